This is an optimization exercise on Yosys and OpenROAD, whose aim is small area and a short achievable clock period, not a production implementation. At most, simulation tests tie the RTL to the original design; equivalence was not proved. The runs stand in the order in which they began. Some may have run side by side, so a run need not build on the results above it, and the first need not be the original design. The series may have gaps, and a smaller design here may also do less where the tests do not look. For run 1, only the layout was checked, not whether the RTL still works.

## design/flow/design.v

```verilog
module md5_radd #(parameter S = 7) (
  input  wire [31:0] B, X, F,
  output wire [31:0] Y);
  wire [31:0] Xr = (X << S) | (X >> (32 - S));
  wire [31:0] Fr = (F << S) | (F >> (32 - S));
  wire [31:0] t = B ^ Xr ^ Fr;
  wire [31:0] w = (B & Xr) | (B & Fr) | (Xr & Fr);
  wire [31:0] ws;
  wire [31:0] G [0:5];
  wire [31:0] P [0:5];
  wire [31:0] GX [0:5];
  wire [31:0] PX [0:5];
  genvar i, l;
  generate
    for (i = 0; i < 32; i = i + 1) begin : g_ws
      if (i == 0 || i == S) begin : z
        assign ws[i] = 1'b0;
      end else begin : nz
        assign ws[i] = w[i-1];
      end
    end
  endgenerate
  assign P[0] = t ^ ws;
  assign G[0] = t & ws;
  assign PX[0] = Xr ^ Fr;
  assign GX[0] = Xr & Fr;
  generate
    for (l = 0; l < 5; l = l + 1) begin : g_lvl
      for (i = 0; i < 32; i = i + 1) begin : g_bit
        if (i - (1 << l) >= ((i < S) ? 0 : S)) begin : comb
          assign G[l+1][i]  = G[l][i]  | (P[l][i]  & G[l][i - (1 << l)]);
          assign P[l+1][i]  = P[l][i]  & P[l][i - (1 << l)];
          assign GX[l+1][i] = GX[l][i] | (PX[l][i] & GX[l][i - (1 << l)]);
          assign PX[l+1][i] = PX[l][i] & PX[l][i - (1 << l)];
        end else begin : pass
          assign G[l+1][i]  = G[l][i];
          assign P[l+1][i]  = P[l][i];
          assign GX[l+1][i] = GX[l][i];
          assign PX[l+1][i] = PX[l][i];
        end
      end
    end
  endgenerate
  wire c1 = GX[5][31];
  wire c3_0 = w[S-1] ^ G[5][S-1] ^ GX[5][S-1];
  wire c3_1 = w[S-1] ^ (G[5][S-1] | P[5][S-1]) ^ (GX[5][S-1] | PX[5][S-1]);
  wire c3 = c1 ? c3_1 : c3_0;
  wire [31:0] cy;
  generate
    for (i = 0; i < 32; i = i + 1) begin : g_cy
      if (i == 0) begin : b0
        assign cy[i] = c1;
      end else if (i == S) begin : bs
        assign cy[i] = c3;
      end else if (i < S) begin : lo
        assign cy[i] = G[5][i-1] | (P[5][i-1] & c1);
      end else begin : hi
        assign cy[i] = G[5][i-1] | (P[5][i-1] & c3);
      end
    end
  endgenerate
  assign Y = P[0] ^ cy;
endmodule
module md5_fstep #(parameter R = 0, parameter S = 7) (
  input  wire [31:0] B, C, D, X,
  output wire [31:0] Y);
  wire [31:0] F = (R == 0) ? ((B & C) | (~B & D)) :
                  (R == 1) ? ((D & B) | (~D & C)) :
                  (R == 2) ? (B ^ C ^ D) : (C ^ (B | ~D));
  md5_radd #(.S(S)) u_add (.B(B), .X(X), .F(F), .Y(Y));
endmodule
module md5_step0 #(parameter S = 7, parameter [31:0] K = 32'h0) (
  input  wire [31:0] A, B, C, D, M,
  output wire [31:0] Y);
  wire [31:0] F = (B & C) | (~B & D);
  wire [31:0] xs = A ^ M ^ K;
  wire [31:0] xc = (A & M) | (A & K) | (M & K);
  wire [31:0] xc2 = {xc[30:0], 1'b0};
  wire [31:0] u = xs ^ xc2 ^ F;
  wire [31:0] v = (xs & xc2) | (xs & F) | (xc2 & F);
  md5_radd #(.S(S)) u_add (.B(B), .X(u), .F({v[30:0], 1'b0}), .Y(Y));
endmodule
module md5_xadd #(parameter [31:0] K = 32'h0) (
  input  wire [31:0] D, M,
  output wire [31:0] X);
  assign X = D + M + K;
endmodule
module Md5Core (
  input  wire clk,
  input  wire [511:0] wordChunk,
  input  wire [31:0] A0,
  input  wire [31:0] B0,
  input  wire [31:0] C0,
  input  wire [31:0] D0,
  output wire [31:0] A64,
  output wire [31:0] B64,
  output wire [31:0] C64,
  output wire [31:0] D64,
  output reg  [127:0] digestValue);
  reg [31:0] B1, C1, D1;
  reg [31:0] X1;
  reg [31:0] B2, C2, D2;
  reg [31:0] X2;
  reg [31:0] B3, C3, D3;
  reg [31:0] X3;
  reg [31:0] B4, C4, D4;
  reg [31:0] X4;
  reg [31:0] B5, C5, D5;
  reg [31:0] X5;
  reg [31:0] B6, C6, D6;
  reg [31:0] X6;
  reg [31:0] B7, C7, D7;
  reg [31:0] X7;
  reg [31:0] B8, C8, D8;
  reg [31:0] X8;
  reg [31:0] B9, C9, D9;
  reg [31:0] X9;
  reg [31:0] B10, C10, D10;
  reg [31:0] X10;
  reg [31:0] B11, C11, D11;
  reg [31:0] X11;
  reg [31:0] B12, C12, D12;
  reg [31:0] X12;
  reg [31:0] B13, C13, D13;
  reg [31:0] X13;
  reg [31:0] B14, C14, D14;
  reg [31:0] X14;
  reg [31:0] B15, C15, D15;
  reg [31:0] X15;
  reg [31:0] B16, C16, D16;
  reg [31:0] X16;
  reg [31:0] B17, C17, D17;
  reg [31:0] X17;
  reg [31:0] B18, C18, D18;
  reg [31:0] X18;
  reg [31:0] B19, C19, D19;
  reg [31:0] X19;
  reg [31:0] B20, C20, D20;
  reg [31:0] X20;
  reg [31:0] B21, C21, D21;
  reg [31:0] X21;
  reg [31:0] B22, C22, D22;
  reg [31:0] X22;
  reg [31:0] B23, C23, D23;
  reg [31:0] X23;
  reg [31:0] B24, C24, D24;
  reg [31:0] X24;
  reg [31:0] B25, C25, D25;
  reg [31:0] X25;
  reg [31:0] B26, C26, D26;
  reg [31:0] X26;
  reg [31:0] B27, C27, D27;
  reg [31:0] X27;
  reg [31:0] B28, C28, D28;
  reg [31:0] X28;
  reg [31:0] B29, C29, D29;
  reg [31:0] X29;
  reg [31:0] B30, C30, D30;
  reg [31:0] X30;
  reg [31:0] B31, C31, D31;
  reg [31:0] X31;
  reg [31:0] B32, C32, D32;
  reg [31:0] X32;
  reg [31:0] B33, C33, D33;
  reg [31:0] X33;
  reg [31:0] B34, C34, D34;
  reg [31:0] X34;
  reg [31:0] B35, C35, D35;
  reg [31:0] X35;
  reg [31:0] B36, C36, D36;
  reg [31:0] X36;
  reg [31:0] B37, C37, D37;
  reg [31:0] X37;
  reg [31:0] B38, C38, D38;
  reg [31:0] X38;
  reg [31:0] B39, C39, D39;
  reg [31:0] X39;
  reg [31:0] B40, C40, D40;
  reg [31:0] X40;
  reg [31:0] B41, C41, D41;
  reg [31:0] X41;
  reg [31:0] B42, C42, D42;
  reg [31:0] X42;
  reg [31:0] B43, C43, D43;
  reg [31:0] X43;
  reg [31:0] B44, C44, D44;
  reg [31:0] X44;
  reg [31:0] B45, C45, D45;
  reg [31:0] X45;
  reg [31:0] B46, C46, D46;
  reg [31:0] X46;
  reg [31:0] B47, C47, D47;
  reg [31:0] X47;
  reg [31:0] B48, C48, D48;
  reg [31:0] X48;
  reg [31:0] B49, C49, D49;
  reg [31:0] X49;
  reg [31:0] B50, C50, D50;
  reg [31:0] X50;
  reg [31:0] B51, C51, D51;
  reg [31:0] X51;
  reg [31:0] B52, C52, D52;
  reg [31:0] X52;
  reg [31:0] B53, C53, D53;
  reg [31:0] X53;
  reg [31:0] B54, C54, D54;
  reg [31:0] X54;
  reg [31:0] B55, C55, D55;
  reg [31:0] X55;
  reg [31:0] B56, C56, D56;
  reg [31:0] X56;
  reg [31:0] B57, C57, D57;
  reg [31:0] X57;
  reg [31:0] B58, C58, D58;
  reg [31:0] X58;
  reg [31:0] B59, C59, D59;
  reg [31:0] X59;
  reg [31:0] B60, C60, D60;
  reg [31:0] X60;
  reg [31:0] B61, C61, D61;
  reg [31:0] X61;
  reg [31:0] B62, C62, D62;
  reg [31:0] X62;
  reg [31:0] B63, C63, D63;
  reg [31:0] X63;
  reg [31:0] B64r, C64r, D64r;
  reg [31:0] A64r;
  reg [31:0] m1_0;
  reg [31:0] m2_0;
  reg [31:0] m3_0;
  reg [31:0] m4_0;
  reg [31:0] m5_0;
  reg [31:0] m6_0;
  reg [31:0] m7_0;
  reg [31:0] m8_0;
  reg [31:0] m9_0;
  reg [31:0] m10_0;
  reg [31:0] m11_0;
  reg [31:0] m12_0;
  reg [31:0] m13_0;
  reg [31:0] m14_0;
  reg [31:0] m15_0;
  reg [31:0] m16_0;
  reg [31:0] m17_0;
  reg [31:0] m18_0;
  reg [31:0] m19_0;
  reg [31:0] m20_0;
  reg [31:0] m21_0;
  reg [31:0] m22_0;
  reg [31:0] m23_0;
  reg [31:0] m24_0;
  reg [31:0] m25_0;
  reg [31:0] m26_0;
  reg [31:0] m27_0;
  reg [31:0] m28_0;
  reg [31:0] m29_0;
  reg [31:0] m30_0;
  reg [31:0] m31_0;
  reg [31:0] m32_0;
  reg [31:0] m33_0;
  reg [31:0] m34_0;
  reg [31:0] m35_0;
  reg [31:0] m36_0;
  reg [31:0] m37_0;
  reg [31:0] m38_0;
  reg [31:0] m39_0;
  reg [31:0] m40_0;
  reg [31:0] m41_0;
  reg [31:0] m42_0;
  reg [31:0] m43_0;
  reg [31:0] m44_0;
  reg [31:0] m45_0;
  reg [31:0] m46_0;
  reg [31:0] m47_0;
  reg [31:0] m1_1;
  reg [31:0] m2_1;
  reg [31:0] m3_1;
  reg [31:0] m4_1;
  reg [31:0] m5_1;
  reg [31:0] m6_1;
  reg [31:0] m7_1;
  reg [31:0] m8_1;
  reg [31:0] m9_1;
  reg [31:0] m10_1;
  reg [31:0] m11_1;
  reg [31:0] m12_1;
  reg [31:0] m13_1;
  reg [31:0] m14_1;
  reg [31:0] m15_1;
  reg [31:0] m16_1;
  reg [31:0] m17_1;
  reg [31:0] m18_1;
  reg [31:0] m19_1;
  reg [31:0] m20_1;
  reg [31:0] m21_1;
  reg [31:0] m22_1;
  reg [31:0] m23_1;
  reg [31:0] m24_1;
  reg [31:0] m25_1;
  reg [31:0] m26_1;
  reg [31:0] m27_1;
  reg [31:0] m28_1;
  reg [31:0] m29_1;
  reg [31:0] m30_1;
  reg [31:0] m31_1;
  reg [31:0] m32_1;
  reg [31:0] m33_1;
  reg [31:0] m34_1;
  reg [31:0] m35_1;
  reg [31:0] m36_1;
  reg [31:0] m37_1;
  reg [31:0] m38_1;
  reg [31:0] m39_1;
  reg [31:0] m40_1;
  reg [31:0] m41_1;
  reg [31:0] m42_1;
  reg [31:0] m43_1;
  reg [31:0] m44_1;
  reg [31:0] m45_1;
  reg [31:0] m46_1;
  reg [31:0] m47_1;
  reg [31:0] m48_1;
  reg [31:0] m49_1;
  reg [31:0] m50_1;
  reg [31:0] m51_1;
  reg [31:0] m52_1;
  reg [31:0] m53_1;
  reg [31:0] m54_1;
  reg [31:0] m1_2;
  reg [31:0] m2_2;
  reg [31:0] m3_2;
  reg [31:0] m4_2;
  reg [31:0] m5_2;
  reg [31:0] m6_2;
  reg [31:0] m7_2;
  reg [31:0] m8_2;
  reg [31:0] m9_2;
  reg [31:0] m10_2;
  reg [31:0] m11_2;
  reg [31:0] m12_2;
  reg [31:0] m13_2;
  reg [31:0] m14_2;
  reg [31:0] m15_2;
  reg [31:0] m16_2;
  reg [31:0] m17_2;
  reg [31:0] m18_2;
  reg [31:0] m19_2;
  reg [31:0] m20_2;
  reg [31:0] m21_2;
  reg [31:0] m22_2;
  reg [31:0] m23_2;
  reg [31:0] m24_2;
  reg [31:0] m25_2;
  reg [31:0] m26_2;
  reg [31:0] m27_2;
  reg [31:0] m28_2;
  reg [31:0] m29_2;
  reg [31:0] m30_2;
  reg [31:0] m31_2;
  reg [31:0] m32_2;
  reg [31:0] m33_2;
  reg [31:0] m34_2;
  reg [31:0] m35_2;
  reg [31:0] m36_2;
  reg [31:0] m37_2;
  reg [31:0] m38_2;
  reg [31:0] m39_2;
  reg [31:0] m40_2;
  reg [31:0] m41_2;
  reg [31:0] m42_2;
  reg [31:0] m43_2;
  reg [31:0] m44_2;
  reg [31:0] m45_2;
  reg [31:0] m46_2;
  reg [31:0] m47_2;
  reg [31:0] m48_2;
  reg [31:0] m49_2;
  reg [31:0] m50_2;
  reg [31:0] m51_2;
  reg [31:0] m52_2;
  reg [31:0] m53_2;
  reg [31:0] m54_2;
  reg [31:0] m55_2;
  reg [31:0] m56_2;
  reg [31:0] m57_2;
  reg [31:0] m58_2;
  reg [31:0] m59_2;
  reg [31:0] m60_2;
  reg [31:0] m61_2;
  reg [31:0] m1_3;
  reg [31:0] m2_3;
  reg [31:0] m3_3;
  reg [31:0] m4_3;
  reg [31:0] m5_3;
  reg [31:0] m6_3;
  reg [31:0] m7_3;
  reg [31:0] m8_3;
  reg [31:0] m9_3;
  reg [31:0] m10_3;
  reg [31:0] m11_3;
  reg [31:0] m12_3;
  reg [31:0] m13_3;
  reg [31:0] m14_3;
  reg [31:0] m15_3;
  reg [31:0] m16_3;
  reg [31:0] m17_3;
  reg [31:0] m18_3;
  reg [31:0] m19_3;
  reg [31:0] m20_3;
  reg [31:0] m21_3;
  reg [31:0] m22_3;
  reg [31:0] m23_3;
  reg [31:0] m24_3;
  reg [31:0] m25_3;
  reg [31:0] m26_3;
  reg [31:0] m27_3;
  reg [31:0] m28_3;
  reg [31:0] m29_3;
  reg [31:0] m30_3;
  reg [31:0] m31_3;
  reg [31:0] m32_3;
  reg [31:0] m33_3;
  reg [31:0] m34_3;
  reg [31:0] m35_3;
  reg [31:0] m36_3;
  reg [31:0] m37_3;
  reg [31:0] m38_3;
  reg [31:0] m39_3;
  reg [31:0] m40_3;
  reg [31:0] m41_3;
  reg [31:0] m42_3;
  reg [31:0] m43_3;
  reg [31:0] m44_3;
  reg [31:0] m45_3;
  reg [31:0] m46_3;
  reg [31:0] m47_3;
  reg [31:0] m48_3;
  reg [31:0] m49_3;
  reg [31:0] m50_3;
  reg [31:0] m51_3;
  reg [31:0] m52_3;
  reg [31:0] m1_4;
  reg [31:0] m2_4;
  reg [31:0] m3_4;
  reg [31:0] m4_4;
  reg [31:0] m5_4;
  reg [31:0] m6_4;
  reg [31:0] m7_4;
  reg [31:0] m8_4;
  reg [31:0] m9_4;
  reg [31:0] m10_4;
  reg [31:0] m11_4;
  reg [31:0] m12_4;
  reg [31:0] m13_4;
  reg [31:0] m14_4;
  reg [31:0] m15_4;
  reg [31:0] m16_4;
  reg [31:0] m17_4;
  reg [31:0] m18_4;
  reg [31:0] m19_4;
  reg [31:0] m20_4;
  reg [31:0] m21_4;
  reg [31:0] m22_4;
  reg [31:0] m23_4;
  reg [31:0] m24_4;
  reg [31:0] m25_4;
  reg [31:0] m26_4;
  reg [31:0] m27_4;
  reg [31:0] m28_4;
  reg [31:0] m29_4;
  reg [31:0] m30_4;
  reg [31:0] m31_4;
  reg [31:0] m32_4;
  reg [31:0] m33_4;
  reg [31:0] m34_4;
  reg [31:0] m35_4;
  reg [31:0] m36_4;
  reg [31:0] m37_4;
  reg [31:0] m38_4;
  reg [31:0] m39_4;
  reg [31:0] m40_4;
  reg [31:0] m41_4;
  reg [31:0] m42_4;
  reg [31:0] m43_4;
  reg [31:0] m44_4;
  reg [31:0] m45_4;
  reg [31:0] m46_4;
  reg [31:0] m47_4;
  reg [31:0] m48_4;
  reg [31:0] m49_4;
  reg [31:0] m50_4;
  reg [31:0] m51_4;
  reg [31:0] m52_4;
  reg [31:0] m53_4;
  reg [31:0] m54_4;
  reg [31:0] m55_4;
  reg [31:0] m56_4;
  reg [31:0] m57_4;
  reg [31:0] m58_4;
  reg [31:0] m59_4;
  reg [31:0] m1_5;
  reg [31:0] m2_5;
  reg [31:0] m3_5;
  reg [31:0] m4_5;
  reg [31:0] m5_5;
  reg [31:0] m6_5;
  reg [31:0] m7_5;
  reg [31:0] m8_5;
  reg [31:0] m9_5;
  reg [31:0] m10_5;
  reg [31:0] m11_5;
  reg [31:0] m12_5;
  reg [31:0] m13_5;
  reg [31:0] m14_5;
  reg [31:0] m15_5;
  reg [31:0] m16_5;
  reg [31:0] m17_5;
  reg [31:0] m18_5;
  reg [31:0] m19_5;
  reg [31:0] m20_5;
  reg [31:0] m21_5;
  reg [31:0] m22_5;
  reg [31:0] m23_5;
  reg [31:0] m24_5;
  reg [31:0] m25_5;
  reg [31:0] m26_5;
  reg [31:0] m27_5;
  reg [31:0] m28_5;
  reg [31:0] m29_5;
  reg [31:0] m30_5;
  reg [31:0] m31_5;
  reg [31:0] m32_5;
  reg [31:0] m33_5;
  reg [31:0] m34_5;
  reg [31:0] m35_5;
  reg [31:0] m36_5;
  reg [31:0] m37_5;
  reg [31:0] m38_5;
  reg [31:0] m39_5;
  reg [31:0] m40_5;
  reg [31:0] m41_5;
  reg [31:0] m42_5;
  reg [31:0] m43_5;
  reg [31:0] m44_5;
  reg [31:0] m45_5;
  reg [31:0] m46_5;
  reg [31:0] m47_5;
  reg [31:0] m48_5;
  reg [31:0] m49_5;
  reg [31:0] m50_5;
  reg [31:0] m1_6;
  reg [31:0] m2_6;
  reg [31:0] m3_6;
  reg [31:0] m4_6;
  reg [31:0] m5_6;
  reg [31:0] m6_6;
  reg [31:0] m7_6;
  reg [31:0] m8_6;
  reg [31:0] m9_6;
  reg [31:0] m10_6;
  reg [31:0] m11_6;
  reg [31:0] m12_6;
  reg [31:0] m13_6;
  reg [31:0] m14_6;
  reg [31:0] m15_6;
  reg [31:0] m16_6;
  reg [31:0] m17_6;
  reg [31:0] m18_6;
  reg [31:0] m19_6;
  reg [31:0] m20_6;
  reg [31:0] m21_6;
  reg [31:0] m22_6;
  reg [31:0] m23_6;
  reg [31:0] m24_6;
  reg [31:0] m25_6;
  reg [31:0] m26_6;
  reg [31:0] m27_6;
  reg [31:0] m28_6;
  reg [31:0] m29_6;
  reg [31:0] m30_6;
  reg [31:0] m31_6;
  reg [31:0] m32_6;
  reg [31:0] m33_6;
  reg [31:0] m34_6;
  reg [31:0] m35_6;
  reg [31:0] m36_6;
  reg [31:0] m37_6;
  reg [31:0] m38_6;
  reg [31:0] m39_6;
  reg [31:0] m40_6;
  reg [31:0] m41_6;
  reg [31:0] m42_6;
  reg [31:0] m43_6;
  reg [31:0] m44_6;
  reg [31:0] m45_6;
  reg [31:0] m46_6;
  reg [31:0] m47_6;
  reg [31:0] m48_6;
  reg [31:0] m49_6;
  reg [31:0] m50_6;
  reg [31:0] m51_6;
  reg [31:0] m52_6;
  reg [31:0] m53_6;
  reg [31:0] m54_6;
  reg [31:0] m55_6;
  reg [31:0] m56_6;
  reg [31:0] m57_6;
  reg [31:0] m1_7;
  reg [31:0] m2_7;
  reg [31:0] m3_7;
  reg [31:0] m4_7;
  reg [31:0] m5_7;
  reg [31:0] m6_7;
  reg [31:0] m7_7;
  reg [31:0] m8_7;
  reg [31:0] m9_7;
  reg [31:0] m10_7;
  reg [31:0] m11_7;
  reg [31:0] m12_7;
  reg [31:0] m13_7;
  reg [31:0] m14_7;
  reg [31:0] m15_7;
  reg [31:0] m16_7;
  reg [31:0] m17_7;
  reg [31:0] m18_7;
  reg [31:0] m19_7;
  reg [31:0] m20_7;
  reg [31:0] m21_7;
  reg [31:0] m22_7;
  reg [31:0] m23_7;
  reg [31:0] m24_7;
  reg [31:0] m25_7;
  reg [31:0] m26_7;
  reg [31:0] m27_7;
  reg [31:0] m28_7;
  reg [31:0] m29_7;
  reg [31:0] m30_7;
  reg [31:0] m31_7;
  reg [31:0] m32_7;
  reg [31:0] m33_7;
  reg [31:0] m34_7;
  reg [31:0] m35_7;
  reg [31:0] m36_7;
  reg [31:0] m37_7;
  reg [31:0] m38_7;
  reg [31:0] m39_7;
  reg [31:0] m40_7;
  reg [31:0] m41_7;
  reg [31:0] m42_7;
  reg [31:0] m43_7;
  reg [31:0] m44_7;
  reg [31:0] m45_7;
  reg [31:0] m46_7;
  reg [31:0] m47_7;
  reg [31:0] m48_7;
  reg [31:0] m1_8;
  reg [31:0] m2_8;
  reg [31:0] m3_8;
  reg [31:0] m4_8;
  reg [31:0] m5_8;
  reg [31:0] m6_8;
  reg [31:0] m7_8;
  reg [31:0] m8_8;
  reg [31:0] m9_8;
  reg [31:0] m10_8;
  reg [31:0] m11_8;
  reg [31:0] m12_8;
  reg [31:0] m13_8;
  reg [31:0] m14_8;
  reg [31:0] m15_8;
  reg [31:0] m16_8;
  reg [31:0] m17_8;
  reg [31:0] m18_8;
  reg [31:0] m19_8;
  reg [31:0] m20_8;
  reg [31:0] m21_8;
  reg [31:0] m22_8;
  reg [31:0] m23_8;
  reg [31:0] m24_8;
  reg [31:0] m25_8;
  reg [31:0] m26_8;
  reg [31:0] m27_8;
  reg [31:0] m28_8;
  reg [31:0] m29_8;
  reg [31:0] m30_8;
  reg [31:0] m31_8;
  reg [31:0] m32_8;
  reg [31:0] m33_8;
  reg [31:0] m34_8;
  reg [31:0] m35_8;
  reg [31:0] m36_8;
  reg [31:0] m37_8;
  reg [31:0] m38_8;
  reg [31:0] m39_8;
  reg [31:0] m40_8;
  reg [31:0] m41_8;
  reg [31:0] m42_8;
  reg [31:0] m43_8;
  reg [31:0] m44_8;
  reg [31:0] m45_8;
  reg [31:0] m46_8;
  reg [31:0] m47_8;
  reg [31:0] m48_8;
  reg [31:0] m49_8;
  reg [31:0] m50_8;
  reg [31:0] m51_8;
  reg [31:0] m52_8;
  reg [31:0] m53_8;
  reg [31:0] m54_8;
  reg [31:0] m55_8;
  reg [31:0] m1_9;
  reg [31:0] m2_9;
  reg [31:0] m3_9;
  reg [31:0] m4_9;
  reg [31:0] m5_9;
  reg [31:0] m6_9;
  reg [31:0] m7_9;
  reg [31:0] m8_9;
  reg [31:0] m9_9;
  reg [31:0] m10_9;
  reg [31:0] m11_9;
  reg [31:0] m12_9;
  reg [31:0] m13_9;
  reg [31:0] m14_9;
  reg [31:0] m15_9;
  reg [31:0] m16_9;
  reg [31:0] m17_9;
  reg [31:0] m18_9;
  reg [31:0] m19_9;
  reg [31:0] m20_9;
  reg [31:0] m21_9;
  reg [31:0] m22_9;
  reg [31:0] m23_9;
  reg [31:0] m24_9;
  reg [31:0] m25_9;
  reg [31:0] m26_9;
  reg [31:0] m27_9;
  reg [31:0] m28_9;
  reg [31:0] m29_9;
  reg [31:0] m30_9;
  reg [31:0] m31_9;
  reg [31:0] m32_9;
  reg [31:0] m33_9;
  reg [31:0] m34_9;
  reg [31:0] m35_9;
  reg [31:0] m36_9;
  reg [31:0] m37_9;
  reg [31:0] m38_9;
  reg [31:0] m39_9;
  reg [31:0] m40_9;
  reg [31:0] m41_9;
  reg [31:0] m42_9;
  reg [31:0] m43_9;
  reg [31:0] m44_9;
  reg [31:0] m45_9;
  reg [31:0] m46_9;
  reg [31:0] m47_9;
  reg [31:0] m48_9;
  reg [31:0] m49_9;
  reg [31:0] m50_9;
  reg [31:0] m51_9;
  reg [31:0] m52_9;
  reg [31:0] m53_9;
  reg [31:0] m54_9;
  reg [31:0] m55_9;
  reg [31:0] m56_9;
  reg [31:0] m57_9;
  reg [31:0] m58_9;
  reg [31:0] m59_9;
  reg [31:0] m60_9;
  reg [31:0] m61_9;
  reg [31:0] m62_9;
  reg [31:0] m1_10;
  reg [31:0] m2_10;
  reg [31:0] m3_10;
  reg [31:0] m4_10;
  reg [31:0] m5_10;
  reg [31:0] m6_10;
  reg [31:0] m7_10;
  reg [31:0] m8_10;
  reg [31:0] m9_10;
  reg [31:0] m10_10;
  reg [31:0] m11_10;
  reg [31:0] m12_10;
  reg [31:0] m13_10;
  reg [31:0] m14_10;
  reg [31:0] m15_10;
  reg [31:0] m16_10;
  reg [31:0] m17_10;
  reg [31:0] m18_10;
  reg [31:0] m19_10;
  reg [31:0] m20_10;
  reg [31:0] m21_10;
  reg [31:0] m22_10;
  reg [31:0] m23_10;
  reg [31:0] m24_10;
  reg [31:0] m25_10;
  reg [31:0] m26_10;
  reg [31:0] m27_10;
  reg [31:0] m28_10;
  reg [31:0] m29_10;
  reg [31:0] m30_10;
  reg [31:0] m31_10;
  reg [31:0] m32_10;
  reg [31:0] m33_10;
  reg [31:0] m34_10;
  reg [31:0] m35_10;
  reg [31:0] m36_10;
  reg [31:0] m37_10;
  reg [31:0] m38_10;
  reg [31:0] m39_10;
  reg [31:0] m40_10;
  reg [31:0] m41_10;
  reg [31:0] m42_10;
  reg [31:0] m43_10;
  reg [31:0] m44_10;
  reg [31:0] m45_10;
  reg [31:0] m46_10;
  reg [31:0] m47_10;
  reg [31:0] m48_10;
  reg [31:0] m49_10;
  reg [31:0] m50_10;
  reg [31:0] m51_10;
  reg [31:0] m52_10;
  reg [31:0] m53_10;
  reg [31:0] m1_11;
  reg [31:0] m2_11;
  reg [31:0] m3_11;
  reg [31:0] m4_11;
  reg [31:0] m5_11;
  reg [31:0] m6_11;
  reg [31:0] m7_11;
  reg [31:0] m8_11;
  reg [31:0] m9_11;
  reg [31:0] m10_11;
  reg [31:0] m11_11;
  reg [31:0] m12_11;
  reg [31:0] m13_11;
  reg [31:0] m14_11;
  reg [31:0] m15_11;
  reg [31:0] m16_11;
  reg [31:0] m17_11;
  reg [31:0] m18_11;
  reg [31:0] m19_11;
  reg [31:0] m20_11;
  reg [31:0] m21_11;
  reg [31:0] m22_11;
  reg [31:0] m23_11;
  reg [31:0] m24_11;
  reg [31:0] m25_11;
  reg [31:0] m26_11;
  reg [31:0] m27_11;
  reg [31:0] m28_11;
  reg [31:0] m29_11;
  reg [31:0] m30_11;
  reg [31:0] m31_11;
  reg [31:0] m32_11;
  reg [31:0] m33_11;
  reg [31:0] m34_11;
  reg [31:0] m35_11;
  reg [31:0] m36_11;
  reg [31:0] m37_11;
  reg [31:0] m38_11;
  reg [31:0] m39_11;
  reg [31:0] m40_11;
  reg [31:0] m41_11;
  reg [31:0] m42_11;
  reg [31:0] m43_11;
  reg [31:0] m44_11;
  reg [31:0] m45_11;
  reg [31:0] m46_11;
  reg [31:0] m47_11;
  reg [31:0] m48_11;
  reg [31:0] m49_11;
  reg [31:0] m50_11;
  reg [31:0] m51_11;
  reg [31:0] m52_11;
  reg [31:0] m53_11;
  reg [31:0] m54_11;
  reg [31:0] m55_11;
  reg [31:0] m56_11;
  reg [31:0] m57_11;
  reg [31:0] m58_11;
  reg [31:0] m59_11;
  reg [31:0] m60_11;
  reg [31:0] m1_12;
  reg [31:0] m2_12;
  reg [31:0] m3_12;
  reg [31:0] m4_12;
  reg [31:0] m5_12;
  reg [31:0] m6_12;
  reg [31:0] m7_12;
  reg [31:0] m8_12;
  reg [31:0] m9_12;
  reg [31:0] m10_12;
  reg [31:0] m11_12;
  reg [31:0] m12_12;
  reg [31:0] m13_12;
  reg [31:0] m14_12;
  reg [31:0] m15_12;
  reg [31:0] m16_12;
  reg [31:0] m17_12;
  reg [31:0] m18_12;
  reg [31:0] m19_12;
  reg [31:0] m20_12;
  reg [31:0] m21_12;
  reg [31:0] m22_12;
  reg [31:0] m23_12;
  reg [31:0] m24_12;
  reg [31:0] m25_12;
  reg [31:0] m26_12;
  reg [31:0] m27_12;
  reg [31:0] m28_12;
  reg [31:0] m29_12;
  reg [31:0] m30_12;
  reg [31:0] m31_12;
  reg [31:0] m32_12;
  reg [31:0] m33_12;
  reg [31:0] m34_12;
  reg [31:0] m35_12;
  reg [31:0] m36_12;
  reg [31:0] m37_12;
  reg [31:0] m38_12;
  reg [31:0] m39_12;
  reg [31:0] m40_12;
  reg [31:0] m41_12;
  reg [31:0] m42_12;
  reg [31:0] m43_12;
  reg [31:0] m44_12;
  reg [31:0] m45_12;
  reg [31:0] m46_12;
  reg [31:0] m47_12;
  reg [31:0] m48_12;
  reg [31:0] m49_12;
  reg [31:0] m50_12;
  reg [31:0] m51_12;
  reg [31:0] m1_13;
  reg [31:0] m2_13;
  reg [31:0] m3_13;
  reg [31:0] m4_13;
  reg [31:0] m5_13;
  reg [31:0] m6_13;
  reg [31:0] m7_13;
  reg [31:0] m8_13;
  reg [31:0] m9_13;
  reg [31:0] m10_13;
  reg [31:0] m11_13;
  reg [31:0] m12_13;
  reg [31:0] m13_13;
  reg [31:0] m14_13;
  reg [31:0] m15_13;
  reg [31:0] m16_13;
  reg [31:0] m17_13;
  reg [31:0] m18_13;
  reg [31:0] m19_13;
  reg [31:0] m20_13;
  reg [31:0] m21_13;
  reg [31:0] m22_13;
  reg [31:0] m23_13;
  reg [31:0] m24_13;
  reg [31:0] m25_13;
  reg [31:0] m26_13;
  reg [31:0] m27_13;
  reg [31:0] m28_13;
  reg [31:0] m29_13;
  reg [31:0] m30_13;
  reg [31:0] m31_13;
  reg [31:0] m32_13;
  reg [31:0] m33_13;
  reg [31:0] m34_13;
  reg [31:0] m35_13;
  reg [31:0] m36_13;
  reg [31:0] m37_13;
  reg [31:0] m38_13;
  reg [31:0] m39_13;
  reg [31:0] m40_13;
  reg [31:0] m41_13;
  reg [31:0] m42_13;
  reg [31:0] m43_13;
  reg [31:0] m44_13;
  reg [31:0] m45_13;
  reg [31:0] m46_13;
  reg [31:0] m47_13;
  reg [31:0] m48_13;
  reg [31:0] m49_13;
  reg [31:0] m50_13;
  reg [31:0] m51_13;
  reg [31:0] m52_13;
  reg [31:0] m53_13;
  reg [31:0] m54_13;
  reg [31:0] m55_13;
  reg [31:0] m56_13;
  reg [31:0] m57_13;
  reg [31:0] m58_13;
  reg [31:0] m1_14;
  reg [31:0] m2_14;
  reg [31:0] m3_14;
  reg [31:0] m4_14;
  reg [31:0] m5_14;
  reg [31:0] m6_14;
  reg [31:0] m7_14;
  reg [31:0] m8_14;
  reg [31:0] m9_14;
  reg [31:0] m10_14;
  reg [31:0] m11_14;
  reg [31:0] m12_14;
  reg [31:0] m13_14;
  reg [31:0] m14_14;
  reg [31:0] m15_14;
  reg [31:0] m16_14;
  reg [31:0] m17_14;
  reg [31:0] m18_14;
  reg [31:0] m19_14;
  reg [31:0] m20_14;
  reg [31:0] m21_14;
  reg [31:0] m22_14;
  reg [31:0] m23_14;
  reg [31:0] m24_14;
  reg [31:0] m25_14;
  reg [31:0] m26_14;
  reg [31:0] m27_14;
  reg [31:0] m28_14;
  reg [31:0] m29_14;
  reg [31:0] m30_14;
  reg [31:0] m31_14;
  reg [31:0] m32_14;
  reg [31:0] m33_14;
  reg [31:0] m34_14;
  reg [31:0] m35_14;
  reg [31:0] m36_14;
  reg [31:0] m37_14;
  reg [31:0] m38_14;
  reg [31:0] m39_14;
  reg [31:0] m40_14;
  reg [31:0] m41_14;
  reg [31:0] m42_14;
  reg [31:0] m43_14;
  reg [31:0] m44_14;
  reg [31:0] m45_14;
  reg [31:0] m46_14;
  reg [31:0] m47_14;
  reg [31:0] m48_14;
  reg [31:0] m49_14;
  reg [31:0] m1_15;
  reg [31:0] m2_15;
  reg [31:0] m3_15;
  reg [31:0] m4_15;
  reg [31:0] m5_15;
  reg [31:0] m6_15;
  reg [31:0] m7_15;
  reg [31:0] m8_15;
  reg [31:0] m9_15;
  reg [31:0] m10_15;
  reg [31:0] m11_15;
  reg [31:0] m12_15;
  reg [31:0] m13_15;
  reg [31:0] m14_15;
  reg [31:0] m15_15;
  reg [31:0] m16_15;
  reg [31:0] m17_15;
  reg [31:0] m18_15;
  reg [31:0] m19_15;
  reg [31:0] m20_15;
  reg [31:0] m21_15;
  reg [31:0] m22_15;
  reg [31:0] m23_15;
  reg [31:0] m24_15;
  reg [31:0] m25_15;
  reg [31:0] m26_15;
  reg [31:0] m27_15;
  reg [31:0] m28_15;
  reg [31:0] m29_15;
  reg [31:0] m30_15;
  reg [31:0] m31_15;
  reg [31:0] m32_15;
  reg [31:0] m33_15;
  reg [31:0] m34_15;
  reg [31:0] m35_15;
  reg [31:0] m36_15;
  reg [31:0] m37_15;
  reg [31:0] m38_15;
  reg [31:0] m39_15;
  reg [31:0] m40_15;
  reg [31:0] m41_15;
  reg [31:0] m42_15;
  reg [31:0] m43_15;
  reg [31:0] m44_15;
  reg [31:0] m45_15;
  reg [31:0] m46_15;
  reg [31:0] m47_15;
  reg [31:0] m48_15;
  reg [31:0] m49_15;
  reg [31:0] m50_15;
  reg [31:0] m51_15;
  reg [31:0] m52_15;
  reg [31:0] m53_15;
  reg [31:0] m54_15;
  reg [31:0] m55_15;
  reg [31:0] m56_15;
  reg [31:0] dA, dB, dC, dD;
  wire [31:0] M0 = wordChunk[31:0];
  wire [31:0] M1 = wordChunk[63:32];
  wire [31:0] M2 = wordChunk[95:64];
  wire [31:0] M3 = wordChunk[127:96];
  wire [31:0] M4 = wordChunk[159:128];
  wire [31:0] M5 = wordChunk[191:160];
  wire [31:0] M6 = wordChunk[223:192];
  wire [31:0] M7 = wordChunk[255:224];
  wire [31:0] M8 = wordChunk[287:256];
  wire [31:0] M9 = wordChunk[319:288];
  wire [31:0] M10 = wordChunk[351:320];
  wire [31:0] M11 = wordChunk[383:352];
  wire [31:0] M12 = wordChunk[415:384];
  wire [31:0] M13 = wordChunk[447:416];
  wire [31:0] M14 = wordChunk[479:448];
  wire [31:0] M15 = wordChunk[511:480];
  wire [31:0] Y0;
  md5_step0 #(.S(7), .K(32'hd76aa478)) st0 (.A(A0), .B(B0), .C(C0), .D(D0), .M(M0), .Y(Y0));
  wire [31:0] X1n;
  md5_xadd #(.K(32'he8c7b756)) xa1 (.D(D0), .M(M1), .X(X1n));
  wire [31:0] X2n;
  md5_xadd #(.K(32'h242070db)) xa2 (.D(D1), .M(m1_2), .X(X2n));
  wire [31:0] X3n;
  md5_xadd #(.K(32'hc1bdceee)) xa3 (.D(D2), .M(m2_3), .X(X3n));
  wire [31:0] X4n;
  md5_xadd #(.K(32'hf57c0faf)) xa4 (.D(D3), .M(m3_4), .X(X4n));
  wire [31:0] X5n;
  md5_xadd #(.K(32'h4787c62a)) xa5 (.D(D4), .M(m4_5), .X(X5n));
  wire [31:0] X6n;
  md5_xadd #(.K(32'ha8304613)) xa6 (.D(D5), .M(m5_6), .X(X6n));
  wire [31:0] X7n;
  md5_xadd #(.K(32'hfd469501)) xa7 (.D(D6), .M(m6_7), .X(X7n));
  wire [31:0] X8n;
  md5_xadd #(.K(32'h698098d8)) xa8 (.D(D7), .M(m7_8), .X(X8n));
  wire [31:0] X9n;
  md5_xadd #(.K(32'h8b44f7af)) xa9 (.D(D8), .M(m8_9), .X(X9n));
  wire [31:0] X10n;
  md5_xadd #(.K(32'hffff5bb1)) xa10 (.D(D9), .M(m9_10), .X(X10n));
  wire [31:0] X11n;
  md5_xadd #(.K(32'h895cd7be)) xa11 (.D(D10), .M(m10_11), .X(X11n));
  wire [31:0] X12n;
  md5_xadd #(.K(32'h6b901122)) xa12 (.D(D11), .M(m11_12), .X(X12n));
  wire [31:0] X13n;
  md5_xadd #(.K(32'hfd987193)) xa13 (.D(D12), .M(m12_13), .X(X13n));
  wire [31:0] X14n;
  md5_xadd #(.K(32'ha679438e)) xa14 (.D(D13), .M(m13_14), .X(X14n));
  wire [31:0] X15n;
  md5_xadd #(.K(32'h49b40821)) xa15 (.D(D14), .M(m14_15), .X(X15n));
  wire [31:0] X16n;
  md5_xadd #(.K(32'hf61e2562)) xa16 (.D(D15), .M(m15_1), .X(X16n));
  wire [31:0] X17n;
  md5_xadd #(.K(32'hc040b340)) xa17 (.D(D16), .M(m16_6), .X(X17n));
  wire [31:0] X18n;
  md5_xadd #(.K(32'h265e5a51)) xa18 (.D(D17), .M(m17_11), .X(X18n));
  wire [31:0] X19n;
  md5_xadd #(.K(32'he9b6c7aa)) xa19 (.D(D18), .M(m18_0), .X(X19n));
  wire [31:0] X20n;
  md5_xadd #(.K(32'hd62f105d)) xa20 (.D(D19), .M(m19_5), .X(X20n));
  wire [31:0] X21n;
  md5_xadd #(.K(32'h02441453)) xa21 (.D(D20), .M(m20_10), .X(X21n));
  wire [31:0] X22n;
  md5_xadd #(.K(32'hd8a1e681)) xa22 (.D(D21), .M(m21_15), .X(X22n));
  wire [31:0] X23n;
  md5_xadd #(.K(32'he7d3fbc8)) xa23 (.D(D22), .M(m22_4), .X(X23n));
  wire [31:0] X24n;
  md5_xadd #(.K(32'h21e1cde6)) xa24 (.D(D23), .M(m23_9), .X(X24n));
  wire [31:0] X25n;
  md5_xadd #(.K(32'hc33707d6)) xa25 (.D(D24), .M(m24_14), .X(X25n));
  wire [31:0] X26n;
  md5_xadd #(.K(32'hf4d50d87)) xa26 (.D(D25), .M(m25_3), .X(X26n));
  wire [31:0] X27n;
  md5_xadd #(.K(32'h455a14ed)) xa27 (.D(D26), .M(m26_8), .X(X27n));
  wire [31:0] X28n;
  md5_xadd #(.K(32'ha9e3e905)) xa28 (.D(D27), .M(m27_13), .X(X28n));
  wire [31:0] X29n;
  md5_xadd #(.K(32'hfcefa3f8)) xa29 (.D(D28), .M(m28_2), .X(X29n));
  wire [31:0] X30n;
  md5_xadd #(.K(32'h676f02d9)) xa30 (.D(D29), .M(m29_7), .X(X30n));
  wire [31:0] X31n;
  md5_xadd #(.K(32'h8d2a4c8a)) xa31 (.D(D30), .M(m30_12), .X(X31n));
  wire [31:0] X32n;
  md5_xadd #(.K(32'hfffa3942)) xa32 (.D(D31), .M(m31_5), .X(X32n));
  wire [31:0] X33n;
  md5_xadd #(.K(32'h8771f681)) xa33 (.D(D32), .M(m32_8), .X(X33n));
  wire [31:0] X34n;
  md5_xadd #(.K(32'h6d9d6122)) xa34 (.D(D33), .M(m33_11), .X(X34n));
  wire [31:0] X35n;
  md5_xadd #(.K(32'hfde5380c)) xa35 (.D(D34), .M(m34_14), .X(X35n));
  wire [31:0] X36n;
  md5_xadd #(.K(32'ha4beea44)) xa36 (.D(D35), .M(m35_1), .X(X36n));
  wire [31:0] X37n;
  md5_xadd #(.K(32'h4bdecfa9)) xa37 (.D(D36), .M(m36_4), .X(X37n));
  wire [31:0] X38n;
  md5_xadd #(.K(32'hf6bb4b60)) xa38 (.D(D37), .M(m37_7), .X(X38n));
  wire [31:0] X39n;
  md5_xadd #(.K(32'hbebfbc70)) xa39 (.D(D38), .M(m38_10), .X(X39n));
  wire [31:0] X40n;
  md5_xadd #(.K(32'h289b7ec6)) xa40 (.D(D39), .M(m39_13), .X(X40n));
  wire [31:0] X41n;
  md5_xadd #(.K(32'heaa127fa)) xa41 (.D(D40), .M(m40_0), .X(X41n));
  wire [31:0] X42n;
  md5_xadd #(.K(32'hd4ef3085)) xa42 (.D(D41), .M(m41_3), .X(X42n));
  wire [31:0] X43n;
  md5_xadd #(.K(32'h04881d05)) xa43 (.D(D42), .M(m42_6), .X(X43n));
  wire [31:0] X44n;
  md5_xadd #(.K(32'hd9d4d039)) xa44 (.D(D43), .M(m43_9), .X(X44n));
  wire [31:0] X45n;
  md5_xadd #(.K(32'he6db99e5)) xa45 (.D(D44), .M(m44_12), .X(X45n));
  wire [31:0] X46n;
  md5_xadd #(.K(32'h1fa27cf8)) xa46 (.D(D45), .M(m45_15), .X(X46n));
  wire [31:0] X47n;
  md5_xadd #(.K(32'hc4ac5665)) xa47 (.D(D46), .M(m46_2), .X(X47n));
  wire [31:0] X48n;
  md5_xadd #(.K(32'hf4292244)) xa48 (.D(D47), .M(m47_0), .X(X48n));
  wire [31:0] X49n;
  md5_xadd #(.K(32'h432aff97)) xa49 (.D(D48), .M(m48_7), .X(X49n));
  wire [31:0] X50n;
  md5_xadd #(.K(32'hab9423a7)) xa50 (.D(D49), .M(m49_14), .X(X50n));
  wire [31:0] X51n;
  md5_xadd #(.K(32'hfc93a039)) xa51 (.D(D50), .M(m50_5), .X(X51n));
  wire [31:0] X52n;
  md5_xadd #(.K(32'h655b59c3)) xa52 (.D(D51), .M(m51_12), .X(X52n));
  wire [31:0] X53n;
  md5_xadd #(.K(32'h8f0ccc92)) xa53 (.D(D52), .M(m52_3), .X(X53n));
  wire [31:0] X54n;
  md5_xadd #(.K(32'hffeff47d)) xa54 (.D(D53), .M(m53_10), .X(X54n));
  wire [31:0] X55n;
  md5_xadd #(.K(32'h85845dd1)) xa55 (.D(D54), .M(m54_1), .X(X55n));
  wire [31:0] X56n;
  md5_xadd #(.K(32'h6fa87e4f)) xa56 (.D(D55), .M(m55_8), .X(X56n));
  wire [31:0] X57n;
  md5_xadd #(.K(32'hfe2ce6e0)) xa57 (.D(D56), .M(m56_15), .X(X57n));
  wire [31:0] X58n;
  md5_xadd #(.K(32'ha3014314)) xa58 (.D(D57), .M(m57_6), .X(X58n));
  wire [31:0] X59n;
  md5_xadd #(.K(32'h4e0811a1)) xa59 (.D(D58), .M(m58_13), .X(X59n));
  wire [31:0] X60n;
  md5_xadd #(.K(32'hf7537e82)) xa60 (.D(D59), .M(m59_4), .X(X60n));
  wire [31:0] X61n;
  md5_xadd #(.K(32'hbd3af235)) xa61 (.D(D60), .M(m60_11), .X(X61n));
  wire [31:0] X62n;
  md5_xadd #(.K(32'h2ad7d2bb)) xa62 (.D(D61), .M(m61_2), .X(X62n));
  wire [31:0] X63n;
  md5_xadd #(.K(32'heb86d391)) xa63 (.D(D62), .M(m62_9), .X(X63n));
  wire [31:0] Y1;
  md5_fstep #(.R(0), .S(12)) st1 (.B(B1), .C(C1), .D(D1), .X(X1), .Y(Y1));
  wire [31:0] Y2;
  md5_fstep #(.R(0), .S(17)) st2 (.B(B2), .C(C2), .D(D2), .X(X2), .Y(Y2));
  wire [31:0] Y3;
  md5_fstep #(.R(0), .S(22)) st3 (.B(B3), .C(C3), .D(D3), .X(X3), .Y(Y3));
  wire [31:0] Y4;
  md5_fstep #(.R(0), .S(7)) st4 (.B(B4), .C(C4), .D(D4), .X(X4), .Y(Y4));
  wire [31:0] Y5;
  md5_fstep #(.R(0), .S(12)) st5 (.B(B5), .C(C5), .D(D5), .X(X5), .Y(Y5));
  wire [31:0] Y6;
  md5_fstep #(.R(0), .S(17)) st6 (.B(B6), .C(C6), .D(D6), .X(X6), .Y(Y6));
  wire [31:0] Y7;
  md5_fstep #(.R(0), .S(22)) st7 (.B(B7), .C(C7), .D(D7), .X(X7), .Y(Y7));
  wire [31:0] Y8;
  md5_fstep #(.R(0), .S(7)) st8 (.B(B8), .C(C8), .D(D8), .X(X8), .Y(Y8));
  wire [31:0] Y9;
  md5_fstep #(.R(0), .S(12)) st9 (.B(B9), .C(C9), .D(D9), .X(X9), .Y(Y9));
  wire [31:0] Y10;
  md5_fstep #(.R(0), .S(17)) st10 (.B(B10), .C(C10), .D(D10), .X(X10), .Y(Y10));
  wire [31:0] Y11;
  md5_fstep #(.R(0), .S(22)) st11 (.B(B11), .C(C11), .D(D11), .X(X11), .Y(Y11));
  wire [31:0] Y12;
  md5_fstep #(.R(0), .S(7)) st12 (.B(B12), .C(C12), .D(D12), .X(X12), .Y(Y12));
  wire [31:0] Y13;
  md5_fstep #(.R(0), .S(12)) st13 (.B(B13), .C(C13), .D(D13), .X(X13), .Y(Y13));
  wire [31:0] Y14;
  md5_fstep #(.R(0), .S(17)) st14 (.B(B14), .C(C14), .D(D14), .X(X14), .Y(Y14));
  wire [31:0] Y15;
  md5_fstep #(.R(0), .S(22)) st15 (.B(B15), .C(C15), .D(D15), .X(X15), .Y(Y15));
  wire [31:0] Y16;
  md5_fstep #(.R(1), .S(5)) st16 (.B(B16), .C(C16), .D(D16), .X(X16), .Y(Y16));
  wire [31:0] Y17;
  md5_fstep #(.R(1), .S(9)) st17 (.B(B17), .C(C17), .D(D17), .X(X17), .Y(Y17));
  wire [31:0] Y18;
  md5_fstep #(.R(1), .S(14)) st18 (.B(B18), .C(C18), .D(D18), .X(X18), .Y(Y18));
  wire [31:0] Y19;
  md5_fstep #(.R(1), .S(20)) st19 (.B(B19), .C(C19), .D(D19), .X(X19), .Y(Y19));
  wire [31:0] Y20;
  md5_fstep #(.R(1), .S(5)) st20 (.B(B20), .C(C20), .D(D20), .X(X20), .Y(Y20));
  wire [31:0] Y21;
  md5_fstep #(.R(1), .S(9)) st21 (.B(B21), .C(C21), .D(D21), .X(X21), .Y(Y21));
  wire [31:0] Y22;
  md5_fstep #(.R(1), .S(14)) st22 (.B(B22), .C(C22), .D(D22), .X(X22), .Y(Y22));
  wire [31:0] Y23;
  md5_fstep #(.R(1), .S(20)) st23 (.B(B23), .C(C23), .D(D23), .X(X23), .Y(Y23));
  wire [31:0] Y24;
  md5_fstep #(.R(1), .S(5)) st24 (.B(B24), .C(C24), .D(D24), .X(X24), .Y(Y24));
  wire [31:0] Y25;
  md5_fstep #(.R(1), .S(9)) st25 (.B(B25), .C(C25), .D(D25), .X(X25), .Y(Y25));
  wire [31:0] Y26;
  md5_fstep #(.R(1), .S(14)) st26 (.B(B26), .C(C26), .D(D26), .X(X26), .Y(Y26));
  wire [31:0] Y27;
  md5_fstep #(.R(1), .S(20)) st27 (.B(B27), .C(C27), .D(D27), .X(X27), .Y(Y27));
  wire [31:0] Y28;
  md5_fstep #(.R(1), .S(5)) st28 (.B(B28), .C(C28), .D(D28), .X(X28), .Y(Y28));
  wire [31:0] Y29;
  md5_fstep #(.R(1), .S(9)) st29 (.B(B29), .C(C29), .D(D29), .X(X29), .Y(Y29));
  wire [31:0] Y30;
  md5_fstep #(.R(1), .S(14)) st30 (.B(B30), .C(C30), .D(D30), .X(X30), .Y(Y30));
  wire [31:0] Y31;
  md5_fstep #(.R(1), .S(20)) st31 (.B(B31), .C(C31), .D(D31), .X(X31), .Y(Y31));
  wire [31:0] Y32;
  md5_fstep #(.R(2), .S(4)) st32 (.B(B32), .C(C32), .D(D32), .X(X32), .Y(Y32));
  wire [31:0] Y33;
  md5_fstep #(.R(2), .S(11)) st33 (.B(B33), .C(C33), .D(D33), .X(X33), .Y(Y33));
  wire [31:0] Y34;
  md5_fstep #(.R(2), .S(16)) st34 (.B(B34), .C(C34), .D(D34), .X(X34), .Y(Y34));
  wire [31:0] Y35;
  md5_fstep #(.R(2), .S(23)) st35 (.B(B35), .C(C35), .D(D35), .X(X35), .Y(Y35));
  wire [31:0] Y36;
  md5_fstep #(.R(2), .S(4)) st36 (.B(B36), .C(C36), .D(D36), .X(X36), .Y(Y36));
  wire [31:0] Y37;
  md5_fstep #(.R(2), .S(11)) st37 (.B(B37), .C(C37), .D(D37), .X(X37), .Y(Y37));
  wire [31:0] Y38;
  md5_fstep #(.R(2), .S(16)) st38 (.B(B38), .C(C38), .D(D38), .X(X38), .Y(Y38));
  wire [31:0] Y39;
  md5_fstep #(.R(2), .S(23)) st39 (.B(B39), .C(C39), .D(D39), .X(X39), .Y(Y39));
  wire [31:0] Y40;
  md5_fstep #(.R(2), .S(4)) st40 (.B(B40), .C(C40), .D(D40), .X(X40), .Y(Y40));
  wire [31:0] Y41;
  md5_fstep #(.R(2), .S(11)) st41 (.B(B41), .C(C41), .D(D41), .X(X41), .Y(Y41));
  wire [31:0] Y42;
  md5_fstep #(.R(2), .S(16)) st42 (.B(B42), .C(C42), .D(D42), .X(X42), .Y(Y42));
  wire [31:0] Y43;
  md5_fstep #(.R(2), .S(23)) st43 (.B(B43), .C(C43), .D(D43), .X(X43), .Y(Y43));
  wire [31:0] Y44;
  md5_fstep #(.R(2), .S(4)) st44 (.B(B44), .C(C44), .D(D44), .X(X44), .Y(Y44));
  wire [31:0] Y45;
  md5_fstep #(.R(2), .S(11)) st45 (.B(B45), .C(C45), .D(D45), .X(X45), .Y(Y45));
  wire [31:0] Y46;
  md5_fstep #(.R(2), .S(16)) st46 (.B(B46), .C(C46), .D(D46), .X(X46), .Y(Y46));
  wire [31:0] Y47;
  md5_fstep #(.R(2), .S(23)) st47 (.B(B47), .C(C47), .D(D47), .X(X47), .Y(Y47));
  wire [31:0] Y48;
  md5_fstep #(.R(3), .S(6)) st48 (.B(B48), .C(C48), .D(D48), .X(X48), .Y(Y48));
  wire [31:0] Y49;
  md5_fstep #(.R(3), .S(10)) st49 (.B(B49), .C(C49), .D(D49), .X(X49), .Y(Y49));
  wire [31:0] Y50;
  md5_fstep #(.R(3), .S(15)) st50 (.B(B50), .C(C50), .D(D50), .X(X50), .Y(Y50));
  wire [31:0] Y51;
  md5_fstep #(.R(3), .S(21)) st51 (.B(B51), .C(C51), .D(D51), .X(X51), .Y(Y51));
  wire [31:0] Y52;
  md5_fstep #(.R(3), .S(6)) st52 (.B(B52), .C(C52), .D(D52), .X(X52), .Y(Y52));
  wire [31:0] Y53;
  md5_fstep #(.R(3), .S(10)) st53 (.B(B53), .C(C53), .D(D53), .X(X53), .Y(Y53));
  wire [31:0] Y54;
  md5_fstep #(.R(3), .S(15)) st54 (.B(B54), .C(C54), .D(D54), .X(X54), .Y(Y54));
  wire [31:0] Y55;
  md5_fstep #(.R(3), .S(21)) st55 (.B(B55), .C(C55), .D(D55), .X(X55), .Y(Y55));
  wire [31:0] Y56;
  md5_fstep #(.R(3), .S(6)) st56 (.B(B56), .C(C56), .D(D56), .X(X56), .Y(Y56));
  wire [31:0] Y57;
  md5_fstep #(.R(3), .S(10)) st57 (.B(B57), .C(C57), .D(D57), .X(X57), .Y(Y57));
  wire [31:0] Y58;
  md5_fstep #(.R(3), .S(15)) st58 (.B(B58), .C(C58), .D(D58), .X(X58), .Y(Y58));
  wire [31:0] Y59;
  md5_fstep #(.R(3), .S(21)) st59 (.B(B59), .C(C59), .D(D59), .X(X59), .Y(Y59));
  wire [31:0] Y60;
  md5_fstep #(.R(3), .S(6)) st60 (.B(B60), .C(C60), .D(D60), .X(X60), .Y(Y60));
  wire [31:0] Y61;
  md5_fstep #(.R(3), .S(10)) st61 (.B(B61), .C(C61), .D(D61), .X(X61), .Y(Y61));
  wire [31:0] Y62;
  md5_fstep #(.R(3), .S(15)) st62 (.B(B62), .C(C62), .D(D62), .X(X62), .Y(Y62));
  wire [31:0] Y63;
  md5_fstep #(.R(3), .S(21)) st63 (.B(B63), .C(C63), .D(D63), .X(X63), .Y(Y63));
  always @(posedge clk) begin
    B1 <= Y0; C1 <= B0; D1 <= C0; X1 <= X1n;
    m1_0 <= M0;
    m1_1 <= M1;
    m1_2 <= M2;
    m1_3 <= M3;
    m1_4 <= M4;
    m1_5 <= M5;
    m1_6 <= M6;
    m1_7 <= M7;
    m1_8 <= M8;
    m1_9 <= M9;
    m1_10 <= M10;
    m1_11 <= M11;
    m1_12 <= M12;
    m1_13 <= M13;
    m1_14 <= M14;
    m1_15 <= M15;
    B2 <= Y1; C2 <= B1; D2 <= C1;
    X2 <= X2n;
    m2_0 <= m1_0;
    m2_1 <= m1_1;
    m2_2 <= m1_2;
    m2_3 <= m1_3;
    m2_4 <= m1_4;
    m2_5 <= m1_5;
    m2_6 <= m1_6;
    m2_7 <= m1_7;
    m2_8 <= m1_8;
    m2_9 <= m1_9;
    m2_10 <= m1_10;
    m2_11 <= m1_11;
    m2_12 <= m1_12;
    m2_13 <= m1_13;
    m2_14 <= m1_14;
    m2_15 <= m1_15;
    B3 <= Y2; C3 <= B2; D3 <= C2;
    X3 <= X3n;
    m3_0 <= m2_0;
    m3_1 <= m2_1;
    m3_2 <= m2_2;
    m3_3 <= m2_3;
    m3_4 <= m2_4;
    m3_5 <= m2_5;
    m3_6 <= m2_6;
    m3_7 <= m2_7;
    m3_8 <= m2_8;
    m3_9 <= m2_9;
    m3_10 <= m2_10;
    m3_11 <= m2_11;
    m3_12 <= m2_12;
    m3_13 <= m2_13;
    m3_14 <= m2_14;
    m3_15 <= m2_15;
    B4 <= Y3; C4 <= B3; D4 <= C3;
    X4 <= X4n;
    m4_0 <= m3_0;
    m4_1 <= m3_1;
    m4_2 <= m3_2;
    m4_3 <= m3_3;
    m4_4 <= m3_4;
    m4_5 <= m3_5;
    m4_6 <= m3_6;
    m4_7 <= m3_7;
    m4_8 <= m3_8;
    m4_9 <= m3_9;
    m4_10 <= m3_10;
    m4_11 <= m3_11;
    m4_12 <= m3_12;
    m4_13 <= m3_13;
    m4_14 <= m3_14;
    m4_15 <= m3_15;
    B5 <= Y4; C5 <= B4; D5 <= C4;
    X5 <= X5n;
    m5_0 <= m4_0;
    m5_1 <= m4_1;
    m5_2 <= m4_2;
    m5_3 <= m4_3;
    m5_4 <= m4_4;
    m5_5 <= m4_5;
    m5_6 <= m4_6;
    m5_7 <= m4_7;
    m5_8 <= m4_8;
    m5_9 <= m4_9;
    m5_10 <= m4_10;
    m5_11 <= m4_11;
    m5_12 <= m4_12;
    m5_13 <= m4_13;
    m5_14 <= m4_14;
    m5_15 <= m4_15;
    B6 <= Y5; C6 <= B5; D6 <= C5;
    X6 <= X6n;
    m6_0 <= m5_0;
    m6_1 <= m5_1;
    m6_2 <= m5_2;
    m6_3 <= m5_3;
    m6_4 <= m5_4;
    m6_5 <= m5_5;
    m6_6 <= m5_6;
    m6_7 <= m5_7;
    m6_8 <= m5_8;
    m6_9 <= m5_9;
    m6_10 <= m5_10;
    m6_11 <= m5_11;
    m6_12 <= m5_12;
    m6_13 <= m5_13;
    m6_14 <= m5_14;
    m6_15 <= m5_15;
    B7 <= Y6; C7 <= B6; D7 <= C6;
    X7 <= X7n;
    m7_0 <= m6_0;
    m7_1 <= m6_1;
    m7_2 <= m6_2;
    m7_3 <= m6_3;
    m7_4 <= m6_4;
    m7_5 <= m6_5;
    m7_6 <= m6_6;
    m7_7 <= m6_7;
    m7_8 <= m6_8;
    m7_9 <= m6_9;
    m7_10 <= m6_10;
    m7_11 <= m6_11;
    m7_12 <= m6_12;
    m7_13 <= m6_13;
    m7_14 <= m6_14;
    m7_15 <= m6_15;
    B8 <= Y7; C8 <= B7; D8 <= C7;
    X8 <= X8n;
    m8_0 <= m7_0;
    m8_1 <= m7_1;
    m8_2 <= m7_2;
    m8_3 <= m7_3;
    m8_4 <= m7_4;
    m8_5 <= m7_5;
    m8_6 <= m7_6;
    m8_7 <= m7_7;
    m8_8 <= m7_8;
    m8_9 <= m7_9;
    m8_10 <= m7_10;
    m8_11 <= m7_11;
    m8_12 <= m7_12;
    m8_13 <= m7_13;
    m8_14 <= m7_14;
    m8_15 <= m7_15;
    B9 <= Y8; C9 <= B8; D9 <= C8;
    X9 <= X9n;
    m9_0 <= m8_0;
    m9_1 <= m8_1;
    m9_2 <= m8_2;
    m9_3 <= m8_3;
    m9_4 <= m8_4;
    m9_5 <= m8_5;
    m9_6 <= m8_6;
    m9_7 <= m8_7;
    m9_8 <= m8_8;
    m9_9 <= m8_9;
    m9_10 <= m8_10;
    m9_11 <= m8_11;
    m9_12 <= m8_12;
    m9_13 <= m8_13;
    m9_14 <= m8_14;
    m9_15 <= m8_15;
    B10 <= Y9; C10 <= B9; D10 <= C9;
    X10 <= X10n;
    m10_0 <= m9_0;
    m10_1 <= m9_1;
    m10_2 <= m9_2;
    m10_3 <= m9_3;
    m10_4 <= m9_4;
    m10_5 <= m9_5;
    m10_6 <= m9_6;
    m10_7 <= m9_7;
    m10_8 <= m9_8;
    m10_9 <= m9_9;
    m10_10 <= m9_10;
    m10_11 <= m9_11;
    m10_12 <= m9_12;
    m10_13 <= m9_13;
    m10_14 <= m9_14;
    m10_15 <= m9_15;
    B11 <= Y10; C11 <= B10; D11 <= C10;
    X11 <= X11n;
    m11_0 <= m10_0;
    m11_1 <= m10_1;
    m11_2 <= m10_2;
    m11_3 <= m10_3;
    m11_4 <= m10_4;
    m11_5 <= m10_5;
    m11_6 <= m10_6;
    m11_7 <= m10_7;
    m11_8 <= m10_8;
    m11_9 <= m10_9;
    m11_10 <= m10_10;
    m11_11 <= m10_11;
    m11_12 <= m10_12;
    m11_13 <= m10_13;
    m11_14 <= m10_14;
    m11_15 <= m10_15;
    B12 <= Y11; C12 <= B11; D12 <= C11;
    X12 <= X12n;
    m12_0 <= m11_0;
    m12_1 <= m11_1;
    m12_2 <= m11_2;
    m12_3 <= m11_3;
    m12_4 <= m11_4;
    m12_5 <= m11_5;
    m12_6 <= m11_6;
    m12_7 <= m11_7;
    m12_8 <= m11_8;
    m12_9 <= m11_9;
    m12_10 <= m11_10;
    m12_11 <= m11_11;
    m12_12 <= m11_12;
    m12_13 <= m11_13;
    m12_14 <= m11_14;
    m12_15 <= m11_15;
    B13 <= Y12; C13 <= B12; D13 <= C12;
    X13 <= X13n;
    m13_0 <= m12_0;
    m13_1 <= m12_1;
    m13_2 <= m12_2;
    m13_3 <= m12_3;
    m13_4 <= m12_4;
    m13_5 <= m12_5;
    m13_6 <= m12_6;
    m13_7 <= m12_7;
    m13_8 <= m12_8;
    m13_9 <= m12_9;
    m13_10 <= m12_10;
    m13_11 <= m12_11;
    m13_12 <= m12_12;
    m13_13 <= m12_13;
    m13_14 <= m12_14;
    m13_15 <= m12_15;
    B14 <= Y13; C14 <= B13; D14 <= C13;
    X14 <= X14n;
    m14_0 <= m13_0;
    m14_1 <= m13_1;
    m14_2 <= m13_2;
    m14_3 <= m13_3;
    m14_4 <= m13_4;
    m14_5 <= m13_5;
    m14_6 <= m13_6;
    m14_7 <= m13_7;
    m14_8 <= m13_8;
    m14_9 <= m13_9;
    m14_10 <= m13_10;
    m14_11 <= m13_11;
    m14_12 <= m13_12;
    m14_13 <= m13_13;
    m14_14 <= m13_14;
    m14_15 <= m13_15;
    B15 <= Y14; C15 <= B14; D15 <= C14;
    X15 <= X15n;
    m15_0 <= m14_0;
    m15_1 <= m14_1;
    m15_2 <= m14_2;
    m15_3 <= m14_3;
    m15_4 <= m14_4;
    m15_5 <= m14_5;
    m15_6 <= m14_6;
    m15_7 <= m14_7;
    m15_8 <= m14_8;
    m15_9 <= m14_9;
    m15_10 <= m14_10;
    m15_11 <= m14_11;
    m15_12 <= m14_12;
    m15_13 <= m14_13;
    m15_14 <= m14_14;
    m15_15 <= m14_15;
    B16 <= Y15; C16 <= B15; D16 <= C15;
    X16 <= X16n;
    m16_0 <= m15_0;
    m16_1 <= m15_1;
    m16_2 <= m15_2;
    m16_3 <= m15_3;
    m16_4 <= m15_4;
    m16_5 <= m15_5;
    m16_6 <= m15_6;
    m16_7 <= m15_7;
    m16_8 <= m15_8;
    m16_9 <= m15_9;
    m16_10 <= m15_10;
    m16_11 <= m15_11;
    m16_12 <= m15_12;
    m16_13 <= m15_13;
    m16_14 <= m15_14;
    m16_15 <= m15_15;
    B17 <= Y16; C17 <= B16; D17 <= C16;
    X17 <= X17n;
    m17_0 <= m16_0;
    m17_1 <= m16_1;
    m17_2 <= m16_2;
    m17_3 <= m16_3;
    m17_4 <= m16_4;
    m17_5 <= m16_5;
    m17_6 <= m16_6;
    m17_7 <= m16_7;
    m17_8 <= m16_8;
    m17_9 <= m16_9;
    m17_10 <= m16_10;
    m17_11 <= m16_11;
    m17_12 <= m16_12;
    m17_13 <= m16_13;
    m17_14 <= m16_14;
    m17_15 <= m16_15;
    B18 <= Y17; C18 <= B17; D18 <= C17;
    X18 <= X18n;
    m18_0 <= m17_0;
    m18_1 <= m17_1;
    m18_2 <= m17_2;
    m18_3 <= m17_3;
    m18_4 <= m17_4;
    m18_5 <= m17_5;
    m18_6 <= m17_6;
    m18_7 <= m17_7;
    m18_8 <= m17_8;
    m18_9 <= m17_9;
    m18_10 <= m17_10;
    m18_11 <= m17_11;
    m18_12 <= m17_12;
    m18_13 <= m17_13;
    m18_14 <= m17_14;
    m18_15 <= m17_15;
    B19 <= Y18; C19 <= B18; D19 <= C18;
    X19 <= X19n;
    m19_0 <= m18_0;
    m19_1 <= m18_1;
    m19_2 <= m18_2;
    m19_3 <= m18_3;
    m19_4 <= m18_4;
    m19_5 <= m18_5;
    m19_6 <= m18_6;
    m19_7 <= m18_7;
    m19_8 <= m18_8;
    m19_9 <= m18_9;
    m19_10 <= m18_10;
    m19_11 <= m18_11;
    m19_12 <= m18_12;
    m19_13 <= m18_13;
    m19_14 <= m18_14;
    m19_15 <= m18_15;
    B20 <= Y19; C20 <= B19; D20 <= C19;
    X20 <= X20n;
    m20_0 <= m19_0;
    m20_1 <= m19_1;
    m20_2 <= m19_2;
    m20_3 <= m19_3;
    m20_4 <= m19_4;
    m20_5 <= m19_5;
    m20_6 <= m19_6;
    m20_7 <= m19_7;
    m20_8 <= m19_8;
    m20_9 <= m19_9;
    m20_10 <= m19_10;
    m20_11 <= m19_11;
    m20_12 <= m19_12;
    m20_13 <= m19_13;
    m20_14 <= m19_14;
    m20_15 <= m19_15;
    B21 <= Y20; C21 <= B20; D21 <= C20;
    X21 <= X21n;
    m21_0 <= m20_0;
    m21_1 <= m20_1;
    m21_2 <= m20_2;
    m21_3 <= m20_3;
    m21_4 <= m20_4;
    m21_5 <= m20_5;
    m21_6 <= m20_6;
    m21_7 <= m20_7;
    m21_8 <= m20_8;
    m21_9 <= m20_9;
    m21_10 <= m20_10;
    m21_11 <= m20_11;
    m21_12 <= m20_12;
    m21_13 <= m20_13;
    m21_14 <= m20_14;
    m21_15 <= m20_15;
    B22 <= Y21; C22 <= B21; D22 <= C21;
    X22 <= X22n;
    m22_0 <= m21_0;
    m22_1 <= m21_1;
    m22_2 <= m21_2;
    m22_3 <= m21_3;
    m22_4 <= m21_4;
    m22_5 <= m21_5;
    m22_6 <= m21_6;
    m22_7 <= m21_7;
    m22_8 <= m21_8;
    m22_9 <= m21_9;
    m22_10 <= m21_10;
    m22_11 <= m21_11;
    m22_12 <= m21_12;
    m22_13 <= m21_13;
    m22_14 <= m21_14;
    m22_15 <= m21_15;
    B23 <= Y22; C23 <= B22; D23 <= C22;
    X23 <= X23n;
    m23_0 <= m22_0;
    m23_1 <= m22_1;
    m23_2 <= m22_2;
    m23_3 <= m22_3;
    m23_4 <= m22_4;
    m23_5 <= m22_5;
    m23_6 <= m22_6;
    m23_7 <= m22_7;
    m23_8 <= m22_8;
    m23_9 <= m22_9;
    m23_10 <= m22_10;
    m23_11 <= m22_11;
    m23_12 <= m22_12;
    m23_13 <= m22_13;
    m23_14 <= m22_14;
    m23_15 <= m22_15;
    B24 <= Y23; C24 <= B23; D24 <= C23;
    X24 <= X24n;
    m24_0 <= m23_0;
    m24_1 <= m23_1;
    m24_2 <= m23_2;
    m24_3 <= m23_3;
    m24_4 <= m23_4;
    m24_5 <= m23_5;
    m24_6 <= m23_6;
    m24_7 <= m23_7;
    m24_8 <= m23_8;
    m24_9 <= m23_9;
    m24_10 <= m23_10;
    m24_11 <= m23_11;
    m24_12 <= m23_12;
    m24_13 <= m23_13;
    m24_14 <= m23_14;
    m24_15 <= m23_15;
    B25 <= Y24; C25 <= B24; D25 <= C24;
    X25 <= X25n;
    m25_0 <= m24_0;
    m25_1 <= m24_1;
    m25_2 <= m24_2;
    m25_3 <= m24_3;
    m25_4 <= m24_4;
    m25_5 <= m24_5;
    m25_6 <= m24_6;
    m25_7 <= m24_7;
    m25_8 <= m24_8;
    m25_9 <= m24_9;
    m25_10 <= m24_10;
    m25_11 <= m24_11;
    m25_12 <= m24_12;
    m25_13 <= m24_13;
    m25_14 <= m24_14;
    m25_15 <= m24_15;
    B26 <= Y25; C26 <= B25; D26 <= C25;
    X26 <= X26n;
    m26_0 <= m25_0;
    m26_1 <= m25_1;
    m26_2 <= m25_2;
    m26_3 <= m25_3;
    m26_4 <= m25_4;
    m26_5 <= m25_5;
    m26_6 <= m25_6;
    m26_7 <= m25_7;
    m26_8 <= m25_8;
    m26_9 <= m25_9;
    m26_10 <= m25_10;
    m26_11 <= m25_11;
    m26_12 <= m25_12;
    m26_13 <= m25_13;
    m26_14 <= m25_14;
    m26_15 <= m25_15;
    B27 <= Y26; C27 <= B26; D27 <= C26;
    X27 <= X27n;
    m27_0 <= m26_0;
    m27_1 <= m26_1;
    m27_2 <= m26_2;
    m27_3 <= m26_3;
    m27_4 <= m26_4;
    m27_5 <= m26_5;
    m27_6 <= m26_6;
    m27_7 <= m26_7;
    m27_8 <= m26_8;
    m27_9 <= m26_9;
    m27_10 <= m26_10;
    m27_11 <= m26_11;
    m27_12 <= m26_12;
    m27_13 <= m26_13;
    m27_14 <= m26_14;
    m27_15 <= m26_15;
    B28 <= Y27; C28 <= B27; D28 <= C27;
    X28 <= X28n;
    m28_0 <= m27_0;
    m28_1 <= m27_1;
    m28_2 <= m27_2;
    m28_3 <= m27_3;
    m28_4 <= m27_4;
    m28_5 <= m27_5;
    m28_6 <= m27_6;
    m28_7 <= m27_7;
    m28_8 <= m27_8;
    m28_9 <= m27_9;
    m28_10 <= m27_10;
    m28_11 <= m27_11;
    m28_12 <= m27_12;
    m28_13 <= m27_13;
    m28_14 <= m27_14;
    m28_15 <= m27_15;
    B29 <= Y28; C29 <= B28; D29 <= C28;
    X29 <= X29n;
    m29_0 <= m28_0;
    m29_1 <= m28_1;
    m29_2 <= m28_2;
    m29_3 <= m28_3;
    m29_4 <= m28_4;
    m29_5 <= m28_5;
    m29_6 <= m28_6;
    m29_7 <= m28_7;
    m29_8 <= m28_8;
    m29_9 <= m28_9;
    m29_10 <= m28_10;
    m29_11 <= m28_11;
    m29_12 <= m28_12;
    m29_13 <= m28_13;
    m29_14 <= m28_14;
    m29_15 <= m28_15;
    B30 <= Y29; C30 <= B29; D30 <= C29;
    X30 <= X30n;
    m30_0 <= m29_0;
    m30_1 <= m29_1;
    m30_2 <= m29_2;
    m30_3 <= m29_3;
    m30_4 <= m29_4;
    m30_5 <= m29_5;
    m30_6 <= m29_6;
    m30_7 <= m29_7;
    m30_8 <= m29_8;
    m30_9 <= m29_9;
    m30_10 <= m29_10;
    m30_11 <= m29_11;
    m30_12 <= m29_12;
    m30_13 <= m29_13;
    m30_14 <= m29_14;
    m30_15 <= m29_15;
    B31 <= Y30; C31 <= B30; D31 <= C30;
    X31 <= X31n;
    m31_0 <= m30_0;
    m31_1 <= m30_1;
    m31_2 <= m30_2;
    m31_3 <= m30_3;
    m31_4 <= m30_4;
    m31_5 <= m30_5;
    m31_6 <= m30_6;
    m31_7 <= m30_7;
    m31_8 <= m30_8;
    m31_9 <= m30_9;
    m31_10 <= m30_10;
    m31_11 <= m30_11;
    m31_12 <= m30_12;
    m31_13 <= m30_13;
    m31_14 <= m30_14;
    m31_15 <= m30_15;
    B32 <= Y31; C32 <= B31; D32 <= C31;
    X32 <= X32n;
    m32_0 <= m31_0;
    m32_1 <= m31_1;
    m32_2 <= m31_2;
    m32_3 <= m31_3;
    m32_4 <= m31_4;
    m32_5 <= m31_5;
    m32_6 <= m31_6;
    m32_7 <= m31_7;
    m32_8 <= m31_8;
    m32_9 <= m31_9;
    m32_10 <= m31_10;
    m32_11 <= m31_11;
    m32_12 <= m31_12;
    m32_13 <= m31_13;
    m32_14 <= m31_14;
    m32_15 <= m31_15;
    B33 <= Y32; C33 <= B32; D33 <= C32;
    X33 <= X33n;
    m33_0 <= m32_0;
    m33_1 <= m32_1;
    m33_2 <= m32_2;
    m33_3 <= m32_3;
    m33_4 <= m32_4;
    m33_5 <= m32_5;
    m33_6 <= m32_6;
    m33_7 <= m32_7;
    m33_8 <= m32_8;
    m33_9 <= m32_9;
    m33_10 <= m32_10;
    m33_11 <= m32_11;
    m33_12 <= m32_12;
    m33_13 <= m32_13;
    m33_14 <= m32_14;
    m33_15 <= m32_15;
    B34 <= Y33; C34 <= B33; D34 <= C33;
    X34 <= X34n;
    m34_0 <= m33_0;
    m34_1 <= m33_1;
    m34_2 <= m33_2;
    m34_3 <= m33_3;
    m34_4 <= m33_4;
    m34_5 <= m33_5;
    m34_6 <= m33_6;
    m34_7 <= m33_7;
    m34_8 <= m33_8;
    m34_9 <= m33_9;
    m34_10 <= m33_10;
    m34_11 <= m33_11;
    m34_12 <= m33_12;
    m34_13 <= m33_13;
    m34_14 <= m33_14;
    m34_15 <= m33_15;
    B35 <= Y34; C35 <= B34; D35 <= C34;
    X35 <= X35n;
    m35_0 <= m34_0;
    m35_1 <= m34_1;
    m35_2 <= m34_2;
    m35_3 <= m34_3;
    m35_4 <= m34_4;
    m35_5 <= m34_5;
    m35_6 <= m34_6;
    m35_7 <= m34_7;
    m35_8 <= m34_8;
    m35_9 <= m34_9;
    m35_10 <= m34_10;
    m35_11 <= m34_11;
    m35_12 <= m34_12;
    m35_13 <= m34_13;
    m35_14 <= m34_14;
    m35_15 <= m34_15;
    B36 <= Y35; C36 <= B35; D36 <= C35;
    X36 <= X36n;
    m36_0 <= m35_0;
    m36_1 <= m35_1;
    m36_2 <= m35_2;
    m36_3 <= m35_3;
    m36_4 <= m35_4;
    m36_5 <= m35_5;
    m36_6 <= m35_6;
    m36_7 <= m35_7;
    m36_8 <= m35_8;
    m36_9 <= m35_9;
    m36_10 <= m35_10;
    m36_11 <= m35_11;
    m36_12 <= m35_12;
    m36_13 <= m35_13;
    m36_14 <= m35_14;
    m36_15 <= m35_15;
    B37 <= Y36; C37 <= B36; D37 <= C36;
    X37 <= X37n;
    m37_0 <= m36_0;
    m37_1 <= m36_1;
    m37_2 <= m36_2;
    m37_3 <= m36_3;
    m37_4 <= m36_4;
    m37_5 <= m36_5;
    m37_6 <= m36_6;
    m37_7 <= m36_7;
    m37_8 <= m36_8;
    m37_9 <= m36_9;
    m37_10 <= m36_10;
    m37_11 <= m36_11;
    m37_12 <= m36_12;
    m37_13 <= m36_13;
    m37_14 <= m36_14;
    m37_15 <= m36_15;
    B38 <= Y37; C38 <= B37; D38 <= C37;
    X38 <= X38n;
    m38_0 <= m37_0;
    m38_1 <= m37_1;
    m38_2 <= m37_2;
    m38_3 <= m37_3;
    m38_4 <= m37_4;
    m38_5 <= m37_5;
    m38_6 <= m37_6;
    m38_7 <= m37_7;
    m38_8 <= m37_8;
    m38_9 <= m37_9;
    m38_10 <= m37_10;
    m38_11 <= m37_11;
    m38_12 <= m37_12;
    m38_13 <= m37_13;
    m38_14 <= m37_14;
    m38_15 <= m37_15;
    B39 <= Y38; C39 <= B38; D39 <= C38;
    X39 <= X39n;
    m39_0 <= m38_0;
    m39_1 <= m38_1;
    m39_2 <= m38_2;
    m39_3 <= m38_3;
    m39_4 <= m38_4;
    m39_5 <= m38_5;
    m39_6 <= m38_6;
    m39_7 <= m38_7;
    m39_8 <= m38_8;
    m39_9 <= m38_9;
    m39_10 <= m38_10;
    m39_11 <= m38_11;
    m39_12 <= m38_12;
    m39_13 <= m38_13;
    m39_14 <= m38_14;
    m39_15 <= m38_15;
    B40 <= Y39; C40 <= B39; D40 <= C39;
    X40 <= X40n;
    m40_0 <= m39_0;
    m40_1 <= m39_1;
    m40_2 <= m39_2;
    m40_3 <= m39_3;
    m40_4 <= m39_4;
    m40_5 <= m39_5;
    m40_6 <= m39_6;
    m40_7 <= m39_7;
    m40_8 <= m39_8;
    m40_9 <= m39_9;
    m40_10 <= m39_10;
    m40_11 <= m39_11;
    m40_12 <= m39_12;
    m40_13 <= m39_13;
    m40_14 <= m39_14;
    m40_15 <= m39_15;
    B41 <= Y40; C41 <= B40; D41 <= C40;
    X41 <= X41n;
    m41_0 <= m40_0;
    m41_1 <= m40_1;
    m41_2 <= m40_2;
    m41_3 <= m40_3;
    m41_4 <= m40_4;
    m41_5 <= m40_5;
    m41_6 <= m40_6;
    m41_7 <= m40_7;
    m41_8 <= m40_8;
    m41_9 <= m40_9;
    m41_10 <= m40_10;
    m41_11 <= m40_11;
    m41_12 <= m40_12;
    m41_13 <= m40_13;
    m41_14 <= m40_14;
    m41_15 <= m40_15;
    B42 <= Y41; C42 <= B41; D42 <= C41;
    X42 <= X42n;
    m42_0 <= m41_0;
    m42_1 <= m41_1;
    m42_2 <= m41_2;
    m42_3 <= m41_3;
    m42_4 <= m41_4;
    m42_5 <= m41_5;
    m42_6 <= m41_6;
    m42_7 <= m41_7;
    m42_8 <= m41_8;
    m42_9 <= m41_9;
    m42_10 <= m41_10;
    m42_11 <= m41_11;
    m42_12 <= m41_12;
    m42_13 <= m41_13;
    m42_14 <= m41_14;
    m42_15 <= m41_15;
    B43 <= Y42; C43 <= B42; D43 <= C42;
    X43 <= X43n;
    m43_0 <= m42_0;
    m43_1 <= m42_1;
    m43_2 <= m42_2;
    m43_3 <= m42_3;
    m43_4 <= m42_4;
    m43_5 <= m42_5;
    m43_6 <= m42_6;
    m43_7 <= m42_7;
    m43_8 <= m42_8;
    m43_9 <= m42_9;
    m43_10 <= m42_10;
    m43_11 <= m42_11;
    m43_12 <= m42_12;
    m43_13 <= m42_13;
    m43_14 <= m42_14;
    m43_15 <= m42_15;
    B44 <= Y43; C44 <= B43; D44 <= C43;
    X44 <= X44n;
    m44_0 <= m43_0;
    m44_1 <= m43_1;
    m44_2 <= m43_2;
    m44_3 <= m43_3;
    m44_4 <= m43_4;
    m44_5 <= m43_5;
    m44_6 <= m43_6;
    m44_7 <= m43_7;
    m44_8 <= m43_8;
    m44_9 <= m43_9;
    m44_10 <= m43_10;
    m44_11 <= m43_11;
    m44_12 <= m43_12;
    m44_13 <= m43_13;
    m44_14 <= m43_14;
    m44_15 <= m43_15;
    B45 <= Y44; C45 <= B44; D45 <= C44;
    X45 <= X45n;
    m45_0 <= m44_0;
    m45_1 <= m44_1;
    m45_2 <= m44_2;
    m45_3 <= m44_3;
    m45_4 <= m44_4;
    m45_5 <= m44_5;
    m45_6 <= m44_6;
    m45_7 <= m44_7;
    m45_8 <= m44_8;
    m45_9 <= m44_9;
    m45_10 <= m44_10;
    m45_11 <= m44_11;
    m45_12 <= m44_12;
    m45_13 <= m44_13;
    m45_14 <= m44_14;
    m45_15 <= m44_15;
    B46 <= Y45; C46 <= B45; D46 <= C45;
    X46 <= X46n;
    m46_0 <= m45_0;
    m46_1 <= m45_1;
    m46_2 <= m45_2;
    m46_3 <= m45_3;
    m46_4 <= m45_4;
    m46_5 <= m45_5;
    m46_6 <= m45_6;
    m46_7 <= m45_7;
    m46_8 <= m45_8;
    m46_9 <= m45_9;
    m46_10 <= m45_10;
    m46_11 <= m45_11;
    m46_12 <= m45_12;
    m46_13 <= m45_13;
    m46_14 <= m45_14;
    m46_15 <= m45_15;
    B47 <= Y46; C47 <= B46; D47 <= C46;
    X47 <= X47n;
    m47_0 <= m46_0;
    m47_1 <= m46_1;
    m47_2 <= m46_2;
    m47_3 <= m46_3;
    m47_4 <= m46_4;
    m47_5 <= m46_5;
    m47_6 <= m46_6;
    m47_7 <= m46_7;
    m47_8 <= m46_8;
    m47_9 <= m46_9;
    m47_10 <= m46_10;
    m47_11 <= m46_11;
    m47_12 <= m46_12;
    m47_13 <= m46_13;
    m47_14 <= m46_14;
    m47_15 <= m46_15;
    B48 <= Y47; C48 <= B47; D48 <= C47;
    X48 <= X48n;
    m48_1 <= m47_1;
    m48_2 <= m47_2;
    m48_3 <= m47_3;
    m48_4 <= m47_4;
    m48_5 <= m47_5;
    m48_6 <= m47_6;
    m48_7 <= m47_7;
    m48_8 <= m47_8;
    m48_9 <= m47_9;
    m48_10 <= m47_10;
    m48_11 <= m47_11;
    m48_12 <= m47_12;
    m48_13 <= m47_13;
    m48_14 <= m47_14;
    m48_15 <= m47_15;
    B49 <= Y48; C49 <= B48; D49 <= C48;
    X49 <= X49n;
    m49_1 <= m48_1;
    m49_2 <= m48_2;
    m49_3 <= m48_3;
    m49_4 <= m48_4;
    m49_5 <= m48_5;
    m49_6 <= m48_6;
    m49_8 <= m48_8;
    m49_9 <= m48_9;
    m49_10 <= m48_10;
    m49_11 <= m48_11;
    m49_12 <= m48_12;
    m49_13 <= m48_13;
    m49_14 <= m48_14;
    m49_15 <= m48_15;
    B50 <= Y49; C50 <= B49; D50 <= C49;
    X50 <= X50n;
    m50_1 <= m49_1;
    m50_2 <= m49_2;
    m50_3 <= m49_3;
    m50_4 <= m49_4;
    m50_5 <= m49_5;
    m50_6 <= m49_6;
    m50_8 <= m49_8;
    m50_9 <= m49_9;
    m50_10 <= m49_10;
    m50_11 <= m49_11;
    m50_12 <= m49_12;
    m50_13 <= m49_13;
    m50_15 <= m49_15;
    B51 <= Y50; C51 <= B50; D51 <= C50;
    X51 <= X51n;
    m51_1 <= m50_1;
    m51_2 <= m50_2;
    m51_3 <= m50_3;
    m51_4 <= m50_4;
    m51_6 <= m50_6;
    m51_8 <= m50_8;
    m51_9 <= m50_9;
    m51_10 <= m50_10;
    m51_11 <= m50_11;
    m51_12 <= m50_12;
    m51_13 <= m50_13;
    m51_15 <= m50_15;
    B52 <= Y51; C52 <= B51; D52 <= C51;
    X52 <= X52n;
    m52_1 <= m51_1;
    m52_2 <= m51_2;
    m52_3 <= m51_3;
    m52_4 <= m51_4;
    m52_6 <= m51_6;
    m52_8 <= m51_8;
    m52_9 <= m51_9;
    m52_10 <= m51_10;
    m52_11 <= m51_11;
    m52_13 <= m51_13;
    m52_15 <= m51_15;
    B53 <= Y52; C53 <= B52; D53 <= C52;
    X53 <= X53n;
    m53_1 <= m52_1;
    m53_2 <= m52_2;
    m53_4 <= m52_4;
    m53_6 <= m52_6;
    m53_8 <= m52_8;
    m53_9 <= m52_9;
    m53_10 <= m52_10;
    m53_11 <= m52_11;
    m53_13 <= m52_13;
    m53_15 <= m52_15;
    B54 <= Y53; C54 <= B53; D54 <= C53;
    X54 <= X54n;
    m54_1 <= m53_1;
    m54_2 <= m53_2;
    m54_4 <= m53_4;
    m54_6 <= m53_6;
    m54_8 <= m53_8;
    m54_9 <= m53_9;
    m54_11 <= m53_11;
    m54_13 <= m53_13;
    m54_15 <= m53_15;
    B55 <= Y54; C55 <= B54; D55 <= C54;
    X55 <= X55n;
    m55_2 <= m54_2;
    m55_4 <= m54_4;
    m55_6 <= m54_6;
    m55_8 <= m54_8;
    m55_9 <= m54_9;
    m55_11 <= m54_11;
    m55_13 <= m54_13;
    m55_15 <= m54_15;
    B56 <= Y55; C56 <= B55; D56 <= C55;
    X56 <= X56n;
    m56_2 <= m55_2;
    m56_4 <= m55_4;
    m56_6 <= m55_6;
    m56_9 <= m55_9;
    m56_11 <= m55_11;
    m56_13 <= m55_13;
    m56_15 <= m55_15;
    B57 <= Y56; C57 <= B56; D57 <= C56;
    X57 <= X57n;
    m57_2 <= m56_2;
    m57_4 <= m56_4;
    m57_6 <= m56_6;
    m57_9 <= m56_9;
    m57_11 <= m56_11;
    m57_13 <= m56_13;
    B58 <= Y57; C58 <= B57; D58 <= C57;
    X58 <= X58n;
    m58_2 <= m57_2;
    m58_4 <= m57_4;
    m58_9 <= m57_9;
    m58_11 <= m57_11;
    m58_13 <= m57_13;
    B59 <= Y58; C59 <= B58; D59 <= C58;
    X59 <= X59n;
    m59_2 <= m58_2;
    m59_4 <= m58_4;
    m59_9 <= m58_9;
    m59_11 <= m58_11;
    B60 <= Y59; C60 <= B59; D60 <= C59;
    X60 <= X60n;
    m60_2 <= m59_2;
    m60_9 <= m59_9;
    m60_11 <= m59_11;
    B61 <= Y60; C61 <= B60; D61 <= C60;
    X61 <= X61n;
    m61_2 <= m60_2;
    m61_9 <= m60_9;
    B62 <= Y61; C62 <= B61; D62 <= C61;
    X62 <= X62n;
    m62_9 <= m61_9;
    B63 <= Y62; C63 <= B62; D63 <= C62;
    X63 <= X63n;
    B64r <= Y63; C64r <= B63; D64r <= C63;
    A64r <= D63;
    dA <= A64r + 32'h67452301; dB <= B64 + 32'hefcdab89; dC <= C64 + 32'h98badcfe; dD <= D64 + 32'h10325476;
    digestValue <= {dA, dB, dC, dD};
  end
  assign A64 = A64r;
  assign B64 = B64r;
  assign C64 = C64r;
  assign D64 = D64r;
endmodule
```

## design/flow/run.sh

```bash
#!/bin/bash
# synth_recipe.tcl (not shown) runs the flow's synth.tcl, then flattens the netlist and writes it again
# the make line also repeats each setting of config.mk as NAME=value (left out here)
make -C /OpenROAD-flow-scripts/flow DESIGN_CONFIG=/design/flow/config.mk WORK_HOME=/design/flow/orfs CLKGATE_MAP_FILE= SYNTH_SCRIPT=/design/flow/synth_recipe.tcl finish
```

## design/flow/config.mk

```make
export PLATFORM = sky130hd
export DESIGN_NAME = Md5Core
export DESIGN_NICKNAME = Md5Core
export VERILOG_FILES = /design/flow/design.v
export SDC_FILE = /design/flow/constraint.sdc
export NUM_CORES = 8
export LEC_CHECK = 0
export CAP_MARGIN = 20
export CORE_MARGIN = 2
export CORE_UTILIZATION = 55
export PLACE_DENSITY = 0.65
export SETUP_SLACK_MARGIN = 4.5
export SLEW_MARGIN = 20
export SYNTH_HIERARCHICAL = 1
```

## design/flow/constraint.sdc

```tcl
create_clock -name core_clock -period 8.5 [get_ports {clk}]
set_input_delay 1.7000 -clock core_clock [delete_from_list [all_inputs] [get_ports {clk}]]
set_output_delay 1.7000 -clock core_clock [all_outputs]
set_load 0.01 [all_outputs]
```

==> notes.md, run 1 <==
- From bottom edge to top edge, the die measures between 1 and 1.5 mm.
* WL/cell: between 30 and 40 um
- The worst hold path belongs to the class in -> reg.
* Setup Skew: between 0.15 and 0.2 ns
- Required arrival time at the worst endpoint: ~10 ns
* Area enclosed by the die boundary: around 2000000 um^2
- Die outline width: roughly 1.4 mm
* Worst stage delay on the critical path: 0.88 ns
* CTS tree: built
- STA classifies the critical path startpoint as a flip-flop.
- After filler insertion, the fill cell instance count of the layout stands at 142000.
- Capturing element of the worst setup path: X16[31]$_DFF_P_
- Number of top-level design ports: 897
- Max-cap violations in this run came to 2.
- The register with the most flip-flops in the layout has 128 of them.
- Clk pin slew, worst setup/hold paths: roughly 0.08 ns
- Counting every sink on the clock net gives around 36000.
* # nets final: roughly 95000
* Sum of overflow across all layers after global routing: 0
* Data arrival time of the critical path: around 5.7 ns
* Layout violations: antenna rules, capacitance limit, slew limit
* Headroom to the max-slew limit: -15.0%
* Cell breakdown of the critical path: inv_1 -> ha_1 -> inv_1 -> ha_1 -> fa_1 -> nand3_1 -> a31oi_2 -> o311ai_4 -> o21ai_2 -> and4bb_1 -> nor4_2
- In this run, post-CTS hold repair placed 0 buffers.
- Average footprint of a synthesized cell: roughly 14 um^2
- Post-detailed-placement cell area: between 1000000 and 1500000 um^2
- Timing-limited maximum frequency: between 200 and 250 MHz
- Number of core rows: about 520
- Count of warnings emitted by yosys: 23
- In this run, CTS created clock tree buffers numbering ~3200.
* Post-synth design cell area: ~1100000 um^2
- Core Region: between 1500000 and 2000000 um^2
* Via density per instance: roughly 5.3
* Actual transition at the worst max-transition pin: roughly 1.7 ns
* First-pass DRT Iterations: 10
- The routed layout has 618000 vias.
- Mapped Cells: around 80000
- Compared with the post-synthesis result, the final layout area differs by 16.9%.
- Pin count of the biggest net entering global routing: 26
* Drc violations: 0
* Max Fanout on Critical Path: 8
* Top reg by flops: digestValue
- The initial antenna violation count is between 1000 and 1500.
- In this run the remaining antenna-violating nets after routing total 1.
- Adding up every negative setup slack in the final design gives 0 ns.
* Startpoint of the most critical setup path: m15_1[1]$_DFF_P_
- Final period demand of the worst path: approximately 4.2 ns
* Final WL: about 3900 mm
- Clock network latency to the later pin of the worst-skew pair: around 1.7 ns
- Number of global-route vias before repair: a little over 600k
* GRT Total Usage: between 30% and 40%
- H-tree levels: 8
- The worst setup path is of the reg -> reg kind.
- Post-DP HPWL: slightly below 3000 mm
* Launching point of the worst reg2reg path: m15_1[1]$_DFF_P_
- Final worst path period share: around half
- The first global-routing pass estimated between 4000 and 5000 mm of wire.
* Critical path endpoint category: flip-flop
* Effective utilization at floorplan: about 55%
* Slowest cell on the critical path: sky130_fd_sc_hd__dfxtp_1
* Setup repair after global routing missed its margin: true
- R2R setup slack: 4.29 ns
* Cell count of the worst reg-to-reg path: 11
* Post-route design area: roughly 1300000 um^2
- The run finished, with violations left.
- The final number of hold-violating endpoints came to 0.
* Root Buffer Master: sky130_fd_sc_hd__clkbuf_16
- Reg2Reg Capture Point: X16[31]$_DFF_P_
- Total count of max-transition violations in the final report: slightly above 70
* Final core area utilization: ~64%
- Last weighted congestion value of the routability-driven placer: roughly 1.0
* Post-route worst hold slack: approximately 0.17 ns
- During placement, the flow inserted port buffers numbering approximately 900.
- Share of cells above drive strength 1: between 10% and 20%
- Number of setup violations in the final report: 0
- Worst-case clock buffer depth: 6
* Initial DRC count: between 50000 and 60000
cell usage in the layout (no fill, tap or decap), types with 555 or more instances in the layout:
cell	instances
sky130_fd_sc_hd__a21o_1	1483
sky130_fd_sc_hd__diode_2	3169
sky130_fd_sc_hd__nor3_1	676
sky130_fd_sc_hd__inv_1	4980
sky130_fd_sc_hd__ha_1	7332
sky130_fd_sc_hd__a21oi_1	3488
sky130_fd_sc_hd__nand3_1	847
sky130_fd_sc_hd__mux2_4	1017
sky130_fd_sc_hd__dfxtp_2	1135
sky130_fd_sc_hd__xor2_1	1418
sky130_fd_sc_hd__dfxtp_1	34700
sky130_fd_sc_hd__nand2_1	2547
sky130_fd_sc_hd__nand4_1	877
sky130_fd_sc_hd__buf_4	818
sky130_fd_sc_hd__dfxtp_4	555
sky130_fd_sc_hd__xnor2_1	2579
sky130_fd_sc_hd__clkbuf_8	676
sky130_fd_sc_hd__nor2_1	2084
sky130_fd_sc_hd__o21ai_0	1516
sky130_fd_sc_hd__clkbuf_16	3222
sky130_fd_sc_hd__fa_1	2027
layout make-up:
| class | instances | area (um^2) | share of cell area, % |
|---|---|---|---|
| multi-input cells | 37700 | 358000 | 28.0 |
| repair buffers | 1740 | 14900 | 1.16 |
| clock inverters | 1513 | 21900 | 1.72 |
| diodes | 3169 | 7930 | 0.621 |
| well taps | 26500 | 33200 | 2.60 |
| clock buffers | 4417 | 91900 | 7.19 |
| inverters | 5043 | 19000 | 1.48 |
| flip-flops and latches | 36400 | 731000 | 57.2 |
per-layer routing:
layer  vias to the layer above  track usage [%]  part of all wire (%)
li1                     282000                -                     -
met1                    302000             40.3                    36
met2                     24500             60.3                    48
met3                      8980             5.91                   5.8
met4                       210             34.7                    11
met5                         -                0                 0.037
worst max-delay path: cells and delay by family (launching register included):
family                     cells  cell delay (ns)
and+or+nand+nor                3             0.69
buffers and inverters          2             0.26
AOI/OAI and AO/OA              3             0.96
adders and majority gates      3             1.19
DFF                            1             0.88
metrics by stage:
stage,cells,setup slack [ns]
after global placement,107000,1.39
after CTS,113000,4.39
after global routing,116000,4.17
final,116000,4.29
after detailed placement,107000,1.47
after floorplan,79600,3.33
worst min path at each step:
stage | from | to | slack, ns | cells past startpoint
finish | C0[27] | D1[27]$_DFF_P_ | 0.17 | 1
global route | C0[29] | D1[29]$_DFF_P_ | 0.12 | 1
CTS | B0[30] | C1[30]$_DFF_P_ | 0.06 | 1
detailed placement | m25_8[20]$_DFF_P_ | m26_8[20]$_DFF_P_ | 0.31 | 0
global placement | m51_4[2]$_DFF_P_ | m52_4[2]$_DFF_P_ | 0.31 | 0
floorplan | dD[0]$_DFF_P_ | digestValue[0]$_DFF_P_ | 0.31 | 0
timing repair:
action	4_1_cts	5_1_grt
pin swaps	497	834
buffers inserted	332	346
resized for setup	3780	1955
setup endpoints to repair	1232	781
Power of run 1 is left out: the tool's default activity adds up to more than one toggle a clock period on the data nets, which glitch-free logic cannot reach.
==> run 2: changes to the inputs <==
--- a/design/flow/design.v
+++ b/design/flow/design.v
@@ -84,5 +84,37 @@
   input  wire [31:0] D, M,
   output wire [31:0] X);
-  assign X = D + M + K;
+  wire [31:0] xs = D ^ M ^ K;
+  wire [31:0] xc = (D & M) | (D & K) | (M & K);
+  wire [31:0] a = xs, b = {xc[30:0], 1'b0};
+  wire [31:0] p0 = a ^ b, g0 = a & b;
+  wire [31:0] G [0:9];
+  wire [31:0] P [0:9];
+  assign G[0] = g0; assign P[0] = p0;
+  genvar i, l;
+  generate
+    for (l = 0; l < 5; l = l + 1) begin : up
+      for (i = 0; i < 32; i = i + 1) begin : b
+        if ((i % (2 << l)) == (2 << l) - 1) begin : c
+          assign G[l+1][i] = G[l][i] | (P[l][i] & G[l][i - (1 << l)]);
+          assign P[l+1][i] = P[l][i] & P[l][i - (1 << l)];
+        end else begin : p
+          assign G[l+1][i] = G[l][i];
+          assign P[l+1][i] = P[l][i];
+        end
+      end
+    end
+    for (l = 0; l < 4; l = l + 1) begin : dn
+      for (i = 0; i < 32; i = i + 1) begin : b
+        if (i >= (3 << (3 - l)) - 1 && (i % (2 << (3 - l))) == (3 << (3 - l)) - 1 - (2 << (3 - l)) * ((3 << (3 - l)) - 1 >= (2 << (3 - l)) ? 1 : 0)) begin : c
+          assign G[l+6][i] = G[l+5][i] | (P[l+5][i] & G[l+5][i - (1 << (3 - l))]);
+          assign P[l+6][i] = P[l+5][i] & P[l+5][i - (1 << (3 - l))];
+        end else begin : p
+          assign G[l+6][i] = G[l+5][i];
+          assign P[l+6][i] = P[l+5][i];
+        end
+      end
+    end
+  endgenerate
+  assign X = p0 ^ {G[9][30:0], 1'b0};
 endmodule
 module Md5Core (
==> design/flow/flow/run.sh (new file) <==
#!/bin/bash
# Own flow: the standard layout (standard.sh) with a few extra settings
# appended to config.mk (see flow/extra.mk).  All tool output goes to
# orfs/logs/... (per step) and flow_standard.log (the make run).
set -euo pipefail
cat flow/extra.mk >> config.mk
bash standard.sh > flow_standard.log 2>&1
==> design/flow/flow/extra.mk (new file) <==
# Added to the standard flow's config.mk by run.sh.
# Keep synthesis and repair away from the slow 3- and 4-input complex cells.
export DONT_USE_CELLS += sky130_fd_sc_hd__a2111o_1 sky130_fd_sc_hd__a2111o_2 sky130_fd_sc_hd__a2111o_4 sky130_fd_sc_hd__a2111oi_0 sky130_fd_sc_hd__a2111oi_1 sky130_fd_sc_hd__a2111oi_2 sky130_fd_sc_hd__a2111oi_4 sky130_fd_sc_hd__a211o_1 sky130_fd_sc_hd__a211o_2 sky130_fd_sc_hd__a211o_4 sky130_fd_sc_hd__a211oi_1 sky130_fd_sc_hd__a211oi_2 sky130_fd_sc_hd__a211oi_4 sky130_fd_sc_hd__a221o_1 sky130_fd_sc_hd__a221o_2 sky130_fd_sc_hd__a221o_4 sky130_fd_sc_hd__a221oi_1 sky130_fd_sc_hd__a221oi_2 sky130_fd_sc_hd__a221oi_4 sky130_fd_sc_hd__a222oi_1 sky130_fd_sc_hd__a311o_1 sky130_fd_sc_hd__a311o_2 sky130_fd_sc_hd__a311o_4 sky130_fd_sc_hd__a311oi_1 sky130_fd_sc_hd__a311oi_2 sky130_fd_sc_hd__a311oi_4 sky130_fd_sc_hd__a31o_1 sky130_fd_sc_hd__a31o_2 sky130_fd_sc_hd__a31o_4 sky130_fd_sc_hd__a31oi_1 sky130_fd_sc_hd__a31oi_2 sky130_fd_sc_hd__a31oi_4 sky130_fd_sc_hd__a32o_1 sky130_fd_sc_hd__a32o_2 sky130_fd_sc_hd__a32o_4 sky130_fd_sc_hd__a32oi_1 sky130_fd_sc_hd__a32oi_2 sky130_fd_sc_hd__a32oi_4 sky130_fd_sc_hd__a41o_1 sky130_fd_sc_hd__a41o_2 sky130_fd_sc_hd__a41o_4 sky130_fd_sc_hd__a41oi_1 sky130_fd_sc_hd__a41oi_2 sky130_fd_sc_hd__a41oi_4 sky130_fd_sc_hd__and3_1 sky130_fd_sc_hd__and3_2 sky130_fd_sc_hd__and3_4 sky130_fd_sc_hd__and3b_1 sky130_fd_sc_hd__and3b_2 sky130_fd_sc_hd__and3b_4 sky130_fd_sc_hd__and4_1 sky130_fd_sc_hd__and4_2 sky130_fd_sc_hd__and4_4 sky130_fd_sc_hd__and4b_1 sky130_fd_sc_hd__and4b_2 sky130_fd_sc_hd__and4b_4 sky130_fd_sc_hd__and4bb_1 sky130_fd_sc_hd__and4bb_2 sky130_fd_sc_hd__and4bb_4 sky130_fd_sc_hd__nand3_1 sky130_fd_sc_hd__nand3_2 sky130_fd_sc_hd__nand3_4 sky130_fd_sc_hd__nand3b_1 sky130_fd_sc_hd__nand3b_2 sky130_fd_sc_hd__nand3b_4 sky130_fd_sc_hd__nand4_1 sky130_fd_sc_hd__nand4_2 sky130_fd_sc_hd__nand4_4 sky130_fd_sc_hd__nand4b_1 sky130_fd_sc_hd__nand4b_2 sky130_fd_sc_hd__nand4b_4 sky130_fd_sc_hd__nand4bb_1 sky130_fd_sc_hd__nand4bb_2 sky130_fd_sc_hd__nand4bb_4 sky130_fd_sc_hd__nor3_1 sky130_fd_sc_hd__nor3_2 sky130_fd_sc_hd__nor3_4 sky130_fd_sc_hd__nor3b_1 sky130_fd_sc_hd__nor3b_2 sky130_fd_sc_hd__nor3b_4 sky130_fd_sc_hd__nor4_1 sky130_fd_sc_hd__nor4_2 sky130_fd_sc_hd__nor4_4 sky130_fd_sc_hd__nor4b_1 sky130_fd_sc_hd__nor4b_2 sky130_fd_sc_hd__nor4b_4 sky130_fd_sc_hd__nor4bb_1 sky130_fd_sc_hd__nor4bb_2 sky130_fd_sc_hd__nor4bb_4 sky130_fd_sc_hd__o2111a_1 sky130_fd_sc_hd__o2111a_2 sky130_fd_sc_hd__o2111a_4 sky130_fd_sc_hd__o2111ai_1 sky130_fd_sc_hd__o2111ai_2 sky130_fd_sc_hd__o2111ai_4 sky130_fd_sc_hd__o211a_1 sky130_fd_sc_hd__o211a_2 sky130_fd_sc_hd__o211a_4 sky130_fd_sc_hd__o211ai_1 sky130_fd_sc_hd__o211ai_2 sky130_fd_sc_hd__o211ai_4 sky130_fd_sc_hd__o221a_1 sky130_fd_sc_hd__o221a_2 sky130_fd_sc_hd__o221a_4 sky130_fd_sc_hd__o221ai_1 sky130_fd_sc_hd__o221ai_2 sky130_fd_sc_hd__o221ai_4 sky130_fd_sc_hd__o311a_1 sky130_fd_sc_hd__o311a_2 sky130_fd_sc_hd__o311a_4 sky130_fd_sc_hd__o311ai_0 sky130_fd_sc_hd__o311ai_1 sky130_fd_sc_hd__o311ai_2 sky130_fd_sc_hd__o311ai_4 sky130_fd_sc_hd__o31a_1 sky130_fd_sc_hd__o31a_2 sky130_fd_sc_hd__o31a_4 sky130_fd_sc_hd__o31ai_1 sky130_fd_sc_hd__o31ai_2 sky130_fd_sc_hd__o31ai_4 sky130_fd_sc_hd__o32a_1 sky130_fd_sc_hd__o32a_2 sky130_fd_sc_hd__o32a_4 sky130_fd_sc_hd__o32ai_1 sky130_fd_sc_hd__o32ai_2 sky130_fd_sc_hd__o32ai_4 sky130_fd_sc_hd__o41a_1 sky130_fd_sc_hd__o41a_2 sky130_fd_sc_hd__o41a_4 sky130_fd_sc_hd__o41ai_1 sky130_fd_sc_hd__o41ai_2 sky130_fd_sc_hd__o41ai_4 sky130_fd_sc_hd__or3_1 sky130_fd_sc_hd__or3_2 sky130_fd_sc_hd__or3_4 sky130_fd_sc_hd__or3b_1 sky130_fd_sc_hd__or3b_2 sky130_fd_sc_hd__or3b_4 sky130_fd_sc_hd__or4_1 sky130_fd_sc_hd__or4_2 sky130_fd_sc_hd__or4_4 sky130_fd_sc_hd__or4b_1 sky130_fd_sc_hd__or4b_2 sky130_fd_sc_hd__or4b_4 sky130_fd_sc_hd__or4bb_1 sky130_fd_sc_hd__or4bb_2 sky130_fd_sc_hd__or4bb_4 sky130_fd_sc_hd__xnor3_1 sky130_fd_sc_hd__xnor3_2 sky130_fd_sc_hd__xnor3_4 sky130_fd_sc_hd__xor3_1 sky130_fd_sc_hd__xor3_2 sky130_fd_sc_hd__xor3_4 
# Clock tree: larger sink clusters and no dummy loads (fewer clock buffers).
export CTS_ARGS = -sink_clustering_enable -repair_clock_nets -dont_use_dummy_load -sink_clustering_size 25 -sink_clustering_max_diameter 60
==> design/flow/standard.sh (new file) <==
#!/bin/bash
# synth_recipe.tcl (not shown) runs the flow's synth.tcl, then flattens the netlist and writes it again
# the make line also repeats each setting of config.mk as NAME=value (left out here)
make -C /OpenROAD-flow-scripts/flow DESIGN_CONFIG=/design/flow/config.mk WORK_HOME=/design/flow/orfs CLKGATE_MAP_FILE= SYNTH_SCRIPT=/design/flow/synth_recipe.tcl "${@:-finish}"
==> design/flow/config.mk (replaced) <==
export PLATFORM = sky130hd
export DESIGN_NAME = Md5Core
export DESIGN_NICKNAME = Md5Core
export VERILOG_FILES = /design/flow/design.v
export SDC_FILE = /design/flow/constraint.sdc
export NUM_CORES = 8
export LEC_CHECK = 0
export CAP_MARGIN = 30
export CORE_MARGIN = 2
export CORE_UTILIZATION = 62
export PLACE_DENSITY = 0.72
export SETUP_SLACK_MARGIN = 4.6
export SLEW_MARGIN = 30
export SYNTH_HIERARCHICAL = 1
# Added to bench's config.mk by run.sh.
# Keep synthesis and repair away from the slow 3- and 4-input complex cells.
export DONT_USE_CELLS += sky130_fd_sc_hd__a2111o_1 sky130_fd_sc_hd__a2111o_2 sky130_fd_sc_hd__a2111o_4 sky130_fd_sc_hd__a2111oi_0 sky130_fd_sc_hd__a2111oi_1 sky130_fd_sc_hd__a2111oi_2 sky130_fd_sc_hd__a2111oi_4 sky130_fd_sc_hd__a211o_1 sky130_fd_sc_hd__a211o_2 sky130_fd_sc_hd__a211o_4 sky130_fd_sc_hd__a211oi_1 sky130_fd_sc_hd__a211oi_2 sky130_fd_sc_hd__a211oi_4 sky130_fd_sc_hd__a221o_1 sky130_fd_sc_hd__a221o_2 sky130_fd_sc_hd__a221o_4 sky130_fd_sc_hd__a221oi_1 sky130_fd_sc_hd__a221oi_2 sky130_fd_sc_hd__a221oi_4 sky130_fd_sc_hd__a222oi_1 sky130_fd_sc_hd__a311o_1 sky130_fd_sc_hd__a311o_2 sky130_fd_sc_hd__a311o_4 sky130_fd_sc_hd__a311oi_1 sky130_fd_sc_hd__a311oi_2 sky130_fd_sc_hd__a311oi_4 sky130_fd_sc_hd__a31o_1 sky130_fd_sc_hd__a31o_2 sky130_fd_sc_hd__a31o_4 sky130_fd_sc_hd__a31oi_1 sky130_fd_sc_hd__a31oi_2 sky130_fd_sc_hd__a31oi_4 sky130_fd_sc_hd__a32o_1 sky130_fd_sc_hd__a32o_2 sky130_fd_sc_hd__a32o_4 sky130_fd_sc_hd__a32oi_1 sky130_fd_sc_hd__a32oi_2 sky130_fd_sc_hd__a32oi_4 sky130_fd_sc_hd__a41o_1 sky130_fd_sc_hd__a41o_2 sky130_fd_sc_hd__a41o_4 sky130_fd_sc_hd__a41oi_1 sky130_fd_sc_hd__a41oi_2 sky130_fd_sc_hd__a41oi_4 sky130_fd_sc_hd__and3_1 sky130_fd_sc_hd__and3_2 sky130_fd_sc_hd__and3_4 sky130_fd_sc_hd__and3b_1 sky130_fd_sc_hd__and3b_2 sky130_fd_sc_hd__and3b_4 sky130_fd_sc_hd__and4_1 sky130_fd_sc_hd__and4_2 sky130_fd_sc_hd__and4_4 sky130_fd_sc_hd__and4b_1 sky130_fd_sc_hd__and4b_2 sky130_fd_sc_hd__and4b_4 sky130_fd_sc_hd__and4bb_1 sky130_fd_sc_hd__and4bb_2 sky130_fd_sc_hd__and4bb_4 sky130_fd_sc_hd__nand3_1 sky130_fd_sc_hd__nand3_2 sky130_fd_sc_hd__nand3_4 sky130_fd_sc_hd__nand3b_1 sky130_fd_sc_hd__nand3b_2 sky130_fd_sc_hd__nand3b_4 sky130_fd_sc_hd__nand4_1 sky130_fd_sc_hd__nand4_2 sky130_fd_sc_hd__nand4_4 sky130_fd_sc_hd__nand4b_1 sky130_fd_sc_hd__nand4b_2 sky130_fd_sc_hd__nand4b_4 sky130_fd_sc_hd__nand4bb_1 sky130_fd_sc_hd__nand4bb_2 sky130_fd_sc_hd__nand4bb_4 sky130_fd_sc_hd__nor3_1 sky130_fd_sc_hd__nor3_2 sky130_fd_sc_hd__nor3_4 sky130_fd_sc_hd__nor3b_1 sky130_fd_sc_hd__nor3b_2 sky130_fd_sc_hd__nor3b_4 sky130_fd_sc_hd__nor4_1 sky130_fd_sc_hd__nor4_2 sky130_fd_sc_hd__nor4_4 sky130_fd_sc_hd__nor4b_1 sky130_fd_sc_hd__nor4b_2 sky130_fd_sc_hd__nor4b_4 sky130_fd_sc_hd__nor4bb_1 sky130_fd_sc_hd__nor4bb_2 sky130_fd_sc_hd__nor4bb_4 sky130_fd_sc_hd__o2111a_1 sky130_fd_sc_hd__o2111a_2 sky130_fd_sc_hd__o2111a_4 sky130_fd_sc_hd__o2111ai_1 sky130_fd_sc_hd__o2111ai_2 sky130_fd_sc_hd__o2111ai_4 sky130_fd_sc_hd__o211a_1 sky130_fd_sc_hd__o211a_2 sky130_fd_sc_hd__o211a_4 sky130_fd_sc_hd__o211ai_1 sky130_fd_sc_hd__o211ai_2 sky130_fd_sc_hd__o211ai_4 sky130_fd_sc_hd__o221a_1 sky130_fd_sc_hd__o221a_2 sky130_fd_sc_hd__o221a_4 sky130_fd_sc_hd__o221ai_1 sky130_fd_sc_hd__o221ai_2 sky130_fd_sc_hd__o221ai_4 sky130_fd_sc_hd__o311a_1 sky130_fd_sc_hd__o311a_2 sky130_fd_sc_hd__o311a_4 sky130_fd_sc_hd__o311ai_0 sky130_fd_sc_hd__o311ai_1 sky130_fd_sc_hd__o311ai_2 sky130_fd_sc_hd__o311ai_4 sky130_fd_sc_hd__o31a_1 sky130_fd_sc_hd__o31a_2 sky130_fd_sc_hd__o31a_4 sky130_fd_sc_hd__o31ai_1 sky130_fd_sc_hd__o31ai_2 sky130_fd_sc_hd__o31ai_4 sky130_fd_sc_hd__o32a_1 sky130_fd_sc_hd__o32a_2 sky130_fd_sc_hd__o32a_4 sky130_fd_sc_hd__o32ai_1 sky130_fd_sc_hd__o32ai_2 sky130_fd_sc_hd__o32ai_4 sky130_fd_sc_hd__o41a_1 sky130_fd_sc_hd__o41a_2 sky130_fd_sc_hd__o41a_4 sky130_fd_sc_hd__o41ai_1 sky130_fd_sc_hd__o41ai_2 sky130_fd_sc_hd__o41ai_4 sky130_fd_sc_hd__or3_1 sky130_fd_sc_hd__or3_2 sky130_fd_sc_hd__or3_4 sky130_fd_sc_hd__or3b_1 sky130_fd_sc_hd__or3b_2 sky130_fd_sc_hd__or3b_4 sky130_fd_sc_hd__or4_1 sky130_fd_sc_hd__or4_2 sky130_fd_sc_hd__or4_4 sky130_fd_sc_hd__or4b_1 sky130_fd_sc_hd__or4b_2 sky130_fd_sc_hd__or4b_4 sky130_fd_sc_hd__or4bb_1 sky130_fd_sc_hd__or4bb_2 sky130_fd_sc_hd__or4bb_4 sky130_fd_sc_hd__xnor3_1 sky130_fd_sc_hd__xnor3_2 sky130_fd_sc_hd__xnor3_4 sky130_fd_sc_hd__xor3_1 sky130_fd_sc_hd__xor3_2 sky130_fd_sc_hd__xor3_4 
# Clock tree: larger sink clusters and no dummy loads (fewer clock buffers).
export CTS_ARGS = -sink_clustering_enable -repair_clock_nets -dont_use_dummy_load -sink_clustering_size 25 -sink_clustering_max_diameter 60
removed: design/flow/run.sh
==> run 2 against run 1 <==
Net effect:
- the run now fails in clock tree synthesis (4_1_cts)
- area after synthesis shrank 2.3%
- synthesized cell count shrank 3.3%
==> notes.md, run 2 <==
- Yosys instantiated no cell more often than sky130_fd_sc_hd__dfxtp_1.
- Post-DP HPWL: a little over 3000 mm
* Number of distinct standard cells referenced by the synthesized netlist: 87
- Summed over all instances, the cell type with the most area after synthesis is sky130_fd_sc_hd__dfxtp_1.
- Stage at which the run stopped: clock tree synthesis (4_1_cts)
- Die outline width: approximately 1.3 mm
- Post-synthesis xor/xnor area fraction: ~4%
- Worst-case clock buffer depth: 6
- Root Buffer Master: sky130_fd_sc_hd__clkbuf_16
- In this run the cell area of the synthesized design comes to ~1100000 um^2.
* Last weighted congestion value of the routability-driven placer: 1.05
* Buffers inserted by post-CTS timing repair: 300
- Post-synth top area share: 68.2%
- Of the total synthesized cell area, the portion taken by full adders, half adders and majority gates is between 10% and 20%.
* H-tree levels: 8
- Count of buffers inserted at the top-level ports: 896
- Count of warnings emitted by yosys: 86
- Pre-CTS setup slack: about 1.6 ns
- Number of register bits inferred by synthesis: between 30000 and 40000
- For this run, asynchronously set or reset flops after synthesis account for 0%.
- Post-detailed-placement cell area: 1110000 um^2
- The floorplan has a little under 500 rows.
- For this run, the leading register cell type out of synthesis is sky130_fd_sc_hd__dfxtp_1.
- The synthesized netlist devotes 4.95% of its cell area to compound gates.
- Largest family of logic cells by synthesized area: adder cells
- Top cells by area, synth: sky130_fd_sc_hd__dfxtp_1, sky130_fd_sc_hd__ha_1, sky130_fd_sc_hd__fa_1
- Sequential cells were found to cover 68.2% of the synthesized design area.
- Average footprint of a synthesized cell: 13.9 um^2
* CTS resizes: around 3200
- Mapped Cells: a little under 80000
* Effective utilization at floorplan: about 62%
- The die is 1.32 mm tall.
* Outcome: aborted with a tool error
- Error text reported by the tool: [ERROR DPL-0033] detailed placement checks failed during check placement.
- Simple-gate share of the synthesized area: roughly 4.5%
- CTS saw roughly 36000 sinks.
- Dpl cells: 101000
- In this run the count of I/O pins placed on the die edge is ~900.
- After synthesis, the most frequently instantiated cells are sky130_fd_sc_hd__dfxtp_1, sky130_fd_sc_hd__ha_1, sky130_fd_sc_hd__inv_1.
* Mux contribution to synthesized area: approximately 1.6%
- Hold buffer count at cts: 0
* Number of enable-type register cells in the synthesized netlist: 0
* Inserted Clock Buffers: ~2200
==> run 2: cell families after synthesis <==
logic type	after synthesis
xor gates and xnor gates	4824
buffers and inverters	5925
and+or+nand+nor	9778
adders and majority gates	10700
other	1
AOI/OAI and AO/OA	8188
muxes	1201
DFF	36400
==> run 2: worst max-delay path by stage <==
stage / slack, ns / cells past startpoint / to / start
floorplan: 3.47 / 20 / B1[24]$_DFF_P_ / A0[30]
global placement: 1.56 / 19 / B1[31]$_DFF_P_ / B0[24]
detailed placement: 1.62 / 19 / B1[31]$_DFF_P_ / B0[24]
==> run 2: stage by stage <==
stage	util, %	hold WS, ns
3_3_place_gp	64.3	0.310
3_5_place_dp	64.3	0.312
2_1_floorplan	-	0.310
==> run 3: changes to the inputs <==
--- a/design/flow/design.v
+++ b/design/flow/design.v
@@ -76,8 +76,5 @@
   wire [31:0] xs = A ^ M ^ K;
   wire [31:0] xc = (A & M) | (A & K) | (M & K);
-  wire [31:0] xc2 = {xc[30:0], 1'b0};
-  wire [31:0] u = xs ^ xc2 ^ F;
-  wire [31:0] v = (xs & xc2) | (xs & F) | (xc2 & F);
-  md5_radd #(.S(S)) u_add (.B(B), .X(u), .F({v[30:0], 1'b0}), .Y(Y));
+  md5_radd3 #(.S(S)) u_add (.B(B), .U(xs), .V({xc[30:0], 1'b0}), .F(F), .Y(Y));
 endmodule
 module md5_xadd #(parameter [31:0] K = 32'h0) (
@@ -87,15 +84,15 @@
   wire [31:0] xc = (D & M) | (D & K) | (M & K);
   wire [31:0] a = xs, b = {xc[30:0], 1'b0};
-  wire [31:0] p0 = a ^ b, g0 = a & b;
-  wire [31:0] G [0:9];
-  wire [31:0] P [0:9];
-  assign G[0] = g0; assign P[0] = p0;
+  wire [31:0] G [0:5];
+  wire [31:0] P [0:5];
+  assign G[0] = a & b;
+  assign P[0] = a ^ b;
   genvar i, l;
   generate
-    for (l = 0; l < 5; l = l + 1) begin : up
+    for (l = 0; l < 5; l = l + 1) begin : lv
       for (i = 0; i < 32; i = i + 1) begin : b
-        if ((i % (2 << l)) == (2 << l) - 1) begin : c
-          assign G[l+1][i] = G[l][i] | (P[l][i] & G[l][i - (1 << l)]);
-          assign P[l+1][i] = P[l][i] & P[l][i - (1 << l)];
+        if ((i >> l) & 1) begin : c
+          assign G[l+1][i] = G[l][i] | (P[l][i] & G[l][((i >> l) << l) - 1]);
+          assign P[l+1][i] = P[l][i] & P[l][((i >> l) << l) - 1];
         end else begin : p
           assign G[l+1][i] = G[l][i];
@@ -104,17 +101,86 @@
       end
     end
-    for (l = 0; l < 4; l = l + 1) begin : dn
-      for (i = 0; i < 32; i = i + 1) begin : b
-        if (i >= (3 << (3 - l)) - 1 && (i % (2 << (3 - l))) == (3 << (3 - l)) - 1 - (2 << (3 - l)) * ((3 << (3 - l)) - 1 >= (2 << (3 - l)) ? 1 : 0)) begin : c
-          assign G[l+6][i] = G[l+5][i] | (P[l+5][i] & G[l+5][i - (1 << (3 - l))]);
-          assign P[l+6][i] = P[l+5][i] & P[l+5][i - (1 << (3 - l))];
-        end else begin : p
-          assign G[l+6][i] = G[l+5][i];
-          assign P[l+6][i] = P[l+5][i];
+  endgenerate
+  assign X = P[0] ^ {G[5][30:0], 1'b0};
+endmodule
+module md5_radd3 #(parameter S = 7) (
+  input  wire [31:0] B, U, V, F,
+  output wire [31:0] Y);
+  localparam N = 32 - S;
+  wire [31:0] Ur = (U << S) | (U >> N);
+  wire [31:0] Vr = (V << S) | (V >> N);
+  wire [31:0] Fr = (F << S) | (F >> N);
+  wire [31:0] u = U ^ V ^ F;
+  wire [31:0] v = (U & V) | (U & F) | (V & F);
+  wire [31:0] v2 = {v[30:0], 1'b0};
+  wire c1a = v[N-1];
+  wire [31:0] s1 = B ^ Ur ^ Vr;
+  wire [31:0] k1 = (B & Ur) | (B & Vr) | (Ur & Vr);
+  wire [31:0] k1s, ws;
+  wire [31:0] t = s1 ^ k1s ^ Fr;
+  wire [31:0] w = (s1 & k1s) | (s1 & Fr) | (k1s & Fr);
+  genvar i, l;
+  generate
+    for (i = 0; i < 32; i = i + 1) begin : g_sh
+      if (i == 0) begin : b0
+        assign k1s[i] = 1'b0;
+        assign ws[i] = c1a;
+      end else if (i == S) begin : bs
+        assign k1s[i] = 1'b0;
+        assign ws[i] = 1'b0;
+      end else begin : bn
+        assign k1s[i] = k1[i-1];
+        assign ws[i] = w[i-1];
+      end
+    end
+  endgenerate
+  wire [31:0] G [0:5];
+  wire [31:0] P [0:5];
+  wire [31:0] GX [0:5];
+  wire [31:0] PX [0:5];
+  assign P[0] = t ^ ws;
+  assign G[0] = t & ws;
+  assign PX[0] = u ^ v2;
+  assign GX[0] = u & v2;
+  generate
+    for (l = 0; l < 5; l = l + 1) begin : g_lvl
+      for (i = 0; i < 32; i = i + 1) begin : g_bit
+        if (i - (1 << l) >= ((i < S) ? 0 : S)) begin : comb
+          assign G[l+1][i] = G[l][i] | (P[l][i] & G[l][i - (1 << l)]);
+          assign P[l+1][i] = P[l][i] & P[l][i - (1 << l)];
+        end else begin : pass
+          assign G[l+1][i] = G[l][i];
+          assign P[l+1][i] = P[l][i];
         end
+        if (i - (1 << l) >= ((i < N) ? 0 : N)) begin : combx
+          assign GX[l+1][i] = GX[l][i] | (PX[l][i] & GX[l][i - (1 << l)]);
+          assign PX[l+1][i] = PX[l][i] & PX[l][i - (1 << l)];
+        end else begin : passx
+          assign GX[l+1][i] = GX[l][i];
+          assign PX[l+1][i] = PX[l][i];
+        end
+      end
+    end
+  endgenerate
+  wire c1b = GX[5][N-1];                     
+  wire base = k1[S-1] ^ w[S-1] ^ v[31];
+  wire c3_0 = base ^ G[5][S-1] ^ GX[5][31];
+  wire c3_1 = base ^ (G[5][S-1] | P[5][S-1]) ^ (GX[5][31] | PX[5][31]);
+  wire c3 = c1b ? c3_1 : c3_0;
+  wire [31:0] cy;
+  generate
+    for (i = 0; i < 32; i = i + 1) begin : g_cy
+      if (i == 0) begin : b0
+        assign cy[i] = c1b;
+      end else if (i == S) begin : bs
+        assign cy[i] = c3;
+      end else if (i < S) begin : lo
+        assign cy[i] = G[5][i-1] | (P[5][i-1] & c1b);
+      end else begin : hi
+        assign cy[i] = G[5][i-1] | (P[5][i-1] & c3);
       end
     end
   endgenerate
-  assign X = p0 ^ {G[9][30:0], 1'b0};
+  assign Y = P[0] ^ cy;
 endmodule
 module Md5Core (
@@ -1131,4 +1197,5 @@
   reg [31:0] m56_15;
   reg [31:0] dA, dB, dC, dD;
+  reg [31:0] tA, tC, tD, tB, tS;
   wire [31:0] M0 = wordChunk[31:0];
   wire [31:0] M1 = wordChunk[63:32];
@@ -1401,4 +1468,7 @@
   wire [31:0] Y63;
   md5_fstep #(.R(3), .S(21)) st63 (.B(B63), .C(C63), .D(D63), .X(X63), .Y(Y63));
+  wire [31:0] F63 = C63 ^ (B63 | ~D63);
+  wire [31:0] T63 = X63 + F63;
+  wire [31:0] S63 = (T63 << 21) | (T63 >> 11);
   always @(posedge clk) begin
     B1 <= Y0; C1 <= B0; D1 <= C0; X1 <= X1n;
@@ -2401,5 +2471,7 @@
     B64r <= Y63; C64r <= B63; D64r <= C63;
     A64r <= D63;
-    dA <= A64r + 32'h67452301; dB <= B64 + 32'hefcdab89; dC <= C64 + 32'h98badcfe; dD <= D64 + 32'h10325476;
+    tA <= D63 + 32'h67452301; tC <= B63 + 32'h98badcfe; tD <= C63 + 32'h10325476;
+    tB <= B63 + 32'hefcdab89; tS <= S63;
+    dA <= tA; dB <= tB + tS; dC <= tC; dD <= tD;
     digestValue <= {dA, dB, dC, dD};
   end
==> design/flow/flow/run.sh (replaced) <==
#!/bin/bash
# Own flow: the standard layout (standard.sh) with extra settings appended
# to config.mk (flow/extra.mk), and the pipeline state registers upsized to
# dfxtp_2 after synthesis (flow/upsize.tcl).  Each tool's output is in
# orfs/logs/... (per step), flow_synth.log, upsize.log and flow_standard.log.
set -euo pipefail
cat flow/extra.mk >> config.mk
bash standard.sh synth > flow_synth.log 2>&1
RESULTS=$(pwd)/orfs/results/$FLOW_PLATFORM/Md5Core/base openroad -no_init -exit flow/upsize.tcl > upsize.log 2>&1
bash standard.sh > flow_standard.log 2>&1
==> design/flow/flow/extra.mk (replaced) <==
# Added to the standard flow's config.mk by run.sh.
# Keep synthesis and repair away from the slow 3- and 4-input complex cells.
export DONT_USE_CELLS += sky130_fd_sc_hd__a2111o_1 sky130_fd_sc_hd__a2111o_2 sky130_fd_sc_hd__a2111o_4 sky130_fd_sc_hd__a2111oi_0 sky130_fd_sc_hd__a2111oi_1 sky130_fd_sc_hd__a2111oi_2 sky130_fd_sc_hd__a2111oi_4 sky130_fd_sc_hd__a211o_1 sky130_fd_sc_hd__a211o_2 sky130_fd_sc_hd__a211o_4 sky130_fd_sc_hd__a211oi_1 sky130_fd_sc_hd__a211oi_2 sky130_fd_sc_hd__a211oi_4 sky130_fd_sc_hd__a221o_1 sky130_fd_sc_hd__a221o_2 sky130_fd_sc_hd__a221o_4 sky130_fd_sc_hd__a221oi_1 sky130_fd_sc_hd__a221oi_2 sky130_fd_sc_hd__a221oi_4 sky130_fd_sc_hd__a222oi_1 sky130_fd_sc_hd__a311o_1 sky130_fd_sc_hd__a311o_2 sky130_fd_sc_hd__a311o_4 sky130_fd_sc_hd__a311oi_1 sky130_fd_sc_hd__a311oi_2 sky130_fd_sc_hd__a311oi_4 sky130_fd_sc_hd__a31o_1 sky130_fd_sc_hd__a31o_2 sky130_fd_sc_hd__a31o_4 sky130_fd_sc_hd__a31oi_1 sky130_fd_sc_hd__a31oi_2 sky130_fd_sc_hd__a31oi_4 sky130_fd_sc_hd__a32o_1 sky130_fd_sc_hd__a32o_2 sky130_fd_sc_hd__a32o_4 sky130_fd_sc_hd__a32oi_1 sky130_fd_sc_hd__a32oi_2 sky130_fd_sc_hd__a32oi_4 sky130_fd_sc_hd__a41o_1 sky130_fd_sc_hd__a41o_2 sky130_fd_sc_hd__a41o_4 sky130_fd_sc_hd__a41oi_1 sky130_fd_sc_hd__a41oi_2 sky130_fd_sc_hd__a41oi_4 sky130_fd_sc_hd__and3_1 sky130_fd_sc_hd__and3_2 sky130_fd_sc_hd__and3_4 sky130_fd_sc_hd__and3b_1 sky130_fd_sc_hd__and3b_2 sky130_fd_sc_hd__and3b_4 sky130_fd_sc_hd__and4_1 sky130_fd_sc_hd__and4_2 sky130_fd_sc_hd__and4_4 sky130_fd_sc_hd__and4b_1 sky130_fd_sc_hd__and4b_2 sky130_fd_sc_hd__and4b_4 sky130_fd_sc_hd__and4bb_1 sky130_fd_sc_hd__and4bb_2 sky130_fd_sc_hd__and4bb_4 sky130_fd_sc_hd__nand3_1 sky130_fd_sc_hd__nand3_2 sky130_fd_sc_hd__nand3_4 sky130_fd_sc_hd__nand3b_1 sky130_fd_sc_hd__nand3b_2 sky130_fd_sc_hd__nand3b_4 sky130_fd_sc_hd__nand4_1 sky130_fd_sc_hd__nand4_2 sky130_fd_sc_hd__nand4_4 sky130_fd_sc_hd__nand4b_1 sky130_fd_sc_hd__nand4b_2 sky130_fd_sc_hd__nand4b_4 sky130_fd_sc_hd__nand4bb_1 sky130_fd_sc_hd__nand4bb_2 sky130_fd_sc_hd__nand4bb_4 sky130_fd_sc_hd__nor3_1 sky130_fd_sc_hd__nor3_2 sky130_fd_sc_hd__nor3_4 sky130_fd_sc_hd__nor3b_1 sky130_fd_sc_hd__nor3b_2 sky130_fd_sc_hd__nor3b_4 sky130_fd_sc_hd__nor4_1 sky130_fd_sc_hd__nor4_2 sky130_fd_sc_hd__nor4_4 sky130_fd_sc_hd__nor4b_1 sky130_fd_sc_hd__nor4b_2 sky130_fd_sc_hd__nor4b_4 sky130_fd_sc_hd__nor4bb_1 sky130_fd_sc_hd__nor4bb_2 sky130_fd_sc_hd__nor4bb_4 sky130_fd_sc_hd__o2111a_1 sky130_fd_sc_hd__o2111a_2 sky130_fd_sc_hd__o2111a_4 sky130_fd_sc_hd__o2111ai_1 sky130_fd_sc_hd__o2111ai_2 sky130_fd_sc_hd__o2111ai_4 sky130_fd_sc_hd__o211a_1 sky130_fd_sc_hd__o211a_2 sky130_fd_sc_hd__o211a_4 sky130_fd_sc_hd__o211ai_1 sky130_fd_sc_hd__o211ai_2 sky130_fd_sc_hd__o211ai_4 sky130_fd_sc_hd__o221a_1 sky130_fd_sc_hd__o221a_2 sky130_fd_sc_hd__o221a_4 sky130_fd_sc_hd__o221ai_1 sky130_fd_sc_hd__o221ai_2 sky130_fd_sc_hd__o221ai_4 sky130_fd_sc_hd__o311a_1 sky130_fd_sc_hd__o311a_2 sky130_fd_sc_hd__o311a_4 sky130_fd_sc_hd__o311ai_0 sky130_fd_sc_hd__o311ai_1 sky130_fd_sc_hd__o311ai_2 sky130_fd_sc_hd__o311ai_4 sky130_fd_sc_hd__o31a_1 sky130_fd_sc_hd__o31a_2 sky130_fd_sc_hd__o31a_4 sky130_fd_sc_hd__o31ai_1 sky130_fd_sc_hd__o31ai_2 sky130_fd_sc_hd__o31ai_4 sky130_fd_sc_hd__o32a_1 sky130_fd_sc_hd__o32a_2 sky130_fd_sc_hd__o32a_4 sky130_fd_sc_hd__o32ai_1 sky130_fd_sc_hd__o32ai_2 sky130_fd_sc_hd__o32ai_4 sky130_fd_sc_hd__o41a_1 sky130_fd_sc_hd__o41a_2 sky130_fd_sc_hd__o41a_4 sky130_fd_sc_hd__o41ai_1 sky130_fd_sc_hd__o41ai_2 sky130_fd_sc_hd__o41ai_4 sky130_fd_sc_hd__or3_1 sky130_fd_sc_hd__or3_2 sky130_fd_sc_hd__or3_4 sky130_fd_sc_hd__or3b_1 sky130_fd_sc_hd__or3b_2 sky130_fd_sc_hd__or3b_4 sky130_fd_sc_hd__or4_1 sky130_fd_sc_hd__or4_2 sky130_fd_sc_hd__or4_4 sky130_fd_sc_hd__or4b_1 sky130_fd_sc_hd__or4b_2 sky130_fd_sc_hd__or4b_4 sky130_fd_sc_hd__or4bb_1 sky130_fd_sc_hd__or4bb_2 sky130_fd_sc_hd__or4bb_4 sky130_fd_sc_hd__xnor3_1 sky130_fd_sc_hd__xnor3_2 sky130_fd_sc_hd__xnor3_4 sky130_fd_sc_hd__xor3_1 sky130_fd_sc_hd__xor3_2 sky130_fd_sc_hd__xor3_4 
# Clock tree: no dummy loads.
export CTS_ARGS = -sink_clustering_enable -repair_clock_nets -dont_use_dummy_load
# Buffer the ports with a plain buffer rather than the default delay cell.
export BUFFER_PORTS_ARGS = -buffer_cell sky130_fd_sc_hd__buf_4
# More antenna repair passes.
export MAX_REPAIR_ANTENNAS_ITER_GRT = 10
export MAX_REPAIR_ANTENNAS_ITER_DRT = 15
==> design/flow/flow/upsize.tcl (new file) <==
# Give the pipeline state registers (B, C, D, X) a stronger output stage:
# dfxtp_1 -> dfxtp_2 (same flip-flop, larger drive), right after synthesis.
set results $::env(RESULTS)
read_db $results/1_synth.odb
set db [ord::get_db]
set m2 [$db findMaster sky130_fd_sc_hd__dfxtp_2]
set n 0
foreach inst [[ord::get_db_block] getInsts] {
  if {[regexp {^[BCDX][0-9]+\\?\[} [$inst getName]] && [[$inst getMaster] getName] eq "sky130_fd_sc_hd__dfxtp_1"} {
    $inst swapMaster $m2
    incr n
  }
}
puts "upsized $n registers"
write_db $results/1_synth.odb
==> design/flow/config.mk (replaced) <==
export PLATFORM = sky130hd
export DESIGN_NAME = Md5Core
export DESIGN_NICKNAME = Md5Core
export VERILOG_FILES = /design/flow/design.v
export SDC_FILE = /design/flow/constraint.sdc
export NUM_CORES = 8
export LEC_CHECK = 0
export CAP_MARGIN = 30
export CORE_MARGIN = 2
export CORE_UTILIZATION = 55
export PLACE_DENSITY = 0.65
export SETUP_SLACK_MARGIN = 4.6
export SLEW_MARGIN = 30
export SYNTH_HIERARCHICAL = 1
export TNS_END_PERCENT = 30
# Added to bench's config.mk by run.sh.
# Keep synthesis and repair away from the slow 3- and 4-input complex cells.
export DONT_USE_CELLS += sky130_fd_sc_hd__a2111o_1 sky130_fd_sc_hd__a2111o_2 sky130_fd_sc_hd__a2111o_4 sky130_fd_sc_hd__a2111oi_0 sky130_fd_sc_hd__a2111oi_1 sky130_fd_sc_hd__a2111oi_2 sky130_fd_sc_hd__a2111oi_4 sky130_fd_sc_hd__a211o_1 sky130_fd_sc_hd__a211o_2 sky130_fd_sc_hd__a211o_4 sky130_fd_sc_hd__a211oi_1 sky130_fd_sc_hd__a211oi_2 sky130_fd_sc_hd__a211oi_4 sky130_fd_sc_hd__a221o_1 sky130_fd_sc_hd__a221o_2 sky130_fd_sc_hd__a221o_4 sky130_fd_sc_hd__a221oi_1 sky130_fd_sc_hd__a221oi_2 sky130_fd_sc_hd__a221oi_4 sky130_fd_sc_hd__a222oi_1 sky130_fd_sc_hd__a311o_1 sky130_fd_sc_hd__a311o_2 sky130_fd_sc_hd__a311o_4 sky130_fd_sc_hd__a311oi_1 sky130_fd_sc_hd__a311oi_2 sky130_fd_sc_hd__a311oi_4 sky130_fd_sc_hd__a31o_1 sky130_fd_sc_hd__a31o_2 sky130_fd_sc_hd__a31o_4 sky130_fd_sc_hd__a31oi_1 sky130_fd_sc_hd__a31oi_2 sky130_fd_sc_hd__a31oi_4 sky130_fd_sc_hd__a32o_1 sky130_fd_sc_hd__a32o_2 sky130_fd_sc_hd__a32o_4 sky130_fd_sc_hd__a32oi_1 sky130_fd_sc_hd__a32oi_2 sky130_fd_sc_hd__a32oi_4 sky130_fd_sc_hd__a41o_1 sky130_fd_sc_hd__a41o_2 sky130_fd_sc_hd__a41o_4 sky130_fd_sc_hd__a41oi_1 sky130_fd_sc_hd__a41oi_2 sky130_fd_sc_hd__a41oi_4 sky130_fd_sc_hd__and3_1 sky130_fd_sc_hd__and3_2 sky130_fd_sc_hd__and3_4 sky130_fd_sc_hd__and3b_1 sky130_fd_sc_hd__and3b_2 sky130_fd_sc_hd__and3b_4 sky130_fd_sc_hd__and4_1 sky130_fd_sc_hd__and4_2 sky130_fd_sc_hd__and4_4 sky130_fd_sc_hd__and4b_1 sky130_fd_sc_hd__and4b_2 sky130_fd_sc_hd__and4b_4 sky130_fd_sc_hd__and4bb_1 sky130_fd_sc_hd__and4bb_2 sky130_fd_sc_hd__and4bb_4 sky130_fd_sc_hd__nand3_1 sky130_fd_sc_hd__nand3_2 sky130_fd_sc_hd__nand3_4 sky130_fd_sc_hd__nand3b_1 sky130_fd_sc_hd__nand3b_2 sky130_fd_sc_hd__nand3b_4 sky130_fd_sc_hd__nand4_1 sky130_fd_sc_hd__nand4_2 sky130_fd_sc_hd__nand4_4 sky130_fd_sc_hd__nand4b_1 sky130_fd_sc_hd__nand4b_2 sky130_fd_sc_hd__nand4b_4 sky130_fd_sc_hd__nand4bb_1 sky130_fd_sc_hd__nand4bb_2 sky130_fd_sc_hd__nand4bb_4 sky130_fd_sc_hd__nor3_1 sky130_fd_sc_hd__nor3_2 sky130_fd_sc_hd__nor3_4 sky130_fd_sc_hd__nor3b_1 sky130_fd_sc_hd__nor3b_2 sky130_fd_sc_hd__nor3b_4 sky130_fd_sc_hd__nor4_1 sky130_fd_sc_hd__nor4_2 sky130_fd_sc_hd__nor4_4 sky130_fd_sc_hd__nor4b_1 sky130_fd_sc_hd__nor4b_2 sky130_fd_sc_hd__nor4b_4 sky130_fd_sc_hd__nor4bb_1 sky130_fd_sc_hd__nor4bb_2 sky130_fd_sc_hd__nor4bb_4 sky130_fd_sc_hd__o2111a_1 sky130_fd_sc_hd__o2111a_2 sky130_fd_sc_hd__o2111a_4 sky130_fd_sc_hd__o2111ai_1 sky130_fd_sc_hd__o2111ai_2 sky130_fd_sc_hd__o2111ai_4 sky130_fd_sc_hd__o211a_1 sky130_fd_sc_hd__o211a_2 sky130_fd_sc_hd__o211a_4 sky130_fd_sc_hd__o211ai_1 sky130_fd_sc_hd__o211ai_2 sky130_fd_sc_hd__o211ai_4 sky130_fd_sc_hd__o221a_1 sky130_fd_sc_hd__o221a_2 sky130_fd_sc_hd__o221a_4 sky130_fd_sc_hd__o221ai_1 sky130_fd_sc_hd__o221ai_2 sky130_fd_sc_hd__o221ai_4 sky130_fd_sc_hd__o311a_1 sky130_fd_sc_hd__o311a_2 sky130_fd_sc_hd__o311a_4 sky130_fd_sc_hd__o311ai_0 sky130_fd_sc_hd__o311ai_1 sky130_fd_sc_hd__o311ai_2 sky130_fd_sc_hd__o311ai_4 sky130_fd_sc_hd__o31a_1 sky130_fd_sc_hd__o31a_2 sky130_fd_sc_hd__o31a_4 sky130_fd_sc_hd__o31ai_1 sky130_fd_sc_hd__o31ai_2 sky130_fd_sc_hd__o31ai_4 sky130_fd_sc_hd__o32a_1 sky130_fd_sc_hd__o32a_2 sky130_fd_sc_hd__o32a_4 sky130_fd_sc_hd__o32ai_1 sky130_fd_sc_hd__o32ai_2 sky130_fd_sc_hd__o32ai_4 sky130_fd_sc_hd__o41a_1 sky130_fd_sc_hd__o41a_2 sky130_fd_sc_hd__o41a_4 sky130_fd_sc_hd__o41ai_1 sky130_fd_sc_hd__o41ai_2 sky130_fd_sc_hd__o41ai_4 sky130_fd_sc_hd__or3_1 sky130_fd_sc_hd__or3_2 sky130_fd_sc_hd__or3_4 sky130_fd_sc_hd__or3b_1 sky130_fd_sc_hd__or3b_2 sky130_fd_sc_hd__or3b_4 sky130_fd_sc_hd__or4_1 sky130_fd_sc_hd__or4_2 sky130_fd_sc_hd__or4_4 sky130_fd_sc_hd__or4b_1 sky130_fd_sc_hd__or4b_2 sky130_fd_sc_hd__or4b_4 sky130_fd_sc_hd__or4bb_1 sky130_fd_sc_hd__or4bb_2 sky130_fd_sc_hd__or4bb_4 sky130_fd_sc_hd__xnor3_1 sky130_fd_sc_hd__xnor3_2 sky130_fd_sc_hd__xnor3_4 sky130_fd_sc_hd__xor3_1 sky130_fd_sc_hd__xor3_2 sky130_fd_sc_hd__xor3_4 
# Clock tree: no dummy loads.
export CTS_ARGS = -sink_clustering_enable -repair_clock_nets -dont_use_dummy_load
# Buffer the ports with a plain buffer rather than the default delay cell.
export BUFFER_PORTS_ARGS = -buffer_cell sky130_fd_sc_hd__buf_4
# More antenna repair passes.
export MAX_REPAIR_ANTENNAS_ITER_GRT = 10
export MAX_REPAIR_ANTENNAS_ITER_DRT = 15
==> run 3 against run 2 <==
Net effect:
- synthesized cell count rose by 2.2%
- area after synthesis rose by 1.7%
- now fails the layout checks on antenna rules
==> notes.md, run 3 <==
- R2R setup slack: approximately 4.3 ns
* Top cells by count, synth: sky130_fd_sc_hd__dfxtp_1, sky130_fd_sc_hd__ha_1, sky130_fd_sc_hd__inv_1
- The initial antenna violation count was between 900 and 1000.
- Worst-case clock buffer depth: 6
* WL/cell: around 34 um
- For this run the aggregate overflow at the end of global routing stands at 0.
* Critical path endpoint category: flip-flop
- Yosys mapped a number of flops with a built-in enable equal to 0.
* Nature of the critical path startpoint: input pin
- After floorplanning, the core was sized to cover approximately 2000000 um^2.
* Layout violations: antenna rules
- Count of warnings emitted by yosys: between 80 and 90
* Post-route design area: ~1200000 um^2
- Fraction of registers with async set or reset after synthesis: 0%
- Yosys mapped the design onto 86 distinct sky130hd cell types.
- Most common cell after layout, fill and taps aside: sky130_fd_sc_hd__dfxtp_1
- Area enclosed by the die boundary: 1990000 um^2
* Post-DP HPWL: 3000 mm
- The run finished, with violations left.
- The first global-routing pass estimated slightly below 5000 mm of wire.
* Height of the chip: approximately 1.4 mm
- Once the floorplan was initialized, standard cells occupied a little under three fifths of the core.
- The final max-slew violation count was 0.
- The worst register-to-register path has a depth of 13.
- In this run the worst path has a maximum fanout of 3.
- Max-cap violations in this run came to 0.
* Timing-limited maximum frequency: 240 MHz
* Vias: 574000
* Number of hold violations in the final report: 0
- By startpoint and endpoint, the worst setup path is classified as in -> reg.
- Global routing used roughly 37% of the available tracks across all layers.
- The worst path needs 4.16 ns of the cycle, external delays included.
- In this run the cell area of the synthesized design comes to 1090000 um^2.
* Top cells by area, synth: sky130_fd_sc_hd__dfxtp_1, sky130_fd_sc_hd__ha_1, sky130_fd_sc_hd__fa_1
- Share of cells above drive strength 1: between 20 and 25%
- Synthesis handed over a netlist of 78700 instances.
- In this run the count of I/O pins placed on the die edge is 897.
- Post-detailed-placement cell area: around 1100000 um^2
- After routing, the total negative slack on setup checks comes to 0 ns.
* Final std cells w/o fill: about 110k
- Signed area change from the synthesized netlist to the final layout: 13.3%
- # nets final: 94200
- In the layout the commonest cells are sky130_fd_sc_hd__dfxtp_1, sky130_fd_sc_hd__dfxtp_2, sky130_fd_sc_hd__ha_1.
- TritonCTS built the clock tree.
* Startpoint of the most critical setup path: B0[17]
* First-pass DRT Iterations: 7
- Most used standard cell by instance count after synthesis: sky130_fd_sc_hd__dfxtp_1
- Flip-flop count of the largest register after layout: ~130
- Number of setup violations in the final report: 0
- Number of global-route vias before repair: between 500k and 600k
- In this run the critical register-to-register path is captured at X46[15]$_DFF_P_.
- The stat command in Yosys gives a chip area of 1080000 um^2.
- The register with the most flip-flops in the final layout is digestValue.
- Average footprint of a synthesized cell: approximately 14 um^2
- The first routing iteration left between 40000 and 50000 violations.
* Die outline width: 1.41 mm
- The detail route stage leaves a number of antenna-violating nets equal to 2.
- Headroom to the max-slew limit: less than 1%
- At the worst endpoint, the required time is between 9 and 10 ns.
- The cell sitting at the root of the clock tree is a sky130_fd_sc_hd__clkbuf_16.
- Clock tree synthesis inserted a total of between 3000 and 4000 buffers.
* Setup repair after global routing missed its margin: true
- Synthesis inferred 36500 register bits.
- For the pin with the worst max-slew slack, the measured transition is 1.49 ns.
* Final WL: 3870 mm
- Final worst path period share: roughly 50%
* Type of the most critical hold path: in -> reg
* Clock network latency to the later pin of the worst-skew pair: roughly 1.7 ns
* Last weighted congestion value of the routability-driven placer: 1.02
- Number of clock sinks: 36500
- Pin count of the biggest net entering global routing: 25
- Clk pin slew, worst setup/hold paths: roughly 0.080 ns
- Across the routed clock network, the largest skew measured is about 0.2 ns.
* Capturing element of the worst setup path: B1[28]$_DFF_P_
- Drc violations: 0
* Number of core rows: about 520
- Top flip-flop cell by instance count after synthesis: sky130_fd_sc_hd__dfxtp_1
- After synthesis, the largest area contributor takes up 67.9% of total cell area.
* Seq/Total Area, Yosys: between 60% and 70%
- The H-tree was split into 8 levels.
- Count of buffers inserted at the top-level ports: approximately 900
- Cell taking the most area after synthesis: sky130_fd_sc_hd__dfxtp_1
* Via density per instance: 5.11
* Dpl cells: ~110k
- Launching point of the worst reg2reg path: m45_15[3]$_DFF_P_
- Data arrival time of the critical path: roughly 5.6 ns
[run 3: cell count changes after synthesis, moves of 158 or more]
cell | before | now
sky130_fd_sc_hd__a21oi_2 | 360 | 535
sky130_fd_sc_hd__dfxtp_1 | 36352 | 36510
sky130_fd_sc_hd__fa_1 | 2959 | 2299
sky130_fd_sc_hd__inv_1 | 5791 | 5289
sky130_fd_sc_hd__nor2_1 | 2909 | 3573
sky130_fd_sc_hd__nor2b_1 | 435 | 673
sky130_fd_sc_hd__o21a_1 | 402 | 582
sky130_fd_sc_hd__xnor2_1 | 3525 | 4249
[run 3: how the worst min path moves through the flow]
stage	start	to	cells past startpoint
6_report	wordChunk[491]	m1_15[11]$_DFF_P_	1
3_5_place_dp	m13_1[2]$_DFF_P_	m14_1[2]$_DFF_P_	0
3_3_place_gp	m39_4[13]$_DFF_P_	m40_4[13]$_DFF_P_	0
4_1_cts	wordChunk[491]	m1_15[11]$_DFF_P_	1
2_1_floorplan	tA[0]$_DFF_P_	dA[0]$_DFF_P_	0
5_1_grt	wordChunk[491]	m1_15[11]$_DFF_P_	1
[run 3: what timing repair did]
item | CTS | global route
endpoints found under the setup margin | 770 | 932
resized for setup | 776 | 1470
hold buffers | 71 | 0
buffers inserted | 125 | 280
pin swaps | 181 | 527
hold endpoints to repair | 71 | 0
[run 3: cells by family after synthesis]
group	synth area share, %
adder cells (fa/ha/maj)	13.5
AO/OA/AOI/OAI	5.39
flip-flops	67.9
buffers and inverters	1.93
other	0.000349
XOR/XNOR	4.52
multiplexers	1.65
AND/OR/NAND/NOR	5.09
[run 3: area by class of cell]
| class | instances | area (um^2) |
|---|---|---|
| Inverter | 5333 | 20100 |
| Clock buffer | 3235 | 81000 |
| Fill cell | 142000 | 741000 |
| Sequential cell | 36500 | 742000 |
| Timing Repair Buffer | 1502 | 11700 |
| Multi-Input combinational cell | 36800 | 336000 |
| Antenna cell | 2696 | 6750 |
| Tap cell | 26200 | 32700 |
[run 3: metal layers]
| layer | part of all wire, % | track usage [%] | routed length (um) |
|---|---|---|---|
| met1 | 34 | 38.9 | 1330000 |
| met2 | 49 | 64.0 | 1890000 |
| met3 | 5.4 | 5.85 | 211000 |
| met4 | 11 | 35.2 | 444000 |
| met5 | 0.036 | 0.0119 | 1410 |
[run 3: per-stage QoR]
stage	hold WS, ns	setup WS (ns)	util [%]
2_1_floorplan	0.310	3.38	-
3_3_place_gp	0.309	1.95	57.1
3_5_place_dp	0.312	2.09	57.1
4_1_cts	0.0000708	4.37	61.5
5_1_grt	0.0638	4.18	62.4
6_report	0.0976	4.34	62.4
[run 3: critical path: stages]
cell and delay, ns:
sky130_fd_sc_hd__buf_4 0.13, sky130_fd_sc_hd__mux2_4 0.38, sky130_fd_sc_hd__fa_1 0.50, sky130_fd_sc_hd__ha_1 0.30, sky130_fd_sc_hd__and2_1 0.16, sky130_fd_sc_hd__nand2_1 0.07
sky130_fd_sc_hd__nor2_2 0.06, sky130_fd_sc_hd__and2_4 0.14, sky130_fd_sc_hd__a22oi_2 0.31, sky130_fd_sc_hd__a21oi_4 0.15, sky130_fd_sc_hd__nor2_4 0.16, sky130_fd_sc_hd__mux2i_1 0.23
sky130_fd_sc_hd__o21a_4 0.29, sky130_fd_sc_hd__mux2i_4 0.28, sky130_fd_sc_hd__nand2_4 0.14, sky130_fd_sc_hd__buf_12 0.16, sky130_fd_sc_hd__a21oi_4 0.14, sky130_fd_sc_hd__o21bai_1 0.10
sky130_fd_sc_hd__xor2_1 0.14
Power of run 3 is left out for the same reason.

==> port drivers added, routing unchanged <==
In the flow no input, the clock included, has a driving cell. The finished layouts below were timed again as built, in two steps. Step 1 sets driving cells, clkbuf_16 on the clock port and buf_2 on the other inputs (assumed; they add their load-dependent delay and slew). Step 2 moves the port delays by t, midway between the first and last clock arrival at a register: inputs arrive t later, outputs are due t later. That takes back most of the time a late clock gives input paths. Three values: ideal, step 1, step 2; two values: the first two.
| run | t (ns) | setup WS [ns] | hold WS [ns] | worst setup path at the end | worst register clock-pin slew, ns | cell pins on the clock port's net |
|---|---|---|---|---|---|---|
| run 1 | 1.857 | 4.290 / 4.290 / 2.637 | 0.170 / 0.003 / 0.178 | input to register | 0.10 / 0.10 | 1 |
| run 3 | 1.900 | 4.335 / 4.258 / 2.661 | 0.098 / -0.117 / 0.151 | input to register | 0.13 / 0.13 | 1 |
For run 3, which loses most, drivers alone change the setup slack by -0.077 ns; drivers and shift together by -1.674 ns.
